Background: an optimization exercise with open tools, aiming at small area, a short achievable clock period and few clock cycles per item. Do not read the settings as production practice. Function was checked by simulation only, so behaviour that the tests miss may differ from the original. Order is by start time. A run may have started before the one above it ended, and the first run may already hold edits. The series may have gaps, and a smaller design here may also do less where the tests do not look.

===== flow/design.v =====
module mux_2to1 
#(parameter WIDTH = 32) (
   input logic  [WIDTH-1:0] i_data1, i_data2, 
	input logic 			    sel,
	output logic [WIDTH-1:0] o_data_mux
);
assign o_data_mux = sel ? i_data2 : i_data1;
endmodule 
module mux2to1
#(parameter WIDTH = 24) (
   input logic  [WIDTH-1:0] i_data1, i_data2, 
	input logic 			    sel,
	output logic [WIDTH-1:0] o_data_mux
);
assign o_data_mux = sel ? i_data2 : i_data1;
endmodule 
module mux3to1
#(parameter WIDTH = 24) (
    input  logic [WIDTH-1:0] i_data1, i_data2, i_data3,
    input  logic [1:0]       sel,
    output logic [WIDTH-1:0] o_data_mux
);
always_comb begin
    case (sel)
        2'b00: o_data_mux = i_data1;
        2'b01: o_data_mux = i_data2;
        2'b10: o_data_mux = i_data3;
        default: o_data_mux = i_data1;  
    endcase
end
endmodule
module alu (
	input logic [31:0] i_operand_a,
	input logic [31:0] i_operand_b,
	input logic [3:0] i_alu_op,
	output logic [31:0] o_alu_data
);
    logic [31:0] subtemp;
    logic less;
    assign subtemp = i_operand_a + ~i_operand_b + 1;  
   assign less = ((i_operand_a[31] == 1) && (i_operand_b[31] == 0)) ? 0 : ((i_operand_a[31] == 0) && (i_operand_b[31] == 1)) ? 1 : ((subtemp[31] == 1) ? 1 : 0);   
	always_comb begin
		case(i_alu_op)
			4'b0000: o_alu_data = i_operand_a + i_operand_b; 
			4'b0001: o_alu_data = i_operand_a + ~i_operand_b+1; 
			4'b0010: if(i_operand_a[31]==1 && i_operand_b[31]==0) 
					o_alu_data = 1;
				else begin
					if((i_operand_a[31]==1 && i_operand_b[31]==1)||(i_operand_a[31]==0 && i_operand_b[31]==0)) 
						begin
				    		if(subtemp[31]) 
								o_alu_data = 1;
							else 
								o_alu_data = 0;
						end
					else 
						o_alu_data = 0;
				end
			4'b0011:  
			if(less) begin
					o_alu_data = 32'b0000_0000_0000_0000_0000_0000_0000_0001;
			end else begin
					o_alu_data = 32'b0000_0000_0000_0000_0000_0000_0000_0000;
            end
			4'b0100: o_alu_data = i_operand_a^i_operand_b;	 
			4'b0101:  o_alu_data = i_operand_a|i_operand_b;	 
			4'b0110: o_alu_data = i_operand_a&i_operand_b;	 
			4'b0111: begin  
			case (i_operand_b)
			32'b00000 : o_alu_data = {i_operand_a[31:0]};
			32'b00001 : o_alu_data = {i_operand_a[30:0],1'b0};
			32'b00010 : o_alu_data = {i_operand_a[29:0],2'b0};
			32'b00011 : o_alu_data = {i_operand_a[28:0],3'b0};
			32'b00100 : o_alu_data = {i_operand_a[27:0],4'b0};
			32'b00101 : o_alu_data = {i_operand_a[26:0],5'b0};
			32'b00110 : o_alu_data = {i_operand_a[25:0],6'b0};
			32'b00111 : o_alu_data = {i_operand_a[24:0],7'b0};
			32'b01000 : o_alu_data = {i_operand_a[23:0],8'b0};
			32'b01001 : o_alu_data = {i_operand_a[22:0],9'b0};
			32'b01010 : o_alu_data = {i_operand_a[21:0],10'b0};
			32'b01011 : o_alu_data = {i_operand_a[20:0],11'b0};
			32'b01100 : o_alu_data = {i_operand_a[19:0],12'b0};
			32'b01101 : o_alu_data = {i_operand_a[18:0],13'b0};
			32'b01110 : o_alu_data = {i_operand_a[17:0],14'b0};
			32'b01111 : o_alu_data = {i_operand_a[16:0],15'b0};
			32'b10000 : o_alu_data = {i_operand_a[15:0],16'b0};
			32'b10001 : o_alu_data = {i_operand_a[14:0],17'b0};
			32'b10010 : o_alu_data = {i_operand_a[13:0],18'b0};
			32'b10011 : o_alu_data = {i_operand_a[12:0],19'b0};
			32'b10100 : o_alu_data = {i_operand_a[11:0],20'b0};
			32'b10101 : o_alu_data = {i_operand_a[10:0],21'b0};
			32'b10110 : o_alu_data = {i_operand_a[9:0],22'b0};
			32'b10111 : o_alu_data = {i_operand_a[8:0],23'b0};
			32'b11000 : o_alu_data = {i_operand_a[7:0],24'b0};
			32'b11001 : o_alu_data = {i_operand_a[6:0],25'b0};
			32'b11010 : o_alu_data = {i_operand_a[5:0],26'b0};
			32'b11011 : o_alu_data = {i_operand_a[4:0],27'b0};
			32'b11100 : o_alu_data = {i_operand_a[3:0],28'b0};
			32'b11101 : o_alu_data = {i_operand_a[2:0],29'b0};
			32'b11110 : o_alu_data = {i_operand_a[1:0],30'b0};
			32'b11111 : o_alu_data = {i_operand_a[0:0],31'b0};
			default: o_alu_data = 32'b0;
	endcase
	end
			4'b1000: begin 			 
			case (i_operand_b)
			32'b00000 : o_alu_data = {i_operand_a[31:0]};
			32'b00001 : o_alu_data = {1'b0, i_operand_a[31:1]};
			32'b00010 : o_alu_data = {2'b0, i_operand_a[31:2]};
			32'b00011 : o_alu_data = {3'b0, i_operand_a[31:3]};
			32'b00100 : o_alu_data = {4'b0, i_operand_a[31:4]};
			32'b00101 : o_alu_data = {5'b0, i_operand_a[31:5]};
			32'b00110 : o_alu_data = {6'b0, i_operand_a[31:6]};
			32'b00111 : o_alu_data = {7'b0, i_operand_a[31:7]};
			32'b01000 : o_alu_data = {8'b0, i_operand_a[31:8]};
			32'b01001 : o_alu_data = {9'b0, i_operand_a[31:9]};
			32'b01010 : o_alu_data = {10'b0, i_operand_a[31:10]};
			32'b01011 : o_alu_data = {11'b0, i_operand_a[31:11]};
			32'b01100 : o_alu_data = {12'b0, i_operand_a[31:12]};
			32'b01101 : o_alu_data = {13'b0, i_operand_a[31:13]};
			32'b01110 : o_alu_data = {14'b0, i_operand_a[31:14]};
			32'b01111 : o_alu_data = {15'b0, i_operand_a[31:15]};
			32'b10000 : o_alu_data = {16'b0, i_operand_a[31:16]};
			32'b10001 : o_alu_data = {17'b0, i_operand_a[31:17]};
			32'b10010 : o_alu_data = {18'b0, i_operand_a[31:18]};
			32'b10011 : o_alu_data = {19'b0, i_operand_a[31:19]};
			32'b10100 : o_alu_data = {20'b0, i_operand_a[31:20]};
			32'b10101 : o_alu_data = {21'b0, i_operand_a[31:21]};
			32'b10110 : o_alu_data = {22'b0, i_operand_a[31:22]};
			32'b10111 : o_alu_data = {23'b0, i_operand_a[31:23]};
			32'b11000 : o_alu_data = {24'b0, i_operand_a[31:24]};
			32'b11001 : o_alu_data = {25'b0, i_operand_a[31:25]};
			32'b11010 : o_alu_data = {26'b0, i_operand_a[31:26]};
			32'b11011 : o_alu_data = {27'b0, i_operand_a[31:27]};
			32'b11100 : o_alu_data = {28'b0, i_operand_a[31:28]};
			32'b11101 : o_alu_data = {29'b0, i_operand_a[31:29]};
			32'b11110 : o_alu_data = {30'b0, i_operand_a[31:30]};
			32'b11111 : o_alu_data = {31'b0, i_operand_a[31:31]};
			default: o_alu_data = 32'b0;
	endcase
	end
			4'b1001: if (i_operand_a[31] == 0 )	 
			begin
			case (i_operand_b)
			32'b00000 : o_alu_data = {i_operand_a[31:0]};
			32'b00001 : o_alu_data = {1'b0, i_operand_a[31:1]};
			32'b00010 : o_alu_data = {2'b0, i_operand_a[31:2]};
			32'b00011 : o_alu_data = {3'b0, i_operand_a[31:3]};
			32'b00100 : o_alu_data = {4'b0, i_operand_a[31:4]};
			32'b00101 : o_alu_data = {5'b0, i_operand_a[31:5]};
			32'b00110 : o_alu_data = {6'b0, i_operand_a[31:6]};
			32'b00111 : o_alu_data = {7'b0, i_operand_a[31:7]};
			32'b01000 : o_alu_data = {8'b0, i_operand_a[31:8]};
			32'b01001 : o_alu_data = {9'b0, i_operand_a[31:9]};
			32'b01010 : o_alu_data = {10'b0, i_operand_a[31:10]};
			32'b01011 : o_alu_data = {11'b0, i_operand_a[31:11]};
			32'b01100 : o_alu_data = {12'b0, i_operand_a[31:12]};
			32'b01101 : o_alu_data = {13'b0, i_operand_a[31:13]};
			32'b01110 : o_alu_data = {14'b0, i_operand_a[31:14]};
			32'b01111 : o_alu_data = {15'b0, i_operand_a[31:15]};
			32'b10000 : o_alu_data = {16'b0, i_operand_a[31:16]};
			32'b10001 : o_alu_data = {17'b0, i_operand_a[31:17]};
			32'b10010 : o_alu_data = {18'b0, i_operand_a[31:18]};
			32'b10011 : o_alu_data = {19'b0, i_operand_a[31:19]};
			32'b10100 : o_alu_data = {20'b0, i_operand_a[31:20]};
			32'b10101 : o_alu_data = {21'b0, i_operand_a[31:21]};
			32'b10110 : o_alu_data = {22'b0, i_operand_a[31:22]};
			32'b10111 : o_alu_data = {23'b0, i_operand_a[31:23]};
			32'b11000 : o_alu_data = {24'b0, i_operand_a[31:24]};
			32'b11001 : o_alu_data = {25'b0, i_operand_a[31:25]};
			32'b11010 : o_alu_data = {26'b0, i_operand_a[31:26]};
			32'b11011 : o_alu_data = {27'b0, i_operand_a[31:27]};
			32'b11100 : o_alu_data = {28'b0, i_operand_a[31:28]};
			32'b11101 : o_alu_data = {29'b0, i_operand_a[31:29]};
			32'b11110 : o_alu_data = {30'b0, i_operand_a[31:30]};
			32'b11111 : o_alu_data = {31'b0, i_operand_a[31:31]};
			default: o_alu_data = 32'b0;
	endcase
	end else begin
			case (i_operand_b)
			32'b00000 : o_alu_data = {i_operand_a[31:0]};
			32'b00001 : o_alu_data = {1'b1, i_operand_a[31:1]};
			32'b00010 : o_alu_data = {2'b11, i_operand_a[31:2]};
			32'b00011 : o_alu_data = {3'b111, i_operand_a[31:3]};
			32'b00100 : o_alu_data = {4'b1111, i_operand_a[31:4]};
			32'b00101 : o_alu_data = {5'b11111, i_operand_a[31:5]};
			32'b00110 : o_alu_data = {6'b111111, i_operand_a[31:6]};
			32'b00111 : o_alu_data = {7'b1111111, i_operand_a[31:7]};
			32'b01000 : o_alu_data = {8'b11111111, i_operand_a[31:8]};
			32'b01001 : o_alu_data = {9'b111111111, i_operand_a[31:9]};
			32'b01010 : o_alu_data = {10'b1111111111, i_operand_a[31:10]};
			32'b01011 : o_alu_data = {11'b11111111111, i_operand_a[31:11]};
			32'b01100 : o_alu_data = {12'b111111111111, i_operand_a[31:12]};
			32'b01101 : o_alu_data = {13'b1111111111111, i_operand_a[31:13]};
			32'b01110 : o_alu_data = {14'b11111111111111, i_operand_a[31:14]};
			32'b01111 : o_alu_data = {15'b111111111111111, i_operand_a[31:15]};
			32'b10000 : o_alu_data = {16'b1111111111111111, i_operand_a[31:16]};
			32'b10001 : o_alu_data = {17'b11111111111111111, i_operand_a[31:17]};
			32'b10010 : o_alu_data = {18'b111111111111111111, i_operand_a[31:18]};
			32'b10011 : o_alu_data = {19'b1111111111111111111, i_operand_a[31:19]};
			32'b10100 : o_alu_data = {20'b11111111111111111111, i_operand_a[31:20]};
			32'b10101 : o_alu_data = {21'b111111111111111111111, i_operand_a[31:21]};
			32'b10110 : o_alu_data = {22'b1111111111111111111111, i_operand_a[31:22]};
			32'b10111 : o_alu_data = {23'b11111111111111111111111, i_operand_a[31:23]};
			32'b11000 : o_alu_data = {24'b111111111111111111111111, i_operand_a[31:24]};
			32'b11001 : o_alu_data = {25'b1111111111111111111111111, i_operand_a[31:25]};
			32'b11010 : o_alu_data = {26'b11111111111111111111111111, i_operand_a[31:26]};
			32'b11011 : o_alu_data = {27'b111111111111111111111111111, i_operand_a[31:27]};
			32'b11100 : o_alu_data = {28'b1111111111111111111111111111, i_operand_a[31:28]};
			32'b11101 : o_alu_data = {29'b11111111111111111111111111111, i_operand_a[31:29]};
			32'b11110 : o_alu_data = {30'b111111111111111111111111111111, i_operand_a[31:30]};
			32'b11111 : o_alu_data = {31'b1111111111111111111111111111111, i_operand_a[31:31]};
			default: o_alu_data = 32'b0;
	endcase
	end
         4'b1110: o_alu_data = i_operand_a + i_operand_b; 
			4'b1111: o_alu_data = i_operand_b;																																 
			default: o_alu_data = 32'b0;
		endcase
	end
endmodule : alu
module combArbiter
#(parameter N = 32)
(  
    input logic [N - 1 : 0] x,
    output logic [N - 1 : 0] out
);
logic [N - 1 : 0] notFoundYet;
genvar i;
assign notFoundYet[0] = 1'b1;
generate
for(i = 1; i < N; i++)
begin: arbiterFor
    assign notFoundYet[i] = (~x[i - 1]) & notFoundYet[i - 1];
end
endgenerate
assign out = x & notFoundYet;
endmodule
module encoder
#(parameter N = 32)
(
    input logic [N - 1 : 0] x,
    output logic [$clog2(N) - 1 : 0] out
);
always_comb
begin
    out = {$clog2(N){1'b0}};
    for (int unsigned i = 0; i < N; i++)
    begin
        if (x[i])
            out |= $clog2(N)'(i);  
    end
end
endmodule
module zeroMSBCounter
#(parameter N = 32)
(  
    input logic [N - 1 : 0] x,
    output logic [$clog2(N) - 1 : 0] out
);
logic [N - 1 : 0] xi;
logic [N - 1 : 0] caOut;
genvar i;
generate
for(i = 0; i < N; i++)
begin: invertbits
   assign xi[i] = x[N - 1 - i];
end
endgenerate
combArbiter #(N) ca(.x(xi), .out(caOut));
encoder #(N) enc(.x(caOut), .out(out));
endmodule
module fpu_add
#(parameter BITS = 32, parameter MANTISSA_BITS = 23, parameter EXPONENT_BITS = 8)  
(
 input logic sub,
 input logic [BITS - 1 : 0] x,
 input logic [BITS - 1 : 0] y,
 output logic [BITS - 1 : 0] out
 );
localparam exponentBias = (1 << (EXPONENT_BITS - 1)) - 1;
localparam maxExponent = (1 << (EXPONENT_BITS - 1)) - 1;
localparam minExponent = 1 - maxExponent;
localparam minBiasedExponent = minExponent + exponentBias;
localparam maxBiasedExponent = maxExponent + exponentBias;
localparam infExponent = maxExponent + 1;
localparam infBiasedExponent = maxExponent + 1 + exponentBias;
localparam zeroOrDenormBiasedExponent = minExponent - 1 + exponentBias;
localparam nanMantissa = 1 << (MANTISSA_BITS - 1);  
logic [MANTISSA_BITS - 1 : 0] xM;
logic [MANTISSA_BITS + 1 - 1 : 0] xMantissa;  
logic [MANTISSA_BITS + 4 - 1 : 0] xAlignedMantissa;  
logic [MANTISSA_BITS - 1 : 0] yM;
logic [MANTISSA_BITS + 1 - 1 : 0] yMantissa;  
logic [MANTISSA_BITS + 4 - 1 : 0] yAlignedMantissa;  
logic [MANTISSA_BITS + 1 - 1 : 0] normalizedMantissa;  
logic [MANTISSA_BITS + 1 - 1 : 0] zMantissa;  
logic [MANTISSA_BITS + 5 - 1 : 0] sum;        
logic [MANTISSA_BITS + 5 - 1 : 0] xPlusY;     
logic [MANTISSA_BITS + 5 - 1 : 0] xMinusY;    
logic [MANTISSA_BITS + 5 - 1 : 0] yMinusX;    
logic [EXPONENT_BITS - 1 : 0] xE; 
logic [EXPONENT_BITS - 1 : 0] xExponent; 
logic [EXPONENT_BITS - 1 : 0] xAlignedExponent; 
logic [EXPONENT_BITS - 1 : 0] yE; 
logic [EXPONENT_BITS - 1 : 0] yExponent; 
logic [EXPONENT_BITS - 1 : 0] yAlignedExponent; 
logic [EXPONENT_BITS - 1 : 0] tentativeExponent; 
logic [EXPONENT_BITS - 1 : 0] zExponent; 
logic [$clog2(MANTISSA_BITS + 4) - 1 : 0] normalizeShiftAmountSum;
logic [$clog2(MANTISSA_BITS + 4) - 1 : 0] shiftAmount;
logic xS;
logic xSign;
logic yS;
logic ySign;
logic xHiddenBit;
logic yHiddenBit;
logic zSign;
logic sumSign;
logic overflow;
logic guardBit;
logic roundBit;
logic stickyBit;
logic roundFlag;
assign xM = x[MANTISSA_BITS - 1 : 0];
assign yM = y[MANTISSA_BITS - 1 : 0];
assign xE = x[BITS - 2 : BITS - 1 - EXPONENT_BITS];
assign yE = y[BITS - 2 : BITS - 1 - EXPONENT_BITS];
assign xS = x[BITS - 1];
assign yS = y[BITS - 1] ^ sub;  
assign out[BITS - 1] = zSign;
assign out[BITS - 2 : BITS - 1 - EXPONENT_BITS] = zExponent;
assign out[BITS - 1 - EXPONENT_BITS - 1 : 0] = zMantissa[MANTISSA_BITS + 1 - 2 : 0];
assign xPlusY = xAlignedMantissa + yAlignedMantissa;
assign xMinusY = xAlignedMantissa - yAlignedMantissa;
assign yMinusX = yAlignedMantissa - xAlignedMantissa;
always_comb
begin: denormOrRegular
	xMantissa[MANTISSA_BITS - 1 : 0] = {xM};
	yMantissa[MANTISSA_BITS - 1 : 0] = {yM};
	xSign = xS;
	ySign = yS;
	if (xE == zeroOrDenormBiasedExponent)  
	begin: xDenorm
		xExponent = minBiasedExponent;
		xMantissa[MANTISSA_BITS] = 1'b0;					
	end
	else  
	begin: xRegular
		xExponent = xE;
		xMantissa[MANTISSA_BITS] = 1'b1;					
	end
	if (yE == zeroOrDenormBiasedExponent)  
	begin: yDenorm
		yExponent = minBiasedExponent;
		yMantissa[MANTISSA_BITS] = 1'b0;					
	end
	else  
	begin: yRegular
		yExponent = yE;
		yMantissa[MANTISSA_BITS] = 1'b1;					
	end
end
always_comb
begin: align
	if(xExponent > yExponent)
	begin: xExpGreater
		if((xExponent - yExponent) >= (MANTISSA_BITS + 4))
		begin: shiftAllOutYMantissa
			yAlignedMantissa[MANTISSA_BITS + 4 - 1 : 1] = 0;
			yAlignedMantissa[0] = (yMantissa != 0);
		end
		else
		begin: shiftYMantissa
			yAlignedMantissa[0] = (xExponent - yExponent) > 2 ?  (yMantissa  & ((1 << (xExponent - yExponent - 2)) - 1)) != 0 : 1'b0; 
			yAlignedMantissa[MANTISSA_BITS + 4 - 1 : 1] = {yMantissa, 2'b00} >> (xExponent - yExponent); 
		end
		yAlignedExponent = xExponent;
        	xAlignedMantissa = {xMantissa, 3'b0};
        	xAlignedExponent = xExponent;
	end        	
	else if(yExponent > xExponent)
	begin: yExpGreater
		if(yExponent - xExponent > (MANTISSA_BITS + 4))
		begin: shiftAllOutXMantissa
			xAlignedMantissa[MANTISSA_BITS + 4 - 1 : 1] = 0;
			xAlignedMantissa[0] = (xMantissa != 0);
		end
		else
		begin: shiftXMantissa
			xAlignedMantissa[0] = (yExponent - xExponent) > 2 ? (xMantissa & ((1 << (yExponent - xExponent - 2)) - 1)) != 0 : 1'b0; 
			xAlignedMantissa[MANTISSA_BITS + 4 - 1 : 1] = {xMantissa, 2'b00} >> (yExponent - xExponent); 
		end
		xAlignedExponent = yExponent;
        	yAlignedMantissa = {yMantissa, 3'b0};
		yAlignedExponent = yExponent;
	end
	else
	begin: sameExp
		xAlignedMantissa = {xMantissa, 3'b0};
		xAlignedExponent = xExponent;
		yAlignedMantissa = {yMantissa, 3'b0};
		yAlignedExponent = yExponent;
	end
end  	
always_comb
begin: sumAndSign
	if(xSign == ySign)
	begin: sameSign
		sum = xPlusY;
		sumSign =  xSign;
	end
	else
	begin: differentSign
		if(xAlignedMantissa >= yAlignedMantissa)
		begin: xMantissaLarger
			sum = xMinusY;
			sumSign = xSign;
		end
		else
		begin: yMantissaLarger
			sum = yMinusX;
			sumSign = ySign;
		end
	end
end
assign overflow = (xSign == ySign) & sum[MANTISSA_BITS + 5 - 1];
zeroMSBCounter #(.N(MANTISSA_BITS + 4)) msbZerosSum(sum[MANTISSA_BITS + 4 - 1 : 0], normalizeShiftAmountSum);
assign shiftAmount = (normalizeShiftAmountSum < xAlignedExponent) ? normalizeShiftAmountSum : xAlignedExponent - 1;
assign guardBit = overflow ? sum[3] : (shiftAmount != 0) ? ((shiftAmount > 1) ? 1'b0 : sum[1]) : sum[2];
assign roundBit = overflow ? sum[2] : (shiftAmount != 0) ? 1'b0 : sum[1];
assign stickyBit = overflow ? sum[1] | sum[0] : sum[0];
assign roundFlag = guardBit && (normalizedMantissa[0] | roundBit | stickyBit);
assign normalizedMantissa = overflow ? sum[MANTISSA_BITS + 5 - 1 : 4] : (sum[MANTISSA_BITS + 4 - 1 : 1] << shiftAmount) >> 2;
assign tentativeExponent = overflow ? xAlignedExponent + 1 : xAlignedExponent - shiftAmount;
always_comb
begin: handleCases
	if (((xE == infBiasedExponent) && (xM != 0)) ||  ((yE == infBiasedExponent) && (yM != 0)))
	begin: NaN
		zSign = 1'b0; 
		zExponent = infBiasedExponent;	
		zMantissa = {1'b0, nanMantissa};
	end
	else if (xE == infBiasedExponent)  
	begin: xInf
		if ((yE == infBiasedExponent) && (xS != yS))  
		begin: oppositeInf
			zSign = 1'b1; 
			zExponent = infBiasedExponent;	
			zMantissa = {1'b0, nanMantissa};
		end
		else
		begin: xInfRes
			zSign = xS;
			zExponent = infBiasedExponent;
			zMantissa = 0;
		end
	end
	else if (yE == infBiasedExponent)  
	begin: yInf
		zSign = yS;
		zExponent = infBiasedExponent;
		zMantissa = 0;
	end
	else if ((xE == zeroOrDenormBiasedExponent) && (xM == 0) && (yE == zeroOrDenormBiasedExponent) && (yM == 0))  
	begin: xZero_yZero 
		zSign = xS & yS;
		zExponent = zeroOrDenormBiasedExponent;
		zMantissa = 0;
	end
	else if ((xE == zeroOrDenormBiasedExponent) && (xM == 0))  
	begin: xZero
		zSign = yS;
		zExponent = yE;
		zMantissa = {1'b0, yM};	
	end 
	else if ((yE == zeroOrDenormBiasedExponent) && (yM == 0))  
	begin: yZero
		zSign = xS;
		zExponent = xE;
		zMantissa = {1'b0, xM};
	end 
	else  
	begin: denormOrRegularAdd
		if(roundFlag == 1'b1)
		begin: doRounding
			zMantissa = (tentativeExponent != infBiasedExponent) ? normalizedMantissa + 1 : {(MANTISSA_BITS + 1){1'b0}};
			if(normalizedMantissa == {(MANTISSA_BITS + 1){1'b1}})  
			begin: roundingCarry
				if(!(tentativeExponent == maxBiasedExponent || tentativeExponent == infBiasedExponent))  
				begin: roundingExpPlus1
					zExponent = tentativeExponent + 1;
				end
				else
				begin: roundingInf
					zExponent = infBiasedExponent;
				end
			end
			else
			begin: roundingNoCarry
				if((tentativeExponent == minBiasedExponent) && (normalizedMantissa[MANTISSA_BITS + 1 - 1] == 1'b0))  
				begin: roundingDenorm
					zExponent = zeroOrDenormBiasedExponent;
				end
				else
				begin: roundingNumber
					zExponent = tentativeExponent;
				end
			end
		end
		else
		begin: noRounding
			zMantissa = (tentativeExponent != infBiasedExponent) ? normalizedMantissa : {(MANTISSA_BITS + 1){1'b0}};
			if((tentativeExponent == minBiasedExponent) && (normalizedMantissa[MANTISSA_BITS + 1 - 1] == 1'b0))  
			begin: noRoundingDenorm
				zExponent = zeroOrDenormBiasedExponent;	
			end
			else
			begin: noRoundingNumber
				zExponent = tentativeExponent;
			end
		end
		if((tentativeExponent == minBiasedExponent) && (normalizedMantissa == {(MANTISSA_BITS + 1){1'b0}}))  
		begin: zeroSignCorrection
			zSign = 1'b0;
		end
		else
		begin:  nonZeroSign
			zSign = sumSign;
		end
	end
end
endmodule
module fpu_mul
#(parameter BITS = 32, parameter MANTISSA_BITS = 23, parameter EXPONENT_BITS = 8)  
(
 input logic [BITS - 1 : 0] x,
 input logic [BITS - 1 : 0] y,
 output logic [BITS - 1 : 0] out
);
localparam exponentBias = (1 << (EXPONENT_BITS - 1)) - 1;
localparam maxExponent = (1 << (EXPONENT_BITS - 1)) - 1;
localparam minExponent = 1 - maxExponent;
localparam minBiasedExponent = minExponent + exponentBias;
localparam maxBiasedExponent = maxExponent + exponentBias;
localparam infExponent = maxExponent + 1;
localparam infBiasedExponent = maxExponent + 1 + exponentBias;
localparam zeroOrDenormBiasedExponent = minExponent - 1 + exponentBias;
localparam nanMantissa = 1 << (MANTISSA_BITS - 1);  
logic [MANTISSA_BITS - 1 : 0] xM;
logic [MANTISSA_BITS + 1 - 1 : 0] xMantissa;  
logic [MANTISSA_BITS - 1 : 0] yM;
logic [MANTISSA_BITS + 1 - 1 : 0] yMantissa;  
logic [MANTISSA_BITS + 1 - 1 : 0] normalizedMantissa;  
logic [MANTISSA_BITS + 1 - 1 : 0] normalizedMantissa2;  
logic [MANTISSA_BITS + 1 - 1 : 0] zMantissa;  
logic [2 * (MANTISSA_BITS + 1) - 1 : 0] prod;  
logic [EXPONENT_BITS - 1 : 0] xE; 
logic [EXPONENT_BITS - 1 : 0] xExponent; 
logic [EXPONENT_BITS - 1 : 0] yE; 
logic [EXPONENT_BITS - 1 : 0] yExponent; 
logic [EXPONENT_BITS + 1 : 0] tentativeExponent;  
logic [EXPONENT_BITS + 1 : 0] tentativeExponent2;  
logic [EXPONENT_BITS - 1 : 0] zExponent; 
logic [$clog2((MANTISSA_BITS + 1) * 2) - 1 : 0] normalizeShiftAmount;
logic [EXPONENT_BITS + 1 : 0] rightShiftAmount;
logic xS;
logic yS;
logic zSign;
logic guardBit;
logic roundBit;
logic stickyBit;
logic guardBit2;
logic roundBit2;
logic stickyBit2;
logic roundFlag;
logic shiftUnderflowFlag;
assign xM = x[MANTISSA_BITS - 1 : 0];
assign yM = y[MANTISSA_BITS - 1 : 0];
assign xE = x[BITS - 2 : BITS - 1 - EXPONENT_BITS];
assign yE = y[BITS - 2 : BITS - 1 - EXPONENT_BITS];
assign xS = x[BITS - 1];
assign yS = y[BITS - 1];
assign out[BITS - 1] = zSign;
assign out[BITS - 2 : BITS - 1 - EXPONENT_BITS] = zExponent;
assign out[BITS - 1 - EXPONENT_BITS - 1 : 0] = zMantissa[MANTISSA_BITS + 1 - 2 : 0];
assign prod = xMantissa * yMantissa;
always_comb
begin: denormOrRegular
	xMantissa[MANTISSA_BITS - 1 : 0] = {xM};
	yMantissa[MANTISSA_BITS - 1 : 0] = {yM};
	if (xE == zeroOrDenormBiasedExponent)  
	begin: xDenorm
		xExponent = minBiasedExponent;
		xMantissa[MANTISSA_BITS] = 1'b0;					
	end
	else  
	begin: xRegular
		xExponent = xE;
		xMantissa[MANTISSA_BITS] = 1'b1;					
	end
	if (yE == zeroOrDenormBiasedExponent)  
	begin: yDenorm
		yExponent = minBiasedExponent;
		yMantissa[MANTISSA_BITS] = 1'b0;					
	end
	else  
	begin: yRegular
		yExponent = yE;
		yMantissa[MANTISSA_BITS] = 1'b1;					
	end
end
zeroMSBCounter #(.N(((MANTISSA_BITS + 1) * 2))) msbZerosSum(prod[(MANTISSA_BITS + 1) * 2 - 1 : 0], normalizeShiftAmount);
assign guardBit = (normalizeShiftAmount <= MANTISSA_BITS) ? prod[MANTISSA_BITS - normalizeShiftAmount] : 1'b0;
assign roundBit = (normalizeShiftAmount <= MANTISSA_BITS - 1) ? prod[MANTISSA_BITS - 1 - normalizeShiftAmount] : 1'b0;
assign stickyBit = prod[MANTISSA_BITS - 2 : 0] != 0;
assign normalizedMantissa = (prod[((MANTISSA_BITS + 1) * 2) - 1 : 0] << normalizeShiftAmount) >> (MANTISSA_BITS + 1);
assign tentativeExponent = {2'b00, xExponent} + {2'b00, yExponent} - exponentBias + 1 - normalizeShiftAmount;
assign shiftUnderflowFlag = $signed(tentativeExponent) < $signed(minBiasedExponent); 
assign rightShiftAmount = minBiasedExponent - tentativeExponent;
assign tentativeExponent2 = shiftUnderflowFlag ? tentativeExponent + rightShiftAmount : tentativeExponent;
assign guardBit2 = (shiftUnderflowFlag) ? (normalizedMantissa >> (rightShiftAmount - 1)) & 1 : guardBit;
assign roundBit2 = (shiftUnderflowFlag) ? rightShiftAmount > 1 ? (normalizedMantissa >> rightShiftAmount - 2) & 1 : guardBit : roundBit;
assign stickyBit2 = stickyBit | (shiftUnderflowFlag ? ((rightShiftAmount > 2) ? (normalizedMantissa >> rightShiftAmount - 3) & 1 : ((rightShiftAmount > 1) ? guardBit : roundBit)) : 0);
assign normalizedMantissa2 = shiftUnderflowFlag ? normalizedMantissa >> rightShiftAmount : normalizedMantissa;
assign roundFlag = guardBit2 && (normalizedMantissa2[0] | roundBit2 | stickyBit2);
always_comb
begin: handleCases
	if (((xE == infBiasedExponent) && (xM != 0)) ||  ((yE == infBiasedExponent) && (yM != 0)))
	begin: NaN
		zSign = 1'b0; 
		zExponent = infBiasedExponent;
		zMantissa = {1'b0, nanMantissa};
	end
	else if (xE == infBiasedExponent)  
	begin: xInf
		if ((yE == zeroOrDenormBiasedExponent) && (yM == 0))  
		begin: infTimesZero
			zSign = 1'b0; 
			zExponent = infBiasedExponent;	
			zMantissa = {1'b0, nanMantissa};
		end
		else
		begin: xInfRes
			zSign = xS ^ yS;
			zExponent = infBiasedExponent;
			zMantissa = 0;
		end
	end
	else if (yE == infBiasedExponent)  
	begin: yInf
		if ((xE == zeroOrDenormBiasedExponent) && (xM == 0))  
		begin: ZeroTimesInf
			zSign = 1'b0;
			zExponent = infBiasedExponent;
			zMantissa = {1'b0, nanMantissa};
		end
		else
		begin: yInfRes
			zSign = xS ^ yS; 
			zExponent = infBiasedExponent;	
			zMantissa = 0;
		end
	end
	else if (((xE == zeroOrDenormBiasedExponent) && (xM == 0)) || ((yE == zeroOrDenormBiasedExponent) && (yM == 0)))  
	begin: xZeroOryZero 
		zSign = xS ^ yS;
		zExponent = zeroOrDenormBiasedExponent;
		zMantissa = 0;
	end
	else  
	begin: denormOrRegularAdd
		if(roundFlag == 1'b1)
		begin: doRounding
			zMantissa = (tentativeExponent2 < infBiasedExponent) ? normalizedMantissa2 + 1 : {(MANTISSA_BITS + 1){1'b0}};
			if(normalizedMantissa2 == {(MANTISSA_BITS + 1){1'b1}})  
			begin: roundingCarry
				if(!(tentativeExponent2 == maxBiasedExponent || tentativeExponent2 == infBiasedExponent))  
				begin: roundingExpPlus1
					zExponent = tentativeExponent2[EXPONENT_BITS - 1 : 0] + 1;
				end
				else
				begin: roundingInf
					zExponent = infBiasedExponent;
				end
			end
			else
			begin: roundingNoCarry
				if((tentativeExponent2 == minBiasedExponent) && (normalizedMantissa2[MANTISSA_BITS + 1 - 1] == 1'b0))  
				begin: roundingDenorm
					zExponent = zeroOrDenormBiasedExponent;
				end
				else
				begin: roundingNumber
					zExponent = (tentativeExponent2 < infBiasedExponent) ? tentativeExponent2[EXPONENT_BITS - 1 : 0] : infBiasedExponent;
				end
			end
		end
		else
		begin: noRounding
			zMantissa = (tentativeExponent2 < infBiasedExponent) ? normalizedMantissa2 : {(MANTISSA_BITS + 1){1'b0}};
			if((tentativeExponent2 == minBiasedExponent) && (normalizedMantissa2[MANTISSA_BITS + 1 - 1] == 1'b0))  
			begin: noRoundingDenorm
				zExponent = zeroOrDenormBiasedExponent;	
			end
			else
			begin: noRoundingNumber
				zExponent = (tentativeExponent2 < infBiasedExponent) ? tentativeExponent2[EXPONENT_BITS - 1 : 0] : infBiasedExponent;
			end
		end
		zSign = xS ^ yS;
	end
end
endmodule
module ROM (
    input logic [8:0] address,
    output logic [23:0] data_const
);
    logic [23:0] mem [0:511];
    initial begin
        $readmemb("511val.mem", mem);
    end
    always_comb begin
        data_const = mem[address];
    end
endmodule
module modifier (
    input logic [17:0] data_2m,
    output logic [23:0] data_modified
);
logic [8:0] M1;
logic [8:0] M2;
assign M1 = data_2m[17:9];
assign M2 = ~data_2m[8:0];
assign data_modified[23:0] = {1'b1, M1, M2, 5'b00000};
endmodule
module multiplier (
	input logic [23:0] A,B,
	output logic [23:0] result_mult
);
logic [47:0] temp_mult;
assign temp_mult = A * B;
assign result_mult = temp_mult[46:23];
endmodule
module register(
    input logic i_ld, i_clk,
    input logic  [23:0] i_data,
    output logic [23:0] o_data
);
always_ff @(posedge i_clk) begin
    if (i_ld) begin
        o_data <= i_data;
    end
end
endmodule
module adder #(
    parameter WIDTH = 24
)(
    input  logic [WIDTH-1:0] A,
    input  logic [WIDTH-1:0] B,
    input  logic             sel,
    output logic [WIDTH-1:0] Sum
);
    always_comb begin
        if (sel == 0)
            Sum = A + B;    
        else
            Sum = A - B;    
    end
endmodule
module DU_reciprocal(
    input logic [23:0] i_X,
    input logic [1:0]  i_sel_MUX31,
    input logic        i_sel_MUX2,
    input logic        i_sel_MUX3,
    input logic        i_sel_MUX4,
    input logic        i_ld_R1,
    input logic        i_ld_R2,
    input logic        i_ld_R3,
    input logic        i_ld_R4,
    input logic        i_sel_adder,
    input logic        i_clk,
    output logic [23:0] D_R3,
    output logic [23:0] D_R1,
    output logic [23:0] D_R2,
    output logic [23:0] A_mult,
    output logic [23:0] B_mult,
    output logic [8:0]  address,
    output logic [23:0] C,
    output logic [17:0] data_2m,
    output logic [23:0] data_modified,
    output logic [23:0] data_mult,
    output logic [23:0] o_1_X
);
assign address = i_X[22:14];
assign data_2m = i_X[22:5];
logic [23:0] Q_R1;
logic [23:0] Q_R2;
logic [23:0] Q_R4; 
ROM rom_inst (
    .address(address),
    .data_const(C)
);
mux3to1 mux_inst (
    .i_data1(C),
    .i_data2(i_X),
    .i_data3(o_1_X),
    .sel(i_sel_MUX31),
    .o_data_mux(A_mult)
);
modifier modifier_inst (
    .data_2m(data_2m),
    .data_modified(data_modified)
);
mux2to1 MUX2 (
    .i_data1(data_modified),
    .i_data2(Q_R4),
    .sel(i_sel_MUX2),
    .o_data_mux(B_mult)
);
multiplier mult_inst (
    .A(A_mult),
    .B(B_mult),
    .result_mult(data_mult)
);
mux2to1 MUX3 (
    .i_data1(data_mult),
    .i_data2(o_1_X),
    .sel(i_sel_MUX3),
    .o_data_mux(D_R1)
);
mux2to1 MUX4 (
    .i_data1(24'hFFFFFF),  
    .i_data2(24'b0),       
    .sel(i_sel_MUX4),
    .o_data_mux(D_R2)
);
register R1 (
    .i_data(D_R1),
    .i_ld(i_ld_R1),
    .i_clk(i_clk),
    .o_data(Q_R1)
);
register R2 (
    .i_data(D_R2),
    .i_ld(i_ld_R2),
    .i_clk(i_clk),
    .o_data(Q_R2)
);
adder adder_inst (
    .A(Q_R2),
    .B(Q_R1),
    .sel(i_sel_adder),
    .Sum(D_R3)
);
register R3 (
    .i_data(D_R3),
    .i_ld(i_ld_R3),
    .i_clk(i_clk),
    .o_data(o_1_X)
);
register R4 (
    .i_data(D_R3),
    .i_ld(i_ld_R4),
    .i_clk(i_clk),
    .o_data(Q_R4)
);
endmodule
module CU_reciprocal(
    input logic i_clk,
    input logic i_rst_n,
    input logic i_start,
    output logic [1:0]  o_sel_MUX31,
    output logic        o_sel_MUX2,
    output logic        o_sel_MUX3,
    output logic        o_sel_MUX4,
    output logic        o_ld_R1,
    output logic        o_ld_R2,
    output logic        o_ld_R3,
    output logic        o_ld_R4,
    output logic        o_sel_adder,
    output logic [4:0]  T,
    output logic        o_done
);
typedef enum logic [4:0] {
    T0, T1, T2, T3, T4, T5, T6, T7,
    T8, T9, T10, T11, T12, T13, T14, T15, T16, T17, T18, T19,
    T20, T21, T22, T23, T24, T25, T26, T27
} state_t;
state_t state, next_state;
assign T = state;
always_ff @(posedge i_clk or negedge i_rst_n) begin
	if (!i_rst_n)
		state <= T0;
	else begin
		case (state)
			T0: if (i_start) 
                state <= T1;
			default: state <= next_state;  
		endcase
	end
end
always_comb begin
    o_sel_MUX31 = 2'b00;
    o_sel_MUX2 = 1'b0;
    o_sel_MUX3 = 1'b0;
    o_sel_MUX4 = 1'b0;
    o_ld_R1 = 1'b0;
    o_ld_R2 = 1'b0;
    o_ld_R3 = 1'b0;
    o_ld_R4 = 1'b0;
    o_sel_adder = 1'b0;
    o_done = 1'b0;
    next_state = state;  
    case (state)
        T0: begin
            next_state = T1;
        end
        T1: begin
            o_sel_MUX31 = 2'b00;  
            o_sel_MUX2 = 1'b0;  
            o_sel_MUX3 = 1'b0;  
            o_sel_MUX4 = 1'b1;  
            o_sel_adder = 1'b1;  
            o_ld_R1 = 1'b1;  
            o_ld_R2 = 1'b1;  
            next_state = T2;
        end
        T2: begin
            o_ld_R1 = 1'b0; 
            o_ld_R2 = 1'b0; 
            o_ld_R3 = 1'b1;  
            o_ld_R4 = 1'b1;  
            next_state = T3;
        end
        T3: begin
            o_sel_MUX31 = 2'b01;  
            o_sel_MUX2 = 1'b1;  
            o_sel_MUX3 = 1'b0;  
            o_sel_MUX4 = 1'b1;  
            o_sel_adder = 1'b1;  
            o_ld_R1 = 1'b1;  
            o_ld_R2 = 1'b0;  
            next_state = T4;
        end
        T4: begin
            o_ld_R3 = 1'b1;  
            o_ld_R4 = 1'b0;  
            next_state = T5;
        end
        T5: begin
            o_sel_MUX3 = 1'b1;  
            o_sel_MUX4 = 1'b0;  
            o_sel_adder = 1'b1;  
            o_ld_R1 = 1'b1;  
            o_ld_R2 = 1'b1;  
            next_state = T6;
        end
        T6: begin
            o_sel_adder = 1'b1;  
            o_ld_R3 = 1'b1;  
            o_ld_R4 = 1'b0;  
            next_state = T7;
        end
        T7: begin
            o_sel_MUX31 = 2'b10;  
            o_sel_MUX2 = 1'b1;  
            o_sel_MUX3 = 1'b0;  
            o_sel_MUX4 = 1'b1;  
            o_sel_adder = 1'b0;  
            o_ld_R1 = 1'b1;  
            o_ld_R2 = 1'b1;  
            next_state = T8;
        end
        T8: begin
            o_ld_R3 = 1'b1;  
            o_ld_R4 = 1'b1;  
            next_state = T9;
        end
        T9: begin
            o_sel_MUX31 = 2'b01;  
            o_sel_MUX2 = 1'b1;  
            o_sel_MUX3 = 1'b0;  
            o_sel_MUX4 = 1'b1;  
            o_sel_adder = 1'b0;  
            o_ld_R1 = 1'b1;  
            o_ld_R2 = 1'b1;  
            next_state = T10;
        end
        T10: begin
            o_ld_R3 = 1'b1;  
            o_ld_R4 = 1'b0;  
            next_state = T11;
        end
        T11: begin
            o_sel_MUX3 = 1'b1;  
            o_sel_MUX4 = 1'b0;  
            o_sel_adder = 1'b1;  
            o_ld_R1 = 1'b1;  
            o_ld_R2 = 1'b1;  
            next_state = T12;
        end
        T12: begin
            o_sel_adder = 1'b1;  
            o_ld_R3 = 1'b1;  
            o_ld_R4 = 1'b0;  
            next_state = T13;
        end
        T13: begin
            o_sel_MUX31 = 2'b10;  
            o_sel_MUX2 = 1'b1;  
            o_sel_MUX3 = 1'b0;  
            o_sel_MUX4 = 1'b1;  
            o_sel_adder = 1'b0;  
            o_ld_R1 = 1'b1;  
            o_ld_R2 = 1'b1;  
            next_state = T14;
        end
        T14: begin
            o_ld_R3 = 1'b1;  
            o_ld_R4 = 1'b1;  
            next_state = T15;
        end
        T15: begin
            o_sel_MUX31 = 2'b01;  
            o_sel_MUX2 = 1'b1;  
            o_sel_MUX3 = 1'b0;  
            o_sel_MUX4 = 1'b1;  
            o_sel_adder = 1'b0;  
            o_ld_R1 = 1'b1;  
            o_ld_R2 = 1'b1;  
            next_state = T16;
        end
        T16: begin
            o_ld_R3 = 1'b1;  
            o_ld_R4 = 1'b0;  
            next_state = T17;
        end
        T17: begin
            o_sel_MUX3 = 1'b1;  
            o_sel_MUX4 = 1'b0;  
            o_sel_adder = 1'b1;  
            o_ld_R1 = 1'b1;  
            o_ld_R2 = 1'b1;  
            next_state = T18;
        end
        T18: begin
            o_sel_adder = 1'b1;  
            o_ld_R3 = 1'b1;  
            o_ld_R4 = 1'b0;  
            next_state = T19;
        end
        T19: begin
            o_sel_adder = 1'b1;  
            o_ld_R3 = 1'b1;  
            o_ld_R4 = 1'b0;  
            next_state = T20;
        end
        T20: begin
            o_sel_MUX31 = 2'b10;  
            o_sel_MUX2 = 1'b1;  
            o_sel_MUX3 = 1'b0;  
            o_sel_MUX4 = 1'b1;  
            o_sel_adder = 1'b0;  
            o_ld_R1 = 1'b1;  
            o_ld_R2 = 1'b1;  
            next_state = T21;
        end
        T21: begin
            o_ld_R3 = 1'b1;  
            o_ld_R4 = 1'b1;  
            o_done = 1'b1;
            next_state = T0;
        end
        default: next_state = T0;  
    endcase
end
endmodule
module DUCU_reciprocal(
    input  logic       i_clk,
    input  logic       i_rst_n,
    input  logic       i_start,
    input  logic [23:0] i_X,
    output logic [23:0] o_1_X, D_R3,
    output logic [23:0] D_R1,
    output logic [23:0] D_R2,
    output logic [23:0] A_mult,
    output logic [23:0] B_mult,
    output logic [8:0]  address,
    output logic [23:0] C,
    output logic [17:0] data_2m,
    output logic [23:0] data_modified,
    output logic [23:0] data_mult,
    output logic [4:0]  T,
    output logic        o_done
);
logic [1:0]  sel_MUX31;
logic        sel_MUX2;
logic        sel_MUX3;
logic        sel_MUX4;
logic        ld_R1;
logic        ld_R2;
logic        ld_R3;
logic        ld_R4;
logic        sel_adder;
logic [23:0] Q_R1;
logic [23:0] Q_R2;
logic [23:0] Q_R4;
DU_reciprocal u_DU_reciprocal (
    .i_X(i_X),
    .i_sel_MUX31(sel_MUX31),
    .i_sel_MUX2(sel_MUX2),
    .i_sel_MUX3(sel_MUX3),
    .i_sel_MUX4(sel_MUX4),
    .i_ld_R1(ld_R1),
    .i_ld_R2(ld_R2),
    .i_ld_R3(ld_R3),
    .i_ld_R4(ld_R4),
    .i_sel_adder(sel_adder),
    .i_clk(i_clk),
    .D_R1(D_R1),
    .D_R2(D_R2),
    .address(address),
    .C(C),
    .A_mult(A_mult),
    .B_mult(B_mult),
    .data_2m(data_2m),
    .data_modified(data_modified),
    .data_mult(data_mult),
    .D_R3(D_R3),
    .o_1_X(o_1_X)
);
CU_reciprocal u_CU_reciprocal (
    .i_clk(i_clk),
    .i_rst_n(i_rst_n),
    .i_start(i_start),
    .o_sel_MUX31(sel_MUX31),
    .o_sel_MUX2(sel_MUX2),
    .o_sel_MUX3(sel_MUX3),
    .o_sel_MUX4(sel_MUX4),
    .o_ld_R1(ld_R1),
    .o_ld_R2(ld_R2),
    .o_ld_R3(ld_R3),
    .o_ld_R4(ld_R4),
    .o_sel_adder(sel_adder),
    .T(T),
    .o_done(o_done)
);
endmodule
module inversion (
    input logic [7:0] i_raw_exponent,
    output logic [8:0] o_inv_exponent
);
    always_comb begin
        o_inv_exponent = ~i_raw_exponent + 1;
    end
endmodule
module LZD (
    input  [23:0] in,
    output reg [4:0] lz
);
    integer i;
    reg found;
    always @(*) begin
        lz = 0;
        found = 0;
        for (i = 23; i >= 0; i = i - 1) begin
            if (!found && in[i]) begin
                lz = 23 - i;
                found = 1;
            end
        end
    end
endmodule
module exponent_update (
    input logic [8:0] i_inv_exponent,
    input logic [1:0] i_offset,
    output logic [7:0] o_exponent
);
logic [8:0] exponent;
assign o_exponent = exponent[7:0];  
always_comb begin
    case (i_offset)
        2'b00: exponent = i_inv_exponent + 9'b011111110;  
        2'b01: exponent = i_inv_exponent + 9'b111111111 + 9'b011111110;  
        default:     
            exponent = i_inv_exponent + 9'b011111110;
    endcase
end
endmodule
module shift_bit (
    input  logic [23:0] i_data,
    input  logic [1:0] i_shift_amount,
    output logic [22:0] o_data
);
    logic [23:0] data;
    assign o_data = data[22:0];  
    always_comb begin
        data = i_data << i_shift_amount;
    end
endmodule
module top_reciprocal (
    input logic i_clk,
    input logic i_rst_n,
    input logic [31:0] i_rs2_f,
    input logic i_start,
    output logic [31:0] o_rs2_f_reciprocal,
    output logic o_done
);
assign o_rs2_f_reciprocal[31] =  i_rs2_f[31];  
logic [7:0] Ex;
assign Ex = i_rs2_f[30:23];  
logic [23:0] Fr;
assign Fr = {1'b1,i_rs2_f[22:0]};  
logic [8:0] inv_exponent;
    logic [23:0] o_1_X, D_R3;
    logic [23:0] D_R1;
    logic [23:0] D_R2;
    logic [23:0] A_mult;
    logic [23:0] B_mult;
    logic [8:0]  address;
    logic [23:0] C;
    logic [17:0] data_2m;
    logic [23:0] data_modified;
    logic [23:0] data_mult;
    logic [4:0]  T;
logic [4:0] lz;
inversion invert_exp (
    .i_raw_exponent(Ex),
    .o_inv_exponent(inv_exponent)
);
DUCU_reciprocal u_DUCU_reciprocal (
    .i_clk         (i_clk),
    .i_rst_n       (i_rst_n),
    .i_start       (i_start),
    .i_X           (Fr),
    .o_1_X         (o_1_X),
    .D_R3          (D_R3),
    .D_R1          (D_R1),
    .D_R2          (D_R2),
    .A_mult        (A_mult),
    .B_mult        (B_mult),
    .address       (address),
    .C             (C),
    .data_2m       (data_2m),
    .data_modified (data_modified),
    .data_mult     (data_mult),
    .T             (T),
    .o_done        (o_done)
);
LZD u_LZD (
    .in           (D_R3),
    .lz           (lz)
);
exponent_update u_exponent_update (
    .i_inv_exponent(inv_exponent),
    .i_offset(lz[1:0]),
    .o_exponent(o_rs2_f_reciprocal[30:23])
);
shift_bit u_shift_bit (
    .i_data(D_R3),
    .i_shift_amount(lz[1:0]),
    .o_data(o_rs2_f_reciprocal[22:0])
);
endmodule
module fclass (
    input  logic [31:0] i_rs1_f,    
    output logic [9:0]  o_rd      
);
    logic sign;
    logic [7:0] exponent;
    logic [22:0] mantissa;
    logic is_zero;
    logic is_subnormal;
    logic is_infinity;
    logic is_nan;
    logic is_snan;
    logic is_qnan;
    assign sign     = i_rs1_f[31];
    assign exponent = i_rs1_f[30:23];
    assign mantissa = i_rs1_f[22:0];
    assign is_zero      = (exponent == 8'b0) && (mantissa == 23'b0);
    assign is_subnormal = (exponent == 8'b0) && (mantissa != 23'b0);
    assign is_infinity  = (exponent == 8'hFF) && (mantissa == 23'b0);
    assign is_nan       = (exponent == 8'hFF) && (mantissa != 23'b0);
    assign is_snan      = is_nan && (mantissa[22] == 1'b0);
    assign is_qnan      = is_nan && (mantissa[22] == 1'b1);
    always_comb begin
        o_rd = 10'b0;
        if (is_infinity && sign)             o_rd[0] = 1'b1;   
        else if (~sign && is_infinity)       o_rd[7] = 1'b1;   
        else if (is_zero && sign)            o_rd[3] = 1'b1;   
        else if (is_zero && ~sign)           o_rd[4] = 1'b1;   
        else if (is_subnormal && sign)       o_rd[2] = 1'b1;   
        else if (is_subnormal && ~sign)      o_rd[5] = 1'b1;   
        else if (~sign && ~is_nan && ~is_infinity && ~is_zero && ~is_subnormal) o_rd[6] = 1'b1;   
        else if (sign && ~is_nan && ~is_infinity && ~is_zero && ~is_subnormal)  o_rd[1] = 1'b1;   
        else if (is_snan)                    o_rd[8] = 1'b1;   
        else if (is_qnan)                    o_rd[9] = 1'b1;   
    end
endmodule
module comparator_1bit (
    input  logic a_1,      
    input  logic b_1,      
    output logic greater_1,  
    output logic equal_1,    
    output logic less_1      
);
    always_comb begin
        greater_1 = 0;
        equal_1 = 0;
        less_1 = 0;
        if (a_1 == b_1) begin
            equal_1 = 1;
        end else if (a_1 > b_1) begin
            greater_1 = 1;
        end else begin
            less_1 = 1;
        end
    end
endmodule
module comparator_8bit (
    input  logic [7:0] a_8,      
    input  logic [7:0] b_8,      
    output logic       greater_8,  
    output logic       equal_8,    
    output logic       less_8      
);
    logic found;
    always_comb begin
        greater_8 = 0;
        equal_8 = 1;
        less_8 = 0;
        found = 0;
        for (int i=7; i>=0; i--) begin
            if (!found && (a_8[i] != b_8[i])) begin
                equal_8 = 0;
                if (a_8[i] == 1 && b_8[i] == 0) begin
                    greater_8 = 1;
                    less_8 = 0;
                end else begin
                    greater_8 = 0;
                    less_8 = 1;
                end
                found = 1;
            end
        end
    end
endmodule
module comparator_23bit (
    input  logic [22:0] a_23,    
    input  logic [22:0] b_23,    
    output logic        greater_23,   
    output logic        equal_23,   
    output logic        less_23    
);
    logic [22:0] diff;
    logic found;
    always_comb begin
        greater_23 = 0;
        equal_23 = 1;
        less_23 = 0;
        found = 0;
        for (int i=22; i>=0; i--) begin
            if (!found && (a_23[i] != b_23[i])) begin
                equal_23 = 0;
                if (a_23[i] == 1 && b_23[i] == 0) begin
                    greater_23 = 1;
                    less_23 = 0;
                end else begin
                    greater_23 = 0;
                    less_23 = 1;
                end
                found = 1;
            end
        end
    end
endmodule
module comp_block (
  input logic [31:0]  i_rs1_f, 
  input logic [31:0]  i_rs2_f,
  output logic        greater_than,            
  output logic        equal,
  output logic        less_than
);
  logic [0:0] Sa, Sb;  
  logic [7:0] Ea, Eb;  
  logic [22:0] Ma, Mb;  
  assign Sa = i_rs1_f[31];
  assign Sb = i_rs2_f[31];
  assign Ea = i_rs1_f[30:23];
  assign Eb = i_rs2_f[30:23];
  assign Ma = i_rs1_f[22:0];
  assign Mb = i_rs2_f[22:0];
  logic Sa_gt, Sa_eq, Sa_lt;
  logic [1:0] Ea_comp, Ma_comp;  
  logic Ea_gt, Ea_eq, Ea_lt;
  logic Ma_gt, Ma_eq, Ma_lt;
  comparator_1bit sign_comp (
    .a_1(Sa),
    .b_1(Sb),
    .greater_1(Sa_gt),
    .equal_1(Sa_eq),
    .less_1(Sa_lt)
  );
  comparator_8bit exponent_comp (
    .a_8(Ea),
    .b_8(Eb),
    .greater_8(Ea_gt),
    .equal_8(Ea_eq),
    .less_8(Ea_lt)
  );
  comparator_23bit mantissa_comp (
    .a_23(Ma),
    .b_23(Mb),
    .greater_23(Ma_gt),
    .equal_23(Ma_eq),
    .less_23(Ma_lt)
  );
  assign greater_than = (Sa_lt) |
                        (Sa_eq & Ea_gt) |
                        (Sa_eq & Ea_eq & Ma_gt);
  assign equal = (Sa_eq & Ea_eq & Ma_eq);
  assign less_than = (Sa_gt) |
                      (Sa_eq & Ea_lt) |
                      (Sa_eq & Ea_eq & Ma_lt);
endmodule
module NaN_detect (
    input  logic [31:0] i_rs1_f,
    input  logic [31:0] i_rs2_f,
    output logic        o_nan
);
    assign o_nan = ((i_rs1_f[30:23] == 8'hFF) && (i_rs1_f[22:0] != 0)) ||
                   ((i_rs2_f[30:23] == 8'hFF) && (i_rs2_f[22:0] != 0));
endmodule
module flag_selector (
    input  logic greater_than,
    input  logic less_than,
    input  logic equal,
    input  logic NaN,
    input  logic [31:0] i_rs1_f,
    input  logic [31:0] i_rs2_f,
    input  logic flt,
    input  logic feq,
    input  logic fle,
    input  logic fmin,
    input  logic fmax,
    output logic [31:0] o_comp_result
);
    always_comb begin
        o_comp_result = 32'd0;
        if (fmin) begin
            if (less_than || equal) begin
                o_comp_result = i_rs1_f;  
            end else begin
                o_comp_result = i_rs2_f;
            end
        end else if (fmax) begin
            if (greater_than || equal) begin
                o_comp_result = i_rs1_f;  
            end else begin
                o_comp_result = i_rs2_f;
            end
        end else begin
            if (NaN) begin
                o_comp_result = 32'd0;
            end else begin
                if (flt) begin
                    o_comp_result = less_than ? 32'd1 : 32'd0;
                end else if (feq) begin
                    o_comp_result = equal ? 32'd1 : 32'd0;
                end else if (fle) begin
                    o_comp_result = (less_than || equal) ? 32'd1 : 32'd0;
                end else begin
                    o_comp_result = 32'd0;
                end
            end
        end
    end
endmodule
module fpu_comp (
    input  logic [31:0] i_rs1_f,  
    input  logic [31:0] i_rs2_f,  
    input  logic        flt,       
    input  logic        feq,       
    input  logic        fle,       
    input  logic        fmin,      
    input  logic        fmax,      
    output logic [31:0] o_comp_result  
);
logic o_nan;  
logic greater_than;  
logic equal;  
logic less_than;  
comp_block comp_block_inst (
    .i_rs1_f(i_rs1_f),
    .i_rs2_f(i_rs2_f),
    .greater_than(greater_than),  
    .equal(equal),          
    .less_than(less_than)       
);
NaN_detect nan_detect_inst (
    .i_rs1_f(i_rs1_f),
    .i_rs2_f(i_rs2_f),
    .o_nan(o_nan)  
);
flag_selector flag_selector_inst (
    .greater_than(greater_than),
    .less_than(less_than),
    .equal(equal),
    .NaN(o_nan),
    .i_rs1_f(i_rs1_f),
    .i_rs2_f(i_rs2_f),
    .flt(flt),
    .feq(feq),
    .fle(fle),
    .fmin(fmin),
    .fmax(fmax),
    .o_comp_result(o_comp_result)
);
endmodule
module fpu_sign_inject (
    input logic [31:0] i_operand_a,
    input logic [31:0] i_operand_b,
    input logic [4:0]  i_alu_op,
    output logic [31:0] o_sign_inject
);
always_comb begin 
    case (i_alu_op) 
        5'b10001: o_sign_inject = {i_operand_b[31], i_operand_a[30:0]};  
        5'b10010: o_sign_inject = {~i_operand_b[31], i_operand_a[30:0]};  
        5'b10011: o_sign_inject = {i_operand_a[31] ^ i_operand_b[31], i_operand_a[30:0]};  
        default:   o_sign_inject = 32'b0;
    endcase
end
endmodule
module fpu_convert (
    input  logic [31:0] i_operand_a,       
    input  logic [31:0] i_rs1_f,           
    input  logic [4:0]  i_alu_op,          
    output logic [31:0] o_data_convert     
);
    localparam OP_FCVT_S_W  = 5'b11001;  
    localparam OP_FCVT_S_WU = 5'b11010;  
    localparam OP_FCVT_W_S  = 5'b10110;  
    localparam OP_FCVT_WU_S = 5'b10111;  
    logic        int_sign;
    logic [31:0] int_abs_val;
    logic [7:0]  float_exponent_unbiased;
    logic [22:0] float_mantissa;
    logic        is_zero_int;
    logic [63:0] shifted_int;
    integer      leading_zeros;  
    logic        float_sign;
    logic [7:0]  float_exponent_biased;
    logic [22:0] float_mantissa_in;
    logic [23:0] float_significand_int;
    logic signed [8:0] float_exponent_actual;    
    logic signed [8:0] shift_amount_flt_int;     
    logic [63:0] shifted_significand;
    logic [31:0] int_result;
    logic        is_zero_float;
    logic        is_denormal_float;
    logic        is_normal_float;
    logic        is_nan_float;
    logic        is_inf_float;
    assign float_sign              = i_rs1_f[31];
    assign float_exponent_biased   = i_rs1_f[30:23];
    assign float_mantissa_in       = i_rs1_f[22:0];
    assign float_exponent_actual   = signed'({1'b0, float_exponent_biased}) - 9'd127;
    assign is_zero_float       = (float_exponent_biased == 8'b0) && (float_mantissa_in == 23'b0);
    assign is_denormal_float   = (float_exponent_biased == 8'b0) && (float_mantissa_in != 23'b0);
    assign is_normal_float     = (float_exponent_biased != 8'b0) && (float_exponent_biased != 8'hFF);
    assign is_inf_float        = (float_exponent_biased == 8'hFF) && (float_mantissa_in == 23'b0);
    assign is_nan_float        = (float_exponent_biased == 8'hFF) && (float_mantissa_in != 23'b0);
    assign float_significand_int = is_normal_float ? {1'b1, float_mantissa_in} : {1'b0, float_mantissa_in};
    assign int_sign    = (i_alu_op == OP_FCVT_S_W) ? i_operand_a[31] : 1'b0;
    assign int_abs_val = (i_alu_op == OP_FCVT_S_W && i_operand_a[31]) ? -i_operand_a : i_operand_a;
    assign is_zero_int = (int_abs_val == 32'b0);
    always_comb begin
        leading_zeros = 32;
        if (!is_zero_int) begin
            for (int i = 0; i <= 31; i = i + 1) begin
                if (int_abs_val[i]) begin
                    leading_zeros = 31 - i;
                end
            end
        end
    end
    assign float_exponent_unbiased = (is_zero_int) ? 8'b0 : 8'( (31 - leading_zeros) + 127 );
    assign shifted_int             = int_abs_val << unsigned'(leading_zeros);
    assign float_mantissa          = (is_zero_int) ? 23'b0 : shifted_int[30:8];
    assign shift_amount_flt_int = float_exponent_actual - 9'd23;
    always_comb begin
        logic overflow_signed;
        logic overflow_unsigned;
        logic [63:0] temp_sig_comb;
        int_result = 32'b0;
        shifted_significand = 64'b0;
        overflow_signed = 1'b0;
        overflow_unsigned = 1'b0;
        temp_sig_comb = 64'b0;
        if (is_nan_float) begin
            if (i_alu_op == OP_FCVT_W_S) int_result = 32'h7FFFFFFF;
            else int_result = 32'hFFFFFFFF;
        end else if (is_inf_float) begin
            if (i_alu_op == OP_FCVT_W_S) int_result = float_sign ? 32'h80000000 : 32'h7FFFFFFF;
            else int_result = float_sign ? 32'h00000000 : 32'hFFFFFFFF;
        end else if (is_zero_float || is_denormal_float || float_exponent_actual < 0) begin
            int_result = 32'b0;
        end else if (float_exponent_actual > 31) begin
            if (i_alu_op == OP_FCVT_W_S) int_result = float_sign ? 32'h80000000 : 32'h7FFFFFFF;
            else int_result = float_sign ? 32'h00000000 : 32'hFFFFFFFF;
        end else begin
            temp_sig_comb = {40'b0, float_significand_int};
            if (shift_amount_flt_int >= 0) begin
                shifted_significand = temp_sig_comb << unsigned'(shift_amount_flt_int);
            end else begin
                shifted_significand = temp_sig_comb >> unsigned'(-shift_amount_flt_int);
            end
            int_result = shifted_significand[31:0];
            overflow_signed   = (float_sign == 0 && shifted_significand[63:31] != 0) ||
                                (float_sign == 1 && shifted_significand > {32'b0, 32'h80000000});
            overflow_unsigned = (shifted_significand[63:32] != 0);
            if (i_alu_op == OP_FCVT_W_S) begin  
                if (overflow_signed) begin
                    int_result = float_sign ? 32'h80000000 : 32'h7FFFFFFF;
                end else if (float_sign) begin
                    int_result = -int_result;
                end
            end else begin  
                if (float_sign) begin
                    int_result = 32'b0;
                end else if (overflow_unsigned) begin
                    int_result = 32'hFFFFFFFF;
                end
            end
        end
    end
    always_comb begin
        case (i_alu_op)
            OP_FCVT_S_W, OP_FCVT_S_WU: begin
                if (is_zero_int) begin
                    o_data_convert = 32'b0;
                end else begin
                    o_data_convert = {int_sign, float_exponent_unbiased, float_mantissa};
                end
            end
            OP_FCVT_W_S, OP_FCVT_WU_S: begin
                o_data_convert = int_result;
            end
            default: begin
                o_data_convert = 32'b0;
            end
        endcase
    end
endmodule
module final_select_fpu (
    input logic [31:0]  fpu_add_result, fpu_mul_result, 
    input logic [31:0]  fpu_sign_inject_result, fpu_class_result,
    input logic [31:0]  fpu_convert_result,fpu_comp_result,
    input logic [4:0] op_sel_F,
    output logic [31:0] result_fpu
);
always_comb begin
    case (op_sel_F)
			5'b01010: result_fpu = fpu_add_result;  
			5'b01011: result_fpu = fpu_add_result;  
			5'b01100: result_fpu = fpu_mul_result;  
			5'b01101: result_fpu = fpu_mul_result;  
			5'b10001: result_fpu = fpu_sign_inject_result;  
			5'b10010: result_fpu = fpu_sign_inject_result;  
			5'b10011: result_fpu = fpu_sign_inject_result;  
			5'b10110: result_fpu = fpu_convert_result;  
			5'b10111: result_fpu = fpu_convert_result;  
			5'b11001: result_fpu = fpu_convert_result;  
			5'b11010: result_fpu = fpu_convert_result;  
			5'b11000: result_fpu = fpu_class_result;  
			5'b10100: result_fpu = fpu_comp_result;  
			5'b10101: result_fpu = fpu_comp_result;  
			5'b11011: result_fpu = fpu_comp_result;  
			5'b11100: result_fpu = fpu_comp_result;  
			5'b11101: result_fpu = fpu_comp_result;  
			5'b11110: result_fpu = fpu_add_result;  
			5'b11111: result_fpu = fpu_add_result;  
    default: result_fpu = 32'b0;
    endcase
end
endmodule
module fpu_top (
	input logic i_clk,
	input logic i_rst_n,	
   input logic [31:0] i_rs1_f,
	input logic [31:0] i_rs2_f,
	input logic [31:0] i_rs3_f,
	input logic [31:0] instr_ex,
	input logic [4:0]  i_alu_op,
	input logic [31:0] i_operand_a,
	output logic o_done,
	output logic [31:0] o_fpu_data
);
logic [31:0] neg_rs1_f;
assign neg_rs1_f = {~i_rs1_f[31], i_rs1_f[30:0]};
logic [3:0]  op_sel_F;  
logic		 	sub_sign;  
logic 		start;  
logic 		min;  
logic 		max;  
logic 		flt;  
logic 		fle;  
logic 		feq;  
logic 		muxa;  
logic 		muxb;  
logic 		muxc;  
logic [31:0] fpu_add_result;  
logic [31:0] fpu_mul_result;  
logic [31:0] fpu_div_result;  
logic [31:0] fpu_sign_inject_result;  
logic [31:0] fpu_convert_result;  
logic [31:0] fpu_class_result;  
logic [31:0] fpu_reciprocal_result;  
logic [31:0] fpu_comp_result;  
logic [31:0] data_mul_rs2;  
logic [31:0] data_mul_rs1;  
logic [31:0] data_add_rs1;  
logic [31:0] data_add_rs2;  
always_comb begin
	sub_sign = 1'b0;
	start    = 1'b0;
	min 		= 1'b0;
	max      = 1'b0;
	fle 		= 1'b0;
	flt    	= 1'b0; 
	feq    	= 1'b0;
	muxa 		= 1'b0;
	muxb 		= 1'b0;
	muxc 		= 1'b0;	
	case (instr_ex[6:2])
		5'b10010: muxa = 1'b1;  
		5'b10011: muxa = 1'b1;  
	endcase
	case (i_alu_op) 			
		5'b01010:	op_sel_F = 4'b0000;  
		5'b01011:	op_sel_F = 4'b0001;  
		5'b01100:	op_sel_F = 4'b0010;  
		5'b01101:	op_sel_F = 4'b0011;  
		5'b10001:	op_sel_F = 4'b0100;  
		5'b10010:	op_sel_F = 4'b0100;  
		5'b10011:	op_sel_F = 4'b0100;  
		5'b10110:	op_sel_F = 4'b0101;  
		5'b10111:	op_sel_F = 4'b0101;  
		5'b11001:	op_sel_F = 4'b0101;  
		5'b11010:	op_sel_F = 4'b0101;  
		5'b11000:	op_sel_F = 4'b0110;  
		5'b10100:	op_sel_F = 4'b0111;  
		5'b10101:	op_sel_F = 4'b1000;  
		5'b11011:	op_sel_F = 4'b1001;  
		5'b11100:	op_sel_F = 4'b1010;  
		5'b11101:	op_sel_F = 4'b1011;  
		5'b11110:	op_sel_F = 4'b1100;  
		5'b11111:	op_sel_F = 4'b1101;  
		default:    op_sel_F = 4'b0000;
	endcase
	case (op_sel_F)
		 4'b0000: sub_sign = 1'b0;
		 4'b0001: sub_sign = 1'b1;
		 4'b0011: start = 1'b1;		 
		 4'b0111: min    = 1'b1;
		 4'b1000: max    = 1'b1;
		 4'b1001: fle    = 1'b1;
		 4'b1010: flt    = 1'b1;
		 4'b1011: feq    = 1'b1;
		 4'b1100: begin
			 muxb   		= 1'b1;
			 muxc 		= 1'b1;			 
		 end
		 4'b1101: begin
			 muxb    	= 1'b1;
			 muxc 		= 1'b1;
			 sub_sign 	= 1'b1;
		 end		 
	endcase   
end
mux_2to1 mux1 (
		.i_data1	(i_rs2_f), 
		.i_data2	(fpu_reciprocal_result), 
		.sel		(start & o_done),
		.o_data_mux	(data_mul_rs2)
);
mux_2to1 mux2 (
		.i_data1	(i_rs1_f), 
		.i_data2	(neg_rs1_f), 
		.sel		(muxa),
		.o_data_mux	(data_mul_rs1)
);
mux_2to1 mux3 (
		.i_data1	(i_rs1_f), 
		.i_data2	(fpu_mul_result), 
		.sel		(muxb),
		.o_data_mux	(data_add_rs1)
);
mux_2to1 mux4 (
		.i_data1	(i_rs2_f), 
		.i_data2	(i_rs3_f), 
		.sel		(muxc),
		.o_data_mux	(data_add_rs2)
);
fpu_add fpu_add_block (
	.sub 	(sub_sign),
	.x		(data_add_rs1),
	.y		(data_add_rs2),
	.out	(fpu_add_result)
);
fpu_mul fpu_mul_block (
	.x		(data_mul_rs1),
	.y		(data_mul_rs2),
	.out	(fpu_mul_result)
);
top_reciprocal reciprocal_block(
	.i_clk				(i_clk),
	.i_rst_n			(i_rst_n),
	.i_rs2_f			(i_rs2_f),
	.i_start			(start),
	.o_rs2_f_reciprocal	(fpu_reciprocal_result),
	.o_done				(o_done)
);
assign fpu_class_result[31:10] = 22'b0;
fclass fclass_block(
.i_rs1_f		(i_rs1_f),    
.o_rd			(fpu_class_result[9:0])      
);
fpu_comp fpu_comp_block(
	.i_rs1_f			(i_rs1_f),  
	.i_rs2_f			(i_rs2_f),  
	.flt				(flt),       
	.feq				(feq),       
	.fle				(fle),       
	.fmin				(min),      
	.fmax				(max),      
	.o_comp_result	(fpu_comp_result)  
);
fpu_sign_inject fpu_sign_inject_block (
	.i_operand_a	(i_rs1_f),
	.i_operand_b	(i_rs2_f),
	.i_alu_op		(i_alu_op),
	.o_sign_inject	(fpu_sign_inject_result)
);
fpu_convert fpu_convert_block(
	.i_operand_a	(i_operand_a),     
	.i_rs1_f		(i_rs1_f),         
	.i_alu_op		(i_alu_op),        
	.o_data_convert	(fpu_convert_result)     
);
final_select_fpu	final_select_mux (
	.fpu_add_result			(fpu_add_result),
	.fpu_mul_result			(fpu_mul_result),
	.fpu_sign_inject_result (fpu_sign_inject_result),
	.fpu_comp_result			(fpu_comp_result),
	.fpu_convert_result		(fpu_convert_result),
	.fpu_class_result		(fpu_class_result),
	.op_sel_F				(i_alu_op),
	.result_fpu				(o_fpu_data)
);
endmodule
module final_select_ALPU (
    input logic [31:0] i_alu_data, 
    input logic [31:0] i_fpu_data, 
    input logic [4:0]  i_alu_op,
    output logic [31:0] o_result
);
always_comb begin
    case (i_alu_op)
		5'b01010:	o_result = i_fpu_data;
		5'b01011:	o_result = i_fpu_data;
		5'b01100:	o_result = i_fpu_data;
		5'b01101:	o_result = i_fpu_data;
		5'b10001: 	o_result = i_fpu_data;
		5'b10010: 	o_result = i_fpu_data;
		5'b10011: 	o_result = i_fpu_data;
		5'b10110: 	o_result = i_fpu_data;
		5'b10111: 	o_result = i_fpu_data;
		5'b11001: 	o_result = i_fpu_data;
		5'b11010: 	o_result = i_fpu_data;
		5'b11000: 	o_result = i_fpu_data;  
		5'b10100: 	o_result = i_fpu_data;
		5'b10101: 	o_result = i_fpu_data;
		5'b11011: 	o_result = i_fpu_data;
		5'b11100: 	o_result = i_fpu_data;
		5'b11101: 	o_result = i_fpu_data;
		5'b11110: 	o_result = i_fpu_data;
		5'b11111: 	o_result = i_fpu_data;		
    default: o_result = i_alu_data;
    endcase
end
endmodule
module alu_fpu (
	input logic i_clk,
	input logic i_rst_n,
	input logic [31:0] i_operand_a,
	input logic [31:0] i_operand_b,
	input logic [31:0] i_rs1_f,
	input logic [31:0] i_rs2_f,
	input logic [31:0] i_rs3_f,
	input logic [31:0] instr_ex,	
	input logic [4:0] i_alu_op,
	output logic o_done,
	output logic [31:0] o_alu_fpu_data
);
logic [31:0] alu_data;  
logic [31:0] fpu_data;  
alu alu_block (
	.i_operand_a		(i_operand_a),
	.i_operand_b		(i_operand_b),
	.i_alu_op			(i_alu_op[3:0]),
	.o_alu_data			(alu_data)
);
fpu_top fpu_block (
	.i_clk			(i_clk),
	.i_rst_n		(i_rst_n),
	.i_operand_a	(i_operand_a),
	.i_rs1_f		(i_rs1_f),
	.i_rs2_f		(i_rs2_f),	
	.i_rs3_f		(i_rs3_f),
	.instr_ex	(instr_ex),	
	.i_alu_op		(i_alu_op),
	.o_done			(o_done),	
	.o_fpu_data		(fpu_data)
);
final_select_ALPU	final_select_block (
	.i_alu_data		(alu_data), 
	.i_fpu_data		(fpu_data), 
	.i_alu_op		(i_alu_op),
	.o_result		(o_alu_fpu_data)
);
endmodule

===== flow/511val.mem =====
100000000010000000000110
011111111010000000110110
011111110010000100100100
011111101010001011010001
011111100010010100111001
011111011010100001011011
011111010010110000110111
011111001011000011001010
011111000011011000010100
011110111011110000010010
011110110100001011000011
011110101100101000100111
011110100101001000111100
011110011101101011111111
011110010110010001110001
011110001110111010001111
011110000111100101011001
011110000000010011001101
011101111001000011101010
011101110001110110101110
011101101010101100011001
011101100011100100101000
011101011100011111011011
011101010101011100110001
011101001110011100101001
011101000111011111000000
011101000000100011110110
011100111001101011001010
011100110010110100111011
011100101100000001000111
011100100101001111101110
011100011110100000101110
011100010111110100000101
011100010001001001110100
011100001010100001111001
011100000011111100010010
011011111101011000111111
011011110110110111111110
011011110000011001001111
011011101001111100110001
011011100011100010100010
011011011101001010100001
011011010110110100101101
011011010000100001000110
011011001010001111101010
011011000100000000011001
011010111101110011010001
011010110111101000010001
011010110001011111011000
011010101011011000100110
011010100101010011111010
011010011111010001010010
011010011001010000101101
011010010011010010001011
011010001101010101101011
011010000111011011001011
011010000001100010101100
011001111011101100001011
011001110101110111101001
011001110000000101000011
011001101010010100011011
011001100100100101101101
011001011110111000111010
011001011001001110000001
011001010011100101000001
011001001101111101111001
011001001000011000101000
011001000010110101001110
011000111101010011101001
011000110111110011111001
011000110010010101111101
011000101100111001110100
011000100111011111011101
011000100010000110111000
011000011100110000000100
011000010111011011000001
011000010010000111101100
011000001100110110000110
011000000111100110001110
011000000010011000000011
010111111101001011100100
010111111000000000110001
010111110010110111101000
010111101101110000001010
010111101000101010010110
010111100011100110001010
010111011110100011100110
010111011001100010101001
010111010100100011010011
010111001111100101100011
010111001010101001011001
010111000101101110110011
010111000000110101110001
010110111011111110010010
010110110111001000010110
010110110010010011111100
010110101101100001000011
010110101000101111101011
010110100011111111110011
010110011111010001011010
010110011010100100100001
010110010101111001000101
010110010001001111000111
010110001100100110100111
010110000111111111100010
010110000011011001111001
010101111110110101101100
010101111010010010111001
010101110101110001100000
010101110001010001100001
010101101100110010111010
010101101000010101101100
010101100011111001110101
010101011111011111010110
010101011011000110001101
010101010110101110011010
010101010010010111111101
010101001110000010110100
010101001001101111000001
010101000101011100100001
010101000001001011010100
010100111100111011011010
010100111000101100110011
010100110100011111011101
010100110000010011011001
010100101100001000100101
010100100111111111000010
010100100011110110101110
010100011111101111101010
010100011011101001110100
010100010111100101001101
010100010011100001110011
010100001111011111100111
010100001011011110101000
010100000111011110110101
010100000011100000001101
010011111111100010110010
010011111011100110100001
010011110111101011011011
010011110011110001011110
010011101111111000101100
010011101100000001000010
010011101000001010100001
010011100100010101001000
010011100000100000110111
010011011100101101101110
010011011000111011101011
010011010101001010101111
010011010001011010111001
010011001101101100001001
010011001001111110011110
010011000110010001110111
010011000010100110010101
010010111110111011110111
010010111011010010011101
010010110111101010000101
010010110100000010110001
010010110000011100011111
010010101100110111001110
010010101001010011000000
010010100101101111110010
010010100010001101100110
010010011110101100011010
010010011011001100001101
010010010111101101000001
010010010100001110110100
010010010000110001100101
010010001101010101010101
010010001001111010000100
010010000110011111110000
010010000011000110011001
010001111111101110000000
010001111100010110100011
010001111001000000000011
010001110101101010011111
010001110010010101110110
010001101111000010001001
010001101011101111010111
010001101000011101011111
010001100101001100100010
010001100001111100011110
010001011110101101010100
010001011011011111000100
010001011000010001101100
010001010101000101001101
010001010001111001100111
010001001110101110111000
010001001011100101000001
010001001000011100000010
010001000101010011111001
010001000010001100100111
010000111111000110001100
010000111100000000100110
010000111000111011110111
010000110101110111111101
010000110010110100111000
010000101111110010101000
010000101100110001001100
010000101001110000100101
010000100110110000110010
010000100011110001110011
010000100000110011100111
010000011101110110001110
010000011010111001101000
010000010111111101110100
010000010101000010110011
010000010010001000100100
010000001111001111000110
010000001100010110011010
010000001001011110011111
010000000110100111010101
010000000011110000111100
010000000000111011010011
001111111110000110011010
001111111011010010010000
001111111000011110110111
001111110101101100001101
001111110010111010010001
001111110000001001000101
001111101101011000100111
001111101010101000110111
001111100111111001110110
001111100101001011100010
001111100010011101111011
001111011111110001000010
001111011101000100110110
001111011010011001010111
001111010111101110100100
001111010101000100011110
001111010010011011000011
001111001111110010010101
001111001101001010010010
001111001010100010111010
001111000111111100001110
001111000101010110001100
001111000010110000110101
001111000000001100001001
001110111101101000000110
001110111011000100101110
001110111000100001111111
001110110101111111111010
001110110011011110011110
001110110000111101101100
001110101110011101100010
001110101011111110000001
001110101001011111001000
001110100111000000111000
001110100100100011001111
001110100010000110001111
001110011111101001110110
001110011101001110000100
001110011010110010111010
001110011000011000010110
001110010101111110011010
001110010011100101000100
001110010001001100010100
001110001110110100001010
001110001100011100100111
001110001010000101101001
001110000111101111010001
001110000101011001011110
001110000011000100010000
001110000000101111101000
001101111110011011100100
001101111100001000000101
001101111001110101001010
001101110111100010110011
001101110101010001000001
001101110010111111110010
001101110000101111000111
001101101110011111000000
001101101100001111011100
001101101010000000011011
001101100111110001111101
001101100101100100000010
001101100011010110101001
001101100001001001110011
001101011110111101100000
001101011100110001101110
001101011010100110011110
001101011000011011110000
001101010110010001100011
001101010100000111111000
001101010001111110101110
001101001111110110000110
001101001101101101111110
001101001011100110010111
001101001001011111010000
001101000111011000101010
001101000101010010100100
001101000011001100111110
001101000001000111111000
001100111111000011010010
001100111100111111001100
001100111010111011100101
001100111000111000011101
001100110110110101110100
001100110100110011101011
001100110010110010000000
001100110000110000110100
001100101110110000000111
001100101100101111110111
001100101010110000000111
001100101000110000110100
001100100110110001111111
001100100100110011101000
001100100010110101101110
001100100000111000010011
001100011110111011010100
001100011100111110110011
001100011011000010101110
001100011001000111000111
001100010111001011111101
001100010101010001001111
001100010011010110111101
001100010001011101001000
001100001111100011110000
001100001101101010110011
001100001011110010010010
001100001001111010001110
001100001000000010100101
001100000110001011010111
001100000100010100100101
001100000010011110001110
001100000000101000010010
001011111110110010110010
001011111100111101101100
001011111011001001000001
001011111001010100110001
001011110111100000111011
001011110101101101100000
001011110011111010011111
001011110010000111111000
001011110000010101101011
001011101110100011111001
001011101100110010011111
001011101011000001100000
001011101001010000111010
001011100111100000101110
001011100101110000111010
001011100100000001100000
001011100010010010100000
001011100000100011111000
001011011110110101101000
001011011101000111110010
001011011011011010010100
001011011001101101001111
001011011000000000100010
001011010110010100001101
001011010100101000010001
001011010010111100101100
001011010001010001100000
001011001111100110101011
001011001101111100001110
001011001100010010001000
001011001010101000011010
001011001000111111000100
001011000111010110000100
001011000101101101011100
001011000100000101001011
001011000010011101010001
001011000000110101101110
001010111111001110100001
001010111101100111101011
001010111100000001001100
001010111010011011000011
001010111000110101010000
001010110111001111110100
001010110101101010101110
001010110100000101111101
001010110010100001100011
001010110000111101011110
001010101111011001110000
001010101101110110010111
001010101100010011010011
001010101010110000100101
001010101001001110001100
001010100111101100001000
001010100110001010011010
001010100100101001000001
001010100011000111111100
001010100001100111001101
001010100000000110110010
001010011110100110101100
001010011101000110111010
001010011011100111011101
001010011010001000010100
001010011000101001100000
001010010111001011000000
001010010101101100110100
001010010100001110111100
001010010010110001011000
001010010001010100001000
001010001111110111001100
001010001110011010100011
001010001100111110001110
001010001011100010001101
001010001010000110011111
001010001000101011000100
001010000111001111111100
001010000101110101001000
001010000100011010100111
001010000011000000011001
001010000001100110011101
001010000000001100110101
001001111110110011011111
001001111101011010011100
001001111100000001101100
001001111010101001001110
001001111001010001000011
001001110111111001001010
001001110110100001100011
001001110101001010001110
001001110011110011001100
001001110010011100011011
001001110001000101111101
001001101111101111110000
001001101110011001110110
001001101101000100001100
001001101011101110110101
001001101010011001101111
001001101001000100111011
001001100111110000011000
001001100110011100000111
001001100101001000000110
001001100011110100010111
001001100010100000111010
001001100001001101101101
001001011111111010110001
001001011110101000000110
001001011101010101101100
001001011100000011100011
001001011010110001101010
001001011001100000000010
001001011000001110101011
001001010110111101100100
001001010101101100101101
001001010100011100000111
001001010011001011110001
001001010001111011101100
001001010000101011110110
001001001111011100010001
001001001110001100111100
001001001100111101110110
001001001011101111000001
001001001010100000011011
001001001001010010000101
001001001000000011111111
001001000110110110001000
001001000101101000100001
001001000100011011001001
001001000011001110000001
001001000010000001001000
001001000000110100011110
001000111111101000000100
001000111110011011111001
001000111101001111111101
001000111100000100010000
001000111010111000110010
001000111001101101100010
001000111000100010100010
001000110111010111110001
001000110110001101001110
001000110101000010111010
001000110011111000110100
001000110010101110111101
001000110001100101010101
001000110000011011111011
001000101111010010101111
001000101110001001110010
001000101101000001000011
001000101011111000100010
001000101010110000010000
001000101001101000001011
001000101000100000010101
001000100111011000101100
001000100110010001010001
001000100101001010000101
001000100100000011000110
001000100010111100010100
001000100001110101110001
001000100000101111011011
001000011111101001010011
001000011110100011011000
001000011101011101101010
001000011100011000001011
001000011011010010111000
001000011010001101110011
001000011001001000111011
001000011000000100010000
001000010110111111110010
001000010101111011100010
001000010100110111011111
001000010011110011101000
001000010010101111111111
001000010001101100100010
001000010000101001010010
001000001111100110001111
001000001110100011011001
001000001101100000101111
001000001100011110010011
001000001011011100000010
001000001010011001111111
001000001001011000000111
001000001000010110011100
001000000111010100111110
001000000110010011101100
001000000101010010100110
001000000100010001101101
001000000011010000111111
001000000010010000011110
001000000001010000001001



===== flow/run.sh =====
#!/bin/bash
# synth_recipe.tcl (not shown) runs the flow's synth.tcl, then flattens the netlist and writes it again
# the make line also repeats each setting of config.mk as NAME=value (left out here)
make -C /OpenROAD-flow-scripts/flow DESIGN_CONFIG=/design/flow/config.mk WORK_HOME=/design/flow/orfs CLKGATE_MAP_FILE= SYNTH_SCRIPT=/design/flow/synth_recipe.tcl finish

===== flow/config.mk =====
export PLATFORM = sky130hd
export DESIGN_NAME = alu_fpu
export DESIGN_NICKNAME = alu_fpu
export VERILOG_FILES = /design/flow/design.v
export SDC_FILE = /design/flow/constraint.sdc
export NUM_CORES = 8
export LEC_CHECK = 0
export CAP_MARGIN = 20
export CORE_MARGIN = 2
export CORE_UTILIZATION = 40
export SETUP_SLACK_MARGIN = 2
export SLEW_MARGIN = 20
export SYNTH_MEMORY_MAX_BITS = 16384

===== flow/constraint.sdc =====
create_clock -name core_clock -period 60.0 [get_ports {i_clk}]
set_input_delay 12.0000 -clock core_clock [delete_from_list [all_inputs] [get_ports {i_clk}]]
set_output_delay 12.0000 -clock core_clock [all_outputs]
set_load 0.01 [all_outputs]

==> summary.txt, run 1 <==
Synthesized instance count = 15080
Final hold vios = 0
Clk Latency, worst-skew pair = 0.34 ns
CP peak stage delay = 0.65 ns
Fin. max-slew vios = 0
Synth Flop Type = edfxtp_1
Syn_area_per_cell = 6.900 sq um
Fraction of layout instances using a drive strength above 1 = 0.08493
Max Clock Freq = 0.01754 GHz
Setup TNS = 0 ns
Worst-Margin Slew = 1.214 ns
WHS Path Cells = 1
Register area = 2317 sq um
First-pass GRT wire length = 814300 microns
Total congestion overflow = 0
TritonRoute pass-1 iters = 15
Yosys top cell area share = 0.1880
GPL Wtd Cong = 1.135
Post-synthesis sequential area ratio = 0.02228
Mapped Nets = 16960
Total die area = 264100 sq um
CTS Buf Count = 9
Number of synthesized flops with an enable pin = 73
Initial core utilization = 0.4016
Avg Vias per Cell = 6.880
Total number of vias = 125100
RSZ-0062 raised after global routing = false
Max-Cap Viols = 0
Hold Path Class = register to register
Asr flop ratio synth = 0.06410
Top cells by count, synth = nand2_1 (2126), inv_1 (1420), nor2_1 (1222), a21oi_1 (1004), clkbuf_1 (988)
IO Pins = 232
Setup CP Type = input pin to output pin
Critical path peak fanout = 26
Total core area = 259000 sq um
Slowest CP cell = a222oi_1
TritonCTS clock tree = yes
Antenna-violating nets left = 0
Detailed Route WL = 560800 microns
H-tree levels = 3
Post-synth top area cell = fa_1
Initial drt markers = 21470
P&R area growth vs syn = 8.102%
FP Rows = 187
Clock Path Buffers = 2
Final Cycle Share = 0.9500
Crit path DAT = 45.00 ns
Input/output buffers = 203
Netlist Area Pre-Place = 104000 sq um
Ys Warns = 24
Number of global-route vias before repair = 116800
Multi-input combinational cell area = 93080 sq um
Clock Skew = 0.01083 ns
# DRC = 0
Clk pin slew, worst setup/hold paths = 0.05 ns
Gr usage total = 0.4078
Largest net degree at the start of global routing = 139
Status = finished clean
Relative slew slack = 0.1676
Most frequent CP cell = buf_4
Pre-CTS setup slack = 0.6958 ns
CP Capture Type = output pin
Root buffer cell = clkbuf_16
Crit path setup slack, layout = 3.002 ns
Worst setup SP type = input pin
Count leader, synth = nand2_1
Finished Core Util = 0.4341
# setup viols final = 0
Detailed-placement wirelength estimate = 420900 microns
Nets = 16650
Die Ht = 514.0 microns
Synth area leaders = fa_1 (19%), ha_1 (8.6%), nand2_1 (7.7%)
Die span in x = 514.0 microns
#FFs+latches synth = 78
Fillers = 27360
Unique masters post-synth = 135
Required time of the critical path = 48.00 ns
R2R depth = 62
CTS Hold Bufs = 0
Initial antenna violation count = 37
Per-cell routed wire length = 30.84 microns
Min Tclk post-route = 57.00 ns
Clk sinks = 78
==> cell usage in the layout (no fill, tap or decap), types with 128 or more instances in the layout <==
cell	Yosys	final
nand4_1	227	227
inv_1	1420	1411
mux2i_1	227	216
and3_1	130	128
o211ai_1	183	183
a22oi_1	277	276
xnor2_1	222	207
o22ai_1	137	134
nand2_1	2126	2119
a31oi_1	208	200
a211oi_1	204	199
nand3_1	395	394
fa_1	977	976
o21ai_0	759	734
a221oi_1	207	203
ha_1	711	693
nor3_1	402	385
a21oi_1	1004	975
buf_4	7	633
and2_1	371	371
a21o_1	154	153
clkdlybuf4s50_1	0	160
nor2_1	1222	1191
==> metrics by stage <==
| stage | area, sq um | std cells | hold slack, ns |
|---|---|---|---|
| after floorplan | 104000 | 15080 | 0.5519 |
| after global placement | 110800 | 18100 | 0.5732 |
| after detailed placement | 110800 | 18100 | 0.5705 |
| after CTS | 111200 | 18120 | 0.5926 |
| after global routing | 112400 | 18180 | 0.6145 |
| final | 112400 | 18190 | 0.5894 |
==> cell type report <==
cell class / count / area share
Sequential cell: 78 / 0.02061
Tap cell: 3402 / 0.03785
Inverter: 1443 / 0.04821
Timing Repair Buffer: 855 / 0.06240
Multi-Input combinational cell: 12370 / 0.8277
Clock inverter: 5 / 0.0007566
Antenna cell: 18 / 0.0004006
Clock buffer: 10 / 0.002036
==> layer usage <==
metal  up-vias  wire, microns  global-route usage
li1      53250              -                   -
met3      2264          74120              0.1194
met1     60080         216200              0.5350
met5         -            213                   0
met4        28          45380              0.2535
met2      9492         224900              0.5838
==> critical path: cells and delay by family <==
family	cells	cell delay, ns
AOI/OAI and AO/OA	38	9.24
xor gates and xnor gates	5	0.83
adders and majority gates	18	7.04
buffers and inverters	25	4.26
muxes	4	1.13
and+or+nand+nor	41	10.27
==> logic make-up (layout without fill, tap and decap cells) <==
group | after synthesis | count (layout) | share of synthesized area
and+or+nand+nor | 5569 | 5570 | 0.2505
other | 0 | 18 | 0
adders and majority gates | 1689 | 1689 | 0.2736
AOI/OAI and AO/OA | 4502 | 4502 | 0.2989
buffers and inverters | 2624 | 2313 | 0.09608
DFF | 78 | 78 | 0.02228
xor gates and xnor gates | 305 | 305 | 0.02568
muxes | 308 | 308 | 0.03289
==> what timing repair did <==
action	4_1_cts	5_1_grt
pin swaps	1	31
endpoints found under the setup margin	32	32
cloned	0	1
gates resized for setup	23	166
setup buffers	1	44
==> final timing paths <==
path                              from  slack, ns                    endpoint
max                        i_rs2_f[23]       3.00          o_alu_fpu_data[28]
min reg2reg                   register       0.59                    register
max reg2reg                   register      46.28                    register
min in group asynchronous      i_rst_n      11.93  asynchronous set/reset pin
min                           register       0.59                    register
max in group asynchronous      i_rst_n      47.83  asynchronous set/reset pin
Testbench counts, summed over its fixed seeds: cycles 44,055, ops 24,000.
Power of run 1 is left out: the tool's default activity adds up to more than one toggle a clock period on the data nets, which glitch-free logic cannot reach.
==> inputs of run 2 (changes only) <==
==> flow/design.v (replaced) <==
module alu_fpu (
  input  logic        i_clk,
  input  logic        i_rst_n,
  input  logic [31:0] i_operand_a,
  input  logic [31:0] i_operand_b,
  input  logic [31:0] i_rs1_f,
  input  logic [31:0] i_rs2_f,
  input  logic [31:0] i_rs3_f,
  input  logic [31:0] instr_ex,
  input  logic [4:0]  i_alu_op,
  output logic        o_done,
  output logic [31:0] o_alu_fpu_data
);
  localparam logic [4:0] OP_FADD = 5'b01010, OP_FSUB = 5'b01011, OP_FMUL = 5'b01100,
                         OP_FDIV = 5'b01101, OP_FMADD = 5'b11110, OP_FMSUB = 5'b11111;
  logic [4:0] op;
  assign op = i_alu_op;
  logic is_div, is_fma, negate;
  assign is_div = (op == OP_FDIV);
  assign is_fma = (op == OP_FMADD) | (op == OP_FMSUB);
  assign negate = (instr_ex[6:3] == 4'b1001);    
  logic [2:0]  cnt;
  logic [23:0] R, T;
  logic        div_step, div_last;
  assign div_step = is_div & (cnt != 3'd6);
  assign div_last = (cnt == 3'd6);
  assign o_done   = div_last;
  always_ff @(posedge i_clk or negedge i_rst_n) begin
    if (!i_rst_n) cnt <= 3'd0;
    else          cnt <= div_step ? cnt + 3'd1 : 3'd0;
  end
  logic [23:0] rom [0:511];
  initial $readmemb("511val.mem", rom);
  logic [23:0] C;
  assign C = rom[i_rs2_f[22:14]];
  logic [23:0] modv, Xd;
  assign modv = {1'b1, i_rs2_f[22:14], ~i_rs2_f[13:5], 5'b00000};
  assign Xd   = {1'b1, i_rs2_f[22:0]};
  logic [7:0]  rexp;
  logic [22:0] rman;
  assign rexp = R[22] ? (8'd253 - i_rs2_f[30:23]) : (8'd254 - i_rs2_f[30:23]);
  assign rman = R[22] ? {R[21:0], 1'b0} : {R[20:0], 2'b00};
  logic [31:0] mx, my;
  assign mx = {i_rs1_f[31] ^ negate, i_rs1_f[30:0]};
  assign my = (is_div & div_last) ? {i_rs2_f[31], rexp, rman} : i_rs2_f;
  logic [23:0] ma, mb;
  logic [47:0] prod;
  always_comb begin
    if (div_step) begin
      ma = (cnt == 3'd0) ? C : (cnt[0] ? Xd : T);
      mb = (cnt == 3'd0) ? modv : R;
    end else begin
      ma = {|mx[30:23], mx[22:0]};
      mb = {|my[30:23], my[22:0]};
    end
  end
  assign prod = ma * mb;
  logic [1:0]  d3;
  logic [25:0] r3;
  assign d3 = ~prod[24:23];
  assign r3 = {2'b00, R} * d3;
  always_ff @(posedge i_clk) begin
    if (div_step) begin
      case (cnt)
        3'd0, 3'd2, 3'd4: R <= prod[46:23];
        3'd5:             R <= R + {22'b0, r3[24:23]};
        default:          T <= ~prod[46:23];
      endcase
    end
  end
  logic [31:0] mul_res;
  fp_mul_post u_mulp (.x(mx), .y(my), .prod(prod), .out(mul_res));
  logic [31:0] add_x, add_y, add_res;
  logic        add_sub;
  assign add_x   = is_fma ? mul_res : i_rs1_f;
  assign add_y   = is_fma ? i_rs3_f : i_rs2_f;
  assign add_sub = (op == OP_FSUB) | (op == OP_FMSUB);
  fp_add u_add (.x(add_x), .y(add_y), .sub(add_sub), .out(add_res));
  logic [31:0] misc_res;
  fp_misc u_misc (.op(op), .a(i_operand_a), .f1(i_rs1_f), .f2(i_rs2_f), .out(misc_res));
  logic [31:0] alu_res;
  int_alu u_alu (.op(op[3:0]), .a(i_operand_a), .b(i_operand_b), .out(alu_res));
  always_comb begin
    case (op)
      OP_FADD, OP_FSUB, OP_FMADD, OP_FMSUB: o_alu_fpu_data = add_res;
      OP_FMUL, OP_FDIV:                     o_alu_fpu_data = mul_res;
      5'b10001, 5'b10010, 5'b10011, 5'b10110, 5'b10111, 5'b11001, 5'b11010,
      5'b11000, 5'b10100, 5'b10101, 5'b11011, 5'b11100, 5'b11101:
                                            o_alu_fpu_data = misc_res;
      default:                              o_alu_fpu_data = alu_res;
    endcase
  end
endmodule
module lzc #(parameter N = 32, parameter W = 5) (
  input  logic [N-1:0] x,
  output logic [W-1:0] n
);
  always_comb begin
    n = '0;
    for (int i = 0; i < N; i++)
      if (x[i]) n = W'(N - 1 - i);
  end
endmodule
module fp_mul_post (
  input  logic [31:0] x,
  input  logic [31:0] y,
  input  logic [47:0] prod,
  output logic [31:0] out
);
  logic       xS, yS, xZ, yZ, xN, yN;
  logic [7:0] xE, yE, xExp, yExp;
  assign xS = x[31]; assign yS = y[31];
  assign xE = x[30:23]; assign yE = y[30:23];
  assign xExp = (xE == 8'd0) ? 8'd1 : xE;
  assign yExp = (yE == 8'd0) ? 8'd1 : yE;
  assign xZ = (x[30:0] == 31'd0);
  assign yZ = (y[30:0] == 31'd0);
  assign xN = (xE == 8'hFF) & (x[22:0] != 23'd0);
  assign yN = (yE == 8'hFF) & (y[22:0] != 23'd0);
  logic [5:0] nsa;
  lzc #(48, 6) u_lzc (.x(prod), .n(nsa));
  logic signed [9:0] E, Em1;
  logic              uf;
  assign E   = $signed({2'b00, xExp}) + $signed({2'b00, yExp}) - 10'sd126;
  assign Em1 = E - 10'sd1;
  assign uf  = Em1 < $signed({4'b0000, nsa});
  logic [47:0] Q;
  logic [9:0]  te;
  always_comb begin
    if (!uf) begin
      Q  = prod << nsa;
      te = E - $signed({4'b0000, nsa});
    end else begin
      Q  = Em1[9] ? (prod >> (-Em1)) : (prod << Em1);
      te = 10'd1;
    end
  end
  logic [23:0] nm;
  logic        rf, sticky;
  assign nm     = Q[47:24];
  assign sticky = (prod[21:0] != 22'd0) | Q[21];
  assign rf     = Q[23] & (nm[0] | Q[22] | sticky);
  logic [23:0] zM;
  logic [7:0]  zE;
  logic        big;
  assign big = (te >= 10'd255);
  always_comb begin
    zM = big ? 24'd0 : nm + {23'd0, rf};
    if (rf & (nm == 24'hFFFFFF))
      zE = (te == 10'd254 || te == 10'd255) ? 8'hFF : te[7:0] + 8'd1;
    else
      zE = (te == 10'd1 && !nm[23]) ? 8'd0 : (big ? 8'hFF : te[7:0]);
  end
  always_comb begin
    if (xN | yN)            out = 32'h7FC00000;
    else if (xE == 8'hFF)   out = yZ ? 32'h7FC00000 : {xS ^ yS, 8'hFF, 23'd0};
    else if (yE == 8'hFF)   out = xZ ? 32'h7FC00000 : {xS ^ yS, 8'hFF, 23'd0};
    else if (xZ | yZ)       out = {xS ^ yS, 31'd0};
    else                    out = {xS ^ yS, zE, zM[22:0]};
  end
endmodule
module fp_add (
  input  logic [31:0] x,
  input  logic [31:0] y,
  input  logic        sub,
  output logic [31:0] out
);
  logic        xS, yS, xH, yH, xZ, yZ, xN, yN;
  logic [7:0]  xE, yE, xExp, yExp;
  logic [23:0] xMant, yMant;
  assign xS = x[31]; assign yS = y[31] ^ sub;
  assign xE = x[30:23]; assign yE = y[30:23];
  assign xH = |xE; assign yH = |yE;
  assign xExp = xH ? xE : 8'd1;
  assign yExp = yH ? yE : 8'd1;
  assign xMant = {xH, x[22:0]};
  assign yMant = {yH, y[22:0]};
  assign xZ = (x[30:0] == 31'd0);
  assign yZ = (y[30:0] == 31'd0);
  assign xN = (xE == 8'hFF) & (x[22:0] != 23'd0);
  assign yN = (yE == 8'hFF) & (y[22:0] != 23'd0);
  logic [8:0] dxy;
  logic       ygt, swap;
  assign dxy  = {1'b0, xExp} - {1'b0, yExp};
  assign ygt  = dxy[8];
  assign swap = ygt | ((dxy == 9'd0) & (yMant > xMant));
  logic [7:0]  d, bigExp;
  logic [4:0]  dc;
  logic [23:0] bigMant, smallMant;
  logic        sumSign, effsub;
  assign d = ygt ? (8'd0 - dxy[7:0]) : dxy[7:0];
  assign dc = (d > 8'd26) ? 5'd26 : d[4:0];
  assign bigExp = ygt ? yExp : xExp;
  assign bigMant = swap ? yMant : xMant;
  assign smallMant = swap ? xMant : yMant;
  assign sumSign = swap ? yS : xS;
  assign effsub = xS ^ yS;
  logic [49:0] W;
  logic [26:0] smallA, bigA;
  assign W = {smallMant, 2'b00, 24'd0} >> dc;
  assign smallA = {W[49:24], |W[23:0]};
  assign bigA = {bigMant, 3'b000};
  logic [27:0] sum;
  assign sum = effsub ? ({1'b0, bigA} - {1'b0, smallA}) : ({1'b0, bigA} + {1'b0, smallA});
  logic       ovf;
  logic [4:0] lz, sa;
  assign ovf = sum[27];
  lzc #(27, 5) u_lzc (.x(sum[26:0]), .n(lz));
  assign sa = ({3'b000, lz} < bigExp) ? lz : 5'(bigExp - 8'd1);
  logic [25:0] shl;
  logic [23:0] nm;
  logic        g, r, s, rf;
  logic [7:0]  te;
  assign shl = sum[26:1] << sa;
  assign nm = ovf ? sum[27:4] : shl[25:2];
  assign g  = ovf ? sum[3] : (sa != 5'd0) ? ((sa > 5'd1) ? 1'b0 : sum[1]) : sum[2];
  assign r  = ovf ? sum[2] : (sa != 5'd0) ? 1'b0 : sum[1];
  assign s  = ovf ? (sum[1] | sum[0]) : sum[0];
  assign rf = g & (nm[0] | r | s);
  assign te = ovf ? bigExp + 8'd1 : bigExp - {3'b000, sa};
  logic [23:0] zM;
  logic [7:0]  zE;
  logic        zS;
  always_comb begin
    zM = (te == 8'hFF) ? 24'd0 : nm + {23'd0, rf};
    if (rf & (nm == 24'hFFFFFF))
      zE = (te >= 8'd254) ? 8'hFF : te + 8'd1;
    else
      zE = (te == 8'd1 && !nm[23]) ? 8'd0 : te;
    zS = (te == 8'd1 && nm == 24'd0) ? 1'b0 : sumSign;
  end
  always_comb begin
    if (xN | yN)             out = 32'h7FC00000;
    else if (xE == 8'hFF)    out = ((yE == 8'hFF) && (xS != yS)) ? 32'hFFC00000 : {xS, 8'hFF, 23'd0};
    else if (yE == 8'hFF)    out = {yS, 8'hFF, 23'd0};
    else if (xZ & yZ)        out = {xS & yS, 31'd0};
    else if (xZ)             out = {yS, y[30:0]};
    else if (yZ)             out = {xS, x[30:0]};
    else                     out = {zS, zE, zM[22:0]};
  end
endmodule
module fp_misc (
  input  logic [4:0]  op,
  input  logic [31:0] a,
  input  logic [31:0] f1,
  input  logic [31:0] f2,
  output logic [31:0] out
);
  logic       s1, s2;
  logic [7:0] e1;
  logic [22:0] m1;
  assign s1 = f1[31]; assign s2 = f2[31];
  assign e1 = f1[30:23]; assign m1 = f1[22:0];
  logic z1, sub1, inf1, nan1;
  logic [9:0] cls;
  assign z1   = (e1 == 8'd0) & (m1 == 23'd0);
  assign sub1 = (e1 == 8'd0) & (m1 != 23'd0);
  assign inf1 = (e1 == 8'hFF) & (m1 == 23'd0);
  assign nan1 = (e1 == 8'hFF) & (m1 != 23'd0);
  assign cls = {nan1 & m1[22], nan1 & ~m1[22], ~s1 & inf1, ~s1 & ~inf1 & ~nan1 & ~z1 & ~sub1,
                ~s1 & sub1, ~s1 & z1, s1 & z1, s1 & sub1, s1 & ~inf1 & ~nan1 & ~z1 & ~sub1, s1 & inf1};
  logic eq, mgt, mlt, gt, lt, nan2;
  assign eq  = (f1 == f2);
  assign mgt = f1[30:0] > f2[30:0];
  assign mlt = f1[30:0] < f2[30:0];
  assign gt  = (~s1 & s2) | ((s1 == s2) & mgt);
  assign lt  = (s1 & ~s2) | ((s1 == s2) & mlt);
  assign nan2 = nan1 | ((f2[30:23] == 8'hFF) & (f2[22:0] != 23'd0));
  logic        isgn;
  logic [31:0] iabs, ishl;
  logic [4:0]  ilz;
  logic [7:0]  iexp;
  assign isgn = (op == 5'b11001) & a[31];
  assign iabs = isgn ? (32'd0 - a) : a;
  lzc #(32, 5) u_ilz (.x(iabs), .n(ilz));
  assign ishl = iabs << ilz;
  assign iexp = 8'd158 - {3'b000, ilz};
  logic [31:0] fsh, f2i_w, f2i_wu;
  logic [4:0]  famt;
  assign famt = 5'(8'd158 - e1);              
  assign fsh = {1'b1, m1, 8'd0} >> famt;
  always_comb begin
    if (nan1)                 f2i_w = 32'h7FFFFFFF;
    else if (e1 >= 8'd158)    f2i_w = s1 ? 32'h80000000 : 32'h7FFFFFFF;
    else if (e1 < 8'd127)     f2i_w = 32'd0;
    else                      f2i_w = s1 ? (32'd0 - fsh) : fsh;
    if (nan1)                 f2i_wu = 32'hFFFFFFFF;
    else if (e1 >= 8'd159)    f2i_wu = s1 ? 32'd0 : 32'hFFFFFFFF;
    else if (e1 < 8'd127)     f2i_wu = 32'd0;
    else                      f2i_wu = s1 ? 32'd0 : fsh;
  end
  always_comb begin
    case (op)
      5'b10001: out = {s2, f1[30:0]};
      5'b10010: out = {~s2, f1[30:0]};
      5'b10011: out = {s1 ^ s2, f1[30:0]};
      5'b10110: out = f2i_w;
      5'b10111: out = f2i_wu;
      5'b11001, 5'b11010: out = (iabs == 32'd0) ? 32'd0 : {isgn, iexp, ishl[30:8]};
      5'b11000: out = {22'd0, cls};
      5'b10100: out = lt ? f1 : f2;
      5'b10101: out = gt ? f1 : f2;
      5'b11011: out = {31'd0, ~nan2 & (lt | eq)};
      5'b11100: out = {31'd0, ~nan2 & lt};
      5'b11101: out = {31'd0, ~nan2 & eq};
      default:  out = 32'd0;
    endcase
  end
endmodule
module int_alu (
  input  logic [3:0]  op,
  input  logic [31:0] a,
  input  logic [31:0] b,
  output logic [31:0] out
);
  logic        sub, big;
  logic [31:0] sum, shr, shl;
  logic [4:0]  sh;
  assign sub = (op == 4'd1) | (op == 4'd2) | (op == 4'd3);
  assign sum = a + (b ^ {32{sub}}) + {31'd0, sub};
  assign big = |b[31:5];
  assign sh  = b[4:0];
  assign shl = a << sh;
  assign shr = 32'($signed({(op == 4'd9) & a[31], a}) >>> sh);
  always_comb begin
    case (op)
      4'd0, 4'd1, 4'd14: out = sum;
      4'd2:  out = {31'd0, (a[31] != b[31]) ? a[31] : sum[31]};
      4'd3:  out = {31'd0, (a[31] != b[31]) ? b[31] : sum[31]};
      4'd4:  out = a ^ b;
      4'd5:  out = a | b;
      4'd6:  out = a & b;
      4'd7:  out = big ? 32'd0 : shl;
      4'd8, 4'd9: out = big ? 32'd0 : shr;
      4'd15: out = b;
      default: out = 32'd0;
    endcase
  end
endmodule
--- a/flow/config.mk
+++ b/flow/config.mk
@@ -5,6 +5,7 @@
 export SDC_FILE = /design/flow/constraint.sdc
 export NUM_CORES = 8
 export LEC_CHECK = 0
+export ABC_AREA = 1
 export CAP_MARGIN = 20
 export CORE_MARGIN = 2
 export CORE_UTILIZATION = 40
==> summary.txt, run 2 <==
Status = finished clean
Unique masters post-synth = 116 (-14%)
Crit Reg-Reg Endpoint = R[23]
Avg Vias per Cell = 6.397 (-7.0%)
Cells resized by post-CTS repair = 0 (-100%)
Cell Area, Placed = 76470 sq um (-31%)
Setup TNS = 0 ns (unchanged)
Post-synthesis sequential area ratio = 0.02159 (-0.0006875)
Clk Latency, worst-skew pair = 0.30 ns (-0.04 ns)
Hold_sp = cnt[2]
First-pass GRT wire length = 622900 microns (-24%)
IO Pins = 232 (unchanged)
Crit path DAT = 44.83 ns (-0.17 ns)
Clock Path Buffers = 2 (unchanged)
Most frequent cells in the layout = nand2_1 (2899), inv_1 (1460), o21ai_0 (1085)
Nets = 13170 (-21%)
TritonRoute pass-1 iters = 9 (-6)
Total core area = 174200 sq um (-33%)
Clk sinks = 51 (-35%)
Reg-to-reg setup timing slack = 43.47 ns (-2.81 ns)
Per-cell routed wire length = 30.98 microns (+0.44%)
CP peak stage delay = 0.73 ns (+0.08 ns)
Netlist Area Pre-Place = 70240 sq um (-32%)
Most common cell after layout, fill and taps aside = nand2_1
TritonCTS clock tree = yes
Critical path peak fanout = 51 (+96%)
Max-Cap Viols = 0 (unchanged)
Synth area leaders = nand2_1 (16%), fa_1 (14%), ha_1 (8.9%)
Yosys top cell area share = 0.1551 (-0.03290)
RSZ-0062 raised after global routing = false
Fillers = 18810 (-31%)
Buffers plus inverters on the worst setup path = 29 (+16%)
Ys Warns = 8 (-67%)
Initial drt markers = 13450 (-37%)
H-tree levels = 2 (-1)
Die Ht = 423.1 microns (-18%)
Syn_area_per_cell = 5.926 sq um (-14%)
CTS Buf Count = 5 (-4)
Antenna-violating nets left = 0 (unchanged)
Hold slack = 0.7121 ns (+0.1227 ns)
Total number of vias = 91790 (-27%)
CP Capture Type = output pin
Required time of the critical path = 48.00 ns (about the same)
Post-CTS setup buffers = 0 (-1)
Number of synthesized flops with an enable pin = 48 (-34%)
Detailed Route WL = 444500 microns (-21%)
GPL Wtd Cong = 1.156 (+1.9%)
Synthesized instance count = 11850 (-21%)
Min Tclk post-route = 56.83 ns (-0.1716 ns)
Gr usage total = 0.4767 (+0.06886)
Largest net degree at the start of global routing = 94 (-32%)
Total die area = 179000 sq um (-32%)
Clock Skew = 0.009977 ns (-0.0008497 ns)
Post-synth top area cell = nand2_1
# setup viols final = 0 (unchanged)
#FFs+latches synth = 51 (-35%)
Relative slew slack = 0.1134 (-0.05420)
Top cells by count, synth = nand2_1 (2903), inv_1 (1464), o21ai_0 (1100), nor2_1 (1047), nand3_1 (1007)
Asr flop ratio synth = 0.05882 (-0.005279)
Total congestion overflow = 0 (unchanged)
Final hold vios = 0 (unchanged)
WHS Path Cells = 2 (+1)
Clk pin slew, worst setup/hold paths = 0.07 ns (+0.02 ns)
WHS Endpoint = cnt[2]
Initial core utilization = 0.4032 (+0.001605)
Multi-input combinational cell area = 59880 sq um (-36%)
Top delay family on crit path = simple AND/OR/NAND/NOR gates
Count leader, synth = nand2_1
Detailed-placement wirelength estimate = 351100 microns (-17%)
Max Clock Freq = 0.01760 GHz (+0.30%)
Register area = 1516 sq um (-35%)
Input/output buffers = 203 (unchanged)
CTS Hold Bufs = 0 (unchanged)
# DRC = 0 (unchanged)
Initial antenna violation count = 60 (+62%)
Root buffer cell = clkbuf_16
Worst setup SP type = input pin
Most frequent CP cell = nand2_1
Slowest CP cell = o21ai_1
Final Cycle Share = 0.9471 (-0.002860)
Hold Path Class = register to register
R2R depth = 68 (+9.7%)
Fin. max-slew vios = 0 (unchanged)
FP Rows = 153 (-18%)
Mapped Nets = 13040 (-23%)
Worst-Margin Slew = 1.322 ns (+0.1079 ns)
Die span in x = 423.1 microns (-18%)
Fraction of layout instances using a drive strength above 1 = 0.1077 (+0.02273)
Setup CP Type = input pin to output pin
Number of global-route vias before repair = 86110 (-26%)
P&R area growth vs syn = 9.400%
FF-to-FF Start = cnt[0]
Synth Flop Type = edfxtp_1
Cell area after layout = 76840 sq um (-32%)
run 2: cell types whose count changed after synthesis, sizes merged, moves of 283 or more:
cell / before / now
a21oi: 1012 / 715
nand2: 2130 / 3102
and2: 379 / 8
nand3: 403 / 1105
nor3: 408 / 125
fa: 977 / 489
clkbuf: 989 / 489
o21ai: 843 / 1213
run 2: layout make-up:
type | instances | share of cell area
antenna | 43 | 0.001400
clock buffer | 5 | 0.001628
clock inverter | 3 | 0.0003582
inverter | 1601 | 0.07913
multi-input combinational | 9571 | 0.7792
sequential | 51 | 0.01973
tap | 2325 | 0.03786
timing repair buffer | 751 | 0.08070
run 2: logic make-up (layout without fill, tap and decap cells):
family | Yosys count | after routing | synth area share
AO/OA/AOI/OAI | 2631 | 2631 | 0.2216
XOR/XNOR | 200 | 200 | 0.02814
other | 0 | 43 | 0
AND/OR/NAND/NOR | 5699 | 5699 | 0.3602
multiplexers | 53 | 53 | 0.007553
buffers and inverters | 2232 | 2360 | 0.1327
adder cells (fa/ha/maj) | 988 | 988 | 0.2283
flip-flops | 51 | 51 | 0.02159
run 2: metal layers:
layer / vias up / GRT usage / share of wire
li1: 39550 / - / -
met1: 43370 / 0.5891 / 0.37
met2: 7057 / 0.6870 / 0.40
met3: 1771 / 0.1394 / 0.13
met4: 44 / 0.3794 / 0.10
met5: - / 0.007796 / 0.00095
run 2: worst max-delay path by stage:
stage                      startpoint            endpoint  slack [ns]  depth (start not counted)
after detailed placement  i_rs2_f[14]  o_alu_fpu_data[15]        4.20                        174
after global routing      i_rs2_f[14]  o_alu_fpu_data[15]        2.01                        163
after CTS                 i_rs2_f[14]  o_alu_fpu_data[15]        4.06                        174
after global placement    i_rs2_f[15]  o_alu_fpu_data[15]        4.47                        166
after floorplan           i_rs2_f[17]  o_alu_fpu_data[26]       11.12                        165
final                     i_rs2_f[14]  o_alu_fpu_data[17]        3.17                        161
run 2: stage by stage:
step,utilization,std cells,worst slack (ns)
after floorplan,-,11850,11.12
after global placement,0.4389,14300,4.466
after detailed placement,0.4390,14300,4.197
after CTS,0.4399,14310,4.056
after global routing,0.4408,14330,2.011
final,0.4411,14350,3.173
run 2: worst register-to-register path: cells and delay by family (launching register included):
kind                       cells  cell delay (ns)
AOI/OAI and AO/OA             12             2.50
xor gates and xnor gates       4             1.44
adders and majority gates     11             4.40
buffers and inverters         17             3.11
DFF                            1             0.38
and+or+nand+nor               24             4.43
Testbench counts for the RTL of run 2, summed over its fixed seeds: cycles 29,730, ops 24,000.
Power of run 2 is left out for the same reason.
==> inputs of run 3 (changes only) <==
==> flow/design.v (replaced) <==
module mul24 (input logic [23:0] a, input logic [23:0] b, output logic [47:0] p);
  logic one1;
  logic two2;
  logic neg3;
  logic pb4;
  logic pb5;
  logic pb6;
  logic pb7;
  logic pb8;
  logic pb9;
  logic pb10;
  logic pb11;
  logic pb12;
  logic pb13;
  logic pb14;
  logic pb15;
  logic pb16;
  logic pb17;
  logic pb18;
  logic pb19;
  logic pb20;
  logic pb21;
  logic pb22;
  logic pb23;
  logic pb24;
  logic pb25;
  logic pb26;
  logic pb27;
  logic pb28;
  logic nn29;
  logic one30;
  logic two31;
  logic neg32;
  logic pb33;
  logic pb34;
  logic pb35;
  logic pb36;
  logic pb37;
  logic pb38;
  logic pb39;
  logic pb40;
  logic pb41;
  logic pb42;
  logic pb43;
  logic pb44;
  logic pb45;
  logic pb46;
  logic pb47;
  logic pb48;
  logic pb49;
  logic pb50;
  logic pb51;
  logic pb52;
  logic pb53;
  logic pb54;
  logic pb55;
  logic pb56;
  logic pb57;
  logic nn58;
  logic one59;
  logic two60;
  logic neg61;
  logic pb62;
  logic pb63;
  logic pb64;
  logic pb65;
  logic pb66;
  logic pb67;
  logic pb68;
  logic pb69;
  logic pb70;
  logic pb71;
  logic pb72;
  logic pb73;
  logic pb74;
  logic pb75;
  logic pb76;
  logic pb77;
  logic pb78;
  logic pb79;
  logic pb80;
  logic pb81;
  logic pb82;
  logic pb83;
  logic pb84;
  logic pb85;
  logic pb86;
  logic nn87;
  logic one88;
  logic two89;
  logic neg90;
  logic pb91;
  logic pb92;
  logic pb93;
  logic pb94;
  logic pb95;
  logic pb96;
  logic pb97;
  logic pb98;
  logic pb99;
  logic pb100;
  logic pb101;
  logic pb102;
  logic pb103;
  logic pb104;
  logic pb105;
  logic pb106;
  logic pb107;
  logic pb108;
  logic pb109;
  logic pb110;
  logic pb111;
  logic pb112;
  logic pb113;
  logic pb114;
  logic pb115;
  logic nn116;
  logic one117;
  logic two118;
  logic neg119;
  logic pb120;
  logic pb121;
  logic pb122;
  logic pb123;
  logic pb124;
  logic pb125;
  logic pb126;
  logic pb127;
  logic pb128;
  logic pb129;
  logic pb130;
  logic pb131;
  logic pb132;
  logic pb133;
  logic pb134;
  logic pb135;
  logic pb136;
  logic pb137;
  logic pb138;
  logic pb139;
  logic pb140;
  logic pb141;
  logic pb142;
  logic pb143;
  logic pb144;
  logic nn145;
  logic one146;
  logic two147;
  logic neg148;
  logic pb149;
  logic pb150;
  logic pb151;
  logic pb152;
  logic pb153;
  logic pb154;
  logic pb155;
  logic pb156;
  logic pb157;
  logic pb158;
  logic pb159;
  logic pb160;
  logic pb161;
  logic pb162;
  logic pb163;
  logic pb164;
  logic pb165;
  logic pb166;
  logic pb167;
  logic pb168;
  logic pb169;
  logic pb170;
  logic pb171;
  logic pb172;
  logic pb173;
  logic nn174;
  logic one175;
  logic two176;
  logic neg177;
  logic pb178;
  logic pb179;
  logic pb180;
  logic pb181;
  logic pb182;
  logic pb183;
  logic pb184;
  logic pb185;
  logic pb186;
  logic pb187;
  logic pb188;
  logic pb189;
  logic pb190;
  logic pb191;
  logic pb192;
  logic pb193;
  logic pb194;
  logic pb195;
  logic pb196;
  logic pb197;
  logic pb198;
  logic pb199;
  logic pb200;
  logic pb201;
  logic pb202;
  logic nn203;
  logic one204;
  logic two205;
  logic neg206;
  logic pb207;
  logic pb208;
  logic pb209;
  logic pb210;
  logic pb211;
  logic pb212;
  logic pb213;
  logic pb214;
  logic pb215;
  logic pb216;
  logic pb217;
  logic pb218;
  logic pb219;
  logic pb220;
  logic pb221;
  logic pb222;
  logic pb223;
  logic pb224;
  logic pb225;
  logic pb226;
  logic pb227;
  logic pb228;
  logic pb229;
  logic pb230;
  logic pb231;
  logic nn232;
  logic one233;
  logic two234;
  logic neg235;
  logic pb236;
  logic pb237;
  logic pb238;
  logic pb239;
  logic pb240;
  logic pb241;
  logic pb242;
  logic pb243;
  logic pb244;
  logic pb245;
  logic pb246;
  logic pb247;
  logic pb248;
  logic pb249;
  logic pb250;
  logic pb251;
  logic pb252;
  logic pb253;
  logic pb254;
  logic pb255;
  logic pb256;
  logic pb257;
  logic pb258;
  logic pb259;
  logic pb260;
  logic nn261;
  logic one262;
  logic two263;
  logic neg264;
  logic pb265;
  logic pb266;
  logic pb267;
  logic pb268;
  logic pb269;
  logic pb270;
  logic pb271;
  logic pb272;
  logic pb273;
  logic pb274;
  logic pb275;
  logic pb276;
  logic pb277;
  logic pb278;
  logic pb279;
  logic pb280;
  logic pb281;
  logic pb282;
  logic pb283;
  logic pb284;
  logic pb285;
  logic pb286;
  logic pb287;
  logic pb288;
  logic pb289;
  logic nn290;
  logic one291;
  logic two292;
  logic neg293;
  logic pb294;
  logic pb295;
  logic pb296;
  logic pb297;
  logic pb298;
  logic pb299;
  logic pb300;
  logic pb301;
  logic pb302;
  logic pb303;
  logic pb304;
  logic pb305;
  logic pb306;
  logic pb307;
  logic pb308;
  logic pb309;
  logic pb310;
  logic pb311;
  logic pb312;
  logic pb313;
  logic pb314;
  logic pb315;
  logic pb316;
  logic pb317;
  logic pb318;
  logic nn319;
  logic one320;
  logic two321;
  logic neg322;
  logic pb323;
  logic pb324;
  logic pb325;
  logic pb326;
  logic pb327;
  logic pb328;
  logic pb329;
  logic pb330;
  logic pb331;
  logic pb332;
  logic pb333;
  logic pb334;
  logic pb335;
  logic pb336;
  logic pb337;
  logic pb338;
  logic pb339;
  logic pb340;
  logic pb341;
  logic pb342;
  logic pb343;
  logic pb344;
  logic pb345;
  logic pb346;
  logic pb347;
  logic nn348;
  logic one349;
  logic two350;
  logic neg351;
  logic pb352;
  logic pb353;
  logic pb354;
  logic pb355;
  logic pb356;
  logic pb357;
  logic pb358;
  logic pb359;
  logic pb360;
  logic pb361;
  logic pb362;
  logic pb363;
  logic pb364;
  logic pb365;
  logic pb366;
  logic pb367;
  logic pb368;
  logic pb369;
  logic pb370;
  logic pb371;
  logic pb372;
  logic pb373;
  logic pb374;
  logic pb375;
  logic s376;
  logic c377;
  logic s378;
  logic c379;
  logic s380;
  logic c381;
  logic s382;
  logic c383;
  logic s384;
  logic c385;
  logic s386;
  logic c387;
  logic s388;
  logic c389;
  logic s390;
  logic c391;
  logic s392;
  logic c393;
  logic s394;
  logic c395;
  logic s396;
  logic c397;
  logic s398;
  logic c399;
  logic s400;
  logic c401;
  logic s402;
  logic c403;
  logic s404;
  logic c405;
  logic s406;
  logic c407;
  logic s408;
  logic c409;
  logic s410;
  logic c411;
  logic s412;
  logic c413;
  logic s414;
  logic c415;
  logic s416;
  logic c417;
  logic s418;
  logic c419;
  logic s420;
  logic c421;
  logic s422;
  logic c423;
  logic s424;
  logic c425;
  logic s426;
  logic c427;
  logic s428;
  logic c429;
  logic s430;
  logic c431;
  logic s432;
  logic c433;
  logic s434;
  logic c435;
  logic s436;
  logic c437;
  logic s438;
  logic c439;
  logic s440;
  logic c441;
  logic s442;
  logic c443;
  logic s444;
  logic c445;
  logic s446;
  logic c447;
  logic s448;
  logic c449;
  logic s450;
  logic c451;
  logic s452;
  logic c453;
  logic s454;
  logic c455;
  logic s456;
  logic c457;
  logic s458;
  logic c459;
  logic s460;
  logic c461;
  logic s462;
  logic c463;
  logic s464;
  logic c465;
  logic s466;
  logic c467;
  logic s468;
  logic c469;
  logic s470;
  logic c471;
  logic s472;
  logic c473;
  logic s474;
  logic c475;
  logic s476;
  logic c477;
  logic s478;
  logic c479;
  logic s480;
  logic c481;
  logic s482;
  logic c483;
  logic s484;
  logic c485;
  logic s486;
  logic c487;
  logic s488;
  logic c489;
  logic s490;
  logic c491;
  logic s492;
  logic c493;
  logic s494;
  logic c495;
  logic s496;
  logic c497;
  logic s498;
  logic c499;
  logic s500;
  logic c501;
  logic s502;
  logic c503;
  logic s504;
  logic c505;
  logic s506;
  logic c507;
  logic s508;
  logic c509;
  logic s510;
  logic c511;
  logic s512;
  logic c513;
  logic s514;
  logic c515;
  logic s516;
  logic c517;
  logic s518;
  logic c519;
  logic s520;
  logic c521;
  logic s522;
  logic c523;
  logic s524;
  logic c525;
  logic s526;
  logic c527;
  logic s528;
  logic c529;
  logic s530;
  logic c531;
  logic s532;
  logic c533;
  logic s534;
  logic c535;
  logic s536;
  logic c537;
  logic s538;
  logic c539;
  logic s540;
  logic c541;
  logic s542;
  logic c543;
  logic s544;
  logic c545;
  logic s546;
  logic c547;
  logic s548;
  logic c549;
  logic s550;
  logic c551;
  logic s552;
  logic c553;
  logic s554;
  logic c555;
  logic s556;
  logic c557;
  logic s558;
  logic c559;
  logic s560;
  logic c561;
  logic s562;
  logic c563;
  logic s564;
  logic c565;
  logic s566;
  logic c567;
  logic s568;
  logic c569;
  logic s570;
  logic c571;
  logic s572;
  logic c573;
  logic s574;
  logic c575;
  logic s576;
  logic c577;
  logic s578;
  logic c579;
  logic s580;
  logic c581;
  logic s582;
  logic c583;
  logic s584;
  logic c585;
  logic s586;
  logic c587;
  logic s588;
  logic c589;
  logic s590;
  logic c591;
  logic s592;
  logic c593;
  logic s594;
  logic c595;
  logic s596;
  logic c597;
  logic s598;
  logic c599;
  logic s600;
  logic c601;
  logic s602;
  logic c603;
  logic s604;
  logic c605;
  logic s606;
  logic c607;
  logic s608;
  logic c609;
  logic s610;
  logic c611;
  logic s612;
  logic c613;
  logic s614;
  logic c615;
  logic s616;
  logic c617;
  logic s618;
  logic c619;
  logic s620;
  logic c621;
  logic s622;
  logic c623;
  logic s624;
  logic c625;
  logic s626;
  logic c627;
  logic s628;
  logic c629;
  logic s630;
  logic c631;
  logic s632;
  logic c633;
  logic s634;
  logic c635;
  logic s636;
  logic c637;
  logic s638;
  logic c639;
  logic s640;
  logic c641;
  logic s642;
  logic c643;
  logic s644;
  logic c645;
  logic s646;
  logic c647;
  logic s648;
  logic c649;
  logic s650;
  logic c651;
  logic s652;
  logic c653;
  logic s654;
  logic c655;
  logic s656;
  logic c657;
  logic s658;
  logic c659;
  logic s660;
  logic c661;
  logic s662;
  logic c663;
  logic s664;
  logic c665;
  logic s666;
  logic c667;
  logic s668;
  logic c669;
  logic s670;
  logic c671;
  logic s672;
  logic c673;
  logic s674;
  logic c675;
  logic s676;
  logic c677;
  logic s678;
  logic c679;
  logic s680;
  logic c681;
  logic s682;
  logic c683;
  logic s684;
  logic c685;
  logic s686;
  logic c687;
  logic s688;
  logic c689;
  logic s690;
  logic c691;
  logic s692;
  logic c693;
  logic s694;
  logic c695;
  logic s696;
  logic c697;
  logic s698;
  logic c699;
  logic s700;
  logic c701;
  logic s702;
  logic c703;
  logic s704;
  logic c705;
  logic s706;
  logic c707;
  logic s708;
  logic c709;
  logic s710;
  logic c711;
  logic s712;
  logic c713;
  logic s714;
  logic c715;
  logic s716;
  logic c717;
  logic s718;
  logic c719;
  logic s720;
  logic c721;
  logic s722;
  logic c723;
  logic s724;
  logic c725;
  logic s726;
  logic c727;
  logic s728;
  logic c729;
  logic s730;
  logic c731;
  logic s732;
  logic c733;
  logic s734;
  logic c735;
  logic s736;
  logic c737;
  logic s738;
  logic c739;
  logic s740;
  logic c741;
  logic s742;
  logic c743;
  logic s744;
  logic c745;
  logic s746;
  logic c747;
  logic s748;
  logic c749;
  logic s750;
  logic c751;
  logic s752;
  logic c753;
  logic s754;
  logic c755;
  logic s756;
  logic c757;
  logic s758;
  logic c759;
  logic s760;
  logic c761;
  logic s762;
  logic c763;
  logic s764;
  logic c765;
  logic s766;
  logic c767;
  logic s768;
  logic c769;
  logic s770;
  logic c771;
  logic s772;
  logic c773;
  logic s774;
  logic c775;
  logic s776;
  logic c777;
  logic s778;
  logic c779;
  logic s780;
  logic c781;
  logic s782;
  logic c783;
  logic s784;
  logic c785;
  logic s786;
  logic c787;
  logic s788;
  logic c789;
  logic s790;
  logic c791;
  logic s792;
  logic c793;
  logic s794;
  logic c795;
  logic s796;
  logic c797;
  logic s798;
  logic c799;
  logic s800;
  logic c801;
  logic s802;
  logic c803;
  logic s804;
  logic c805;
  logic s806;
  logic c807;
  logic s808;
  logic c809;
  logic s810;
  logic c811;
  logic s812;
  logic c813;
  logic s814;
  logic c815;
  logic s816;
  logic c817;
  logic s818;
  logic c819;
  logic s820;
  logic c821;
  logic s822;
  logic c823;
  logic s824;
  logic c825;
  logic s826;
  logic c827;
  logic s828;
  logic c829;
  logic s830;
  logic c831;
  logic s832;
  logic c833;
  logic s834;
  logic c835;
  logic s836;
  logic c837;
  logic s838;
  logic c839;
  logic s840;
  logic c841;
  logic s842;
  logic c843;
  logic s844;
  logic c845;
  logic s846;
  logic c847;
  logic s848;
  logic c849;
  logic s850;
  logic c851;
  logic s852;
  logic c853;
  logic s854;
  logic c855;
  logic s856;
  logic c857;
  logic s858;
  logic c859;
  logic s860;
  logic c861;
  logic s862;
  logic c863;
  logic s864;
  logic c865;
  logic s866;
  logic c867;
  logic s868;
  logic c869;
  logic s870;
  logic c871;
  logic s872;
  logic c873;
  logic s874;
  logic c875;
  logic s876;
  logic c877;
  logic s878;
  logic c879;
  logic s880;
  logic c881;
  logic s882;
  logic c883;
  logic s884;
  logic c885;
  logic s886;
  logic c887;
  logic s888;
  logic c889;
  logic s890;
  logic c891;
  logic s892;
  logic c893;
  logic s894;
  logic c895;
  logic s896;
  logic c897;
  logic s898;
  logic c899;
  logic s900;
  logic c901;
  logic s902;
  logic c903;
  logic s904;
  logic c905;
  logic s906;
  logic c907;
  logic s908;
  logic c909;
  logic s910;
  logic c911;
  logic s912;
  logic c913;
  logic s914;
  logic c915;
  logic s916;
  logic c917;
  logic s918;
  logic c919;
  logic s920;
  logic c921;
  logic s922;
  logic c923;
  logic s924;
  logic c925;
  logic s926;
  logic c927;
  logic s928;
  logic c929;
  logic s930;
  logic c931;
  logic s932;
  logic c933;
  logic s934;
  logic c935;
  logic s936;
  logic c937;
  logic s938;
  logic c939;
  logic s940;
  logic c941;
  logic s942;
  logic c943;
  logic s944;
  logic c945;
  logic s946;
  logic c947;
  logic s948;
  logic c949;
  logic s950;
  logic c951;
  logic s952;
  logic c953;
  logic s954;
  logic c955;
  logic s956;
  logic c957;
  logic s958;
  logic c959;
  logic s960;
  logic c961;
  logic s962;
  logic c963;
  logic s964;
  logic c965;
  logic s966;
  logic c967;
  logic s968;
  logic c969;
  logic s970;
  logic c971;
  logic s972;
  logic c973;
  assign one1 = b[0] ^ 1'b0;
  assign two2 = (b[1] & ~b[0] & ~1'b0) | (~b[1] & b[0] & 1'b0);
  assign neg3 = b[1] & ~(b[0] & 1'b0);
  assign pb4 = ((one1 & a[0]) | (two2 & 1'b0)) ^ neg3;
  assign pb5 = ((one1 & a[1]) | (two2 & a[0])) ^ neg3;
  assign pb6 = ((one1 & a[2]) | (two2 & a[1])) ^ neg3;
  assign pb7 = ((one1 & a[3]) | (two2 & a[2])) ^ neg3;
  assign pb8 = ((one1 & a[4]) | (two2 & a[3])) ^ neg3;
  assign pb9 = ((one1 & a[5]) | (two2 & a[4])) ^ neg3;
  assign pb10 = ((one1 & a[6]) | (two2 & a[5])) ^ neg3;
  assign pb11 = ((one1 & a[7]) | (two2 & a[6])) ^ neg3;
  assign pb12 = ((one1 & a[8]) | (two2 & a[7])) ^ neg3;
  assign pb13 = ((one1 & a[9]) | (two2 & a[8])) ^ neg3;
  assign pb14 = ((one1 & a[10]) | (two2 & a[9])) ^ neg3;
  assign pb15 = ((one1 & a[11]) | (two2 & a[10])) ^ neg3;
  assign pb16 = ((one1 & a[12]) | (two2 & a[11])) ^ neg3;
  assign pb17 = ((one1 & a[13]) | (two2 & a[12])) ^ neg3;
  assign pb18 = ((one1 & a[14]) | (two2 & a[13])) ^ neg3;
  assign pb19 = ((one1 & a[15]) | (two2 & a[14])) ^ neg3;
  assign pb20 = ((one1 & a[16]) | (two2 & a[15])) ^ neg3;
  assign pb21 = ((one1 & a[17]) | (two2 & a[16])) ^ neg3;
  assign pb22 = ((one1 & a[18]) | (two2 & a[17])) ^ neg3;
  assign pb23 = ((one1 & a[19]) | (two2 & a[18])) ^ neg3;
  assign pb24 = ((one1 & a[20]) | (two2 & a[19])) ^ neg3;
  assign pb25 = ((one1 & a[21]) | (two2 & a[20])) ^ neg3;
  assign pb26 = ((one1 & a[22]) | (two2 & a[21])) ^ neg3;
  assign pb27 = ((one1 & a[23]) | (two2 & a[22])) ^ neg3;
  assign pb28 = ((one1 & 1'b0) | (two2 & a[23])) ^ neg3;
  assign nn29 = ~neg3;
  assign one30 = b[2] ^ b[1];
  assign two31 = (b[3] & ~b[2] & ~b[1]) | (~b[3] & b[2] & b[1]);
  assign neg32 = b[3] & ~(b[2] & b[1]);
  assign pb33 = ((one30 & a[0]) | (two31 & 1'b0)) ^ neg32;
  assign pb34 = ((one30 & a[1]) | (two31 & a[0])) ^ neg32;
  assign pb35 = ((one30 & a[2]) | (two31 & a[1])) ^ neg32;
  assign pb36 = ((one30 & a[3]) | (two31 & a[2])) ^ neg32;
  assign pb37 = ((one30 & a[4]) | (two31 & a[3])) ^ neg32;
  assign pb38 = ((one30 & a[5]) | (two31 & a[4])) ^ neg32;
  assign pb39 = ((one30 & a[6]) | (two31 & a[5])) ^ neg32;
  assign pb40 = ((one30 & a[7]) | (two31 & a[6])) ^ neg32;
  assign pb41 = ((one30 & a[8]) | (two31 & a[7])) ^ neg32;
  assign pb42 = ((one30 & a[9]) | (two31 & a[8])) ^ neg32;
  assign pb43 = ((one30 & a[10]) | (two31 & a[9])) ^ neg32;
  assign pb44 = ((one30 & a[11]) | (two31 & a[10])) ^ neg32;
  assign pb45 = ((one30 & a[12]) | (two31 & a[11])) ^ neg32;
  assign pb46 = ((one30 & a[13]) | (two31 & a[12])) ^ neg32;
  assign pb47 = ((one30 & a[14]) | (two31 & a[13])) ^ neg32;
  assign pb48 = ((one30 & a[15]) | (two31 & a[14])) ^ neg32;
  assign pb49 = ((one30 & a[16]) | (two31 & a[15])) ^ neg32;
  assign pb50 = ((one30 & a[17]) | (two31 & a[16])) ^ neg32;
  assign pb51 = ((one30 & a[18]) | (two31 & a[17])) ^ neg32;
  assign pb52 = ((one30 & a[19]) | (two31 & a[18])) ^ neg32;
  assign pb53 = ((one30 & a[20]) | (two31 & a[19])) ^ neg32;
  assign pb54 = ((one30 & a[21]) | (two31 & a[20])) ^ neg32;
  assign pb55 = ((one30 & a[22]) | (two31 & a[21])) ^ neg32;
  assign pb56 = ((one30 & a[23]) | (two31 & a[22])) ^ neg32;
  assign pb57 = ((one30 & 1'b0) | (two31 & a[23])) ^ neg32;
  assign nn58 = ~neg32;
  assign one59 = b[4] ^ b[3];
  assign two60 = (b[5] & ~b[4] & ~b[3]) | (~b[5] & b[4] & b[3]);
  assign neg61 = b[5] & ~(b[4] & b[3]);
  assign pb62 = ((one59 & a[0]) | (two60 & 1'b0)) ^ neg61;
  assign pb63 = ((one59 & a[1]) | (two60 & a[0])) ^ neg61;
  assign pb64 = ((one59 & a[2]) | (two60 & a[1])) ^ neg61;
  assign pb65 = ((one59 & a[3]) | (two60 & a[2])) ^ neg61;
  assign pb66 = ((one59 & a[4]) | (two60 & a[3])) ^ neg61;
  assign pb67 = ((one59 & a[5]) | (two60 & a[4])) ^ neg61;
  assign pb68 = ((one59 & a[6]) | (two60 & a[5])) ^ neg61;
  assign pb69 = ((one59 & a[7]) | (two60 & a[6])) ^ neg61;
  assign pb70 = ((one59 & a[8]) | (two60 & a[7])) ^ neg61;
  assign pb71 = ((one59 & a[9]) | (two60 & a[8])) ^ neg61;
  assign pb72 = ((one59 & a[10]) | (two60 & a[9])) ^ neg61;
  assign pb73 = ((one59 & a[11]) | (two60 & a[10])) ^ neg61;
  assign pb74 = ((one59 & a[12]) | (two60 & a[11])) ^ neg61;
  assign pb75 = ((one59 & a[13]) | (two60 & a[12])) ^ neg61;
  assign pb76 = ((one59 & a[14]) | (two60 & a[13])) ^ neg61;
  assign pb77 = ((one59 & a[15]) | (two60 & a[14])) ^ neg61;
  assign pb78 = ((one59 & a[16]) | (two60 & a[15])) ^ neg61;
  assign pb79 = ((one59 & a[17]) | (two60 & a[16])) ^ neg61;
  assign pb80 = ((one59 & a[18]) | (two60 & a[17])) ^ neg61;
  assign pb81 = ((one59 & a[19]) | (two60 & a[18])) ^ neg61;
  assign pb82 = ((one59 & a[20]) | (two60 & a[19])) ^ neg61;
  assign pb83 = ((one59 & a[21]) | (two60 & a[20])) ^ neg61;
  assign pb84 = ((one59 & a[22]) | (two60 & a[21])) ^ neg61;
  assign pb85 = ((one59 & a[23]) | (two60 & a[22])) ^ neg61;
  assign pb86 = ((one59 & 1'b0) | (two60 & a[23])) ^ neg61;
  assign nn87 = ~neg61;
  assign one88 = b[6] ^ b[5];
  assign two89 = (b[7] & ~b[6] & ~b[5]) | (~b[7] & b[6] & b[5]);
  assign neg90 = b[7] & ~(b[6] & b[5]);
  assign pb91 = ((one88 & a[0]) | (two89 & 1'b0)) ^ neg90;
  assign pb92 = ((one88 & a[1]) | (two89 & a[0])) ^ neg90;
  assign pb93 = ((one88 & a[2]) | (two89 & a[1])) ^ neg90;
  assign pb94 = ((one88 & a[3]) | (two89 & a[2])) ^ neg90;
  assign pb95 = ((one88 & a[4]) | (two89 & a[3])) ^ neg90;
  assign pb96 = ((one88 & a[5]) | (two89 & a[4])) ^ neg90;
  assign pb97 = ((one88 & a[6]) | (two89 & a[5])) ^ neg90;
  assign pb98 = ((one88 & a[7]) | (two89 & a[6])) ^ neg90;
  assign pb99 = ((one88 & a[8]) | (two89 & a[7])) ^ neg90;
  assign pb100 = ((one88 & a[9]) | (two89 & a[8])) ^ neg90;
  assign pb101 = ((one88 & a[10]) | (two89 & a[9])) ^ neg90;
  assign pb102 = ((one88 & a[11]) | (two89 & a[10])) ^ neg90;
  assign pb103 = ((one88 & a[12]) | (two89 & a[11])) ^ neg90;
  assign pb104 = ((one88 & a[13]) | (two89 & a[12])) ^ neg90;
  assign pb105 = ((one88 & a[14]) | (two89 & a[13])) ^ neg90;
  assign pb106 = ((one88 & a[15]) | (two89 & a[14])) ^ neg90;
  assign pb107 = ((one88 & a[16]) | (two89 & a[15])) ^ neg90;
  assign pb108 = ((one88 & a[17]) | (two89 & a[16])) ^ neg90;
  assign pb109 = ((one88 & a[18]) | (two89 & a[17])) ^ neg90;
  assign pb110 = ((one88 & a[19]) | (two89 & a[18])) ^ neg90;
  assign pb111 = ((one88 & a[20]) | (two89 & a[19])) ^ neg90;
  assign pb112 = ((one88 & a[21]) | (two89 & a[20])) ^ neg90;
  assign pb113 = ((one88 & a[22]) | (two89 & a[21])) ^ neg90;
  assign pb114 = ((one88 & a[23]) | (two89 & a[22])) ^ neg90;
  assign pb115 = ((one88 & 1'b0) | (two89 & a[23])) ^ neg90;
  assign nn116 = ~neg90;
  assign one117 = b[8] ^ b[7];
  assign two118 = (b[9] & ~b[8] & ~b[7]) | (~b[9] & b[8] & b[7]);
  assign neg119 = b[9] & ~(b[8] & b[7]);
  assign pb120 = ((one117 & a[0]) | (two118 & 1'b0)) ^ neg119;
  assign pb121 = ((one117 & a[1]) | (two118 & a[0])) ^ neg119;
  assign pb122 = ((one117 & a[2]) | (two118 & a[1])) ^ neg119;
  assign pb123 = ((one117 & a[3]) | (two118 & a[2])) ^ neg119;
  assign pb124 = ((one117 & a[4]) | (two118 & a[3])) ^ neg119;
  assign pb125 = ((one117 & a[5]) | (two118 & a[4])) ^ neg119;
  assign pb126 = ((one117 & a[6]) | (two118 & a[5])) ^ neg119;
  assign pb127 = ((one117 & a[7]) | (two118 & a[6])) ^ neg119;
  assign pb128 = ((one117 & a[8]) | (two118 & a[7])) ^ neg119;
  assign pb129 = ((one117 & a[9]) | (two118 & a[8])) ^ neg119;
  assign pb130 = ((one117 & a[10]) | (two118 & a[9])) ^ neg119;
  assign pb131 = ((one117 & a[11]) | (two118 & a[10])) ^ neg119;
  assign pb132 = ((one117 & a[12]) | (two118 & a[11])) ^ neg119;
  assign pb133 = ((one117 & a[13]) | (two118 & a[12])) ^ neg119;
  assign pb134 = ((one117 & a[14]) | (two118 & a[13])) ^ neg119;
  assign pb135 = ((one117 & a[15]) | (two118 & a[14])) ^ neg119;
  assign pb136 = ((one117 & a[16]) | (two118 & a[15])) ^ neg119;
  assign pb137 = ((one117 & a[17]) | (two118 & a[16])) ^ neg119;
  assign pb138 = ((one117 & a[18]) | (two118 & a[17])) ^ neg119;
  assign pb139 = ((one117 & a[19]) | (two118 & a[18])) ^ neg119;
  assign pb140 = ((one117 & a[20]) | (two118 & a[19])) ^ neg119;
  assign pb141 = ((one117 & a[21]) | (two118 & a[20])) ^ neg119;
  assign pb142 = ((one117 & a[22]) | (two118 & a[21])) ^ neg119;
  assign pb143 = ((one117 & a[23]) | (two118 & a[22])) ^ neg119;
  assign pb144 = ((one117 & 1'b0) | (two118 & a[23])) ^ neg119;
  assign nn145 = ~neg119;
  assign one146 = b[10] ^ b[9];
  assign two147 = (b[11] & ~b[10] & ~b[9]) | (~b[11] & b[10] & b[9]);
  assign neg148 = b[11] & ~(b[10] & b[9]);
  assign pb149 = ((one146 & a[0]) | (two147 & 1'b0)) ^ neg148;
  assign pb150 = ((one146 & a[1]) | (two147 & a[0])) ^ neg148;
  assign pb151 = ((one146 & a[2]) | (two147 & a[1])) ^ neg148;
  assign pb152 = ((one146 & a[3]) | (two147 & a[2])) ^ neg148;
  assign pb153 = ((one146 & a[4]) | (two147 & a[3])) ^ neg148;
  assign pb154 = ((one146 & a[5]) | (two147 & a[4])) ^ neg148;
  assign pb155 = ((one146 & a[6]) | (two147 & a[5])) ^ neg148;
  assign pb156 = ((one146 & a[7]) | (two147 & a[6])) ^ neg148;
  assign pb157 = ((one146 & a[8]) | (two147 & a[7])) ^ neg148;
  assign pb158 = ((one146 & a[9]) | (two147 & a[8])) ^ neg148;
  assign pb159 = ((one146 & a[10]) | (two147 & a[9])) ^ neg148;
  assign pb160 = ((one146 & a[11]) | (two147 & a[10])) ^ neg148;
  assign pb161 = ((one146 & a[12]) | (two147 & a[11])) ^ neg148;
  assign pb162 = ((one146 & a[13]) | (two147 & a[12])) ^ neg148;
  assign pb163 = ((one146 & a[14]) | (two147 & a[13])) ^ neg148;
  assign pb164 = ((one146 & a[15]) | (two147 & a[14])) ^ neg148;
  assign pb165 = ((one146 & a[16]) | (two147 & a[15])) ^ neg148;
  assign pb166 = ((one146 & a[17]) | (two147 & a[16])) ^ neg148;
  assign pb167 = ((one146 & a[18]) | (two147 & a[17])) ^ neg148;
  assign pb168 = ((one146 & a[19]) | (two147 & a[18])) ^ neg148;
  assign pb169 = ((one146 & a[20]) | (two147 & a[19])) ^ neg148;
  assign pb170 = ((one146 & a[21]) | (two147 & a[20])) ^ neg148;
  assign pb171 = ((one146 & a[22]) | (two147 & a[21])) ^ neg148;
  assign pb172 = ((one146 & a[23]) | (two147 & a[22])) ^ neg148;
  assign pb173 = ((one146 & 1'b0) | (two147 & a[23])) ^ neg148;
  assign nn174 = ~neg148;
  assign one175 = b[12] ^ b[11];
  assign two176 = (b[13] & ~b[12] & ~b[11]) | (~b[13] & b[12] & b[11]);
  assign neg177 = b[13] & ~(b[12] & b[11]);
  assign pb178 = ((one175 & a[0]) | (two176 & 1'b0)) ^ neg177;
  assign pb179 = ((one175 & a[1]) | (two176 & a[0])) ^ neg177;
  assign pb180 = ((one175 & a[2]) | (two176 & a[1])) ^ neg177;
  assign pb181 = ((one175 & a[3]) | (two176 & a[2])) ^ neg177;
  assign pb182 = ((one175 & a[4]) | (two176 & a[3])) ^ neg177;
  assign pb183 = ((one175 & a[5]) | (two176 & a[4])) ^ neg177;
  assign pb184 = ((one175 & a[6]) | (two176 & a[5])) ^ neg177;
  assign pb185 = ((one175 & a[7]) | (two176 & a[6])) ^ neg177;
  assign pb186 = ((one175 & a[8]) | (two176 & a[7])) ^ neg177;
  assign pb187 = ((one175 & a[9]) | (two176 & a[8])) ^ neg177;
  assign pb188 = ((one175 & a[10]) | (two176 & a[9])) ^ neg177;
  assign pb189 = ((one175 & a[11]) | (two176 & a[10])) ^ neg177;
  assign pb190 = ((one175 & a[12]) | (two176 & a[11])) ^ neg177;
  assign pb191 = ((one175 & a[13]) | (two176 & a[12])) ^ neg177;
  assign pb192 = ((one175 & a[14]) | (two176 & a[13])) ^ neg177;
  assign pb193 = ((one175 & a[15]) | (two176 & a[14])) ^ neg177;
  assign pb194 = ((one175 & a[16]) | (two176 & a[15])) ^ neg177;
  assign pb195 = ((one175 & a[17]) | (two176 & a[16])) ^ neg177;
  assign pb196 = ((one175 & a[18]) | (two176 & a[17])) ^ neg177;
  assign pb197 = ((one175 & a[19]) | (two176 & a[18])) ^ neg177;
  assign pb198 = ((one175 & a[20]) | (two176 & a[19])) ^ neg177;
  assign pb199 = ((one175 & a[21]) | (two176 & a[20])) ^ neg177;
  assign pb200 = ((one175 & a[22]) | (two176 & a[21])) ^ neg177;
  assign pb201 = ((one175 & a[23]) | (two176 & a[22])) ^ neg177;
  assign pb202 = ((one175 & 1'b0) | (two176 & a[23])) ^ neg177;
  assign nn203 = ~neg177;
  assign one204 = b[14] ^ b[13];
  assign two205 = (b[15] & ~b[14] & ~b[13]) | (~b[15] & b[14] & b[13]);
  assign neg206 = b[15] & ~(b[14] & b[13]);
  assign pb207 = ((one204 & a[0]) | (two205 & 1'b0)) ^ neg206;
  assign pb208 = ((one204 & a[1]) | (two205 & a[0])) ^ neg206;
  assign pb209 = ((one204 & a[2]) | (two205 & a[1])) ^ neg206;
  assign pb210 = ((one204 & a[3]) | (two205 & a[2])) ^ neg206;
  assign pb211 = ((one204 & a[4]) | (two205 & a[3])) ^ neg206;
  assign pb212 = ((one204 & a[5]) | (two205 & a[4])) ^ neg206;
  assign pb213 = ((one204 & a[6]) | (two205 & a[5])) ^ neg206;
  assign pb214 = ((one204 & a[7]) | (two205 & a[6])) ^ neg206;
  assign pb215 = ((one204 & a[8]) | (two205 & a[7])) ^ neg206;
  assign pb216 = ((one204 & a[9]) | (two205 & a[8])) ^ neg206;
  assign pb217 = ((one204 & a[10]) | (two205 & a[9])) ^ neg206;
  assign pb218 = ((one204 & a[11]) | (two205 & a[10])) ^ neg206;
  assign pb219 = ((one204 & a[12]) | (two205 & a[11])) ^ neg206;
  assign pb220 = ((one204 & a[13]) | (two205 & a[12])) ^ neg206;
  assign pb221 = ((one204 & a[14]) | (two205 & a[13])) ^ neg206;
  assign pb222 = ((one204 & a[15]) | (two205 & a[14])) ^ neg206;
  assign pb223 = ((one204 & a[16]) | (two205 & a[15])) ^ neg206;
  assign pb224 = ((one204 & a[17]) | (two205 & a[16])) ^ neg206;
  assign pb225 = ((one204 & a[18]) | (two205 & a[17])) ^ neg206;
  assign pb226 = ((one204 & a[19]) | (two205 & a[18])) ^ neg206;
  assign pb227 = ((one204 & a[20]) | (two205 & a[19])) ^ neg206;
  assign pb228 = ((one204 & a[21]) | (two205 & a[20])) ^ neg206;
  assign pb229 = ((one204 & a[22]) | (two205 & a[21])) ^ neg206;
  assign pb230 = ((one204 & a[23]) | (two205 & a[22])) ^ neg206;
  assign pb231 = ((one204 & 1'b0) | (two205 & a[23])) ^ neg206;
  assign nn232 = ~neg206;
  assign one233 = b[16] ^ b[15];
  assign two234 = (b[17] & ~b[16] & ~b[15]) | (~b[17] & b[16] & b[15]);
  assign neg235 = b[17] & ~(b[16] & b[15]);
  assign pb236 = ((one233 & a[0]) | (two234 & 1'b0)) ^ neg235;
  assign pb237 = ((one233 & a[1]) | (two234 & a[0])) ^ neg235;
  assign pb238 = ((one233 & a[2]) | (two234 & a[1])) ^ neg235;
  assign pb239 = ((one233 & a[3]) | (two234 & a[2])) ^ neg235;
  assign pb240 = ((one233 & a[4]) | (two234 & a[3])) ^ neg235;
  assign pb241 = ((one233 & a[5]) | (two234 & a[4])) ^ neg235;
  assign pb242 = ((one233 & a[6]) | (two234 & a[5])) ^ neg235;
  assign pb243 = ((one233 & a[7]) | (two234 & a[6])) ^ neg235;
  assign pb244 = ((one233 & a[8]) | (two234 & a[7])) ^ neg235;
  assign pb245 = ((one233 & a[9]) | (two234 & a[8])) ^ neg235;
  assign pb246 = ((one233 & a[10]) | (two234 & a[9])) ^ neg235;
  assign pb247 = ((one233 & a[11]) | (two234 & a[10])) ^ neg235;
  assign pb248 = ((one233 & a[12]) | (two234 & a[11])) ^ neg235;
  assign pb249 = ((one233 & a[13]) | (two234 & a[12])) ^ neg235;
  assign pb250 = ((one233 & a[14]) | (two234 & a[13])) ^ neg235;
  assign pb251 = ((one233 & a[15]) | (two234 & a[14])) ^ neg235;
  assign pb252 = ((one233 & a[16]) | (two234 & a[15])) ^ neg235;
  assign pb253 = ((one233 & a[17]) | (two234 & a[16])) ^ neg235;
  assign pb254 = ((one233 & a[18]) | (two234 & a[17])) ^ neg235;
  assign pb255 = ((one233 & a[19]) | (two234 & a[18])) ^ neg235;
  assign pb256 = ((one233 & a[20]) | (two234 & a[19])) ^ neg235;
  assign pb257 = ((one233 & a[21]) | (two234 & a[20])) ^ neg235;
  assign pb258 = ((one233 & a[22]) | (two234 & a[21])) ^ neg235;
  assign pb259 = ((one233 & a[23]) | (two234 & a[22])) ^ neg235;
  assign pb260 = ((one233 & 1'b0) | (two234 & a[23])) ^ neg235;
  assign nn261 = ~neg235;
  assign one262 = b[18] ^ b[17];
  assign two263 = (b[19] & ~b[18] & ~b[17]) | (~b[19] & b[18] & b[17]);
  assign neg264 = b[19] & ~(b[18] & b[17]);
  assign pb265 = ((one262 & a[0]) | (two263 & 1'b0)) ^ neg264;
  assign pb266 = ((one262 & a[1]) | (two263 & a[0])) ^ neg264;
  assign pb267 = ((one262 & a[2]) | (two263 & a[1])) ^ neg264;
  assign pb268 = ((one262 & a[3]) | (two263 & a[2])) ^ neg264;
  assign pb269 = ((one262 & a[4]) | (two263 & a[3])) ^ neg264;
  assign pb270 = ((one262 & a[5]) | (two263 & a[4])) ^ neg264;
  assign pb271 = ((one262 & a[6]) | (two263 & a[5])) ^ neg264;
  assign pb272 = ((one262 & a[7]) | (two263 & a[6])) ^ neg264;
  assign pb273 = ((one262 & a[8]) | (two263 & a[7])) ^ neg264;
  assign pb274 = ((one262 & a[9]) | (two263 & a[8])) ^ neg264;
  assign pb275 = ((one262 & a[10]) | (two263 & a[9])) ^ neg264;
  assign pb276 = ((one262 & a[11]) | (two263 & a[10])) ^ neg264;
  assign pb277 = ((one262 & a[12]) | (two263 & a[11])) ^ neg264;
  assign pb278 = ((one262 & a[13]) | (two263 & a[12])) ^ neg264;
  assign pb279 = ((one262 & a[14]) | (two263 & a[13])) ^ neg264;
  assign pb280 = ((one262 & a[15]) | (two263 & a[14])) ^ neg264;
  assign pb281 = ((one262 & a[16]) | (two263 & a[15])) ^ neg264;
  assign pb282 = ((one262 & a[17]) | (two263 & a[16])) ^ neg264;
  assign pb283 = ((one262 & a[18]) | (two263 & a[17])) ^ neg264;
  assign pb284 = ((one262 & a[19]) | (two263 & a[18])) ^ neg264;
  assign pb285 = ((one262 & a[20]) | (two263 & a[19])) ^ neg264;
  assign pb286 = ((one262 & a[21]) | (two263 & a[20])) ^ neg264;
  assign pb287 = ((one262 & a[22]) | (two263 & a[21])) ^ neg264;
  assign pb288 = ((one262 & a[23]) | (two263 & a[22])) ^ neg264;
  assign pb289 = ((one262 & 1'b0) | (two263 & a[23])) ^ neg264;
  assign nn290 = ~neg264;
  assign one291 = b[20] ^ b[19];
  assign two292 = (b[21] & ~b[20] & ~b[19]) | (~b[21] & b[20] & b[19]);
  assign neg293 = b[21] & ~(b[20] & b[19]);
  assign pb294 = ((one291 & a[0]) | (two292 & 1'b0)) ^ neg293;
  assign pb295 = ((one291 & a[1]) | (two292 & a[0])) ^ neg293;
  assign pb296 = ((one291 & a[2]) | (two292 & a[1])) ^ neg293;
  assign pb297 = ((one291 & a[3]) | (two292 & a[2])) ^ neg293;
  assign pb298 = ((one291 & a[4]) | (two292 & a[3])) ^ neg293;
  assign pb299 = ((one291 & a[5]) | (two292 & a[4])) ^ neg293;
  assign pb300 = ((one291 & a[6]) | (two292 & a[5])) ^ neg293;
  assign pb301 = ((one291 & a[7]) | (two292 & a[6])) ^ neg293;
  assign pb302 = ((one291 & a[8]) | (two292 & a[7])) ^ neg293;
  assign pb303 = ((one291 & a[9]) | (two292 & a[8])) ^ neg293;
  assign pb304 = ((one291 & a[10]) | (two292 & a[9])) ^ neg293;
  assign pb305 = ((one291 & a[11]) | (two292 & a[10])) ^ neg293;
  assign pb306 = ((one291 & a[12]) | (two292 & a[11])) ^ neg293;
  assign pb307 = ((one291 & a[13]) | (two292 & a[12])) ^ neg293;
  assign pb308 = ((one291 & a[14]) | (two292 & a[13])) ^ neg293;
  assign pb309 = ((one291 & a[15]) | (two292 & a[14])) ^ neg293;
  assign pb310 = ((one291 & a[16]) | (two292 & a[15])) ^ neg293;
  assign pb311 = ((one291 & a[17]) | (two292 & a[16])) ^ neg293;
  assign pb312 = ((one291 & a[18]) | (two292 & a[17])) ^ neg293;
  assign pb313 = ((one291 & a[19]) | (two292 & a[18])) ^ neg293;
  assign pb314 = ((one291 & a[20]) | (two292 & a[19])) ^ neg293;
  assign pb315 = ((one291 & a[21]) | (two292 & a[20])) ^ neg293;
  assign pb316 = ((one291 & a[22]) | (two292 & a[21])) ^ neg293;
  assign pb317 = ((one291 & a[23]) | (two292 & a[22])) ^ neg293;
  assign pb318 = ((one291 & 1'b0) | (two292 & a[23])) ^ neg293;
  assign nn319 = ~neg293;
  assign one320 = b[22] ^ b[21];
  assign two321 = (b[23] & ~b[22] & ~b[21]) | (~b[23] & b[22] & b[21]);
  assign neg322 = b[23] & ~(b[22] & b[21]);
  assign pb323 = ((one320 & a[0]) | (two321 & 1'b0)) ^ neg322;
  assign pb324 = ((one320 & a[1]) | (two321 & a[0])) ^ neg322;
  assign pb325 = ((one320 & a[2]) | (two321 & a[1])) ^ neg322;
  assign pb326 = ((one320 & a[3]) | (two321 & a[2])) ^ neg322;
  assign pb327 = ((one320 & a[4]) | (two321 & a[3])) ^ neg322;
  assign pb328 = ((one320 & a[5]) | (two321 & a[4])) ^ neg322;
  assign pb329 = ((one320 & a[6]) | (two321 & a[5])) ^ neg322;
  assign pb330 = ((one320 & a[7]) | (two321 & a[6])) ^ neg322;
  assign pb331 = ((one320 & a[8]) | (two321 & a[7])) ^ neg322;
  assign pb332 = ((one320 & a[9]) | (two321 & a[8])) ^ neg322;
  assign pb333 = ((one320 & a[10]) | (two321 & a[9])) ^ neg322;
  assign pb334 = ((one320 & a[11]) | (two321 & a[10])) ^ neg322;
  assign pb335 = ((one320 & a[12]) | (two321 & a[11])) ^ neg322;
  assign pb336 = ((one320 & a[13]) | (two321 & a[12])) ^ neg322;
  assign pb337 = ((one320 & a[14]) | (two321 & a[13])) ^ neg322;
  assign pb338 = ((one320 & a[15]) | (two321 & a[14])) ^ neg322;
  assign pb339 = ((one320 & a[16]) | (two321 & a[15])) ^ neg322;
  assign pb340 = ((one320 & a[17]) | (two321 & a[16])) ^ neg322;
  assign pb341 = ((one320 & a[18]) | (two321 & a[17])) ^ neg322;
  assign pb342 = ((one320 & a[19]) | (two321 & a[18])) ^ neg322;
  assign pb343 = ((one320 & a[20]) | (two321 & a[19])) ^ neg322;
  assign pb344 = ((one320 & a[21]) | (two321 & a[20])) ^ neg322;
  assign pb345 = ((one320 & a[22]) | (two321 & a[21])) ^ neg322;
  assign pb346 = ((one320 & a[23]) | (two321 & a[22])) ^ neg322;
  assign pb347 = ((one320 & 1'b0) | (two321 & a[23])) ^ neg322;
  assign nn348 = ~neg322;
  assign one349 = 1'b0 ^ b[23];
  assign two350 = (1'b0 & ~1'b0 & ~b[23]) | (~1'b0 & 1'b0 & b[23]);
  assign neg351 = 1'b0 & ~(1'b0 & b[23]);
  assign pb352 = ((one349 & a[0]) | (two350 & 1'b0)) ^ neg351;
  assign pb353 = ((one349 & a[1]) | (two350 & a[0])) ^ neg351;
  assign pb354 = ((one349 & a[2]) | (two350 & a[1])) ^ neg351;
  assign pb355 = ((one349 & a[3]) | (two350 & a[2])) ^ neg351;
  assign pb356 = ((one349 & a[4]) | (two350 & a[3])) ^ neg351;
  assign pb357 = ((one349 & a[5]) | (two350 & a[4])) ^ neg351;
  assign pb358 = ((one349 & a[6]) | (two350 & a[5])) ^ neg351;
  assign pb359 = ((one349 & a[7]) | (two350 & a[6])) ^ neg351;
  assign pb360 = ((one349 & a[8]) | (two350 & a[7])) ^ neg351;
  assign pb361 = ((one349 & a[9]) | (two350 & a[8])) ^ neg351;
  assign pb362 = ((one349 & a[10]) | (two350 & a[9])) ^ neg351;
  assign pb363 = ((one349 & a[11]) | (two350 & a[10])) ^ neg351;
  assign pb364 = ((one349 & a[12]) | (two350 & a[11])) ^ neg351;
  assign pb365 = ((one349 & a[13]) | (two350 & a[12])) ^ neg351;
  assign pb366 = ((one349 & a[14]) | (two350 & a[13])) ^ neg351;
  assign pb367 = ((one349 & a[15]) | (two350 & a[14])) ^ neg351;
  assign pb368 = ((one349 & a[16]) | (two350 & a[15])) ^ neg351;
  assign pb369 = ((one349 & a[17]) | (two350 & a[16])) ^ neg351;
  assign pb370 = ((one349 & a[18]) | (two350 & a[17])) ^ neg351;
  assign pb371 = ((one349 & a[19]) | (two350 & a[18])) ^ neg351;
  assign pb372 = ((one349 & a[20]) | (two350 & a[19])) ^ neg351;
  assign pb373 = ((one349 & a[21]) | (two350 & a[20])) ^ neg351;
  assign pb374 = ((one349 & a[22]) | (two350 & a[21])) ^ neg351;
  assign pb375 = ((one349 & a[23]) | (two350 & a[22])) ^ neg351;
  assign s376 = pb28 ^ pb55;
  assign c377 = pb28 & pb55;
  assign s378 = nn29 ^ pb56 ^ pb83;
  assign c379 = (nn29 & pb56) | (nn29 & pb83) | (pb56 & pb83);
  assign s380 = pb57 ^ pb84;
  assign c381 = pb57 & pb84;
  assign s382 = pb20 ^ pb47;
  assign c383 = pb20 & pb47;
  assign s384 = pb21 ^ pb48;
  assign c385 = pb21 & pb48;
  assign s386 = pb22 ^ pb49 ^ pb76;
  assign c387 = (pb22 & pb49) | (pb22 & pb76) | (pb49 & pb76);
  assign s388 = pb103 ^ pb130;
  assign c389 = pb103 & pb130;
  assign s390 = pb23 ^ pb50 ^ pb77;
  assign c391 = (pb23 & pb50) | (pb23 & pb77) | (pb50 & pb77);
  assign s392 = pb104 ^ pb131;
  assign c393 = pb104 & pb131;
  assign s394 = pb24 ^ pb51 ^ pb78;
  assign c395 = (pb24 & pb51) | (pb24 & pb78) | (pb51 & pb78);
  assign s396 = pb105 ^ pb132 ^ pb159;
  assign c397 = (pb105 & pb132) | (pb105 & pb159) | (pb132 & pb159);
  assign s398 = pb186 ^ pb213;
  assign c399 = pb186 & pb213;
  assign s400 = pb25 ^ pb52 ^ pb79;
  assign c401 = (pb25 & pb52) | (pb25 & pb79) | (pb52 & pb79);
  assign s402 = pb106 ^ pb133 ^ pb160;
  assign c403 = (pb106 & pb133) | (pb106 & pb160) | (pb133 & pb160);
  assign s404 = pb187 ^ pb214;
  assign c405 = pb187 & pb214;
  assign s406 = pb26 ^ pb53 ^ pb80;
  assign c407 = (pb26 & pb53) | (pb26 & pb80) | (pb53 & pb80);
  assign s408 = pb107 ^ pb134 ^ pb161;
  assign c409 = (pb107 & pb134) | (pb107 & pb161) | (pb134 & pb161);
  assign s410 = pb188 ^ pb215 ^ pb242;
  assign c411 = (pb188 & pb215) | (pb188 & pb242) | (pb215 & pb242);
  assign s412 = pb269 ^ pb296;
  assign c413 = pb269 & pb296;
  assign s414 = pb27 ^ pb54 ^ pb81;
  assign c415 = (pb27 & pb54) | (pb27 & pb81) | (pb54 & pb81);
  assign s416 = pb108 ^ pb135 ^ pb162;
  assign c417 = (pb108 & pb135) | (pb108 & pb162) | (pb135 & pb162);
  assign s418 = pb189 ^ pb216 ^ pb243;
  assign c419 = (pb189 & pb216) | (pb189 & pb243) | (pb216 & pb243);
  assign s420 = pb270 ^ pb297;
  assign c421 = pb270 & pb297;
  assign s422 = s376 ^ pb82 ^ pb109;
  assign c423 = (s376 & pb82) | (s376 & pb109) | (pb82 & pb109);
  assign s424 = pb136 ^ pb163 ^ pb190;
  assign c425 = (pb136 & pb163) | (pb136 & pb190) | (pb163 & pb190);
  assign s426 = pb217 ^ pb244 ^ pb271;
  assign c427 = (pb217 & pb244) | (pb217 & pb271) | (pb244 & pb271);
  assign s428 = pb298 ^ pb325 ^ pb352;
  assign c429 = (pb298 & pb325) | (pb298 & pb352) | (pb325 & pb352);
  assign s430 = c377 ^ s378 ^ pb110;
  assign c431 = (c377 & s378) | (c377 & pb110) | (s378 & pb110);
  assign s432 = pb137 ^ pb164 ^ pb191;
  assign c433 = (pb137 & pb164) | (pb137 & pb191) | (pb164 & pb191);
  assign s434 = pb218 ^ pb245 ^ pb272;
  assign c435 = (pb218 & pb245) | (pb218 & pb272) | (pb245 & pb272);
  assign s436 = pb299 ^ pb326 ^ pb353;
  assign c437 = (pb299 & pb326) | (pb299 & pb353) | (pb326 & pb353);
  assign s438 = c379 ^ s380 ^ pb111;
  assign c439 = (c379 & s380) | (c379 & pb111) | (s380 & pb111);
  assign s440 = pb138 ^ pb165 ^ pb192;
  assign c441 = (pb138 & pb165) | (pb138 & pb192) | (pb165 & pb192);
  assign s442 = pb219 ^ pb246 ^ pb273;
  assign c443 = (pb219 & pb246) | (pb219 & pb273) | (pb246 & pb273);
  assign s444 = pb300 ^ pb327 ^ pb354;
  assign c445 = (pb300 & pb327) | (pb300 & pb354) | (pb327 & pb354);
  assign s446 = c381 ^ nn58 ^ pb85;
  assign c447 = (c381 & nn58) | (c381 & pb85) | (nn58 & pb85);
  assign s448 = pb112 ^ pb139 ^ pb166;
  assign c449 = (pb112 & pb139) | (pb112 & pb166) | (pb139 & pb166);
  assign s450 = pb193 ^ pb220 ^ pb247;
  assign c451 = (pb193 & pb220) | (pb193 & pb247) | (pb220 & pb247);
  assign s452 = pb274 ^ pb301 ^ pb328;
  assign c453 = (pb274 & pb301) | (pb274 & pb328) | (pb301 & pb328);
  assign s454 = pb86 ^ pb113 ^ pb140;
  assign c455 = (pb86 & pb113) | (pb86 & pb140) | (pb113 & pb140);
  assign s456 = pb167 ^ pb194 ^ pb221;
  assign c457 = (pb167 & pb194) | (pb167 & pb221) | (pb194 & pb221);
  assign s458 = pb248 ^ pb275 ^ pb302;
  assign c459 = (pb248 & pb275) | (pb248 & pb302) | (pb275 & pb302);
  assign s460 = pb329 ^ pb356;
  assign c461 = pb329 & pb356;
  assign s462 = nn87 ^ pb114 ^ pb141;
  assign c463 = (nn87 & pb114) | (nn87 & pb141) | (pb114 & pb141);
  assign s464 = pb168 ^ pb195 ^ pb222;
  assign c465 = (pb168 & pb195) | (pb168 & pb222) | (pb195 & pb222);
  assign s466 = pb249 ^ pb276 ^ pb303;
  assign c467 = (pb249 & pb276) | (pb249 & pb303) | (pb276 & pb303);
  assign s468 = pb115 ^ pb142 ^ pb169;
  assign c469 = (pb115 & pb142) | (pb115 & pb169) | (pb142 & pb169);
  assign s470 = pb196 ^ pb223 ^ pb250;
  assign c471 = (pb196 & pb223) | (pb196 & pb250) | (pb223 & pb250);
  assign s472 = pb277 ^ pb304;
  assign c473 = pb277 & pb304;
  assign s474 = nn116 ^ pb143 ^ pb170;
  assign c475 = (nn116 & pb143) | (nn116 & pb170) | (pb143 & pb170);
  assign s476 = pb197 ^ pb224 ^ pb251;
  assign c477 = (pb197 & pb224) | (pb197 & pb251) | (pb224 & pb251);
  assign s478 = pb144 ^ pb171 ^ pb198;
  assign c479 = (pb144 & pb171) | (pb144 & pb198) | (pb171 & pb198);
  assign s480 = pb225 ^ pb252;
  assign c481 = pb225 & pb252;
  assign s482 = nn145 ^ pb172 ^ pb199;
  assign c483 = (nn145 & pb172) | (nn145 & pb199) | (pb172 & pb199);
  assign s484 = pb173 ^ pb200;
  assign c485 = pb173 & pb200;
  assign s486 = pb14 ^ pb41;
  assign c487 = pb14 & pb41;
  assign s488 = pb15 ^ pb42;
  assign c489 = pb15 & pb42;
  assign s490 = pb16 ^ pb43 ^ pb70;
  assign c491 = (pb16 & pb43) | (pb16 & pb70) | (pb43 & pb70);
  assign s492 = pb97 ^ pb124;
  assign c493 = pb97 & pb124;
  assign s494 = pb17 ^ pb44 ^ pb71;
  assign c495 = (pb17 & pb44) | (pb17 & pb71) | (pb44 & pb71);
  assign s496 = pb98 ^ pb125;
  assign c497 = pb98 & pb125;
  assign s498 = pb18 ^ pb45 ^ pb72;
  assign c499 = (pb18 & pb45) | (pb18 & pb72) | (pb45 & pb72);
  assign s500 = pb99 ^ pb126 ^ pb153;
  assign c501 = (pb99 & pb126) | (pb99 & pb153) | (pb126 & pb153);
  assign s502 = pb180 ^ pb207;
  assign c503 = pb180 & pb207;
  assign s504 = pb19 ^ pb46 ^ pb73;
  assign c505 = (pb19 & pb46) | (pb19 & pb73) | (pb46 & pb73);
  assign s506 = pb100 ^ pb127 ^ pb154;
  assign c507 = (pb100 & pb127) | (pb100 & pb154) | (pb127 & pb154);
  assign s508 = pb181 ^ pb208;
  assign c509 = pb181 & pb208;
  assign s510 = s382 ^ pb74 ^ pb101;
  assign c511 = (s382 & pb74) | (s382 & pb101) | (pb74 & pb101);
  assign s512 = pb128 ^ pb155 ^ pb182;
  assign c513 = (pb128 & pb155) | (pb128 & pb182) | (pb155 & pb182);
  assign s514 = pb209 ^ pb236 ^ neg235;
  assign c515 = (pb209 & pb236) | (pb209 & neg235) | (pb236 & neg235);
  assign s516 = c383 ^ s384 ^ pb75;
  assign c517 = (c383 & s384) | (c383 & pb75) | (s384 & pb75);
  assign s518 = pb102 ^ pb129 ^ pb156;
  assign c519 = (pb102 & pb129) | (pb102 & pb156) | (pb129 & pb156);
  assign s520 = pb183 ^ pb210 ^ pb237;
  assign c521 = (pb183 & pb210) | (pb183 & pb237) | (pb210 & pb237);
  assign s522 = c385 ^ s386 ^ s388;
  assign c523 = (c385 & s386) | (c385 & s388) | (s386 & s388);
  assign s524 = pb157 ^ pb184 ^ pb211;
  assign c525 = (pb157 & pb184) | (pb157 & pb211) | (pb184 & pb211);
  assign s526 = pb238 ^ pb265 ^ neg264;
  assign c527 = (pb238 & pb265) | (pb238 & neg264) | (pb265 & neg264);
  assign s528 = c387 ^ c389 ^ s390;
  assign c529 = (c387 & c389) | (c387 & s390) | (c389 & s390);
  assign s530 = s392 ^ pb158 ^ pb185;
  assign c531 = (s392 & pb158) | (s392 & pb185) | (pb158 & pb185);
  assign s532 = pb212 ^ pb239 ^ pb266;
  assign c533 = (pb212 & pb239) | (pb212 & pb266) | (pb239 & pb266);
  assign s534 = c391 ^ c393 ^ s394;
  assign c535 = (c391 & c393) | (c391 & s394) | (c393 & s394);
  assign s536 = s396 ^ s398 ^ pb240;
  assign c537 = (s396 & s398) | (s396 & pb240) | (s398 & pb240);
  assign s538 = pb267 ^ pb294 ^ neg293;
  assign c539 = (pb267 & pb294) | (pb267 & neg293) | (pb294 & neg293);
  assign s540 = c395 ^ c397 ^ c399;
  assign c541 = (c395 & c397) | (c395 & c399) | (c397 & c399);
  assign s542 = s400 ^ s402 ^ s404;
  assign c543 = (s400 & s402) | (s400 & s404) | (s402 & s404);
  assign s544 = pb241 ^ pb268 ^ pb295;
  assign c545 = (pb241 & pb268) | (pb241 & pb295) | (pb268 & pb295);
  assign s546 = c401 ^ c403 ^ c405;
  assign c547 = (c401 & c403) | (c401 & c405) | (c403 & c405);
  assign s548 = s406 ^ s408 ^ s410;
  assign c549 = (s406 & s408) | (s406 & s410) | (s408 & s410);
  assign s550 = s412 ^ pb323 ^ neg322;
  assign c551 = (s412 & pb323) | (s412 & neg322) | (pb323 & neg322);
  assign s552 = c407 ^ c409 ^ c411;
  assign c553 = (c407 & c409) | (c407 & c411) | (c409 & c411);
  assign s554 = c413 ^ s414 ^ s416;
  assign c555 = (c413 & s414) | (c413 & s416) | (s414 & s416);
  assign s556 = s418 ^ s420 ^ pb324;
  assign c557 = (s418 & s420) | (s418 & pb324) | (s420 & pb324);
  assign s558 = c415 ^ c417 ^ c419;
  assign c559 = (c415 & c417) | (c415 & c419) | (c417 & c419);
  assign s560 = c421 ^ s422 ^ s424;
  assign c561 = (c421 & s422) | (c421 & s424) | (s422 & s424);
  assign s562 = s426 ^ s428 ^ neg351;
  assign c563 = (s426 & s428) | (s426 & neg351) | (s428 & neg351);
  assign s564 = c423 ^ c425 ^ c427;
  assign c565 = (c423 & c425) | (c423 & c427) | (c425 & c427);
  assign s566 = c429 ^ s430 ^ s432;
  assign c567 = (c429 & s430) | (c429 & s432) | (s430 & s432);
  assign s568 = s434 ^ s436 ^ 1'b1;
  assign c569 = (s434 & s436) | (s434 & 1'b1) | (s436 & 1'b1);
  assign s570 = c431 ^ c433 ^ c435;
  assign c571 = (c431 & c433) | (c431 & c435) | (c433 & c435);
  assign s572 = c437 ^ s438 ^ s440;
  assign c573 = (c437 & s438) | (c437 & s440) | (s438 & s440);
  assign s574 = s442 ^ s444 ^ 1'b1;
  assign c575 = (s442 & s444) | (s442 & 1'b1) | (s444 & 1'b1);
  assign s576 = c439 ^ c441 ^ c443;
  assign c577 = (c439 & c441) | (c439 & c443) | (c441 & c443);
  assign s578 = c445 ^ s446 ^ s448;
  assign c579 = (c445 & s446) | (c445 & s448) | (s446 & s448);
  assign s580 = s450 ^ s452 ^ pb355;
  assign c581 = (s450 & s452) | (s450 & pb355) | (s452 & pb355);
  assign s582 = c447 ^ c449 ^ c451;
  assign c583 = (c447 & c449) | (c447 & c451) | (c449 & c451);
  assign s584 = c453 ^ s454 ^ s456;
  assign c585 = (c453 & s454) | (c453 & s456) | (s454 & s456);
  assign s586 = s458 ^ s460 ^ 1'b1;
  assign c587 = (s458 & s460) | (s458 & 1'b1) | (s460 & 1'b1);
  assign s588 = c455 ^ c457 ^ c459;
  assign c589 = (c455 & c457) | (c455 & c459) | (c457 & c459);
  assign s590 = c461 ^ s462 ^ s464;
  assign c591 = (c461 & s462) | (c461 & s464) | (s462 & s464);
  assign s592 = s466 ^ pb330 ^ pb357;
  assign c593 = (s466 & pb330) | (s466 & pb357) | (pb330 & pb357);
  assign s594 = c463 ^ c465 ^ c467;
  assign c595 = (c463 & c465) | (c463 & c467) | (c465 & c467);
  assign s596 = s468 ^ s470 ^ s472;
  assign c597 = (s468 & s470) | (s468 & s472) | (s470 & s472);
  assign s598 = pb331 ^ pb358 ^ 1'b1;
  assign c599 = (pb331 & pb358) | (pb331 & 1'b1) | (pb358 & 1'b1);
  assign s600 = c469 ^ c471 ^ c473;
  assign c601 = (c469 & c471) | (c469 & c473) | (c471 & c473);
  assign s602 = s474 ^ s476 ^ pb278;
  assign c603 = (s474 & s476) | (s474 & pb278) | (s476 & pb278);
  assign s604 = pb305 ^ pb332 ^ pb359;
  assign c605 = (pb305 & pb332) | (pb305 & pb359) | (pb332 & pb359);
  assign s606 = c475 ^ c477 ^ s478;
  assign c607 = (c475 & c477) | (c475 & s478) | (c477 & s478);
  assign s608 = s480 ^ pb279 ^ pb306;
  assign c609 = (s480 & pb279) | (s480 & pb306) | (pb279 & pb306);
  assign s610 = pb333 ^ pb360 ^ 1'b1;
  assign c611 = (pb333 & pb360) | (pb333 & 1'b1) | (pb360 & 1'b1);
  assign s612 = c479 ^ c481 ^ s482;
  assign c613 = (c479 & c481) | (c479 & s482) | (c481 & s482);
  assign s614 = pb226 ^ pb253 ^ pb280;
  assign c615 = (pb226 & pb253) | (pb226 & pb280) | (pb253 & pb280);
  assign s616 = pb307 ^ pb334 ^ pb361;
  assign c617 = (pb307 & pb334) | (pb307 & pb361) | (pb334 & pb361);
  assign s618 = c483 ^ s484 ^ pb227;
  assign c619 = (c483 & s484) | (c483 & pb227) | (s484 & pb227);
  assign s620 = pb254 ^ pb281 ^ pb308;
  assign c621 = (pb254 & pb281) | (pb254 & pb308) | (pb281 & pb308);
  assign s622 = pb335 ^ pb362 ^ 1'b1;
  assign c623 = (pb335 & pb362) | (pb335 & 1'b1) | (pb362 & 1'b1);
  assign s624 = c485 ^ nn174 ^ pb201;
  assign c625 = (c485 & nn174) | (c485 & pb201) | (nn174 & pb201);
  assign s626 = pb228 ^ pb255 ^ pb282;
  assign c627 = (pb228 & pb255) | (pb228 & pb282) | (pb255 & pb282);
  assign s628 = pb309 ^ pb336 ^ pb363;
  assign c629 = (pb309 & pb336) | (pb309 & pb363) | (pb336 & pb363);
  assign s630 = pb202 ^ pb229 ^ pb256;
  assign c631 = (pb202 & pb229) | (pb202 & pb256) | (pb229 & pb256);
  assign s632 = pb283 ^ pb310 ^ pb337;
  assign c633 = (pb283 & pb310) | (pb283 & pb337) | (pb310 & pb337);
  assign s634 = pb364 ^ 1'b1;
  assign c635 = pb364 & 1'b1;
  assign s636 = nn203 ^ pb230 ^ pb257;
  assign c637 = (nn203 & pb230) | (nn203 & pb257) | (pb230 & pb257);
  assign s638 = pb284 ^ pb311 ^ pb338;
  assign c639 = (pb284 & pb311) | (pb284 & pb338) | (pb311 & pb338);
  assign s640 = pb231 ^ pb258 ^ pb285;
  assign c641 = (pb231 & pb258) | (pb231 & pb285) | (pb258 & pb285);
  assign s642 = pb312 ^ pb339;
  assign c643 = pb312 & pb339;
  assign s644 = nn232 ^ pb259 ^ pb286;
  assign c645 = (nn232 & pb259) | (nn232 & pb286) | (pb259 & pb286);
  assign s646 = pb260 ^ pb287;
  assign c647 = pb260 & pb287;
  assign s648 = pb10 ^ pb37;
  assign c649 = pb10 & pb37;
  assign s650 = pb11 ^ pb38;
  assign c651 = pb11 & pb38;
  assign s652 = pb12 ^ pb39 ^ pb66;
  assign c653 = (pb12 & pb39) | (pb12 & pb66) | (pb39 & pb66);
  assign s654 = pb93 ^ pb120;
  assign c655 = pb93 & pb120;
  assign s656 = pb13 ^ pb40 ^ pb67;
  assign c657 = (pb13 & pb40) | (pb13 & pb67) | (pb40 & pb67);
  assign s658 = pb94 ^ pb121;
  assign c659 = pb94 & pb121;
  assign s660 = s486 ^ pb68 ^ pb95;
  assign c661 = (s486 & pb68) | (s486 & pb95) | (pb68 & pb95);
  assign s662 = pb122 ^ pb149 ^ neg148;
  assign c663 = (pb122 & pb149) | (pb122 & neg148) | (pb149 & neg148);
  assign s664 = c487 ^ s488 ^ pb69;
  assign c665 = (c487 & s488) | (c487 & pb69) | (s488 & pb69);
  assign s666 = pb96 ^ pb123 ^ pb150;
  assign c667 = (pb96 & pb123) | (pb96 & pb150) | (pb123 & pb150);
  assign s668 = c489 ^ s490 ^ s492;
  assign c669 = (c489 & s490) | (c489 & s492) | (s490 & s492);
  assign s670 = pb151 ^ pb178 ^ neg177;
  assign c671 = (pb151 & pb178) | (pb151 & neg177) | (pb178 & neg177);
  assign s672 = c491 ^ c493 ^ s494;
  assign c673 = (c491 & c493) | (c491 & s494) | (c493 & s494);
  assign s674 = s496 ^ pb152 ^ pb179;
  assign c675 = (s496 & pb152) | (s496 & pb179) | (pb152 & pb179);
  assign s676 = c495 ^ c497 ^ s498;
  assign c677 = (c495 & c497) | (c495 & s498) | (c497 & s498);
  assign s678 = s500 ^ s502 ^ neg206;
  assign c679 = (s500 & s502) | (s500 & neg206) | (s502 & neg206);
  assign s680 = c499 ^ c501 ^ c503;
  assign c681 = (c499 & c501) | (c499 & c503) | (c501 & c503);
  assign s682 = s504 ^ s506 ^ s508;
  assign c683 = (s504 & s506) | (s504 & s508) | (s506 & s508);
  assign s684 = c505 ^ c507 ^ c509;
  assign c685 = (c505 & c507) | (c505 & c509) | (c507 & c509);
  assign s686 = s510 ^ s512 ^ s514;
  assign c687 = (s510 & s512) | (s510 & s514) | (s512 & s514);
  assign s688 = c511 ^ c513 ^ c515;
  assign c689 = (c511 & c513) | (c511 & c515) | (c513 & c515);
  assign s690 = s516 ^ s518 ^ s520;
  assign c691 = (s516 & s518) | (s516 & s520) | (s518 & s520);
  assign s692 = c517 ^ c519 ^ c521;
  assign c693 = (c517 & c519) | (c517 & c521) | (c519 & c521);
  assign s694 = s522 ^ s524 ^ s526;
  assign c695 = (s522 & s524) | (s522 & s526) | (s524 & s526);
  assign s696 = c523 ^ c525 ^ c527;
  assign c697 = (c523 & c525) | (c523 & c527) | (c525 & c527);
  assign s698 = s528 ^ s530 ^ s532;
  assign c699 = (s528 & s530) | (s528 & s532) | (s530 & s532);
  assign s700 = c529 ^ c531 ^ c533;
  assign c701 = (c529 & c531) | (c529 & c533) | (c531 & c533);
  assign s702 = s534 ^ s536 ^ s538;
  assign c703 = (s534 & s536) | (s534 & s538) | (s536 & s538);
  assign s704 = c535 ^ c537 ^ c539;
  assign c705 = (c535 & c537) | (c535 & c539) | (c537 & c539);
  assign s706 = s540 ^ s542 ^ s544;
  assign c707 = (s540 & s542) | (s540 & s544) | (s542 & s544);
  assign s708 = c541 ^ c543 ^ c545;
  assign c709 = (c541 & c543) | (c541 & c545) | (c543 & c545);
  assign s710 = s546 ^ s548 ^ s550;
  assign c711 = (s546 & s548) | (s546 & s550) | (s548 & s550);
  assign s712 = c547 ^ c549 ^ c551;
  assign c713 = (c547 & c549) | (c547 & c551) | (c549 & c551);
  assign s714 = s552 ^ s554 ^ s556;
  assign c715 = (s552 & s554) | (s552 & s556) | (s554 & s556);
  assign s716 = c553 ^ c555 ^ c557;
  assign c717 = (c553 & c555) | (c553 & c557) | (c555 & c557);
  assign s718 = s558 ^ s560 ^ s562;
  assign c719 = (s558 & s560) | (s558 & s562) | (s560 & s562);
  assign s720 = c559 ^ c561 ^ c563;
  assign c721 = (c559 & c561) | (c559 & c563) | (c561 & c563);
  assign s722 = s564 ^ s566 ^ s568;
  assign c723 = (s564 & s566) | (s564 & s568) | (s566 & s568);
  assign s724 = c565 ^ c567 ^ c569;
  assign c725 = (c565 & c567) | (c565 & c569) | (c567 & c569);
  assign s726 = s570 ^ s572 ^ s574;
  assign c727 = (s570 & s572) | (s570 & s574) | (s572 & s574);
  assign s728 = c571 ^ c573 ^ c575;
  assign c729 = (c571 & c573) | (c571 & c575) | (c573 & c575);
  assign s730 = s576 ^ s578 ^ s580;
  assign c731 = (s576 & s578) | (s576 & s580) | (s578 & s580);
  assign s732 = c577 ^ c579 ^ c581;
  assign c733 = (c577 & c579) | (c577 & c581) | (c579 & c581);
  assign s734 = s582 ^ s584 ^ s586;
  assign c735 = (s582 & s584) | (s582 & s586) | (s584 & s586);
  assign s736 = c583 ^ c585 ^ c587;
  assign c737 = (c583 & c585) | (c583 & c587) | (c585 & c587);
  assign s738 = s588 ^ s590 ^ s592;
  assign c739 = (s588 & s590) | (s588 & s592) | (s590 & s592);
  assign s740 = c589 ^ c591 ^ c593;
  assign c741 = (c589 & c591) | (c589 & c593) | (c591 & c593);
  assign s742 = s594 ^ s596 ^ s598;
  assign c743 = (s594 & s596) | (s594 & s598) | (s596 & s598);
  assign s744 = c595 ^ c597 ^ c599;
  assign c745 = (c595 & c597) | (c595 & c599) | (c597 & c599);
  assign s746 = s600 ^ s602 ^ s604;
  assign c747 = (s600 & s602) | (s600 & s604) | (s602 & s604);
  assign s748 = c601 ^ c603 ^ c605;
  assign c749 = (c601 & c603) | (c601 & c605) | (c603 & c605);
  assign s750 = s606 ^ s608 ^ s610;
  assign c751 = (s606 & s608) | (s606 & s610) | (s608 & s610);
  assign s752 = c607 ^ c609 ^ c611;
  assign c753 = (c607 & c609) | (c607 & c611) | (c609 & c611);
  assign s754 = s612 ^ s614 ^ s616;
  assign c755 = (s612 & s614) | (s612 & s616) | (s614 & s616);
  assign s756 = c613 ^ c615 ^ c617;
  assign c757 = (c613 & c615) | (c613 & c617) | (c615 & c617);
  assign s758 = s618 ^ s620 ^ s622;
  assign c759 = (s618 & s620) | (s618 & s622) | (s620 & s622);
  assign s760 = c619 ^ c621 ^ c623;
  assign c761 = (c619 & c621) | (c619 & c623) | (c621 & c623);
  assign s762 = s624 ^ s626 ^ s628;
  assign c763 = (s624 & s626) | (s624 & s628) | (s626 & s628);
  assign s764 = c625 ^ c627 ^ c629;
  assign c765 = (c625 & c627) | (c625 & c629) | (c627 & c629);
  assign s766 = s630 ^ s632 ^ s634;
  assign c767 = (s630 & s632) | (s630 & s634) | (s632 & s634);
  assign s768 = c631 ^ c633 ^ c635;
  assign c769 = (c631 & c633) | (c631 & c635) | (c633 & c635);
  assign s770 = s636 ^ s638 ^ pb365;
  assign c771 = (s636 & s638) | (s636 & pb365) | (s638 & pb365);
  assign s772 = c637 ^ c639 ^ s640;
  assign c773 = (c637 & c639) | (c637 & s640) | (c639 & s640);
  assign s774 = s642 ^ pb366 ^ 1'b1;
  assign c775 = (s642 & pb366) | (s642 & 1'b1) | (pb366 & 1'b1);
  assign s776 = c641 ^ c643 ^ s644;
  assign c777 = (c641 & c643) | (c641 & s644) | (c643 & s644);
  assign s778 = pb313 ^ pb340 ^ pb367;
  assign c779 = (pb313 & pb340) | (pb313 & pb367) | (pb340 & pb367);
  assign s780 = c645 ^ s646 ^ pb314;
  assign c781 = (c645 & s646) | (c645 & pb314) | (s646 & pb314);
  assign s782 = pb341 ^ pb368 ^ 1'b1;
  assign c783 = (pb341 & pb368) | (pb341 & 1'b1) | (pb368 & 1'b1);
  assign s784 = c647 ^ nn261 ^ pb288;
  assign c785 = (c647 & nn261) | (c647 & pb288) | (nn261 & pb288);
  assign s786 = pb315 ^ pb342 ^ pb369;
  assign c787 = (pb315 & pb342) | (pb315 & pb369) | (pb342 & pb369);
  assign s788 = pb289 ^ pb316 ^ pb343;
  assign c789 = (pb289 & pb316) | (pb289 & pb343) | (pb316 & pb343);
  assign s790 = pb370 ^ 1'b1;
  assign c791 = pb370 & 1'b1;
  assign s792 = nn290 ^ pb317 ^ pb344;
  assign c793 = (nn290 & pb317) | (nn290 & pb344) | (pb317 & pb344);
  assign s794 = pb318 ^ pb345;
  assign c795 = pb318 & pb345;
  assign s796 = pb8 ^ pb35;
  assign c797 = pb8 & pb35;
  assign s798 = pb9 ^ pb36;
  assign c799 = pb9 & pb36;
  assign s800 = s648 ^ pb64 ^ pb91;
  assign c801 = (s648 & pb64) | (s648 & pb91) | (pb64 & pb91);
  assign s802 = c649 ^ s650 ^ pb65;
  assign c803 = (c649 & s650) | (c649 & pb65) | (s650 & pb65);
  assign s804 = c651 ^ s652 ^ s654;
  assign c805 = (c651 & s652) | (c651 & s654) | (s652 & s654);
  assign s806 = c653 ^ c655 ^ s656;
  assign c807 = (c653 & c655) | (c653 & s656) | (c655 & s656);
  assign s808 = c657 ^ c659 ^ s660;
  assign c809 = (c657 & c659) | (c657 & s660) | (c659 & s660);
  assign s810 = c661 ^ c663 ^ s664;
  assign c811 = (c661 & c663) | (c661 & s664) | (c663 & s664);
  assign s812 = c665 ^ c667 ^ s668;
  assign c813 = (c665 & c667) | (c665 & s668) | (c667 & s668);
  assign s814 = c669 ^ c671 ^ s672;
  assign c815 = (c669 & c671) | (c669 & s672) | (c671 & s672);
  assign s816 = c673 ^ c675 ^ s676;
  assign c817 = (c673 & c675) | (c673 & s676) | (c675 & s676);
  assign s818 = c677 ^ c679 ^ s680;
  assign c819 = (c677 & c679) | (c677 & s680) | (c679 & s680);
  assign s820 = c681 ^ c683 ^ s684;
  assign c821 = (c681 & c683) | (c681 & s684) | (c683 & s684);
  assign s822 = c685 ^ c687 ^ s688;
  assign c823 = (c685 & c687) | (c685 & s688) | (c687 & s688);
  assign s824 = c689 ^ c691 ^ s692;
  assign c825 = (c689 & c691) | (c689 & s692) | (c691 & s692);
  assign s826 = c693 ^ c695 ^ s696;
  assign c827 = (c693 & c695) | (c693 & s696) | (c695 & s696);
  assign s828 = c697 ^ c699 ^ s700;
  assign c829 = (c697 & c699) | (c697 & s700) | (c699 & s700);
  assign s830 = c701 ^ c703 ^ s704;
  assign c831 = (c701 & c703) | (c701 & s704) | (c703 & s704);
  assign s832 = c705 ^ c707 ^ s708;
  assign c833 = (c705 & c707) | (c705 & s708) | (c707 & s708);
  assign s834 = c709 ^ c711 ^ s712;
  assign c835 = (c709 & c711) | (c709 & s712) | (c711 & s712);
  assign s836 = c713 ^ c715 ^ s716;
  assign c837 = (c713 & c715) | (c713 & s716) | (c715 & s716);
  assign s838 = c717 ^ c719 ^ s720;
  assign c839 = (c717 & c719) | (c717 & s720) | (c719 & s720);
  assign s840 = c721 ^ c723 ^ s724;
  assign c841 = (c721 & c723) | (c721 & s724) | (c723 & s724);
  assign s842 = c725 ^ c727 ^ s728;
  assign c843 = (c725 & c727) | (c725 & s728) | (c727 & s728);
  assign s844 = c729 ^ c731 ^ s732;
  assign c845 = (c729 & c731) | (c729 & s732) | (c731 & s732);
  assign s846 = c733 ^ c735 ^ s736;
  assign c847 = (c733 & c735) | (c733 & s736) | (c735 & s736);
  assign s848 = c737 ^ c739 ^ s740;
  assign c849 = (c737 & c739) | (c737 & s740) | (c739 & s740);
  assign s850 = c741 ^ c743 ^ s744;
  assign c851 = (c741 & c743) | (c741 & s744) | (c743 & s744);
  assign s852 = c745 ^ c747 ^ s748;
  assign c853 = (c745 & c747) | (c745 & s748) | (c747 & s748);
  assign s854 = c749 ^ c751 ^ s752;
  assign c855 = (c749 & c751) | (c749 & s752) | (c751 & s752);
  assign s856 = c753 ^ c755 ^ s756;
  assign c857 = (c753 & c755) | (c753 & s756) | (c755 & s756);
  assign s858 = c757 ^ c759 ^ s760;
  assign c859 = (c757 & c759) | (c757 & s760) | (c759 & s760);
  assign s860 = c761 ^ c763 ^ s764;
  assign c861 = (c761 & c763) | (c761 & s764) | (c763 & s764);
  assign s862 = c765 ^ c767 ^ s768;
  assign c863 = (c765 & c767) | (c765 & s768) | (c767 & s768);
  assign s864 = c769 ^ c771 ^ s772;
  assign c865 = (c769 & c771) | (c769 & s772) | (c771 & s772);
  assign s866 = c773 ^ c775 ^ s776;
  assign c867 = (c773 & c775) | (c773 & s776) | (c775 & s776);
  assign s868 = c777 ^ c779 ^ s780;
  assign c869 = (c777 & c779) | (c777 & s780) | (c779 & s780);
  assign s870 = c781 ^ c783 ^ s784;
  assign c871 = (c781 & c783) | (c781 & s784) | (c783 & s784);
  assign s872 = c785 ^ c787 ^ s788;
  assign c873 = (c785 & c787) | (c785 & s788) | (c787 & s788);
  assign s874 = c789 ^ c791 ^ s792;
  assign c875 = (c789 & c791) | (c789 & s792) | (c791 & s792);
  assign s876 = c793 ^ s794 ^ pb372;
  assign c877 = (c793 & s794) | (c793 & pb372) | (s794 & pb372);
  assign s878 = c795 ^ nn319 ^ pb346;
  assign c879 = (c795 & nn319) | (c795 & pb346) | (nn319 & pb346);
  assign s880 = pb347 ^ pb374;
  assign c881 = pb347 & pb374;
  assign s882 = pb6 ^ pb33;
  assign c883 = pb6 & pb33;
  assign s884 = pb7 ^ pb34;
  assign c885 = pb7 & pb34;
  assign s886 = s796 ^ pb62 ^ neg61;
  assign c887 = (s796 & pb62) | (s796 & neg61) | (pb62 & neg61);
  assign s888 = c797 ^ s798 ^ pb63;
  assign c889 = (c797 & s798) | (c797 & pb63) | (s798 & pb63);
  assign s890 = c799 ^ s800 ^ neg90;
  assign c891 = (c799 & s800) | (c799 & neg90) | (s800 & neg90);
  assign s892 = c801 ^ s802 ^ pb92;
  assign c893 = (c801 & s802) | (c801 & pb92) | (s802 & pb92);
  assign s894 = c803 ^ s804 ^ neg119;
  assign c895 = (c803 & s804) | (c803 & neg119) | (s804 & neg119);
  assign s896 = c805 ^ s806 ^ s658;
  assign c897 = (c805 & s806) | (c805 & s658) | (s806 & s658);
  assign s898 = c807 ^ s808 ^ s662;
  assign c899 = (c807 & s808) | (c807 & s662) | (s808 & s662);
  assign s900 = c809 ^ s810 ^ s666;
  assign c901 = (c809 & s810) | (c809 & s666) | (s810 & s666);
  assign s902 = c811 ^ s812 ^ s670;
  assign c903 = (c811 & s812) | (c811 & s670) | (s812 & s670);
  assign s904 = c813 ^ s814 ^ s674;
  assign c905 = (c813 & s814) | (c813 & s674) | (s814 & s674);
  assign s906 = c815 ^ s816 ^ s678;
  assign c907 = (c815 & s816) | (c815 & s678) | (s816 & s678);
  assign s908 = c817 ^ s818 ^ s682;
  assign c909 = (c817 & s818) | (c817 & s682) | (s818 & s682);
  assign s910 = c819 ^ s820 ^ s686;
  assign c911 = (c819 & s820) | (c819 & s686) | (s820 & s686);
  assign s912 = c821 ^ s822 ^ s690;
  assign c913 = (c821 & s822) | (c821 & s690) | (s822 & s690);
  assign s914 = c823 ^ s824 ^ s694;
  assign c915 = (c823 & s824) | (c823 & s694) | (s824 & s694);
  assign s916 = c825 ^ s826 ^ s698;
  assign c917 = (c825 & s826) | (c825 & s698) | (s826 & s698);
  assign s918 = c827 ^ s828 ^ s702;
  assign c919 = (c827 & s828) | (c827 & s702) | (s828 & s702);
  assign s920 = c829 ^ s830 ^ s706;
  assign c921 = (c829 & s830) | (c829 & s706) | (s830 & s706);
  assign s922 = c831 ^ s832 ^ s710;
  assign c923 = (c831 & s832) | (c831 & s710) | (s832 & s710);
  assign s924 = c833 ^ s834 ^ s714;
  assign c925 = (c833 & s834) | (c833 & s714) | (s834 & s714);
  assign s926 = c835 ^ s836 ^ s718;
  assign c927 = (c835 & s836) | (c835 & s718) | (s836 & s718);
  assign s928 = c837 ^ s838 ^ s722;
  assign c929 = (c837 & s838) | (c837 & s722) | (s838 & s722);
  assign s930 = c839 ^ s840 ^ s726;
  assign c931 = (c839 & s840) | (c839 & s726) | (s840 & s726);
  assign s932 = c841 ^ s842 ^ s730;
  assign c933 = (c841 & s842) | (c841 & s730) | (s842 & s730);
  assign s934 = c843 ^ s844 ^ s734;
  assign c935 = (c843 & s844) | (c843 & s734) | (s844 & s734);
  assign s936 = c845 ^ s846 ^ s738;
  assign c937 = (c845 & s846) | (c845 & s738) | (s846 & s738);
  assign s938 = c847 ^ s848 ^ s742;
  assign c939 = (c847 & s848) | (c847 & s742) | (s848 & s742);
  assign s940 = c849 ^ s850 ^ s746;
  assign c941 = (c849 & s850) | (c849 & s746) | (s850 & s746);
  assign s942 = c851 ^ s852 ^ s750;
  assign c943 = (c851 & s852) | (c851 & s750) | (s852 & s750);
  assign s944 = c853 ^ s854 ^ s754;
  assign c945 = (c853 & s854) | (c853 & s754) | (s854 & s754);
  assign s946 = c855 ^ s856 ^ s758;
  assign c947 = (c855 & s856) | (c855 & s758) | (s856 & s758);
  assign s948 = c857 ^ s858 ^ s762;
  assign c949 = (c857 & s858) | (c857 & s762) | (s858 & s762);
  assign s950 = c859 ^ s860 ^ s766;
  assign c951 = (c859 & s860) | (c859 & s766) | (s860 & s766);
  assign s952 = c861 ^ s862 ^ s770;
  assign c953 = (c861 & s862) | (c861 & s770) | (s862 & s770);
  assign s954 = c863 ^ s864 ^ s774;
  assign c955 = (c863 & s864) | (c863 & s774) | (s864 & s774);
  assign s956 = c865 ^ s866 ^ s778;
  assign c957 = (c865 & s866) | (c865 & s778) | (s866 & s778);
  assign s958 = c867 ^ s868 ^ s782;
  assign c959 = (c867 & s868) | (c867 & s782) | (s868 & s782);
  assign s960 = c869 ^ s870 ^ s786;
  assign c961 = (c869 & s870) | (c869 & s786) | (s870 & s786);
  assign s962 = c871 ^ s872 ^ s790;
  assign c963 = (c871 & s872) | (c871 & s790) | (s872 & s790);
  assign s964 = c873 ^ s874 ^ pb371;
  assign c965 = (c873 & s874) | (c873 & pb371) | (s874 & pb371);
  assign s966 = c875 ^ s876 ^ 1'b1;
  assign c967 = (c875 & s876) | (c875 & 1'b1) | (s876 & 1'b1);
  assign s968 = c877 ^ s878 ^ pb373;
  assign c969 = (c877 & s878) | (c877 & pb373) | (s878 & pb373);
  assign s970 = c879 ^ s880 ^ 1'b1;
  assign c971 = (c879 & s880) | (c879 & 1'b1) | (s880 & 1'b1);
  assign s972 = c881 ^ nn348 ^ pb375;
  assign c973 = (c881 & nn348) | (c881 & pb375) | (nn348 & pb375);
  logic [47:0] ra, rb;
  assign ra = {c971, c969, c967, c965, c963, c961, c959, c957, c955, c953, c951, c949, c947, c945, c943, c941, c939, c937, c935, c933, c931, c929, c927, c925, c923, c921, c919, c917, c915, c913, c911, c909, c907, c905, c903, c901, c899, c897, c895, c893, c891, c889, c887, c885, c883, s882, pb5, pb4};
  assign rb = {s972, s970, s968, s966, s964, s962, s960, s958, s956, s954, s952, s950, s948, s946, s944, s942, s940, s938, s936, s934, s932, s930, s928, s926, s924, s922, s920, s918, s916, s914, s912, s910, s908, s906, s904, s902, s900, s898, s896, s894, s892, s890, s888, s886, s884, neg32, 1'b0, neg3};
  assign p = ra + rb;
endmodule
module alu_fpu (
  input  logic        i_clk,
  input  logic        i_rst_n,
  input  logic [31:0] i_operand_a,
  input  logic [31:0] i_operand_b,
  input  logic [31:0] i_rs1_f,
  input  logic [31:0] i_rs2_f,
  input  logic [31:0] i_rs3_f,
  input  logic [31:0] instr_ex,
  input  logic [4:0]  i_alu_op,
  output logic        o_done,
  output logic [31:0] o_alu_fpu_data
);
  localparam logic [4:0] OP_FADD = 5'b01010, OP_FSUB = 5'b01011, OP_FMUL = 5'b01100,
                         OP_FDIV = 5'b01101, OP_FMADD = 5'b11110, OP_FMSUB = 5'b11111;
  logic [4:0] op;
  assign op = i_alu_op;
  logic is_div, is_fma, negate;
  assign is_div = (op == OP_FDIV);
  assign is_fma = (op == OP_FMADD) | (op == OP_FMSUB);
  assign negate = (instr_ex[6:3] == 4'b1001);    
  logic [2:0]  cnt;
  logic [8:0]  A;
  logic [23:0] R, T;
  logic        div_step, div_last;
  assign div_step = (cnt != 3'd0) & (cnt != 3'd7);
  assign div_last = (cnt == 3'd7);
  assign o_done   = div_last;
  always_ff @(posedge i_clk or negedge i_rst_n) begin
    if (!i_rst_n) cnt <= 3'd0;
    else          cnt <= (is_div & ~div_last) ? cnt + 3'd1 : 3'd0;
  end
  logic [23:0] rom [0:511];
  initial $readmemb("511val.mem", rom);
  logic [23:0] C;
  assign C = rom[A];
  logic [23:0] modv, Xd;
  assign modv = {1'b1, i_rs2_f[22:14], ~i_rs2_f[13:5], 5'b00000};
  assign Xd   = {1'b1, i_rs2_f[22:0]};
  logic [7:0]  rexp;
  logic [22:0] rman;
  assign rexp = R[22] ? (8'd253 - i_rs2_f[30:23]) : (8'd254 - i_rs2_f[30:23]);
  assign rman = R[22] ? {R[21:0], 1'b0} : {R[20:0], 2'b00};
  logic [31:0] mx, my;
  assign mx = {i_rs1_f[31] ^ negate, i_rs1_f[30:0]};
  assign my = div_last ? {i_rs2_f[31], rexp, rman} : i_rs2_f;
  logic [23:0] ma, mb;
  logic [47:0] prod;
  always_comb begin
    if (div_step) begin
      ma = (cnt == 3'd1) ? C : (cnt[0] ? T : Xd);
      mb = (cnt == 3'd1) ? modv : R;
    end else begin
      ma = {|mx[30:23], mx[22:0]};
      mb = {|my[30:23], my[22:0]};
    end
  end
  mul24 u_mul (.a(ma), .b(mb), .p(prod));
  logic [1:0]  d3;
  logic [25:0] r3;
  assign d3 = ~prod[24:23];
  assign r3 = {2'b00, R} * d3;
  always_ff @(posedge i_clk) begin
    if (cnt == 3'd0) A <= i_rs2_f[22:14];
    if (div_step) begin
      case (cnt)
        3'd1, 3'd3, 3'd5: R <= prod[46:23];
        3'd6:             R <= R + {22'b0, r3[24:23]};
        default:          T <= ~prod[46:23];
      endcase
    end
  end
  logic [31:0] mul_res;
  fp_mul_post u_mulp (.x(mx), .y(my), .prod(prod), .out(mul_res));
  logic [31:0] add_x, add_y, add_res;
  logic        add_sub;
  assign add_x   = is_fma ? mul_res : i_rs1_f;
  assign add_y   = is_fma ? i_rs3_f : i_rs2_f;
  assign add_sub = (op == OP_FSUB) | (op == OP_FMSUB);
  fp_add u_add (.x(add_x), .y(add_y), .sub(add_sub), .out(add_res));
  logic [31:0] misc_res;
  int_misc u_misc (.op(op), .a(i_operand_a), .b(i_operand_b), .f1(i_rs1_f), .f2(i_rs2_f), .out(misc_res));
  always_comb begin
    case (op)
      OP_FADD, OP_FSUB, OP_FMADD, OP_FMSUB: o_alu_fpu_data = add_res;
      OP_FMUL, OP_FDIV:                     o_alu_fpu_data = mul_res;
      default:                              o_alu_fpu_data = misc_res;
    endcase
  end
endmodule
module lzc #(parameter N = 32, parameter W = 5) (
  input  logic [N-1:0] x,
  output logic [W-1:0] n
);
  always_comb begin
    n = '0;
    for (int i = 0; i < N; i++)
      if (x[i]) n = W'(N - 1 - i);
  end
endmodule
module fp_mul_post (
  input  logic [31:0] x,
  input  logic [31:0] y,
  input  logic [47:0] prod,
  output logic [31:0] out
);
  logic       xS, yS, xZ, yZ, xN, yN;
  logic [7:0] xE, yE, xExp, yExp;
  assign xS = x[31]; assign yS = y[31];
  assign xE = x[30:23]; assign yE = y[30:23];
  assign xExp = (xE == 8'd0) ? 8'd1 : xE;
  assign yExp = (yE == 8'd0) ? 8'd1 : yE;
  assign xZ = (x[30:0] == 31'd0);
  assign yZ = (y[30:0] == 31'd0);
  assign xN = (xE == 8'hFF) & (x[22:0] != 23'd0);
  assign yN = (yE == 8'hFF) & (y[22:0] != 23'd0);
  logic [5:0] nsa;
  lzc #(48, 6) u_lzc (.x(prod), .n(nsa));
  logic signed [9:0] E, Em1;
  logic              uf;
  assign E   = $signed({2'b00, xExp}) + $signed({2'b00, yExp}) - 10'sd126;
  assign Em1 = E - 10'sd1;
  assign uf  = Em1 < $signed({4'b0000, nsa});
  logic signed [9:0] s;
  logic [9:0]  t;
  logic [6:0]  tc;
  logic [73:0] pad;
  logic [26:0] Qw;
  logic [9:0]  te;
  assign s   = uf ? Em1 : $signed({4'b0000, nsa});
  assign t   = 10'd47 - s;
  assign tc  = (t > 10'd73) ? 7'd74 : t[6:0];
  assign pad = {prod, 26'd0};
  assign Qw  = 27'(pad >> tc);
  assign te  = uf ? 10'd1 : E - $signed({4'b0000, nsa});
  logic [23:0] nm;
  logic        rf, sticky;
  assign nm     = Qw[26:3];
  assign sticky = (prod[21:0] != 22'd0) | Qw[0];
  assign rf     = Qw[2] & (nm[0] | Qw[1] | sticky);
  logic [23:0] zM;
  logic [7:0]  zE;
  logic        big;
  assign big = (te >= 10'd255);
  always_comb begin
    zM = big ? 24'd0 : nm + {23'd0, rf};
    if (rf & (nm == 24'hFFFFFF))
      zE = (te == 10'd254 || te == 10'd255) ? 8'hFF : te[7:0] + 8'd1;
    else
      zE = (te == 10'd1 && !nm[23]) ? 8'd0 : (big ? 8'hFF : te[7:0]);
  end
  always_comb begin
    if (xN | yN)            out = 32'h7FC00000;
    else if (xE == 8'hFF)   out = yZ ? 32'h7FC00000 : {xS ^ yS, 8'hFF, 23'd0};
    else if (yE == 8'hFF)   out = xZ ? 32'h7FC00000 : {xS ^ yS, 8'hFF, 23'd0};
    else if (xZ | yZ)       out = {xS ^ yS, 31'd0};
    else                    out = {xS ^ yS, zE, zM[22:0]};
  end
endmodule
module fp_add (
  input  logic [31:0] x,
  input  logic [31:0] y,
  input  logic        sub,
  output logic [31:0] out
);
  logic        xS, yS, xH, yH, xZ, yZ, xN, yN;
  logic [7:0]  xE, yE, xExp, yExp;
  logic [23:0] xMant, yMant;
  assign xS = x[31]; assign yS = y[31] ^ sub;
  assign xE = x[30:23]; assign yE = y[30:23];
  assign xH = |xE; assign yH = |yE;
  assign xExp = xH ? xE : 8'd1;
  assign yExp = yH ? yE : 8'd1;
  assign xMant = {xH, x[22:0]};
  assign yMant = {yH, y[22:0]};
  assign xZ = (x[30:0] == 31'd0);
  assign yZ = (y[30:0] == 31'd0);
  assign xN = (xE == 8'hFF) & (x[22:0] != 23'd0);
  assign yN = (yE == 8'hFF) & (y[22:0] != 23'd0);
  logic [8:0] dxy;
  logic       ygt, swap;
  assign dxy  = {1'b0, xExp} - {1'b0, yExp};
  assign ygt  = dxy[8];
  assign swap = ygt | ((dxy == 9'd0) & (yMant > xMant));
  logic [7:0]  d, bigExp;
  logic [4:0]  dc;
  logic [23:0] bigMant, smallMant;
  logic        sumSign, effsub;
  assign d = ygt ? (8'd0 - dxy[7:0]) : dxy[7:0];
  assign dc = (d > 8'd26) ? 5'd26 : d[4:0];
  assign bigExp = ygt ? yExp : xExp;
  assign bigMant = swap ? yMant : xMant;
  assign smallMant = swap ? xMant : yMant;
  assign sumSign = swap ? yS : xS;
  assign effsub = xS ^ yS;
  logic [49:0] W;
  logic [26:0] smallA, bigA;
  assign W = {smallMant, 2'b00, 24'd0} >> dc;
  assign smallA = {W[49:24], |W[23:0]};
  assign bigA = {bigMant, 3'b000};
  logic [27:0] sum;
  assign sum = {1'b0, bigA} + ({1'b0, smallA} ^ {28{effsub}}) + {27'd0, effsub};
  logic       ovf;
  logic [4:0] lz, sa;
  assign ovf = sum[27];
  lzc #(27, 5) u_lzc (.x(sum[26:0]), .n(lz));
  assign sa = ({3'b000, lz} < bigExp) ? lz : 5'(bigExp - 8'd1);
  logic [25:0] shl;
  logic [23:0] nm;
  logic        g, r, s, rf;
  logic [7:0]  te;
  assign shl = sum[26:1] << sa;
  assign nm = ovf ? sum[27:4] : shl[25:2];
  assign g  = ovf ? sum[3] : (sa != 5'd0) ? ((sa > 5'd1) ? 1'b0 : sum[1]) : sum[2];
  assign r  = ovf ? sum[2] : (sa != 5'd0) ? 1'b0 : sum[1];
  assign s  = ovf ? (sum[1] | sum[0]) : sum[0];
  assign rf = g & (nm[0] | r | s);
  assign te = ovf ? bigExp + 8'd1 : bigExp - {3'b000, sa};
  logic [23:0] zM;
  logic [7:0]  zE;
  logic        zS;
  always_comb begin
    zM = (te == 8'hFF) ? 24'd0 : nm + {23'd0, rf};
    if (rf & (nm == 24'hFFFFFF))
      zE = (te >= 8'd254) ? 8'hFF : te + 8'd1;
    else
      zE = (te == 8'd1 && !nm[23]) ? 8'd0 : te;
    zS = (te == 8'd1 && nm == 24'd0) ? 1'b0 : sumSign;
  end
  always_comb begin
    if (xN | yN)             out = 32'h7FC00000;
    else if (xE == 8'hFF)    out = ((yE == 8'hFF) && (xS != yS)) ? 32'hFFC00000 : {xS, 8'hFF, 23'd0};
    else if (yE == 8'hFF)    out = {yS, 8'hFF, 23'd0};
    else if (xZ & yZ)        out = {xS & yS, 31'd0};
    else if (xZ)             out = {yS, y[30:0]};
    else if (yZ)             out = {xS, x[30:0]};
    else                     out = {zS, zE, zM[22:0]};
  end
endmodule
module int_misc (
  input  logic [4:0]  op,
  input  logic [31:0] a,
  input  logic [31:0] b,
  input  logic [31:0] f1,
  input  logic [31:0] f2,
  output logic [31:0] out
);
  logic        s1, s2;
  logic [7:0]  e1;
  logic [22:0] m1;
  assign s1 = f1[31];
  assign s2 = f2[31];
  assign e1 = f1[30:23];
  assign m1 = f1[22:0];
  logic op_sll, op_sra, op_f2i, op_i2f;
  assign op_sll = (op == 5'b00111);
  assign op_sra = (op == 5'b01001);
  assign op_f2i = (op == 5'b10110) | (op == 5'b10111);
  assign op_i2f = (op == 5'b11001) | (op == 5'b11010);
  logic        sub;
  logic [31:0] bx, sum;
  logic [32:0] cy;
  assign sub = (op == 5'b00001) | (op == 5'b00010) | (op == 5'b00011);
  assign bx  = b ^ {32{sub}};
  assign cy[0] = sub;
  for (genvar i = 0; i < 32; i++) begin : g_add
    assign sum[i]  = a[i] ^ bx[i] ^ cy[i];
    assign cy[i+1] = (a[i] & bx[i]) | (a[i] & cy[i]) | (bx[i] & cy[i]);
  end
  logic        isgn;
  logic [31:0] iabs;
  logic [32:0] ic;
  logic [4:0]  ilz;
  assign isgn  = (op == 5'b11001) & a[31];
  assign ic[0] = isgn;
  for (genvar i = 0; i < 32; i++) begin : g_abs
    assign iabs[i]  = (a[i] ^ isgn) ^ ic[i];
    assign ic[i+1]  = (a[i] ^ isgn) & ic[i];
  end
  lzc #(32, 5) u_ilz (.x(iabs), .n(ilz));
  logic [31:0] shin, shv, shout, sho;
  logic [4:0]  amt;
  logic        fill, rev;
  assign rev  = op_sll | op_i2f;
  always_comb begin
    if (op_f2i)      begin shin = {1'b1, m1, 8'd0}; amt = 5'(8'd158 - e1); end
    else if (op_i2f) begin shin = iabs;             amt = ilz;             end
    else             begin shin = a;                amt = b[4:0];          end
  end
  assign fill = op_sra & a[31];
  for (genvar i = 0; i < 32; i++) begin : g_rev
    assign shv[i] = rev ? shin[31-i] : shin[i];
    assign sho[i] = rev ? shout[31-i] : shout[i];
  end
  assign shout = 32'($signed({fill, shv}) >>> amt);
  logic [31:0] fneg, f2i_w, f2i_wu;
  logic [32:0] fc;
  assign fc[0] = 1'b1;
  for (genvar i = 0; i < 32; i++) begin : g_neg
    assign fneg[i]  = ~sho[i] ^ fc[i];
    assign fc[i+1]  = ~sho[i] & fc[i];
  end
  logic nan1, nan2;
  assign nan1 = (e1 == 8'hFF) & (m1 != 23'd0);
  assign nan2 = (f2[30:23] == 8'hFF) & (f2[22:0] != 23'd0);
  always_comb begin
    if (nan1)                 f2i_w = 32'h7FFFFFFF;
    else if (e1 >= 8'd158)    f2i_w = s1 ? 32'h80000000 : 32'h7FFFFFFF;
    else if (e1 < 8'd127)     f2i_w = 32'd0;
    else                      f2i_w = s1 ? fneg : sho;
    if (nan1)                 f2i_wu = 32'hFFFFFFFF;
    else if (e1 >= 8'd159)    f2i_wu = s1 ? 32'd0 : 32'hFFFFFFFF;
    else if (e1 < 8'd127)     f2i_wu = 32'd0;
    else                      f2i_wu = s1 ? 32'd0 : sho;
  end
  logic z1, sub1, inf1, nrm1;
  logic [9:0] cls;
  assign z1   = (e1 == 8'd0) & (m1 == 23'd0);
  assign sub1 = (e1 == 8'd0) & (m1 != 23'd0);
  assign inf1 = (e1 == 8'hFF) & (m1 == 23'd0);
  assign nrm1 = (e1 != 8'd0) & (e1 != 8'hFF);
  assign cls = {nan1 & m1[22], nan1 & ~m1[22], ~s1 & inf1, ~s1 & nrm1, ~s1 & sub1, ~s1 & z1,
                s1 & z1, s1 & sub1, s1 & nrm1, s1 & inf1};
  logic        meq, mlt, eq, gt, lt;
  logic [31:0] mc;
  assign mc[0] = 1'b0;
  for (genvar i = 0; i < 31; i++) begin : g_cmp
    assign mc[i+1] = (~f1[i] & f2[i]) | (~(f1[i] ^ f2[i]) & mc[i]);
  end
  assign mlt = mc[31];
  assign meq = (f1[30:0] == f2[30:0]);
  assign eq  = meq & (s1 == s2);
  assign lt  = (s1 & ~s2) | ((s1 == s2) & mlt);
  assign gt  = (~s1 & s2) | ((s1 == s2) & ~mlt & ~meq);
  always_comb begin
    case (op)
      5'b00000, 5'b00001, 5'b01110, 5'b10000: out = sum;
      5'b00010: out = {31'd0, (a[31] != b[31]) ? a[31] : sum[31]};
      5'b00011: out = {31'd0, (a[31] != b[31]) ? b[31] : sum[31]};
      5'b00100: out = a ^ b;
      5'b00101: out = a | b;
      5'b00110: out = a & b;
      5'b00111, 5'b01000, 5'b01001: out = (|b[31:5]) ? 32'd0 : sho;
      5'b01111: out = b;
      5'b10001: out = {s2, f1[30:0]};
      5'b10010: out = {~s2, f1[30:0]};
      5'b10011: out = {s1 ^ s2, f1[30:0]};
      5'b10110: out = f2i_w;
      5'b10111: out = f2i_wu;
      5'b11001, 5'b11010: out = (iabs == 32'd0) ? 32'd0 : {isgn, 8'd158 - {3'b000, ilz}, sho[30:8]};
      5'b11000: out = {22'd0, cls};
      5'b10100: out = lt ? f1 : f2;
      5'b10101: out = gt ? f1 : f2;
      5'b11011: out = {31'd0, ~(nan1 | nan2) & (lt | eq)};
      5'b11100: out = {31'd0, ~(nan1 | nan2) & lt};
      5'b11101: out = {31'd0, ~(nan1 | nan2) & eq};
      default:  out = 32'd0;
    endcase
  end
endmodule
==> summary.txt, run 3 <==
Die Ht = 394.2 microns (-6.8%)
Count leader, synth = nand2_1
WHS Endpoint = cnt[0]
CP Capture Type = output pin
Max Clock Freq = 0.01781 GHz (+1.2%)
Top cells by count, synth = nand2_1 (2049), inv_1 (1273), nand3_1 (915), nor2_1 (828), o21ai_0 (738)
Clock Path Buffers = 2 (unchanged)
Antenna-violating nets left = 0 (unchanged)
Most common cell after layout, fill and taps aside = nand2_1
Critical path peak fanout = 66 (+29%)
CP peak stage delay = 0.82 ns (+0.09 ns)
Clk pin slew, worst setup/hold paths = 0.07 ns (about the same)
Number of global-route vias before repair = 72450 (-16%)
Post-synthesis sequential area ratio = 0.03723 (+0.01564)
Slowest CP cell = clkdlybuf4s50_1
Buffers plus inverters on the worst setup path = 24 (-17%)
Fin. max-slew vios = 0 (unchanged)
Netlist Area Pre-Place = 60890 sq um (-13%)
Worst-Margin Slew = 1.225 ns (-0.09650 ns)
Input/output buffers = 203 (unchanged)
Setup CP Type = input pin to output pin
Nets = 10960 (-17%)
R2R depth = 54 (-21%)
Fraction of layout instances using a drive strength above 1 = 0.08393 (-0.02373)
Initial drt markers = 11050 (-18%)
Status = finished clean
Cell area after layout = 65290 sq um (-15%)
Root buffer cell = clkbuf_16
Clk Latency, worst-skew pair = 0.37 ns (+0.07 ns)
Clock Skew = 0.008016 ns (-0.001961 ns)
Yosys top cell area share = 0.1263 (-0.02883)
Detailed Route WL = 362400 microns (-18%)
Setup TNS = 0 ns (unchanged)
Fillers = 16710 (-11%)
WHS Path Cells = 1 (-1)
Initial core utilization = 0.4018 (-0.001406)
Final cell count without fillers = 12110 (-16%)
Number of synthesized flops with an enable pin = 57 (+19%)
FP Rows = 143 (-6.5%)
Avg Vias per Cell = 6.421 (+0.38%)
CTS Buf Count = 9 (+4)
Gr usage total = 0.4453 (-0.03138)
Most frequent cells in the layout = nand2_1 (2045), inv_1 (1269), nand3_1 (915)
Hold Path Class = register to register
Post-synth top area cell = nand2_1
Asr flop ratio synth = 0.03571 (-0.02311)
Initial antenna violation count = 32 (-47%)
IO Pins = 232 (unchanged)
Relative slew slack = 0.1745 (+0.06115)
FF-to-FF Start = cnt[0]
Crit path DAT = 44.14 ns (-0.69 ns)
Worst setup SP type = input pin
Final hold vios = 0 (unchanged)
Total core area = 151500 sq um (-13%)
Crit Reg-Reg Endpoint = R[23]
Hold_sp = cnt[0]
# DRC = 0 (unchanged)
Synth area leaders = nand2_1 (13%), fa_1 (9.1%), ha_1 (9.0%)
Mapped Nets = 11020 (-15%)
Ys Warns = 7 (-1)
Reg-to-reg setup timing slack = 45.74 ns (+2.27 ns)
Syn_area_per_cell = 6.024 sq um (+1.7%)
#FFs+latches synth = 84 (+65%)
Largest net degree at the start of global routing = 78 (-17%)
Clk sinks = 84 (+65%)
Required time of the critical path = 48.00 ns (about the same)
Synthesized instance count = 10110 (-15%)
Cell Area, Placed = 64800 sq um (-15%)
Placed cells = 12060 (-16%)
Total number of vias = 77750 (-15%)
Die span in x = 394.2 microns (-6.8%)
Total die area = 155400 sq um (-13%)
Unique masters post-synth = 109 (-6.0%)
Detailed-placement wirelength estimate = 278400 microns (-21%)
Min Tclk post-route = 56.14 ns (-0.6902 ns)
P&R area growth vs syn = 7.221%
Per-cell routed wire length = 29.93 microns (-3.4%)
Top delay family on crit path = simple AND/OR/NAND/NOR gates
Synth Flop Type = edfxtp_1
Total congestion overflow = 0 (unchanged)
Final Cycle Share = 0.9356 (-0.01150)
CTS Hold Bufs = 0 (unchanged)
TritonRoute pass-1 iters = 8 (-1)
# setup viols final = 0 (unchanged)
RSZ-0062 raised after global routing = false
GPL Wtd Cong = 1.117 (-3.4%)
Most frequent CP cell = nand2_1
Max-Cap Viols = 0 (unchanged)
H-tree levels = 3 (+1)
First-pass GRT wire length = 513900 microns (-18%)
TritonCTS clock tree = yes
[run 3: layout make-up]
type	instances	area, sq um	area share
antenna	22	55.05	0.0008432
clock buffer	9	225.2	0.003450
clock inverter	7	67.56	0.001035
inverter	1371	5186	0.07943
multi-input combinational	8094	50680	0.7763
sequential	84	2267	0.03473
tap	2030	2540	0.03890
timing repair buffer	491	4264	0.06531
[run 3: through the flow]
stage	hold WS (ns)	setup WS, ns	util
after floorplan	0.5265	12.82	-
after global placement	0.6076	3.764	0.4276
after detailed placement	0.6154	3.524	0.4276
after CTS	0.6278	3.330	0.4296
after global routing	0.6550	2.111	0.4305
final	0.6412	3.864	0.4308
[run 3: worst max path at each step]
| stage | startpoint | endpoint | slack [ns] | depth (start not counted) |
|---|---|---|---|---|
| final | i_rs2_f[24] | o_alu_fpu_data[9] | 3.86 | 154 |
| after global routing | i_rs2_f[25] | o_alu_fpu_data[9] | 2.11 | 162 |
| after CTS | i_rs2_f[7] | o_alu_fpu_data[9] | 3.33 | 153 |
| after detailed placement | i_rs2_f[7] | o_alu_fpu_data[9] | 3.52 | 153 |
| after global placement | i_rs2_f[7] | o_alu_fpu_data[9] | 3.76 | 154 |
| after floorplan | i_rs2_f[4] | o_alu_fpu_data[1] | 12.82 | 159 |
[run 3: what timing repair did]
action,CTS,global route
resized for setup,0,12
endpoints found under the setup margin,0,32
buffers inserted,0,4
[run 3: cells by family after synthesis]
logic type                 share of synthesized area
and+or+nand+nor                               0.3222
AOI/OAI and AO/OA                             0.2475
buffers and inverters                         0.1359
adders and majority gates                     0.1810
xor gates and xnor gates                     0.07455
DFF                                          0.03723
muxes                                       0.001644
[run 3: routing by layer]
| layer | vias to the layer above | global-route usage | share of wire |
|---|---|---|---|
| met2 | 5624 | 0.6562 | 0.41 |
| li1 | 34110 | - | - |
| met4 | 22 | 0.2595 | 0.072 |
| met3 | 1207 | 0.1362 | 0.13 |
| met1 | 36780 | 0.5696 | 0.39 |
| met5 | - | 0.01047 | 0.0011 |
Testbench counts for the RTL of run 3, summed over its fixed seeds: cycles 30,685, ops 24,000.
Power of run 3 is left out for the same reason.
==> run 4: too many edits to list; what changed since run 3 <==
flow/design.v: 2312 -> 5599 lines; modules unchanged: 1
  seed_rom: new, 2619 lines, shown in part
  mul24: edited, 1952 -> 2537 lines, not shown
  alu_fpu: edited, 90 -> 97 lines
  lzc32t: new, 28 lines
  fp_mul_post: edited, 59 -> 81 lines
  fp_add: edited, 80 -> 87 lines
  int_misc: edited, 121 -> 140 lines
==> module seed_rom as of run 4, first 26 of 2619 lines <==
module seed_rom ( 
    x0, x1, x2, x3, x4, x5, x6, x7, x8,
    z00, z01, z02, z03, z04, z05, z06, z07, z08, z09, z10, z11, z12, z13,
    z14, z15, z16, z17, z18, z19, z20, z21, z22, z23  );
  input  x0, x1, x2, x3, x4, x5, x6, x7, x8;
  output z00, z01, z02, z03, z04, z05, z06, z07, z08, z09, z10, z11, z12, z13,
    z14, z15, z16, z17, z18, z19, z20, z21, z22, z23;
  wire new_n34, new_n35, new_n36, new_n37, new_n38, new_n39, new_n40,
    new_n42, new_n43, new_n44, new_n45, new_n46, new_n47, new_n48, new_n49,
    new_n51, new_n52, new_n53, new_n55, new_n56, new_n57, new_n58, new_n59,
    new_n60, new_n61, new_n62, new_n63, new_n64, new_n65, new_n66, new_n67,
    new_n68, new_n69, new_n70, new_n71, new_n72, new_n73, new_n75, new_n76,
    new_n77, new_n78, new_n79, new_n80, new_n81, new_n82, new_n83, new_n84,
    new_n85, new_n86, new_n87, new_n88, new_n89, new_n90, new_n91, new_n92,
    new_n93, new_n94, new_n95, new_n96, new_n97, new_n98, new_n99,
    new_n100, new_n101, new_n102, new_n103, new_n104, new_n105, new_n106,
    new_n107, new_n108, new_n109, new_n110, new_n111, new_n112, new_n113,
    new_n114, new_n115, new_n116, new_n118, new_n119, new_n120, new_n121,
    new_n122, new_n123, new_n124, new_n125, new_n126, new_n127, new_n128,
    new_n129, new_n130, new_n131, new_n132, new_n133, new_n134, new_n135,
    new_n136, new_n137, new_n138, new_n139, new_n140, new_n141, new_n142,
    new_n143, new_n144, new_n145, new_n146, new_n147, new_n148, new_n149,
    new_n150, new_n151, new_n152, new_n153, new_n154, new_n155, new_n156,
    new_n157, new_n158, new_n159, new_n160, new_n161, new_n162, new_n163,
    new_n164, new_n165, new_n167, new_n168, new_n169, new_n170, new_n171,
    new_n172, new_n173, new_n174, new_n175, new_n176, new_n177, new_n178,
==> module alu_fpu, changes in run 4 <==
@@ -21,7 +21,9 @@
   assign negate = (instr_ex[6:3] == 4'b1001);    
   logic [2:0]  cnt;
   logic [8:0]  A;
-  logic [23:0] R, T;
+  logic [23:0] R;
+  logic [14:0] Tl;
+  logic [23:0] T;
   logic        div_step, div_last;
   assign div_step = (cnt != 3'd0) & (cnt != 3'd7);
   assign div_last = (cnt == 3'd7);
@@ -30,10 +32,12 @@
     if (!i_rst_n) cnt <= 3'd0;
     else          cnt <= (is_div & ~div_last) ? cnt + 3'd1 : 3'd0;
   end
-  logic [23:0] rom [0:511];
-  initial $readmemb("511val.mem", rom);
   logic [23:0] C;
-  assign C = rom[A];
+  seed_rom u_rom (
+    .x0(A[8]), .x1(A[7]), .x2(A[6]), .x3(A[5]), .x4(A[4]), .x5(A[3]), .x6(A[2]), .x7(A[1]), .x8(A[0]),
+    .z00(C[23]), .z01(C[22]), .z02(C[21]), .z03(C[20]), .z04(C[19]), .z05(C[18]), .z06(C[17]), .z07(C[16]),
+    .z08(C[15]), .z09(C[14]), .z10(C[13]), .z11(C[12]), .z12(C[11]), .z13(C[10]), .z14(C[9]),  .z15(C[8]),
+    .z16(C[7]),  .z17(C[6]),  .z18(C[5]),  .z19(C[4]),  .z20(C[3]),  .z21(C[2]),  .z22(C[1]),  .z23(C[0]));
   logic [23:0] modv, Xd;
   assign modv = {1'b1, i_rs2_f[22:14], ~i_rs2_f[13:5], 5'b00000};
   assign Xd   = {1'b1, i_rs2_f[22:0]};
@@ -41,9 +45,12 @@
   logic [22:0] rman;
   assign rexp = R[22] ? (8'd253 - i_rs2_f[30:23]) : (8'd254 - i_rs2_f[30:23]);
   assign rman = R[22] ? {R[21:0], 1'b0} : {R[20:0], 2'b00};
+  assign T = {(cnt == 3'd3) ? 9'h0FF : 9'h100, Tl};
   logic [31:0] mx, my;
   assign mx = {i_rs1_f[31] ^ negate, i_rs1_f[30:0]};
   assign my = div_last ? {i_rs2_f[31], rexp, rman} : i_rs2_f;
+  logic yhid;
+  assign yhid = div_last ? (i_rs2_f[30:23] != (R[22] ? 8'd253 : 8'd254)) : (|i_rs2_f[30:23]);
   logic [23:0] ma, mb;
   logic [47:0] prod;
   always_comb begin
@@ -52,7 +59,7 @@
       mb = (cnt == 3'd1) ? modv : R;
     end else begin
       ma = {|mx[30:23], mx[22:0]};
-      mb = {|my[30:23], my[22:0]};
+      mb = {yhid, my[22:0]};
     end
   end
   mul24 u_mul (.a(ma), .b(mb), .p(prod));
@@ -66,7 +73,7 @@
       case (cnt)
         3'd1, 3'd3, 3'd5: R <= prod[46:23];
         3'd6:             R <= R + {22'b0, r3[24:23]};
-        default:          T <= ~prod[46:23];
+        default:          Tl <= ~prod[37:23];
       endcase
     end
   end
==> module lzc32t as of run 4 <==
module lzc32t (
  input  logic [31:0] x,
  output logic [4:0]  n,
  output logic        v
);
  logic [15:0] v1; logic [15:0]      p1;
  logic [7:0]  v2; logic [7:0][1:0] p2;
  logic [3:0]  v3; logic [3:0][2:0] p3;
  logic [1:0]  v4; logic [1:0][3:0] p4;
  for (genvar i = 0; i < 16; i++) begin : l1
    assign v1[i] = x[2*i+1] | x[2*i];
    assign p1[i] = ~x[2*i+1];
  end
  for (genvar i = 0; i < 8; i++) begin : l2
    assign v2[i] = v1[2*i+1] | v1[2*i];
    assign p2[i] = v1[2*i+1] ? {1'b0, p1[2*i+1]} : {1'b1, p1[2*i]};
  end
  for (genvar i = 0; i < 4; i++) begin : l3
    assign v3[i] = v2[2*i+1] | v2[2*i];
    assign p3[i] = v2[2*i+1] ? {1'b0, p2[2*i+1]} : {1'b1, p2[2*i]};
  end
  for (genvar i = 0; i < 2; i++) begin : l4
    assign v4[i] = v3[2*i+1] | v3[2*i];
    assign p4[i] = v3[2*i+1] ? {1'b0, p3[2*i+1]} : {1'b1, p3[2*i]};
  end
  assign v = v4[1] | v4[0];
  assign n = v4[1] ? {1'b0, p4[1]} : (v4[0] ? {1'b1, p4[0]} : 5'd0);
endmodule
==> module fp_mul_post as of run 4 <==
module fp_mul_post (
  input  logic [31:0] x,
  input  logic [31:0] y,
  input  logic [47:0] prod,
  output logic [31:0] out
);
  logic       xS, yS, xZ, yZ, xN, yN, xH, yH;
  logic [7:0] xE, yE, xExp, yExp;
  assign xS = x[31];
  assign yS = y[31];
  assign xE = x[30:23];
  assign yE = y[30:23];
  assign xH = |xE;
  assign yH = |yE;
  assign xExp = xH ? xE : 8'd1;
  assign yExp = yH ? yE : 8'd1;
  assign xZ = (x[30:0] == 31'd0);
  assign yZ = (y[30:0] == 31'd0);
  assign xN = (xE == 8'hFF) & (x[22:0] != 23'd0);
  assign yN = (yE == 8'hFF) & (y[22:0] != 23'd0);
  logic [4:0] lx, ly;
  lzc #(24, 5) u_lx (.x({xH, x[22:0]}), .n(lx));
  lzc #(24, 5) u_ly (.x({yH, y[22:0]}), .n(ly));
  logic [9:0] L, E, Em1, s0, t0, teA, teB;
  logic       can;
  assign L   = {5'd0, lx} + {5'd0, ly};
  assign E   = {2'b00, xExp} + {2'b00, yExp} - 10'd126;
  assign Em1 = E - 10'd1;
  assign can = ~Em1[9] & (Em1 > L);
  assign s0  = (~Em1[9] & (Em1 >= L)) ? L : Em1;
  assign t0  = 10'd47 - s0;
  assign teA = E - s0;
  assign teB = teA - 10'd1;
  logic [6:0]  tc;
  logic [74:0] pad;
  logic [27:0] W0;
  assign tc  = (t0 > 10'd74) ? 7'd75 : t0[6:0];
  assign pad = {prod, 27'd0};
  assign W0  = 28'(pad >> tc);
  logic        c;
  logic [26:0] Qw;
  assign c  = can & ~W0[27];
  assign Qw = c ? W0[26:0] : W0[27:1];
  logic [23:0] nm, nm1;
  logic        rf, sticky;
  assign nm     = Qw[26:3];
  assign nm1    = nm + 24'd1;
  assign sticky = (prod[21:0] != 22'd0) | Qw[0];
  assign rf     = Qw[2] & (nm[0] | Qw[1] | sticky);
  logic       bigA, bigB, oneA, oneB, topA, topB, big, one, top;
  logic [7:0] incA, incB, inc, tev;
  assign bigA = (teA >= 10'd255);
  assign bigB = (teB >= 10'd255);
  assign oneA = (teA == 10'd1);
  assign oneB = (teB == 10'd1);
  assign topA = (teA == 10'd254) | (teA == 10'd255);
  assign topB = (teB == 10'd254) | (teB == 10'd255);
  assign incA = teA[7:0] + 8'd1;
  assign incB = teA[7:0];
  assign big  = c ? bigB : bigA;
  assign one  = c ? oneB : oneA;
  assign top  = c ? topB : topA;
  assign inc  = c ? incB : incA;
  assign tev  = c ? teB[7:0] : teA[7:0];
  logic [23:0] zM;
  logic [7:0]  zE;
  always_comb begin
    zM = big ? 24'd0 : (rf ? nm1 : nm);
    if (rf & (nm == 24'hFFFFFF))
      zE = top ? 8'hFF : inc;
    else
      zE = (one && !nm[23]) ? 8'd0 : (big ? 8'hFF : tev);
  end
  always_comb begin
    if (xN | yN)            out = 32'h7FC00000;
    else if (xE == 8'hFF)   out = yZ ? 32'h7FC00000 : {xS ^ yS, 8'hFF, 23'd0};
    else if (yE == 8'hFF)   out = xZ ? 32'h7FC00000 : {xS ^ yS, 8'hFF, 23'd0};
    else if (xZ | yZ)       out = {xS ^ yS, 31'd0};
    else                    out = {xS ^ yS, zE, zM[22:0]};
  end
endmodule
==> module fp_add, changes in run 4 <==
@@ -41,11 +41,18 @@
   assign bigA = {bigMant, 3'b000};
   logic [27:0] sum;
   assign sum = {1'b0, bigA} + ({1'b0, smallA} ^ {28{effsub}}) + {27'd0, effsub};
-  logic       ovf;
-  logic [4:0] lz, sa;
-  assign ovf = sum[27];
-  lzc #(27, 5) u_lzc (.x(sum[26:0]), .n(lz));
-  assign sa = ({3'b000, lz} < bigExp) ? lz : 5'(bigExp - 8'd1);
+  logic        ovf, sumz, lzv;
+  logic [4:0]  lz, sa;
+  logic [26:0] cap;
+  assign ovf  = sum[27];
+  assign sumz = effsub & (dxy == 9'd0) & (xMant == yMant);
+  always_comb begin
+    cap = '0;
+    for (int k = 1; k <= 27; k++)
+      if (bigExp == 8'(k)) cap[27-k] = 1'b1;
+  end
+  lzc32t u_lzc (.x({sum[26:0] | cap, 5'd0}), .n(lz), .v(lzv));
+  assign sa = sumz ? 5'd0 : lz;
   logic [25:0] shl;
   logic [23:0] nm;
   logic        g, r, s, rf;
==> module int_misc, changes in run 4 <==
@@ -93,29 +93,48 @@
   assign eq  = meq & (s1 == s2);
   assign lt  = (s1 & ~s2) | ((s1 == s2) & mlt);
   assign gt  = (~s1 & s2) | ((s1 == s2) & ~mlt & ~meq);
-  always_comb begin
-    case (op)
-      5'b00000, 5'b00001, 5'b01110, 5'b10000: out = sum;
-      5'b00010: out = {31'd0, (a[31] != b[31]) ? a[31] : sum[31]};
-      5'b00011: out = {31'd0, (a[31] != b[31]) ? b[31] : sum[31]};
-      5'b00100: out = a ^ b;
-      5'b00101: out = a | b;
-      5'b00110: out = a & b;
-      5'b00111, 5'b01000, 5'b01001: out = (|b[31:5]) ? 32'd0 : sho;
-      5'b01111: out = b;
-      5'b10001: out = {s2, f1[30:0]};
-      5'b10010: out = {~s2, f1[30:0]};
-      5'b10011: out = {s1 ^ s2, f1[30:0]};
-      5'b10110: out = f2i_w;
-      5'b10111: out = f2i_wu;
-      5'b11001, 5'b11010: out = (iabs == 32'd0) ? 32'd0 : {isgn, 8'd158 - {3'b000, ilz}, sho[30:8]};
-      5'b11000: out = {22'd0, cls};
-      5'b10100: out = lt ? f1 : f2;
-      5'b10101: out = gt ? f1 : f2;
-      5'b11011: out = {31'd0, ~(nan1 | nan2) & (lt | eq)};
-      5'b11100: out = {31'd0, ~(nan1 | nan2) & lt};
-      5'b11101: out = {31'd0, ~(nan1 | nan2) & eq};
-      default:  out = 32'd0;
-    endcase
-  end
+  logic big, s_sum, s_slt, s_sltu, s_log, s_sh, s_w, s_wu, s_i2f, s_cls, s_min, s_max, s_le, s_lt, s_eq, s_sgn;
+  assign big    = |b[31:5];
+  assign s_sum  = (op == 5'b00000) | (op == 5'b00001) | (op == 5'b01110) | (op == 5'b10000);
+  assign s_slt  = (op == 5'b00010);
+  assign s_sltu = (op == 5'b00011);
+  assign s_log  = (op == 5'b00100) | (op == 5'b00101) | (op == 5'b00110) | (op == 5'b01111);
+  assign s_sh   = ((op == 5'b00111) | (op == 5'b01000) | (op == 5'b01001)) & ~big;
+  assign s_w    = (op == 5'b10110);
+  assign s_wu   = (op == 5'b10111);
+  assign s_i2f  = op_i2f & (iabs != 32'd0);
+  assign s_cls  = (op == 5'b11000);
+  assign s_min  = (op == 5'b10100);
+  assign s_max  = (op == 5'b10101);
+  assign s_le   = (op == 5'b11011);
+  assign s_lt   = (op == 5'b11100);
+  assign s_eq   = (op == 5'b11101);
+  assign s_sgn  = (op == 5'b10001) | (op == 5'b10010) | (op == 5'b10011);
+  logic [31:0] lg;
+  assign lg = (op[1:0] == 2'b00) ? (a ^ b) : (op[1:0] == 2'b01) ? (a | b) : (op[1:0] == 2'b10) ? (a & b) : b;
+  logic f_in, f_pos, f_neg, f_sat;
+  logic [31:0] f_satv;
+  assign f_in   = ~nan1 & (e1 >= 8'd127) & (s_w ? (e1 < 8'd158) : (e1 < 8'd159));
+  assign f_pos  = (s_w | s_wu) & f_in & ~s1;
+  assign f_neg  = s_w & f_in & s1;
+  assign f_sat  = (s_w | s_wu) & ~f_in & (nan1 | (e1 >= 8'd127));
+  assign f_satv = nan1 ? {~s_w, 31'h7FFFFFFF} : (s_w ? {s1, {31{~s1}}} : {32{~s1}});
+  logic f1sel, f2sel, bit0;
+  assign f1sel = s_sgn | (s_min & lt) | (s_max & gt);
+  assign f2sel = (s_min & ~lt) | (s_max & ~gt);
+  assign bit0  = (s_slt & ((a[31] != b[31]) ? a[31] : sum[31])) |
+                 (s_sltu & ((a[31] != b[31]) ? b[31] : sum[31])) |
+                 (~(nan1 | nan2) & ((s_le & (lt | eq)) | (s_lt & lt) | (s_eq & eq)));
+  logic sgnbit;
+  assign sgnbit = (op[1:0] == 2'b01) ? s2 : (op[1:0] == 2'b10) ? ~s2 : (s1 ^ s2);
+  assign out = ({32{s_sum}} & sum)
+             | ({32{s_log}} & lg)
+             | ({32{s_sh | f_pos}} & sho)
+             | ({32{f_neg}} & fneg)
+             | ({32{f_sat}} & f_satv)
+             | ({32{f1sel}} & {s_sgn ? sgnbit : s1, f1[30:0]})
+             | ({32{f2sel}} & f2)
+             | ({32{s_i2f}} & {isgn, 8'd158 - {3'b000, ilz}, sho[30:8]})
+             | ({32{s_cls}} & {22'd0, cls})
+             | {31'd0, bit0};
 endmodule
removed: flow/511val.mem
removed: flow/run.sh
==> flow/flow/run.sh (new file) <==
#!/bin/bash
# Layout flow: the standard ORFS flow (standard.sh, unchanged synthesis) with three
# layout options changed:
#  - repair_timing aims for 15 ns of setup slack instead of the default, so it also
#    shortens paths that already meet the clock;
#  - the resizer may swap a cell for one of another footprint (MATCH_CELL_FOOTPRINT=0);
#  - ports are buffered with sky130_fd_sc_hd__buf_2 (every port still gets a buffer).
# Each ORFS step keeps its own log under orfs/logs/; make's output goes to flow_make.log.
set -euo pipefail
bash standard.sh SETUP_SLACK_MARGIN=15 MATCH_CELL_FOOTPRINT=0 \
  "BUFFER_PORTS_ARGS=-buffer_cell sky130_fd_sc_hd__buf_2" finish > flow_make.log 2>&1
==> flow/standard.sh (new file) <==
#!/bin/bash
# synth_recipe.tcl (not shown) runs the flow's synth.tcl, then flattens the netlist and writes it again
# the make line also repeats each setting of config.mk as NAME=value (left out here)
make -C /OpenROAD-flow-scripts/flow DESIGN_CONFIG=/design/flow/config.mk WORK_HOME=/design/flow/orfs CLKGATE_MAP_FILE= SYNTH_SCRIPT=/design/flow/synth_recipe.tcl "${@:-finish}"
--- a/flow/config.mk
+++ b/flow/config.mk
@@ -9,6 +9,5 @@
 export CAP_MARGIN = 20
 export CORE_MARGIN = 2
 export CORE_UTILIZATION = 40
-export SETUP_SLACK_MARGIN = 2
 export SLEW_MARGIN = 20
 export SYNTH_MEMORY_MAX_BITS = 16384
==> summary.txt, run 4 <==
Antenna-violating nets left = 0 (unchanged)
Crit path DAT = 32.52 ns (-11.62 ns)
Die Ht = 381.7 microns (-3.2%)
Total congestion overflow = 0 (unchanged)
CP peak stage delay = 0.65 ns (-0.17 ns)
Syn_area_per_cell = 5.753 sq um (-4.5%)
Number of synthesized flops with an enable pin = 48 (-16%)
# DRC = 0 (unchanged)
Die span in x = 381.7 microns (-3.2%)
Nets = 10890 (-0.63%)
Initial core utilization = 0.4030 (+0.001191)
Worst setup SP type = input pin
Final hold vios = 0 (unchanged)
Slowest CP cell = fa_2
First-pass GRT wire length = 525300 microns (+2.2%)
Input/output buffers = 203 (unchanged)
Total die area = 145700 sq um (-6.2%)
Clk pin slew, worst setup/hold paths = 0.07 ns (about the same)
RSZ-0062 raised after global routing = false
Detailed Route WL = 381100 microns (+5.2%)
Fraction of layout instances using a drive strength above 1 = 0.1144 (+0.03050)
Clk sinks = 51 (-39%)
Yosys top cell area share = 0.1437 (+0.01743)
Hold slack = 0.7262 ns (+0.08507 ns)
IO Pins = 232 (unchanged)
Clock Skew = 0.01198 ns (+0.003967 ns)
Clk Latency, worst-skew pair = 0.31 ns (-0.06 ns)
Largest Register = R
Required time of the critical path = 48.00 ns (about the same)
Asr flop ratio synth = 0.05882 (+0.02311)
Clock Path Buffers = 2 (unchanged)
Max reg flops = 24
Fin. max-slew vios = 0 (unchanged)
Setup CP Type = input pin to output pin
Synth Flop Type = edfxtp_1
Status = finished clean
TritonCTS clock tree = yes
#FFs+latches synth = 51 (-39%)
Number of global-route vias before repair = 71100 (-1.9%)
Min Tclk post-route = 44.52 ns (-11.62 ns)
Critical path peak fanout = 28 (-58%)
Post-synth top area cell = nand2_1
Hold Path Class = register to register
Most frequent CP cell = nand2_1
CP Capture Type = output pin
CTS Buf Count = 5 (-4)
Per-cell routed wire length = 31.99 microns (+6.9%)
Unique masters post-synth = 74 (-32%)
GPL Wtd Cong = 1.167 (+4.5%)
Buffers plus inverters on the worst setup path = 16 (-33%)
Synth area leaders = nand2_1 (14%), fa_1 (9.9%), ha_1 (9.3%)
Count leader, synth = nand2_1
TritonRoute pass-1 iters = 10 (+2)
Top cells by count, synth = nand2_1 (2185), inv_1 (1346), nand3_1 (957), nor2_1 (881), o21ai_0 (749)
Relative slew slack = 0.05932 (-0.1152)
Total number of vias = 79070 (+1.7%)
Post-synthesis sequential area ratio = 0.02658 (-0.01066)
Gr usage total = 0.4938 (+0.04845)
Total core area = 141600 sq um (-6.6%)
Most frequent cells in the layout = nand2_1 (2136), inv_1 (1312), nand3_1 (933)
Ys Warns = 6 (-1)
Synthesized instance count = 9918 (-1.9%)
Final Cycle Share = 0.7420 (-0.1936)
P&R area growth vs syn = 11.49%
Netlist Area Pre-Place = 57060 sq um (-6.3%)
Initial drt markers = 13420 (+21%)
Top delay family on crit path = simple AND/OR/NAND/NOR gates
# setup viols final = 0 (unchanged)
FP Rows = 138 (-3.5%)
Setup TNS = 0 ns (unchanged)
Max Clock Freq = 0.02246 GHz (+26%)
Initial antenna violation count = 63 (+97%)
Avg Vias per Cell = 6.636 (+3.3%)
Most common cell after layout, fill and taps aside = nand2_1
Max-Cap Viols = 0 (unchanged)
Root buffer cell = clkbuf_16
Largest net degree at the start of global routing = 74 (-5.1%)
Mapped Nets = 10820 (-1.8%)
Detailed-placement wirelength estimate = 289900 microns (+4.1%)
Worst-Margin Slew = 1.400 ns (+0.1750 ns)
H-tree levels = 2 (-1)
CTS Hold Bufs = 0 (unchanged)
[run 4: cell count changes in the layout (fill, tap and decap cells not counted), moves of 47 or more]
cell	change
a21oi_1	-200
buf_2	+193
clkdlybuf4s50_1	-196
nand2_1	+91
nand4_1	+112
o22ai_1	-47
xor2_1	-55
[run 4: path summary, 6_finish.rpt]
| path | from | end | slack, ns | cells after the start |
|---|---|---|---|---|
| max | i_rs2_f[29] | o_alu_fpu_data[4] | 15.48 | 117 |
| min | R[16] | R[16] | 0.73 | 2 |
| max reg2reg | A[2] | R[21] | 43.14 | 63 |
| min reg2reg | R[16] | R[16] | 0.73 | 2 |
| max in group asynchronous | i_rst_n | cnt[2] | 48.22 | 1 |
| min in group asynchronous | i_rst_n | cnt[0] | 11.56 | 1 |
[run 4: layout make-up]
type	count	area, sq um
Fill cell	15290	77970
Multi-Input combinational cell	7924	49730
Clock inverter	2	16.27
Clock buffer	6	138.9
Timing Repair Buffer	567	4177
Antenna cell	36	90.09
Timing Repair inverter	12	88.84
Inverter	1427	5497
Tap cell	1890	2365
Sequential cell	51	1516
[run 4: metrics by stage]
step           instances  worst slack (ns)  cell area [sq um]  utilization
3_3_place_gp       11690             10.08              59990       0.4237
5_1_grt            11890             14.72              63560       0.4489
2_1_floorplan       9918             16.71              57060            -
3_5_place_dp       11690             9.846              59990       0.4237
4_1_cts            11770             15.01              61480       0.4342
6_report           11920             15.48              63610       0.4493
[run 4: kinds of logic after synthesis]
group | synth area share
simple gates | 0.3531
compound gates | 0.2204
buf+inv | 0.1329
fa+ha+maj | 0.1928
xor+xnor | 0.07335
flops | 0.02658
mux | 0.0008772
[run 4: routing by layer]
metal,part of all wire,wire length [microns],GRT usage
met1,0.37,142100,0.6334
met2,0.38,146500,0.6852
met3,0.16,61870,0.2009
met4,0.080,30350,0.2952
met5,0.00092,351,0
[run 4: what timing repair did]
action                                 CTS  global route
setup buffers                           54            95
setup endpoints to repair               32            32
endpoints found under the hold margin    0             0
gates cloned                            22            14
pin swaps                               30            66
resized for setup                      187           286
[run 4: tightest hold or removal path, stage by stage (launching register included)]
cell      delay, ns
edfxtp_1       0.39
xor2_1         0.09
o21ai_0        0.14
Testbench counts for the RTL of run 4, summed over its fixed seeds: cycles 30,685, ops 24,000.
Power of run 4 is left out for the same reason.
==> run 5: too many edits to list; what changed since run 4 <==
flow/design.v: 5599 -> 5666 lines; modules unchanged: 6
  mul24: edited, 2537 -> 2605 lines, shown in part
  fp_mul_post: edited, 81 -> 80 lines
==> module mul24, changes in run 5, first 115 of 2474 lines <==
@@ -1,54 +1,54 @@
 module mul24 (input logic [23:0] a, input logic [23:0] b, output logic [47:0] p);
-  logic one1;
-  logic two2;
-  logic neg3;
-  logic pb4;
-  logic pb5;
-  logic pb6;
-  logic pb7;
-  logic pb8;
-  logic pb9;
-  logic pb10;
-  logic pb11;
-  logic pb12;
-  logic pb13;
-  logic pb14;
-  logic pb15;
-  logic pb16;
-  logic pb17;
-  logic pb18;
-  logic pb19;
-  logic pb20;
-  logic pb21;
-  logic pb22;
-  logic pb23;
-  logic pb24;
-  logic pb25;
-  logic pb26;
-  logic pb27;
-  logic pb28;
-  logic nn29;
-  logic one30;
-  logic two31;
-  logic neg32;
-  logic pb33;
-  logic pb34;
-  logic pb35;
-  logic pb36;
-  logic pb37;
-  logic pb38;
-  logic pb39;
-  logic pb40;
-  logic pb41;
-  logic pb42;
-  logic pb43;
-  logic pb44;
-  logic pb45;
-  logic pb46;
-  logic pb47;
-  logic pb48;
-  logic pb49;
-  logic pb50;
+  logic ha1;
+  logic hb2;
+  logic ha3;
+  logic hb4;
+  logic ha5;
+  logic hb6;
+  logic ha7;
+  logic hb8;
+  logic ha9;
+  logic hb10;
+  logic ha11;
+  logic hb12;
+  logic ha13;
+  logic hb14;
+  logic ha15;
+  logic hb16;
+  logic ha17;
+  logic hb18;
+  logic ha19;
+  logic hb20;
+  logic ha21;
+  logic hb22;
+  logic ha23;
+  logic hb24;
+  logic ha25;
+  logic hb26;
+  logic ha27;
+  logic hb28;
+  logic ha29;
+  logic hb30;
+  logic ha31;
+  logic hb32;
+  logic ha33;
+  logic hb34;
+  logic ha35;
+  logic hb36;
+  logic ha37;
+  logic hb38;
+  logic ha39;
+  logic hb40;
+  logic ha41;
+  logic hb42;
+  logic ha43;
+  logic hb44;
+  logic ha45;
+  logic hb46;
+  logic hh47;
+  logic one48;
+  logic two49;
+  logic neg50;
   logic pb51;
   logic pb52;
   logic pb53;
@@ -56,10 +56,10 @@
   logic pb55;
   logic pb56;
   logic pb57;
-  logic nn58;
-  logic one59;
-  logic two60;
-  logic neg61;
+  logic pb58;
+  logic pb59;
==> module fp_mul_post, changes in run 5 <==
@@ -18,12 +18,11 @@
   assign yZ = (y[30:0] == 31'd0);
   assign xN = (xE == 8'hFF) & (x[22:0] != 23'd0);
   assign yN = (yE == 8'hFF) & (y[22:0] != 23'd0);
-  logic [4:0] lx, ly;
-  lzc #(24, 5) u_lx (.x({xH, x[22:0]}), .n(lx));
-  lzc #(24, 5) u_ly (.x({yH, y[22:0]}), .n(ly));
+  logic [4:0] lz;
+  lzc #(24, 5) u_lz (.x(xH ? {yH, y[22:0]} : {1'b0, x[22:0]}), .n(lz));
   logic [9:0] L, E, Em1, s0, t0, teA, teB;
   logic       can;
-  assign L   = {5'd0, lx} + {5'd0, ly};
+  assign L   = {5'd0, lz};
   assign E   = {2'b00, xExp} + {2'b00, yExp} - 10'd126;
   assign Em1 = E - 10'd1;
   assign can = ~Em1[9] & (Em1 > L);
==> summary.txt, run 5 <==
Fin. max-slew vios = 0 (unchanged)
Most frequent CP cell = nand2_1
Most frequent cells in the layout = nand2_1 (2167), inv_1 (1337), nand3_1 (858)
CP Capture Type = output pin
P&R area growth vs syn = 13.24%
Number of global-route vias before repair = 71860 (+1.1%)
Required time of the critical path = 48.00 ns (about the same)
Slowest CP cell = fa_1
RSZ-0062 raised after global routing = false
Synth Flop Type = edfxtp_1
Initial drt markers = 13840 (+3.1%)
Synthesized instance count = 9836 (-0.83%)
Max reg flops = 24 (unchanged)
Die Ht = 380.9 microns (-0.20%)
#FFs+latches synth = 51 (unchanged)
Input/output buffers = 203 (unchanged)
Hold Path Class = register to register
Most common cell after layout, fill and taps aside = nand2_1
TritonCTS clock tree = yes
Initial antenna violation count = 41 (-35%)
CTS Buf Count = 5 (unchanged)
Crit path DAT = 32.70 ns (+0.18 ns)
Total die area = 145100 sq um (-0.40%)
Count leader, synth = nand2_1
IO Pins = 232 (unchanged)
Netlist Area Pre-Place = 56830 sq um (-0.41%)
Clk pin slew, worst setup/hold paths = 0.08 ns (about the same)
Die span in x = 380.9 microns (-0.20%)
# setup viols final = 0 (unchanged)
Critical path peak fanout = 29 (+3.6%)
Setup CP Type = input pin to output pin
TritonRoute pass-1 iters = 20 (+10)
Fraction of layout instances using a drive strength above 1 = 0.1322 (+0.01780)
Mapped Nets = 10750 (-0.71%)
Finished Core Util = 0.4556 (+0.006298)
Gr usage total = 0.5061 (+0.01234)
Root buffer cell = clkbuf_16
Setup TNS = 0 ns (unchanged)
Per-cell routed wire length = 32.64 microns (+2.0%)
Yosys top cell area share = 0.1468 (+0.003099)
Antenna-violating nets left = 0 (unchanged)
Syn_area_per_cell = 5.777 sq um (+0.42%)
Max Clock Freq = 0.02237 GHz (-0.41%)
Number of synthesized flops with an enable pin = 48 (unchanged)
Clk Latency, worst-skew pair = 0.32 ns (about the same)
Largest Register = R
Min Tclk post-route = 44.70 ns (+0.1843 ns)
Top cells by count, synth = nand2_1 (2223), inv_1 (1376), nand3_1 (886), nor2_1 (844), o21ai_0 (774)
Hold slack = 0.7091 ns (-0.01709 ns)
Total number of vias = 79220 (+0.19%)
Ys Warns = 6 (unchanged)
Detailed Route WL = 388400 microns (+1.9%)
Clock Path Buffers = 2 (unchanged)
Clock Skew = 0.01155 ns (-0.0004326 ns)
Final Cycle Share = 0.7451 (+0.003072)
Final hold vios = 0 (unchanged)
Max-Cap Viols = 0 (unchanged)
First-pass GRT wire length = 533200 microns (+1.5%)
Unique masters post-synth = 85 (+15%)
GPL Wtd Cong = 1.210 (+3.6%)
Worst-Margin Slew = 1.406 ns (+0.005546 ns)
CTS Hold Bufs = 0 (unchanged)
Asr flop ratio synth = 0.05882 (unchanged)
Clk sinks = 51 (unchanged)
CP peak stage delay = 0.54 ns (-0.11 ns)
Initial core utilization = 0.4023 (-0.0006624)
H-tree levels = 2 (unchanged)
Post-synth top area cell = nand2_1
Worst setup SP type = input pin
Total congestion overflow = 0 (unchanged)
Avg Vias per Cell = 6.656 (+0.31%)
Synth area leaders = nand2_1 (15%), fa_1 (10%), ha_1 (9.1%)
Nets = 10890 (-0.0092%)
FP Rows = 138 (unchanged)
Status = finished clean
# DRC = 0 (unchanged)
Detailed-placement wirelength estimate = 299300 microns (+3.2%)
Relative slew slack = 0.05935 (about the same)
Largest net degree at the start of global routing = 80 (+8.1%)
Total core area = 141200 sq um (-0.24%)
Post-synthesis sequential area ratio = 0.02669 (+0.0001088)
==> run 5: cell count changes in the layout (fill, tap and decap cells not counted), sizes merged, moves of 13 or more <==
cell | previous run | this run
nand3 | 982 | 912
o211ai | 119 | 158
inv | 1375 | 1398
o31ai | 32 | 15
nand2 | 2238 | 2282
buf | 549 | 619
fa | 283 | 297
or2 | 68 | 81
nand4 | 208 | 139
nor2 | 926 | 890
o21ai | 827 | 861
a21oi | 413 | 377
xor2 | 407 | 376
o221ai | 43 | 65
==> run 5: critical path, delay by kind of cell <==
kind,cells,cell delay (ns)
buf+inv,29,4.02
xor+xnor,4,1.00
simple gates,55,7.32
compound gates,20,3.71
fa+ha+maj,13,4.47
==> run 5: layer usage <==
| layer | vias up | track usage | wire (microns) |
|---|---|---|---|
| met5 | - | 0.002315 | 330 |
| met4 | 34 | 0.3231 | 33050 |
| met3 | 1747 | 0.2334 | 63950 |
| met2 | 6989 | 0.6895 | 147800 |
| met1 | 37210 | 0.6352 | 143300 |
| li1 | 33240 | - | - |
==> run 5: cells by family (layout without fill, tap and decap cells) <==
logic type                 count (synthesis)  after routing  synth area share
DFF                                       51             51           0.02669
xor gates and xnor gates                 438            438           0.06764
muxes                                      9              9          0.001585
adders and majority gates                714            714            0.1964
other                                      0             28                 0
AOI/OAI and AO/OA                       2140           2140            0.2269
and+or+nand+nor                         4508           4516            0.3449
buffers and inverters                   1976           2115            0.1359
==> run 5: cell type report <==
| type | instances | area (sq um) |
|---|---|---|
| Tap cell | 1890 | 2365 |
| Fill cell | 15180 | 76890 |
| Timing Repair inverter | 12 | 83.83 |
| Antenna cell | 28 | 70.07 |
| Timing Repair Buffer | 640 | 4782 |
| Sequential cell | 51 | 1516 |
| Clock inverter | 3 | 28.78 |
| Clock buffer | 5 | 125.1 |
| Multi-Input combinational cell | 7817 | 49770 |
| Inverter | 1455 | 5613 |
==> run 5: per-stage QoR <==
stage | cells | instance area (sq um) | worst slack (ns)
3_3_place_gp | 11630 | 59800 | 8.850
2_1_floorplan | 9836 | 56830 | 17.17
3_5_place_dp | 11630 | 59800 | 8.400
6_report | 11900 | 64350 | 15.30
4_1_cts | 11740 | 61710 | 15.01
5_1_grt | 11880 | 64290 | 14.76
==> run 5: timing repair <==
action	4_1_cts	5_1_grt
setup buffers	79	128
resized for setup	248	367
gates cloned	20	7
pin swaps	26	107
endpoints found under the setup margin	32	32
==> run 5: worst paths after layout <==
check	startpoint	to	slack (ns)	depth (start not counted)
min in group asynchronous	i_rst_n	cnt[0]	11.55	1
hold reg to reg	R[10]	R[10]	0.71	2
setup / recovery	i_rs1_f[20]	o_alu_fpu_data[18]	15.30	121
max in group asynchronous	i_rst_n	cnt[1]	48.23	1
setup reg to reg	A[1]	R[23]	43.33	68
hold / removal	R[10]	R[10]	0.71	2
Testbench counts for the RTL of run 5, summed over its fixed seeds: cycles 30,685, ops 24,000.
Power of run 5 is left out for the same reason.
==> inputs of run 6 (changes only) <==
--- a/flow/design.v
+++ b/flow/design.v
@@ -5245,16 +5245,18 @@
   assign negate = (instr_ex[6:3] == 4'b1001);    
   logic [2:0]  cnt;
   logic [8:0]  A;
+  logic        div_zero;
   logic [23:0] R;
   logic [14:0] Tl;
   logic [23:0] T;
   logic        div_step, div_last;
   assign div_step = (cnt != 3'd0) & (cnt != 3'd7);
   assign div_last = (cnt == 3'd7);
-  assign o_done   = div_last;
+  assign div_zero = (cnt == 3'd0) & (i_rs1_f[30:0] == 31'd0) & (i_rs2_f[30:24] != 7'h7F);
+  assign o_done   = div_last | (is_div & div_zero);
   always_ff @(posedge i_clk or negedge i_rst_n) begin
     if (!i_rst_n) cnt <= 3'd0;
-    else          cnt <= (is_div & ~div_last) ? cnt + 3'd1 : 3'd0;
+    else          cnt <= (is_div & ~div_last & ~div_zero) ? cnt + 3'd1 : 3'd0;
   end
   logic [23:0] C;
   seed_rom u_rom (
==> summary.txt, run 6 <==
Status = finished clean
RSZ-0062 raised after global routing = false
Mux cell area share after synthesis = 0.003356 (+0.001770)
Number of global-route vias before repair = 70060 (-2.5%)
Clock Skew = 0.007997 ns (-0.003553 ns)
Clock Path Buffers = 2 (unchanged)
Clk pin slew, worst setup/hold paths = 0.07 ns (about the same)
Most frequent cells in the layout = nand2_1 (2125), inv_1 (1297), nand3_1 (861)
Die Ht = 380.4 microns (-0.13%)
Worst Setup SP = i_rs2_f[9]
Avg Vias per Cell = 6.548 (-1.6%)
Relative slew slack = 0.1369 (+0.07753)
GPL Wtd Cong = 1.184 (-2.1%)
Final hold vios = 0 (unchanged)
Yosys top cell area share = 0.1454 (-0.001396)
Number of synthesized flops with an enable pin = 48 (unchanged)
Per-cell routed wire length = 31.44 microns (-3.7%)
TritonCTS clock tree = yes
Post-synthesis compound-gate area fraction = 0.2260 (-0.0008732)
P&R area growth vs syn = 13.33% (about the same)
Unique masters post-synth = 86 (+1.2%)
Detailed-placement wirelength estimate = 283700 microns (-5.2%)
IO Pins = 232 (unchanged)
Post-synthesis sequential area ratio = 0.02676 (+0.00007129)
Clk sinks = 51 (unchanged)
Nets = 10830 (-0.60%)
H-tree levels = 2 (unchanged)
Most common cell after layout, fill and taps aside = nand2_1
Count leader, synth = nand2_1
Synth area leaders = nand2_1 (15%), fa_1 (10%), ha_1 (9.2%)
Hold_sp = cnt[0]
Post-Synth XOR/XNOR Area = 0.06643 (-0.001210)
Required time of the critical path = 48.00 ns (about the same)
Clk Latency, worst-skew pair = 0.32 ns (about the same)
Largest Register = R
Register area = 1516 sq um (unchanged)
WHS Path Cells = 2 (unchanged)
Multi-input combinational cell area = 49950 sq um (+0.37%)
Mapped Nets = 10690 (-0.52%)
FF-to-FF Start = A[3]
Synth Flop Type = edfxtp_1
CTS Buf Count = 5 (unchanged)
CP Capture Type = output pin
Reg-to-reg setup timing slack = 42.50 ns (-0.83 ns)
Total number of vias = 77650 (-2.0%)
Asr flop ratio synth = 0.05882 (unchanged)
Syn_area_per_cell = 5.795 sq um (+0.30%)
Initial antenna violation count = 66 (+61%)
Setup TNS = 0 ns (unchanged)
R2R depth = 63 (-7.4%)
Fillers = 15400 (+1.5%)
Setup CP Type = input pin to output pin
#FFs+latches synth = 51 (unchanged)
Initial core utilization = 0.4018 (-0.0005808)
Total congestion overflow = 0 (unchanged)
Gr usage total = 0.4882 (-0.01786)
Main combinational cell family by area after synthesis = simple AND/OR/NAND/NOR gates
Ys Warns = 6 (unchanged)
# setup viols final = 0 (unchanged)
Crit Reg-Reg Endpoint = R[20]
Slowest CP cell = fa_1
FP Rows = 138 (unchanged)
CP peak stage delay = 0.56 ns (+0.02 ns)
Total core area = 141100 sq um (-0.12%)
Max Clock Freq = 0.02245 GHz (+0.38%)
Initial drt markers = 11950 (-14%)
Final Cycle Share = 0.7423 (-0.002802)
TritonRoute pass-1 iters = 7 (-65%)
Post-Synth Adder-Cell Area = 0.1969 (+0.0005245)
Worst-Margin Slew = 1.290 ns (-0.1159 ns)
Most frequent CP cell = inv_1
Detailed Route WL = 372800 microns (-4.0%)
Min Tclk post-route = 44.54 ns (-0.1681 ns)
Worst setup SP type = input pin
Hold Path Class = register to register
Netlist Area Pre-Place = 56670 sq um (-0.27%)
Top cells by count, synth = nand2_1 (2196), inv_1 (1349), nand3_1 (913), nor2_1 (820), o21ai_0 (757)
Max-Cap Viols = 0 (unchanged)
WHS Endpoint = cnt[0]
# DRC = 0 (unchanged)
Total die area = 144700 sq um (-0.26%)
Critical path peak fanout = 23 (-21%)
Post-synth top area cell = nand2_1
Synthesized instance count = 9780 (-0.57%)
Largest net degree at the start of global routing = 71 (-11%)
Fin. max-slew vios = 0 (unchanged)
Input/output buffers = 203 (unchanged)
Antenna-violating nets left = 0 (unchanged)
Max reg flops = 24 (unchanged)
Die span in x = 380.4 microns (-0.13%)
First-pass GRT wire length = 517700 microns (-2.9%)
Synth Area in Simple Gates = 0.3470 (+0.002069)
Finished Core Util = 0.4553 (about the same)
Fraction of layout instances using a drive strength above 1 = 0.1349 (+0.002681)
Crit path DAT = 32.54 ns (-0.16 ns)
Root buffer cell = clkbuf_16
## run 6: final cells by class
class,count,area share
Clock buffer,5,0.001948
Antenna cell,50,0.001948
Tap cell,1890,0.03682
Timing Repair Buffer,621,0.07063
Timing Repair inverter,12,0.001130
Inverter,1429,0.08589
Clock inverter,3,0.0003701
Sequential cell,51,0.02361
Multi-Input combinational cell,7797,0.7777
## run 6: kinds of logic (layout without fill, tap and decap cells)
family / Yosys count / after routing
buffers and inverters: 1946 / 2070
AND/OR/NAND/NOR: 4505 / 4517
XOR/XNOR: 429 / 429
flip-flops: 51 / 51
other: 0 / 50
adder cells (fa/ha/maj): 714 / 714
multiplexers: 19 / 19
AO/OA/AOI/OAI: 2116 / 2118
## run 6: how the worst max path moves through the flow
stage / end / slack [ns]
2_1_floorplan: o_alu_fpu_data[8] / 17.30
3_3_place_gp: o_alu_fpu_data[5] / 9.72
3_5_place_dp: o_alu_fpu_data[5] / 9.55
4_1_cts: o_alu_fpu_data[5] / 15.01
5_1_grt: o_alu_fpu_data[5] / 14.79
6_report: o_alu_fpu_data[5] / 15.46
## run 6: timing repair
item | CTS | global route
hold buffers | 0 | 0
pin swaps | 38 | 125
endpoints found under the setup margin | 32 | 32
setup buffers | 79 | 103
gates cloned | 24 | 9
resized for setup | 189 | 433
## run 6: worst max-delay path: cells and delay by family
kind | cells | cell delay, ns
buf+inv | 22 | 3.03
simple gates | 49 | 7.12
fa+ha+maj | 13 | 4.63
xor+xnor | 5 | 1.27
compound gates | 26 | 4.38
## run 6: metrics by stage
stage          hold WS, ns  std cells  instance area (sq um)  worst slack (ns)
6_report            0.7067      11860                  64230             15.46
5_1_grt             0.7537      11820                  64140             14.79
4_1_cts             0.6978      11690                  61430             15.01
3_5_place_dp        0.6864      11580                  59780             9.551
3_3_place_gp        0.6680      11580                  59750             9.723
2_1_floorplan       0.6408       9780                  56670             17.30
## run 6: metal layers
layer  share of wire  track usage  routed length [microns]  vias up
li1                -            -                        -    33190
met1            0.38       0.6162                   141500    36790
met2            0.39       0.6813                   145600     6062
met3            0.15       0.2017                    54880     1568
met4           0.082       0.3060                    30500       36
met5         0.00091     0.002976                      338        -
Testbench counts for the RTL of run 6, summed over its fixed seeds: cycles 30,405, ops 24,000.
Power of run 6 is left out for the same reason.
--- run 7: outline of the changes from run 6 ---
flow/design.v: 5668 -> 11038 lines; modules unchanged: 6
  fp_mul_post: edited, 80 -> 2008 lines, not shown
  int_misc: edited, 140 -> 3582 lines, shown in part
==> module int_misc as of run 7, first 115 of 3582 lines <==
module int_misc(op, a, b, f1, f2, out);
  input [4:0] op;
  wire [4:0] op;
  input [31:0] a;
  wire [31:0] a;
  input [31:0] b;
  wire [31:0] b;
  input [31:0] f1;
  wire [31:0] f1;
  input [31:0] f2;
  wire [31:0] f2;
  output [31:0] out;
  wire [31:0] out;
  wire _0000_;
  wire _0001_;
  wire _0002_;
  wire _0003_;
  wire _0004_;
  wire _0005_;
  wire _0006_;
  wire _0007_;
  wire _0008_;
  wire _0009_;
  wire _0010_;
  wire _0011_;
  wire _0012_;
  wire _0013_;
  wire _0014_;
  wire _0015_;
  wire _0016_;
  wire _0017_;
  wire _0018_;
  wire _0019_;
  wire _0020_;
  wire _0021_;
  wire _0022_;
  wire _0023_;
  wire _0024_;
  wire _0025_;
  wire _0026_;
  wire _0027_;
  wire _0028_;
  wire _0029_;
  wire _0030_;
  wire _0031_;
  wire _0032_;
  wire _0033_;
  wire _0034_;
  wire _0035_;
  wire _0036_;
  wire _0037_;
  wire _0038_;
  wire _0039_;
  wire _0040_;
  wire _0041_;
  wire _0042_;
  wire _0043_;
  wire _0044_;
  wire _0045_;
  wire _0046_;
  wire _0047_;
  wire _0048_;
  wire _0049_;
  wire _0050_;
  wire _0051_;
  wire _0052_;
  wire _0053_;
  wire _0054_;
  wire _0055_;
  wire _0056_;
  wire _0057_;
  wire _0058_;
  wire _0059_;
  wire _0060_;
  wire _0061_;
  wire _0062_;
  wire _0063_;
  wire _0064_;
  wire _0065_;
  wire _0066_;
  wire _0067_;
  wire _0068_;
  wire _0069_;
  wire _0070_;
  wire _0071_;
  wire _0072_;
  wire _0073_;
  wire _0074_;
  wire _0075_;
  wire _0076_;
  wire _0077_;
  wire _0078_;
  wire _0079_;
  wire _0080_;
  wire _0081_;
  wire _0082_;
  wire _0083_;
  wire _0084_;
  wire _0085_;
  wire _0086_;
  wire _0087_;
  wire _0088_;
  wire _0089_;
  wire _0090_;
  wire _0091_;
  wire _0092_;
  wire _0093_;
  wire _0094_;
  wire _0095_;
  wire _0096_;
  wire _0097_;
  wire _0098_;
  wire _0099_;
  wire _0100_;
  wire _0101_;
==> summary.txt, run 7 <==
Status = finished clean
Initial antenna violation count = 39 (-41%)
Yosys top cell area share = 0.1316 (-0.01384)
Max reg flops = 24 (unchanged)
GPL Wtd Cong = 1.184 (about the same)
Gr usage total = 0.5058 (+0.01752)
Detailed Route WL = 367700 microns (-1.4%)
Post-synth top area cell = nand2_1
Fraction of layout instances using a drive strength above 1 = 0.1649 (+0.03002)
CP Capture Type = output pin
Most frequent CP cell = nand2_2
Per-cell routed wire length = 32.87 microns (+4.5%)
Relative slew slack = 0.1148 (-0.02203)
Required time of the critical path = 48.00 ns (about the same)
RSZ-0062 raised after global routing = true
H-tree levels = 2 (unchanged)
IO Pins = 232 (unchanged)
Total core area = 133300 sq um (-5.5%)
Synth Flop Type = edfxtp_1
Fin. max-slew vios = 0 (unchanged)
P&R area growth vs syn = 16.49%
Initial core utilization = 0.4027 (+0.0009696)
Total die area = 137100 sq um (-5.2%)
TritonRoute pass-1 iters = 9 (+2)
Largest net degree at the start of global routing = 81 (+14%)
Finished Core Util = 0.4691 (+0.01382)
Nets = 10230 (-5.6%)
Final Cycle Share = 0.7529 (+0.01065)
CTS Buf Count = 5 (unchanged)
Synth area leaders = nand2_1 (13%), fa_1 (11%), inv_1 (9.0%)
Max Clock Freq = 0.02214 GHz (-1.4%)
Worst setup SP type = input pin
Input/output buffers = 203 (unchanged)
Most common cell after layout, fill and taps aside = nand2_1
Root buffer cell = clkbuf_16
Setup TNS = 0 ns (unchanged)
# setup viols final = 0 (unchanged)
#FFs+latches synth = 51 (unchanged)
Total number of vias = 75170 (-3.2%)
Hold Path Class = register to register
Synthesized instance count = 9116 (-6.8%)
FP Rows = 134 (-2.9%)
Die span in x = 370.3 microns (-2.6%)
Netlist Area Pre-Place = 53680 sq um (-5.3%)
Critical path peak fanout = 24 (+4.3%)
Clk pin slew, worst setup/hold paths = 0.08 ns (about the same)
Min Tclk post-route = 45.17 ns (+0.6393 ns)
Largest Register = R
Most frequent cells in the layout = nand2_1 (1777), inv_1 (1224), nor2_1 (752)
Top cells by count, synth = nand2_1 (1882), inv_1 (1287), nor2_1 (812), o21ai_0 (801), nand3_1 (733)
Crit path DAT = 33.17 ns (+0.63 ns)
CP peak stage delay = 0.52 ns (-0.04 ns)
Die Ht = 370.3 microns (-2.6%)
Setup CP Type = input pin to output pin
Unique masters post-synth = 97 (+13%)
Count leader, synth = nand2_1
Antenna-violating nets left = 0 (unchanged)
Slowest CP cell = fa_1
Final hold vios = 0 (unchanged)
Total congestion overflow = 0 (unchanged)
Asr flop ratio synth = 0.05882 (unchanged)
Clk Latency, worst-skew pair = 0.32 ns (about the same)
First-pass GRT wire length = 500900 microns (-3.3%)
Clock Path Buffers = 2 (unchanged)
Clk sinks = 51 (unchanged)
# DRC = 0 (unchanged)
Syn_area_per_cell = 5.888 sq um (+1.6%)
Initial drt markers = 13480 (+13%)
Max-Cap Viols = 0 (unchanged)
Ys Warns = 2 (-4)
Post-synthesis sequential area ratio = 0.02825 (+0.001493)
Detailed-placement wirelength estimate = 278700 microns (-1.7%)
Number of synthesized flops with an enable pin = 48 (unchanged)
Mapped Nets = 9957 (-6.9%)
Clock Skew = 0.01635 ns (+0.008353 ns)
TritonCTS clock tree = yes
Avg Vias per Cell = 6.720 (+2.6%)
Worst-Margin Slew = 1.323 ns (+0.03293 ns)
Number of global-route vias before repair = 67620 (-3.5%)
[run 7: logic make-up (layout without fill, tap and decap cells)]
family                   after synthesis  count (layout)  share of synthesized area
flip-flops                            51              51                    0.02825
multiplexers                          12              12                   0.002238
adder cells (fa/ha/maj)              643             643                     0.1901
AO/OA/AOI/OAI                       2172            2172                     0.2433
other                                  0              31                          0
AND/OR/NAND/NOR                     3986            3993                     0.3270
XOR/XNOR                             415             415                    0.06813
buffers and inverters               1837            2100                     0.1410
[run 7: worst paths after layout]
| path | from | to | slack [ns] | depth (start not counted) |
|---|---|---|---|---|
| max in group asynchronous | i_rst_n | cnt[0] | 48.22 | 1 |
| worst min register to register | R[12] | R[12] | 0.74 | 2 |
| worst max register to register | A[3] | R[23] | 43.05 | 65 |
| worst min-delay path | R[12] | R[12] | 0.74 | 2 |
| worst max-delay path | i_rs1_f[6] | o_alu_fpu_data[9] | 14.83 | 129 |
| min in group asynchronous | i_rst_n | cnt[1] | 11.56 | 1 |
[run 7: layer usage]
| layer | vias up | share of wire | GRT usage |
|---|---|---|---|
| met4 | 39 | 0.084 | 0.3104 |
| met1 | 35270 | 0.37 | 0.6435 |
| met3 | 1801 | 0.16 | 0.2245 |
| met5 | - | 0.0012 | 0.008042 |
| met2 | 6766 | 0.38 | 0.6898 |
| li1 | 31290 | - | - |
[run 7: layout make-up]
cell class | count | area, sq um
flip-flops and latches | 51 | 1516
well taps | 1768 | 2212
diodes | 31 | 77.57
clock buffers | 5 | 125.1
inverters | 1350 | 5311
fillers | 14180 | 70760
repair buffers | 728 | 5879
clock inverters | 3 | 25.02
repair inverters | 14 | 91.34
multi-input cells | 7235 | 47290
[run 7: repair_timing]
action | CTS | global route
resized for setup | 447 | 470
setup endpoints to repair | 32 | 32
gates cloned | 31 | 6
hold buffers | 0 | 0
setup buffers | 183 | 112
pin swaps | 107 | 213
[run 7: critical path, delay by kind of cell]
family                   cells  cell delay (ns)
AO/OA/AOI/OAI               24             4.35
XOR/XNOR                     4             0.86
adder cells (fa/ha/maj)     12             4.54
buffers and inverters       27             3.89
multiplexers                 1             0.20
AND/OR/NAND/NOR             61             7.20
[run 7: through the flow]
stage | area [sq um] | setup slack [ns] | cells | hold slack [ns]
final | 62530 | 14.83 | 11190 | 0.7350
after global routing | 62480 | 14.02 | 11160 | 0.7669
after CTS | 59750 | 15.00 | 11040 | 0.7309
after detailed placement | 56230 | 9.055 | 10810 | 0.7114
after global placement | 56220 | 9.297 | 10810 | 0.6626
after floorplan | 53680 | 15.88 | 9116 | 0.6323
Testbench counts for the RTL of run 7, summed over its fixed seeds: cycles 30,405, ops 24,000.
Power of run 7 is left out for the same reason.
==> run 8: too many edits to list; what changed since run 7 <==
flow/design.v: 11038 -> 11039 lines; modules unchanged: 5
  fp_mul_post: edited, 2008 -> 2005 lines, shown in part
  alu_fpu: edited, 99 -> 98 lines
  fp_add: edited, 87 -> 92 lines
==> module fp_mul_post as of run 8, first 116 of 2005 lines <==
module fp_mul_post(x, y, prod, out, zh);
  input [31:0] x;
  wire [31:0] x;
  input [31:0] y;
  wire [31:0] y;
  input [47:0] prod;
  wire [47:0] prod;
  output [31:0] out;
  wire [31:0] out;
  output zh;
  wire zh;
  wire _0000_;
  wire _0001_;
  wire _0002_;
  wire _0003_;
  wire _0004_;
  wire _0005_;
  wire _0006_;
  wire _0007_;
  wire _0008_;
  wire _0009_;
  wire _0010_;
  wire _0011_;
  wire _0012_;
  wire _0013_;
  wire _0014_;
  wire _0015_;
  wire _0016_;
  wire _0017_;
  wire _0018_;
  wire _0019_;
  wire _0020_;
  wire _0021_;
  wire _0022_;
  wire _0023_;
  wire _0024_;
  wire _0025_;
  wire _0026_;
  wire _0027_;
  wire _0028_;
  wire _0029_;
  wire _0030_;
  wire _0031_;
  wire _0032_;
  wire _0033_;
  wire _0034_;
  wire _0035_;
  wire _0036_;
  wire _0037_;
  wire _0038_;
  wire _0039_;
  wire _0040_;
  wire _0041_;
  wire _0042_;
  wire _0043_;
  wire _0044_;
  wire _0045_;
  wire _0046_;
  wire _0047_;
  wire _0048_;
  wire _0049_;
  wire _0050_;
  wire _0051_;
  wire _0052_;
  wire _0053_;
  wire _0054_;
  wire _0055_;
  wire _0056_;
  wire _0057_;
  wire _0058_;
  wire _0059_;
  wire _0060_;
  wire _0061_;
  wire _0062_;
  wire _0063_;
  wire _0064_;
  wire _0065_;
  wire _0066_;
  wire _0067_;
  wire _0068_;
  wire _0069_;
  wire _0070_;
  wire _0071_;
  wire _0072_;
  wire _0073_;
  wire _0074_;
  wire _0075_;
  wire _0076_;
  wire _0077_;
  wire _0078_;
  wire _0079_;
  wire _0080_;
  wire _0081_;
  wire _0082_;
  wire _0083_;
  wire _0084_;
  wire _0085_;
  wire _0086_;
  wire _0087_;
  wire _0088_;
  wire _0089_;
  wire _0090_;
  wire _0091_;
  wire _0092_;
  wire _0093_;
  wire _0094_;
  wire _0095_;
  wire _0096_;
  wire _0097_;
  wire _0098_;
  wire _0099_;
  wire _0100_;
  wire _0101_;
  wire _0102_;
  wire _0103_;
  wire _0104_;
==> module alu_fpu, changes in run 8 <==
@@ -80,20 +80,19 @@
     end
   end
   logic [31:0] mul_res;
-  fp_mul_post u_mulp (.x(mx), .y(my), .prod(prod), .out(mul_res));
+  logic mzh;
+  fp_mul_post u_mulp (.x(mx), .y(my), .prod(prod), .out(mul_res), .zh(mzh));
   logic [31:0] add_x, add_y, add_res;
   logic        add_sub;
   assign add_x   = is_fma ? mul_res : i_rs1_f;
   assign add_y   = is_fma ? i_rs3_f : i_rs2_f;
   assign add_sub = (op == OP_FSUB) | (op == OP_FMSUB);
-  fp_add u_add (.x(add_x), .y(add_y), .sub(add_sub), .out(add_res));
+  fp_add u_add (.x(add_x), .y(add_y), .sub(add_sub), .fma(is_fma), .mzh(mzh), .out(add_res));
   logic [31:0] misc_res;
   int_misc u_misc (.op(op), .a(i_operand_a), .b(i_operand_b), .f1(i_rs1_f), .f2(i_rs2_f), .out(misc_res));
-  always_comb begin
-    case (op)
-      OP_FADD, OP_FSUB, OP_FMADD, OP_FMSUB: o_alu_fpu_data = add_res;
-      OP_FMUL, OP_FDIV:                     o_alu_fpu_data = mul_res;
-      default:                              o_alu_fpu_data = misc_res;
-    endcase
-  end
+  logic sel_add, sel_mul;
+  assign sel_add = (op == OP_FADD) | (op == OP_FSUB) | is_fma;
+  assign sel_mul = (op == OP_FMUL) | is_div;
+  assign o_alu_fpu_data = ({32{sel_add}} & add_res) | ({32{sel_mul}} & mul_res) |
+                          ({32{~sel_add & ~sel_mul}} & misc_res);
 endmodule
==> module fp_add, changes in run 8 <==
@@ -2,6 +2,8 @@
   input  logic [31:0] x,
   input  logic [31:0] y,
   input  logic        sub,
+  input  logic        fma,     
+  input  logic        mzh,
   output logic [31:0] out
 );
   logic        xS, yS, xH, yH, xZ, yZ, xN, yN;
@@ -9,7 +11,7 @@
   logic [23:0] xMant, yMant;
   assign xS = x[31]; assign yS = y[31] ^ sub;
   assign xE = x[30:23]; assign yE = y[30:23];
-  assign xH = |xE; assign yH = |yE;
+  assign xH = fma ? mzh : |xE; assign yH = |yE;
   assign xExp = xH ? xE : 8'd1;
   assign yExp = yH ? yE : 8'd1;
   assign xMant = {xH, x[22:0]};
@@ -75,13 +77,16 @@
       zE = (te == 8'd1 && !nm[23]) ? 8'd0 : te;
     zS = (te == 8'd1 && nm == 24'd0) ? 1'b0 : sumSign;
   end
+  logic        spec;
+  logic [31:0] sval;
+  assign spec = (xE == 8'hFF) | (yE == 8'hFF) | xZ | yZ;
   always_comb begin
-    if (xN | yN)             out = 32'h7FC00000;
-    else if (xE == 8'hFF)    out = ((yE == 8'hFF) && (xS != yS)) ? 32'hFFC00000 : {xS, 8'hFF, 23'd0};
-    else if (yE == 8'hFF)    out = {yS, 8'hFF, 23'd0};
-    else if (xZ & yZ)        out = {xS & yS, 31'd0};
-    else if (xZ)             out = {yS, y[30:0]};
-    else if (yZ)             out = {xS, x[30:0]};
-    else                     out = {zS, zE, zM[22:0]};
+    if (xN | yN)             sval = 32'h7FC00000;
+    else if (xE == 8'hFF)    sval = ((yE == 8'hFF) && (xS != yS)) ? 32'hFFC00000 : {xS, 8'hFF, 23'd0};
+    else if (yE == 8'hFF)    sval = {yS, 8'hFF, 23'd0};
+    else if (xZ & yZ)        sval = {xS & yS, 31'd0};
+    else if (xZ)             sval = {yS, y[30:0]};
+    else                     sval = {xS, x[30:0]};
   end
+  assign out = spec ? sval : {zS, zE, zM[22:0]};
 endmodule
==> summary.txt, run 8 <==
Largest net degree at the start of global routing = 89 (+9.9%)
Antenna-violating nets left = 0 (unchanged)
Post-synthesis sequential area ratio = 0.02828 (about the same)
GPL Wtd Cong = 1.190 (+0.47%)
Clk sinks = 51 (unchanged)
Count leader, synth = nand2_1
Synth area leaders = nand2_1 (13%), fa_1 (11%), inv_1 (8.9%)
TritonCTS clock tree = yes
# setup viols final = 0 (unchanged)
Clk Latency, worst-skew pair = 0.33 ns (about the same)
Syn_area_per_cell = 5.871 sq um (-0.30%)
Cell Area, Placed = 56260 sq um (about the same)
Gr usage total = 0.4906 (-0.01516)
CP Capture Type = output pin
Min Tclk post-route = 44.83 ns (-0.3491 ns)
P&R area growth vs syn = 16.28%
Root buffer cell = clkbuf_16
Total core area = 133300 sq um (unchanged)
Worst setup SP type = input pin
Most frequent CP cell = nor2_4
Number of synthesized flops with an enable pin = 48 (unchanged)
Required time of the critical path = 48.00 ns (about the same)
Number of global-route vias before repair = 65990 (-2.4%)
Setup CP Type = input pin to output pin
Critical path peak fanout = 17 (-29%)
Multi-input combinational cell area = 47740 sq um (+0.94%)
Status = finished clean
RSZ-0062 raised after global routing = true
Die Ht = 370.2 microns (about the same)
First-pass GRT wire length = 486200 microns (-2.9%)
Clock Path Buffers = 2 (unchanged)
CP peak stage delay = 0.57 ns (+0.05 ns)
Cell area after layout = 62360 sq um (-0.27%)
Final hold vios = 0 (unchanged)
Post-synth top area cell = nand2_1
Avg Vias per Cell = 6.623 (-1.5%)
Yosys top cell area share = 0.1309 (-0.0007171)
Max Clock Freq = 0.02231 GHz (+0.78%)
Total die area = 137000 sq um (about the same)
Per-cell routed wire length = 31.99 microns (-2.7%)
Initial drt markers = 12270 (-9.0%)
Ys Warns = 2 (unchanged)
Asr flop ratio synth = 0.05882 (unchanged)
Slowest CP cell = fa_1
Max reg flops = 24 (unchanged)
Setup TNS = 0 ns (unchanged)
H-tree levels = 2 (unchanged)
Nets = 10230 (+0.039%)
Die span in x = 370.2 microns (about the same)
Max-Cap Viols = 0 (unchanged)
Fillers = 14300 (+0.81%)
Placed cells = 10830 (+0.18%)
Detailed-placement wirelength estimate = 271700 microns (-2.5%)
Hold Path Class = register to register
Initial antenna violation count = 65 (+67%)
Worst-Margin Slew = 1.297 ns (-0.02634 ns)
Initial core utilization = 0.4023 (about the same)
Most common cell after layout, fill and taps aside = nand2_1
Top cells by count, synth = nand2_1 (1870), inv_1 (1271), nor2_1 (852), nand3_1 (783), o21ai_0 (773)
FP Rows = 134 (unchanged)
Input/output buffers = 203 (unchanged)
Netlist Area Pre-Place = 53630 sq um (about the same)
Total congestion overflow = 0 (unchanged)
Detailed Route WL = 358100 microns (-2.6%)
Most frequent cells in the layout = nand2_1 (1798), inv_1 (1194), nor2_1 (807)
CTS Buf Count = 5 (unchanged)
# DRC = 0 (unchanged)
Clock Skew = 0.009914 ns (-0.006435 ns)
Fraction of layout instances using a drive strength above 1 = 0.1622 (-0.002715)
Synthesized instance count = 9135 (+0.21%)
Total number of vias = 74130 (-1.4%)
IO Pins = 232 (unchanged)
Final cell count without fillers = 11190 (+0.080%)
TritonRoute pass-1 iters = 10 (+1)
Synth Flop Type = edfxtp_1
Final Cycle Share = 0.7471 (-0.005818)
#FFs+latches synth = 51 (unchanged)
Fin. max-slew vios = 0 (unchanged)
Clk pin slew, worst setup/hold paths = 0.08 ns (about the same)
Largest Register = R
Relative slew slack = 0.1285 (+0.01362)
Mapped Nets = 9977 (+0.20%)
Register area = 1516 sq um (unchanged)
Crit path DAT = 32.83 ns (-0.34 ns)
CTS Hold Bufs = 0 (unchanged)
Unique masters post-synth = 94 (-3.1%)
==> run 8: cell count changes in the layout (fill, tap and decap cells not counted), moves of 16 or more <==
cell	previous run	this run
buf_12	30	13
buf_2	163	183
clkinvlp_4	39	55
nand3_1	671	728
or2_2	57	40
inv_1	1224	1194
nor2_1	752	807
nand4_1	118	99
nand2_1	1777	1798
o21ai_0	704	681
==> run 8: metrics by stage <==
step,utilization,hold slack (ns),setup WS [ns]
floorplan,-,0.6535,17.01
CTS,0.4397,0.7415,14.98
global placement,0.4221,0.6989,8.988
detailed placement,0.4221,0.7256,8.803
finish,0.4679,0.7473,15.17
global route,0.4674,0.7750,14.36
==> run 8: worst max-delay path, delay by kind of cell <==
kind	cells	cell delay (ns)
buf+inv	23	3.44
simple gates	63	8.18
compound gates	22	3.52
xor+xnor	6	0.99
fa+ha+maj	12	4.55
==> run 8: final timing paths <==
path                                   from                 to  slack, ns  depth (start not counted)
worst max register to register         A[0]              R[23]      43.43                         69
max in group asynchronous           i_rst_n             cnt[1]      48.30                          1
worst min register to register        R[12]              R[12]       0.75                          2
min in group asynchronous           i_rst_n             cnt[2]      11.51                          1
worst min-delay path                  R[12]              R[12]       0.75                          2
worst max-delay path            i_rs1_f[22]  o_alu_fpu_data[8]      15.17                        126
==> run 8: repair_timing <==
item                       CTS  global route
resized for setup          288           549
pin swaps                   70           205
setup buffers              117           158
cloned                      28            13
setup endpoints to repair   32            32
==> run 8: area by class of cell <==
type	count	area share
Sequential cell	51	0.02432
Timing Repair inverter	19	0.002107
Tap cell	1768	0.03547
Timing Repair Buffer	698	0.08453
Clock inverter	2	0.0006220
Inverter	1330	0.08393
Clock buffer	6	0.002067
Multi-Input combinational cell	7283	0.7655
Antenna cell	37	0.001485
==> run 8: routing by layer <==
layer | share of wire | vias to the layer above | global-route usage
met5 | 0.00090 | - | 0
met2 | 0.39 | 6262 | 0.6781
met4 | 0.077 | 48 | 0.2879
met1 | 0.38 | 34980 | 0.6303
met3 | 0.16 | 1550 | 0.2049
li1 | - | 31300 | -
==> run 8: cells by family after synthesis <==
family / after synthesis / share of synthesized area
AO/OA/AOI/OAI: 2122 / 0.2369
buffers and inverters: 1816 / 0.1378
AND/OR/NAND/NOR: 4059 / 0.3336
adder cells (fa/ha/maj): 646 / 0.1909
XOR/XNOR: 425 / 0.06955
multiplexers: 16 / 0.002986
flip-flops: 51 / 0.02828
Testbench counts for the RTL of run 8, summed over its fixed seeds: cycles 30,405, ops 24,000.
Power of run 8 is left out for the same reason.

## afterwards: timing with drivers on the ports
No port has a modelled driver above. Below, the same layouts with a new extraction and two added sets of constraints.
Step 1 sets driving cells, clkbuf_16 on the clock port and buf_2 on the other inputs (assumed; they add their load-dependent delay and slew).
Step 2, shift: input delay + t, output delay - t, t = (earliest + latest rising clock arrival at the registers) / 2. This alone moves slack from input paths to output paths.
a / b / c = no drivers / after step 1 / after step 2; a / b = the first two.
run	shift t [ns]	setup WS [ns]	hold slack, ns
run 1	0.389	3.002 / 2.972 / 2.972	0.589 / 0.589 / 0.589
run 2	0.371	3.173 / 3.153 / 3.153	0.712 / 0.712 / 0.712
run 3	0.439	3.864 / 3.833 / 3.833	0.641 / 0.641 / 0.641
run 4	0.360	15.481 / 15.322 / 15.322	0.726 / 0.726 / 0.726
run 5	0.373	15.297 / 15.204 / 15.204	0.709 / 0.709 / 0.709
run 6	0.389	15.465 / 15.423 / 15.423	0.707 / 0.707 / 0.707
run 7	0.370	14.825 / 14.675 / 14.675	0.735 / 0.735 / 0.735
run 8	0.382	15.175 / 15.043 / 15.043	0.747 / 0.747 / 0.747
After both steps every run listed still meets setup and hold. For run 4, which loses most, drivers alone change the setup slack by -0.159 ns; drivers and shift together by -0.159 ns.
